From an optimization exercise on the open Yosys and OpenROAD flow, aimed at small area; shortcuts taken in it are not production practice. At most, simulation tests tie the RTL to the original design; equivalence was not proved. The runs stand in the order in which they began. Some may have run side by side, so a run need not build on the results above it, and the first need not be the original design. Some runs may be left out. An edit can pass the tests and still lose a function that they never use. Function not checked in runs 4 and 5: the RTL went through the layout flow alone. Power and IR drop assume default switching activity.

===== flow/config.mk =====
export PLATFORM = sky130hd
export DESIGN_NAME = pipeline_cpu
export DESIGN_NICKNAME = pipeline_cpu
export VERILOG_FILES = /design/flow/design.v
export SDC_FILE = /design/flow/constraint.sdc
export NUM_CORES = 4
export LEC_CHECK = 0
export CAP_MARGIN = 20
export CORE_MARGIN = 2
export CORE_UTILIZATION = 40
export SLEW_MARGIN = 20

===== flow/constraint.sdc =====
create_clock -name core_clock -period 7.0 [get_ports {clk}]
set_input_delay 1.4000 -clock core_clock [delete_from_list [all_inputs] [get_ports {clk}]]
set_output_delay 1.4000 -clock core_clock [all_outputs]
set_load 0.01 [all_outputs]

===== flow/design.v =====
module pipeline_cpu(
	clk,
	rst_n,
	in_valid,
	instruction,
	dout,
	out_valid,
	ren,
	wen,
	addr,
	out_addr,
	din,
	out
);
input clk, rst_n, in_valid;
input [18:0] instruction;
input [15:0] dout;
output logic out_valid, ren, wen;
output logic [15:0] out, din;
output logic [3:0] out_addr, addr;
logic [18:0] in, in1, in2;
logic [15:0] out0, out1, out2, out3, out4, out5, out6, out7, out8, out9, out10, out11, out12, out13, out14, out15;
logic [19:0] rd, rs, rt, rl;
logic [19:0] rd1, rs1, rt1, rl1;
logic [19:0] rd2, rs2, rt2, rl2;
logic ok_in, ok_cal1, ok_cal2;
always @(posedge clk or negedge rst_n) begin
	if (!rst_n) begin
		rs <= 0;
		rt <= 0;
		ok_in <= 0;
		in <= 0;
	end else if (in_valid) begin
		ok_in <= 1;
		in <= instruction;
		case (instruction[15:12])
			4'd0: rs <= out0;
			4'd1: rs <= out1;
			4'd2: rs <= out2;
			4'd3: rs <= out3;
			4'd4: rs <= out4;
			4'd5: rs <= out5;
			4'd6: rs <= out6;
			4'd7: rs <= out7;
			4'd8: rs <= out8;
			4'd9: rs <= out9;
			4'd10: rs <= out10;
			4'd11: rs <= out11;
			4'd12: rs <= out12;
			4'd13: rs <= out13;
			4'd14: rs <= out14;
			4'd15: rs <= out15;		
		endcase
		case (instruction[11:8])
			4'd0: rt <= out0;
			4'd1: rt <= out1;
			4'd2: rt <= out2;
			4'd3: rt <= out3;
			4'd4: rt <= out4;
			4'd5: rt <= out5;
			4'd6: rt <= out6;
			4'd7: rt <= out7;
			4'd8: rt <= out8;
			4'd9: rt <= out9;
			4'd10: rt <= out10;
			4'd11: rt <= out11;
			4'd12: rt <= out12;
			4'd13: rt <= out13;
			4'd14: rt <= out14;
			4'd15: rt <= out15;
		endcase
	end else
		ok_in <= 0;
end
always @(posedge clk or negedge rst_n) begin
	if (!rst_n) begin
		rd1 <= 0;
		rs1 <= 0;
		rt1 <= 0;
		rl1 <= 0;
		ok_cal1 <= 0;
		din <= 0;
		ren <= 0;
		wen <= 0;
		in1 <= 0;
		addr <= 0;
		rd2 <= 0;
		rs2 <= 0;
		rt2 <= 0;
		rl2 <= 0;
		in2 <= 0;
		ok_cal2 <= 0;
	end else begin
		if (ok_in) begin
			in1 <= in;
			rd1 <= 0;
			rl1 <= 0;
			ok_cal1 <= 1;
			rs1 <= rs;
			rt1 <= rt;
			case (in[18:16])
				3'b000: begin
					case (in[3:0])
						4'b0000: rd1 <= rs & rt;
						4'b0001: rd1 <= rs | rt;
						4'b0010: rd1 <= rs + rt;
						4'b0011: begin
							if (rs>rt) rd1 <= rs-rt;
							else rd1 <= rt-rs;
						end
					endcase
				end
				3'b001: begin
					rd1 <= rs[15:0]*rt[15:12];
					rs1 <= rs[15:0]*rt[11:8];
					rt1 <= rs[15:0]*rt[7:4];
					rl1 <= rs[15:0]*rt[3:0];
				end
				3'b010: begin
					rt1 <= rs + in[7:0];
				end
				3'b011: begin
					if (rs>in[7:0])
						rt1 <= rs - in[7:0];
					else 
						rt1 <= in[7:0] - rs;
				end
				3'b100: begin
					wen <= 1;
					addr <= rs[3:0];
					din <= rt + in[7:0];
				end
				3'b101: begin
					ren <= 1;
					addr <= rs[3:0];
				end
			endcase
		end else begin
			ok_cal1 <= 0;
		end
		if (ok_cal1) begin
			ok_cal2 <= 1;
			in2 <= in1;
			rd2 <= rd1;
			rs2 <= rs1;
			rt2 <= rt1;
			rl2 <= rl1;
			case (in1[18:16])
				3'b001: begin
					{rd2[15:0],rl2[15:0]} <= (rd1<<12)+(rs1<<8)+(rt1<<4)+rl1;
				end
				3'b100: begin
					rl2 <= din;
					wen <= 0;
				end
				3'b101: begin
					ren <= 0;
					rt2 <= dout + in1[7:0];
				end
			endcase
		end else begin
			ok_cal2 <= 0;
		end
	end
end
always @(posedge clk or negedge rst_n) begin
	if (!rst_n) begin
		out <= 0;
		out_addr <= 0;
		out0 <= 0;
		out1 <= 0;
		out2 <= 0;
		out3 <= 0;
		out4 <= 0;
		out5 <= 0;
		out6 <= 0;
		out7 <= 0;
		out8 <= 0;
		out9 <= 0;
		out10 <= 0;
		out11 <= 0;
		out12 <= 0;
		out13 <= 0;
		out14 <= 0;
		out15 <= 0;
		out_valid <= 0;
	end else if (ok_cal2) begin
		out_valid <= 1;
		case (in2[18:16])
			3'b000: begin
				out <= rd2;
				out_addr <= in2[7:4];
				case (in2[7:4])
					4'd0: out0 <= rd2;
					4'd1: out1 <= rd2;
					4'd2: out2 <= rd2;
					4'd3: out3 <= rd2;
					4'd4: out4 <= rd2;
					4'd5: out5 <= rd2;
					4'd6: out6 <= rd2;
					4'd7: out7 <= rd2;
					4'd8: out8 <= rd2;
					4'd9: out9 <= rd2;
					4'd10: out10 <= rd2;
					4'd11: out11 <= rd2;
					4'd12: out12 <= rd2;
					4'd13: out13 <= rd2;
					4'd14: out14 <= rd2;
					4'd15: out15 <= rd2;
				endcase
			end
			3'b001: begin
				out <= rd2&rl2;
				out_addr <= in2[7:4]+in2[3:0];
				case (in2[7:4])
					4'd0: out0 <= rd2;
					4'd1: out1 <= rd2;
					4'd2: out2 <= rd2;
					4'd3: out3 <= rd2;
					4'd4: out4 <= rd2;
					4'd5: out5 <= rd2;
					4'd6: out6 <= rd2;
					4'd7: out7 <= rd2;
					4'd8: out8 <= rd2;
					4'd9: out9 <= rd2;
					4'd10: out10 <= rd2;
					4'd11: out11 <= rd2;
					4'd12: out12 <= rd2;
					4'd13: out13 <= rd2;
					4'd14: out14 <= rd2;
					4'd15: out15 <= rd2;
				endcase
				case (in2[3:0])
					4'd0: out0 <= rl2;
					4'd1: out1 <= rl2;
					4'd2: out2 <= rl2;
					4'd3: out3 <= rl2;
					4'd4: out4 <= rl2;
					4'd5: out5 <= rl2;
					4'd6: out6 <= rl2;
					4'd7: out7 <= rl2;
					4'd8: out8 <= rl2;
					4'd9: out9 <= rl2;
					4'd10: out10 <= rl2;
					4'd11: out11 <= rl2;
					4'd12: out12 <= rl2;
					4'd13: out13 <= rl2;
					4'd14: out14 <= rl2;
					4'd15: out15 <= rl2;
				endcase
			end
			3'b010: begin
				out_addr <= in2[11:8];
				out <= rt2;
				case (in2[11:8])
					4'd0: out0 <= rt2;
					4'd1: out1 <= rt2;
					4'd2: out2 <= rt2;
					4'd3: out3 <= rt2;
					4'd4: out4 <= rt2;
					4'd5: out5 <= rt2;
					4'd6: out6 <= rt2;
					4'd7: out7 <= rt2;
					4'd8: out8 <= rt2;
					4'd9: out9 <= rt2;
					4'd10: out10 <= rt2;
					4'd11: out11 <= rt2;
					4'd12: out12 <= rt2;
					4'd13: out13 <= rt2;
					4'd14: out14 <= rt2;
					4'd15: out15 <= rt2;
				endcase
			end
			3'b011: begin
				out_addr <= in2[11:8];
				out <= rt2;
				case (in2[11:8])
					4'd0: out0 <= rt2;
					4'd1: out1 <= rt2;
					4'd2: out2 <= rt2;
					4'd3: out3 <= rt2;
					4'd4: out4 <= rt2;
					4'd5: out5 <= rt2;
					4'd6: out6 <= rt2;
					4'd7: out7 <= rt2;
					4'd8: out8 <= rt2;
					4'd9: out9 <= rt2;
					4'd10: out10 <= rt2;
					4'd11: out11 <= rt2;
					4'd12: out12 <= rt2;
					4'd13: out13 <= rt2;
					4'd14: out14 <= rt2;
					4'd15: out15 <= rt2;
				endcase
			end
			3'b100: begin
				out <= rl2;
				case (in2[11:8])
					4'd0: out_addr <= out0[3:0];
					4'd1: out_addr <= out1[3:0];
					4'd2: out_addr <= out2[3:0];
					4'd3: out_addr <= out3[3:0];
					4'd4: out_addr <= out4[3:0];
					4'd5: out_addr <= out5[3:0];
					4'd6: out_addr <= out6[3:0];
					4'd7: out_addr <= out7[3:0];
					4'd8: out_addr <= out8[3:0];
					4'd9: out_addr <= out9[3:0];
					4'd10: out_addr <= out10[3:0];
					4'd11: out_addr <= out11[3:0];
					4'd12: out_addr <= out12[3:0];
					4'd13: out_addr <= out13[3:0];
					4'd14: out_addr <= out14[3:0];
					4'd15: out_addr <= out15[3:0];
				endcase
			end
			3'b101: begin
				out_addr <= in2[11:8];
				out <= rt2;
				case (in2[11:8])
					4'd0: out0 <= rt2;
					4'd1: out1 <= rt2;
					4'd2: out2 <= rt2;
					4'd3: out3 <= rt2;
					4'd4: out4 <= rt2;
					4'd5: out5 <= rt2;
					4'd6: out6 <= rt2;
					4'd7: out7 <= rt2;
					4'd8: out8 <= rt2;
					4'd9: out9 <= rt2;
					4'd10: out10 <= rt2;
					4'd11: out11 <= rt2;
					4'd12: out12 <= rt2;
					4'd13: out13 <= rt2;
					4'd14: out14 <= rt2;
					4'd15: out15 <= rt2;
				endcase
			end
		endcase
	end
end
endmodule

===== flow/run.sh =====
#!/bin/bash
# synth_recipe.tcl (not shown) runs the flow's synth.tcl, then flattens the netlist and writes it again
# the make line also repeats each setting of config.mk as NAME=value (left out here)
make -C /OpenROAD-flow-scripts/flow DESIGN_CONFIG=/design/flow/config.mk WORK_HOME=/design/flow/orfs CLKGATE_MAP_FILE= SYNTH_SCRIPT=/design/flow/synth_recipe.tcl finish

==> impl_metrics.tcl, run 1 <==
set metrics [dict create \
    leakage_nw 21.2 \
    postRouteAntennaNets 0 \
    syn_area_um2 44800 \
    cp-end-kind "flop" \
    std_cell_rows 122 \
    finalHoldViolCount 0 \
    synthTopCellsByArea "dfrtp_1, a21oi_1, nor2_1" \
    final_nets 5983 \
    drcViolationCount 0 \
    core_um2 111000 \
    synth_flop_cell "dfrtp_1" \
    path_class "flop to flop" \
    yosysSeqAreaShare 0.283 \
    yosys.area.top_type_share 0.283 \
    synth_edf_count 0 \
    drv_cap 0 \
    wl_per_cell_um 30.0 \
    p_clk_frac 0.171 \
    comb_power_share 0.537 \
    cts_max_level 3 \
    path_clk_slew_ns 0.07 \
    grt_overflow 0 \
    timing.fmax_ghz 0.191 \
    status "timing/DRC/antenna clean" \
    power-per-cell-area_nw_per_um2 425 \
    totalWireLength_mm 212 \
    clock_latency_ns 0.69 \
    post_cts_buffers 0 \
    netlist_instances 5696 \
    yosys_warnings 1 \
    peakVddDrop_mv 0.213 \
    io_pins 81 \
    hp-class "flop to flop" \
    cts_root_buffer "clkbuf_16" \
    vias 46100 \
    grt_max_degree 163 \
    min_period_over_period 0.747 \
    cts_resized 0 \
    numCtsBuffers 67 \
    tightest_slew_ns 1.29 \
    syn2layout_area_growth_pct 10.5 \
    startpoint_type "flop" \
    drtIter0Drc 6867 \
    required_ns 7.51 \
    min_delay_path_depth 1 \
    gp_congestion 1.03 \
    power_frac_seq 0.292 \
    intPower_mw 10.5 \
    portBuffers 80 \
    syn_area_per_cell_um2 7.86 \
    setup_violations 0 \
    grt_pass1_vias 42200 \
    dp_hpwl_mm 140 \
    async_flop_share 1.00 \
    drt_pass1_iterations 13 \
    avgViaCountPerCell 6.50 \
    ys_ff_latch 507 \
    post-synth-top-count-cell "a21oi_1" \
    synth.largest_area_cell "dfrtp_1" \
    synth_commonest_cells "a21oi_1, nor2_1, dfrtp_1" \
    ctsHoldBuffers 0 \
    rsz0062_at_grt "false" \
    setup_tns_ns 0 \
    die_h_um 339 \
    final_util 0.446 \
    swShare 0.503 \
    initial_utilization 0.404 \
    grt.total_usage 0.358 \
    grt_pass1_wl_mm 301 \
    fin_skew_ns 0.0570 \
    drive_gt1_frac 0.0722 \
    reg2regPathDepth 16 \
    cts_tree "done" \
    antenna_found_initial 13 \
    finalCriticalPeriod_ns 5.23 \
    power_mw 21.0 \
    ctsLongestPathBuffers 3 \
    ff2ff_setup_slack_ns 1.77 \
    cp.arrival_ns 5.74 \
    p_sw_mw 10.6 \
    fp.dieArea_um2 115000 \
    ys_types 86 \
    clock-sinks 507 \
    slew_headroom 0.138 \
    worstPathMaxFanout 16 \
    drv_slew 0 \
    die_width_um 339 \
]
## power groups by stage
| stage | Combinational, mW | Clock (mW) | Sequential, mW |
|---|---|---|---|
| finish | 11.3 | 3.60 | 6.13 |
| CTS | 11.0 | 3.61 | 6.00 |
| global route | 12.4 | 3.72 | 6.17 |
| global placement | 10.8 | 0 | 6.02 |
| detailed placement | 11.0 | 0 | 6.04 |
| floorplan | 8.14 | 0 | 4.95 |
## registers in the layout, indices dropped and copies added, names as in the netlist, 20 cells and up
| signal | count |
|---|---|
| rt1 | 20 |
| rl1 | 20 |
| rs1 | 20 |
| rd1 | 20 |
## metrics by stage
| stage | worst slack (ns) | hold WS, ns | instances | area, um2 |
|---|---|---|---|---|
| after floorplan | 2.71 | 0.352 | 5696 | 44800 |
| after global placement | 2.04 | 0.456 | 6960 | 47100 |
| after detailed placement | 2.00 | 0.457 | 6963 | 47200 |
| after CTS | 1.94 | 0.473 | 7082 | 49400 |
| after global routing | 1.63 | 0.489 | 7083 | 49500 |
| final | 1.77 | 0.469 | 7090 | 49500 |
## final timing paths
check,startpoint,end
max,rs[4],rl1[18]
min,out_valid,out_valid
max reg2reg,rs[4],rl1[18]
min reg2reg,out_valid,out_valid
max in group asynchronous,rst_n,rd1[12]
min in group asynchronous,rst_n,in1[11]
## cell families (layout without fill, tap and decap cells)
kind of cell	after synthesis	in the layout	share of synthesized area
xor gates and xnor gates	129	129	0.0252
and+or+nand+nor	1590	1590	0.152
muxes	334	334	0.0765
DFF	507	507	0.283
AOI/OAI and AO/OA	1927	1927	0.257
buffers and inverters	809	708	0.0699
adders and majority gates	400	400	0.136
other	0	7	0
## cell usage in the layout, fill, tap and decap left out, types with 43 or more instances in the layout
cell / Yosys / final
a21o_1: 47 / 46
a21oi_1: 957 / 949
a221oi_1: 45 / 45
a22o_1: 44 / 44
a22oi_1: 196 / 196
a31oi_1: 43 / 43
buf_4: 4 / 145
clkbuf_16: 0 / 67
clkdlybuf4s50_1: 0 / 78
dfrtp_1: 507 / 504
fa_1: 143 / 143
ha_1: 257 / 257
inv_1: 349 / 349
mux2_2: 54 / 54
mux2i_1: 278 / 278
nand2_1: 365 / 362
nand3_1: 79 / 79
nand4_1: 58 / 58
nor2_1: 860 / 846
nor3_1: 66 / 51
o21ai_0: 316 / 316
o221ai_1: 49 / 49
xnor2_1: 92 / 92
## critical path: stages, from the launching register on
cell	delay, ns
dfrtp_1	0.57
inv_1	0.68
nor2_1	0.15
fa_1	0.52
inv_1	0.06
fa_1	0.53
inv_1	0.04
ha_1	0.19
a21oi_1	0.21
o21ai_0	0.16
a2111oi_0	0.73
o311ai_0	0.38
a21oi_1	0.29
o21bai_1	0.09
a21oi_1	0.18
xor2_1	0.16
o22ai_1	0.09
## layer usage
layer  GRT usage  wire (um)  vias up
li1            -          -    19700
met1       0.449      79300    22200
met2       0.515      86100     3218
met3       0.117      27400      976
met4       0.255      19400       14
met5     0.00250        126        -
## cell type report
class	instances	area (um2)
multi-input combinational	4380	29300
fill	11200	61400
tap	1488	1860
inverter	357	1340
clock inverter	18	273
clock buffer	101	1960
antenna	7	17.5
sequential	507	12700
timing repair buffer	232	2040
==> run 2: changes to the inputs <==
==> flow/design.v (replaced) <==
module pipeline_cpu(
	clk,
	rst_n,
	in_valid,
	instruction,
	dout,
	out_valid,
	ren,
	wen,
	addr,
	out_addr,
	din,
	out
);
input clk, rst_n, in_valid;
input [18:0] instruction;
input [15:0] dout;
output logic out_valid, ren, wen;
output logic [15:0] out, din;
output logic [3:0] out_addr, addr;
localparam K_NOP = 3'd0, K_ONE = 3'd1, K_ABS = 3'd2, K_MUL = 3'd3, K_LD = 3'd4, K_ST = 3'd5;
localparam C_NOP = 2'd0, C_ONE = 2'd1, C_MUL = 2'd2, C_ST = 2'd3;
logic [255:0] rf;    
logic [15:0] rv;     
function automatic [15:0] rd_rf(input [3:0] a, input [255:0] f, input [15:0] v);
	rd_rf = 16'd0;
	for (int i = 0; i < 16; i++)
		rd_rf = rd_rf | (f[16*i +: 16] & {16{v[i] && a == i}});
endfunction
logic        a_v;
logic [14:0] a_ins;      
logic [15:0] a_s, a_t;
logic        b_v;
logic [2:0]  b_k;
logic [7:0]  b_d;
logic [31:0] b_w;
logic        c_v;
logic [1:0]  c_k;
logic [7:0]  c_d;
logic [31:0] c_w;
wire i_mem = instruction[18:17] == 2'b10;
wire [3:0] i_sa = i_mem ? instruction[11:8] : instruction[15:12];
wire [3:0] i_ta = i_mem ? instruction[15:12] : instruction[11:8];
always_ff @(posedge clk) begin
	a_ins <= {instruction[18:16], instruction[11:0]};
	a_s   <= rd_rf(i_sa, rf, rv);
	a_t   <= rd_rf(i_ta, rf, rv);
end
wire [2:0] a_op = a_ins[14:12];
wire [3:0] a_frt = a_ins[11:8];
wire [7:0] a_imm = a_ins[7:0];
wire [3:0] a_fn = a_ins[3:0];
wire a_rr  = a_op == 3'b000;
wire a_sub = (a_rr && a_fn == 4'd3) || a_op == 3'b011;
wire [15:0] a_y = a_rr ? a_t : {8'd0, a_imm};
wire [16:0] a_sum = {1'b0, a_s} + {1'b0, a_y ^ {16{a_sub}}};
logic [2:0]  a_k;
logic [7:0]  a_d;
logic [16:0] a_r;
always_comb begin
	a_k = K_NOP;
	a_d = {4'd0, a_frt};
	a_r = a_sum;
	case (a_op)
		3'b000: begin
			a_k = a_fn == 4'd3 ? K_ABS : K_ONE;
			a_d = {4'd0, a_imm[7:4]};
			case (a_fn)
				4'd0: a_r = {1'b0, a_s & a_t};
				4'd1: a_r = {1'b0, a_s | a_t};
				4'd2, 4'd3: a_r = a_sum;
				default: a_r = 17'd0;
			endcase
		end
		3'b001: begin a_k = K_MUL; a_d = a_imm; end
		3'b010: a_k = K_ONE;
		3'b011: a_k = K_ABS;
		3'b100: a_k = K_ST;
		3'b101: begin a_k = K_LD; a_r = {9'd0, a_imm}; end
		default: ;
	endcase
end
wire [31:0] prod;
mul16 u_mul (.a(a_s), .b(a_t), .p(prod));
always_ff @(posedge clk) begin
	b_k <= a_k;
	b_d <= a_d;
	b_w <= (a_op == 3'b001) ? prod : {15'd0, a_r};
end
wire a_st = a_v && a_op == 3'b100;
wire a_ld = a_v && a_op == 3'b101;
wire b_st = b_v && b_k == K_ST;
wire b_ld = b_v && b_k == K_LD;
always_ff @(posedge clk or negedge rst_n) begin
	if (!rst_n) begin
		a_v <= 1'b0;
		b_v <= 1'b0;
		c_v <= 1'b0;
		wen <= 1'b0;
		ren <= 1'b0;
		addr <= 4'd0;
		din <= 16'd0;
	end else begin
		a_v <= in_valid;
		b_v <= a_v;
		c_v <= b_v;
		wen <= a_st && !b_st;
		ren <= a_ld && !b_ld;
		if (a_st || a_ld) addr <= a_t[3:0];
		if (a_st) din <= a_sum[15:0];
	end
end
always_ff @(posedge clk) begin
	c_d <= b_d;
	case (b_k)
		K_ONE: c_k <= C_ONE;
		K_ABS: c_k <= C_ONE;
		K_LD:  c_k <= C_ONE;
		K_MUL: c_k <= C_MUL;
		K_ST:  c_k <= C_ST;
		default: c_k <= C_NOP;
	endcase
	case (b_k)
		K_LD:  c_w <= {16'd0, dout + {8'd0, b_w[7:0]}};
		K_ABS: c_w <= {16'd0, b_w[16] ? b_w[15:0] + 16'd1 : ~b_w[15:0]};
		K_ST:  c_w <= {16'd0, din};
		default: c_w <= b_w;
	endcase
end
wire c_one = c_v && c_k == C_ONE;
wire c_mul = c_v && c_k == C_MUL;
wire c_st  = c_v && c_k == C_ST;
wire [15:0] lo = c_w[15:0];
wire [15:0] hi = c_w[31:16];
wire [15:0] rd_o = rd_rf(c_d[3:0], rf, rv);
logic [15:0] wl, wh;
always_comb
	for (int i = 0; i < 16; i++) begin
		wl[i] = (c_one || c_mul) && c_d[3:0] == i;
		wh[i] = c_mul && c_d[7:4] == i && c_d[3:0] != i;
	end
always_ff @(posedge clk or negedge rst_n) begin
	if (!rst_n) begin
		out_valid <= 1'b0;
		out <= 16'd0;
		out_addr <= 4'd0;
		rv <= 16'd0;
	end else begin
		if (c_v) out_valid <= 1'b1;
		if (c_one) begin
			out <= lo;
			out_addr <= c_d[3:0];
		end
		if (c_mul) begin
			out <= hi & lo;
			out_addr <= c_d[7:4] + c_d[3:0];
		end
		if (c_st) begin
			out <= lo;
			out_addr <= rd_o[3:0];
		end
		rv <= rv | wl | wh;
	end
end
always_ff @(posedge clk)
	for (int i = 0; i < 16; i++)
		rf[16*i +: 16] <= ({16{wl[i]}} & lo) | ({16{wh[i]}} & hi) | ({16{!(wl[i] || wh[i])}} & rf[16*i +: 16]);
endmodule
module mul16(input [15:0] a, input [15:0] b, output [31:0] p);
wire [255:0] pp;
genvar gi, gj;
generate for (gi = 0; gi < 16; gi = gi + 1) begin : g_i for (gj = 0; gj < 16; gj = gj + 1) begin : g_j assign pp[gi*16+gj] = a[gi] & b[gj]; end end endgenerate
wire t1;
wire t2;
wire t3;
wire t4;
wire t5;
wire t6;
wire t7;
wire t8;
wire t9;
wire t10;
wire t11;
wire t12;
wire t13;
wire t14;
wire t15;
wire t16;
wire t17;
wire t18;
wire t19;
wire t20;
wire t21;
wire t22;
wire t23;
wire t24;
wire t25;
wire t26;
wire t27;
wire t28;
wire t29;
wire t30;
wire t31;
wire t32;
wire t33;
wire t34;
wire t35;
wire t36;
wire t37;
wire t38;
wire t39;
wire t40;
wire t41;
wire t42;
wire t43;
wire t44;
wire t45;
wire t46;
wire t47;
wire t48;
wire t49;
wire t50;
wire t51;
wire t52;
wire t53;
wire t54;
wire t55;
wire t56;
wire t57;
wire t58;
wire t59;
wire t60;
wire t61;
wire t62;
wire t63;
wire t64;
wire t65;
wire t66;
wire t67;
wire t68;
wire t69;
wire t70;
wire t71;
wire t72;
wire t73;
wire t74;
wire t75;
wire t76;
wire t77;
wire t78;
wire t79;
wire t80;
wire t81;
wire t82;
wire t83;
wire t84;
wire t85;
wire t86;
wire t87;
wire t88;
wire t89;
wire t90;
wire t91;
wire t92;
wire t93;
wire t94;
wire t95;
wire t96;
wire t97;
wire t98;
wire t99;
wire t100;
wire t101;
wire t102;
wire t103;
wire t104;
wire t105;
wire t106;
wire t107;
wire t108;
wire t109;
wire t110;
wire t111;
wire t112;
wire t113;
wire t114;
wire t115;
wire t116;
wire t117;
wire t118;
wire t119;
wire t120;
wire t121;
wire t122;
wire t123;
wire t124;
wire t125;
wire t126;
wire t127;
wire t128;
wire t129;
wire t130;
wire t131;
wire t132;
wire t133;
wire t134;
wire t135;
wire t136;
wire t137;
wire t138;
wire t139;
wire t140;
wire t141;
wire t142;
wire t143;
wire t144;
wire t145;
wire t146;
wire t147;
wire t148;
wire t149;
wire t150;
wire t151;
wire t152;
wire t153;
wire t154;
wire t155;
wire t156;
wire t157;
wire t158;
wire t159;
wire t160;
wire t161;
wire t162;
wire t163;
wire t164;
wire t165;
wire t166;
wire t167;
wire t168;
wire t169;
wire t170;
wire t171;
wire t172;
wire t173;
wire t174;
wire t175;
wire t176;
wire t177;
wire t178;
wire t179;
wire t180;
wire t181;
wire t182;
wire t183;
wire t184;
wire t185;
wire t186;
wire t187;
wire t188;
wire t189;
wire t190;
wire t191;
wire t192;
wire t193;
wire t194;
wire t195;
wire t196;
wire t197;
wire t198;
wire t199;
wire t200;
wire t201;
wire t202;
wire t203;
wire t204;
wire t205;
wire t206;
wire t207;
wire t208;
wire t209;
wire t210;
wire t211;
wire t212;
wire t213;
wire t214;
wire t215;
wire t216;
wire t217;
wire t218;
wire t219;
wire t220;
wire t221;
wire t222;
wire t223;
wire t224;
wire t225;
wire t226;
wire t227;
wire t228;
wire t229;
wire t230;
wire t231;
wire t232;
wire t233;
wire t234;
wire t235;
wire t236;
wire t237;
wire t238;
wire t239;
wire t240;
wire t241;
wire t242;
wire t243;
wire t244;
wire t245;
wire t246;
wire t247;
wire t248;
wire t249;
wire t250;
wire t251;
wire t252;
wire t253;
wire t254;
wire t255;
wire t256;
wire t257;
wire t258;
wire t259;
wire t260;
wire t261;
wire t262;
wire t263;
wire t264;
wire t265;
wire t266;
wire t267;
wire t268;
wire t269;
wire t270;
wire t271;
wire t272;
wire t273;
wire t274;
wire t275;
wire t276;
wire t277;
wire t278;
wire t279;
wire t280;
wire t281;
wire t282;
wire t283;
wire t284;
wire t285;
wire t286;
wire t287;
wire t288;
wire t289;
wire t290;
wire t291;
wire t292;
wire t293;
wire t294;
wire t295;
wire t296;
wire t297;
wire t298;
wire t299;
wire t300;
wire t301;
wire t302;
wire t303;
wire t304;
wire t305;
wire t306;
wire t307;
wire t308;
wire t309;
wire t310;
wire t311;
wire t312;
wire t313;
wire t314;
wire t315;
wire t316;
wire t317;
wire t318;
wire t319;
wire t320;
wire t321;
wire t322;
wire t323;
wire t324;
wire t325;
wire t326;
wire t327;
wire t328;
wire t329;
wire t330;
wire t331;
wire t332;
wire t333;
wire t334;
wire t335;
wire t336;
wire t337;
wire t338;
wire t339;
wire t340;
wire t341;
wire t342;
wire t343;
wire t344;
wire t345;
wire t346;
wire t347;
wire t348;
wire t349;
wire t350;
wire t351;
wire t352;
wire t353;
wire t354;
wire t355;
wire t356;
wire t357;
wire t358;
wire t359;
wire t360;
wire t361;
wire t362;
wire t363;
wire t364;
wire t365;
wire t366;
wire t367;
wire t368;
wire t369;
wire t370;
wire t371;
wire t372;
wire t373;
wire t374;
wire t375;
wire t376;
wire t377;
wire t378;
wire t379;
wire t380;
wire t381;
wire t382;
wire t383;
wire t384;
wire t385;
wire t386;
wire t387;
wire t388;
wire t389;
wire t390;
wire t391;
wire t392;
wire t393;
wire t394;
wire t395;
wire t396;
wire t397;
wire t398;
wire t399;
wire t400;
wire t401;
wire t402;
wire t403;
wire t404;
wire t405;
wire t406;
wire t407;
wire t408;
wire t409;
wire t410;
wire t411;
wire t412;
wire t413;
wire t414;
wire t415;
wire t416;
wire t417;
wire t418;
wire t419;
wire t420;
wire t421;
wire t422;
wire t423;
wire t424;
wire t425;
wire t426;
wire t427;
wire t428;
wire t429;
wire t430;
wire t431;
wire t432;
wire t433;
wire t434;
wire t435;
wire t436;
wire t437;
wire t438;
wire t439;
wire t440;
wire t441;
wire t442;
ha ut1 (.a(pp[13]), .b(pp[28]), .s(t1), .co(t2));
fa ut3 (.a(pp[14]), .b(pp[29]), .c(pp[44]), .s(t3), .co(t4));
ha ut5 (.a(pp[59]), .b(pp[74]), .s(t5), .co(t6));
fa ut7 (.a(pp[15]), .b(pp[30]), .c(pp[45]), .s(t7), .co(t8));
fa ut9 (.a(pp[60]), .b(pp[75]), .c(pp[90]), .s(t9), .co(t10));
ha ut11 (.a(pp[105]), .b(pp[120]), .s(t11), .co(t12));
fa ut13 (.a(pp[31]), .b(pp[46]), .c(pp[61]), .s(t13), .co(t14));
fa ut15 (.a(pp[76]), .b(pp[91]), .c(pp[106]), .s(t15), .co(t16));
ha ut17 (.a(pp[121]), .b(pp[136]), .s(t17), .co(t18));
fa ut19 (.a(pp[47]), .b(pp[62]), .c(pp[77]), .s(t19), .co(t20));
fa ut21 (.a(pp[92]), .b(pp[107]), .c(pp[122]), .s(t21), .co(t22));
fa ut23 (.a(pp[63]), .b(pp[78]), .c(pp[93]), .s(t23), .co(t24));
ha ut25 (.a(pp[9]), .b(pp[24]), .s(t25), .co(t26));
fa ut27 (.a(pp[10]), .b(pp[25]), .c(pp[40]), .s(t27), .co(t28));
ha ut29 (.a(pp[55]), .b(pp[70]), .s(t29), .co(t30));
fa ut31 (.a(pp[11]), .b(pp[26]), .c(pp[41]), .s(t31), .co(t32));
fa ut33 (.a(pp[56]), .b(pp[71]), .c(pp[86]), .s(t33), .co(t34));
ha ut35 (.a(pp[101]), .b(pp[116]), .s(t35), .co(t36));
fa ut37 (.a(pp[12]), .b(pp[27]), .c(pp[42]), .s(t37), .co(t38));
fa ut39 (.a(pp[57]), .b(pp[72]), .c(pp[87]), .s(t39), .co(t40));
fa ut41 (.a(pp[102]), .b(pp[117]), .c(pp[132]), .s(t41), .co(t42));
ha ut43 (.a(pp[147]), .b(pp[162]), .s(t43), .co(t44));
fa ut45 (.a(pp[43]), .b(pp[58]), .c(pp[73]), .s(t45), .co(t46));
fa ut47 (.a(pp[88]), .b(pp[103]), .c(pp[118]), .s(t47), .co(t48));
fa ut49 (.a(pp[133]), .b(pp[148]), .c(pp[163]), .s(t49), .co(t50));
fa ut51 (.a(pp[178]), .b(pp[193]), .c(pp[208]), .s(t51), .co(t52));
fa ut53 (.a(pp[89]), .b(pp[104]), .c(pp[119]), .s(t53), .co(t54));
fa ut55 (.a(pp[134]), .b(pp[149]), .c(pp[164]), .s(t55), .co(t56));
fa ut57 (.a(pp[179]), .b(pp[194]), .c(pp[209]), .s(t57), .co(t58));
fa ut59 (.a(pp[224]), .b(t3), .c(t5), .s(t59), .co(t60));
fa ut61 (.a(pp[135]), .b(pp[150]), .c(pp[165]), .s(t61), .co(t62));
fa ut63 (.a(pp[180]), .b(pp[195]), .c(pp[210]), .s(t63), .co(t64));
fa ut65 (.a(pp[225]), .b(pp[240]), .c(t7), .s(t65), .co(t66));
fa ut67 (.a(t9), .b(t11), .c(t4), .s(t67), .co(t68));
fa ut69 (.a(pp[151]), .b(pp[166]), .c(pp[181]), .s(t69), .co(t70));
fa ut71 (.a(pp[196]), .b(pp[211]), .c(pp[226]), .s(t71), .co(t72));
fa ut73 (.a(pp[241]), .b(t13), .c(t15), .s(t73), .co(t74));
fa ut75 (.a(t17), .b(t8), .c(t10), .s(t75), .co(t76));
fa ut77 (.a(pp[137]), .b(pp[152]), .c(pp[167]), .s(t77), .co(t78));
fa ut79 (.a(pp[182]), .b(pp[197]), .c(pp[212]), .s(t79), .co(t80));
fa ut81 (.a(pp[227]), .b(pp[242]), .c(t19), .s(t81), .co(t82));
fa ut83 (.a(t21), .b(t14), .c(t16), .s(t83), .co(t84));
fa ut85 (.a(pp[108]), .b(pp[123]), .c(pp[138]), .s(t85), .co(t86));
fa ut87 (.a(pp[153]), .b(pp[168]), .c(pp[183]), .s(t87), .co(t88));
fa ut89 (.a(pp[198]), .b(pp[213]), .c(pp[228]), .s(t89), .co(t90));
fa ut91 (.a(pp[243]), .b(t23), .c(t20), .s(t91), .co(t92));
fa ut93 (.a(pp[79]), .b(pp[94]), .c(pp[109]), .s(t93), .co(t94));
fa ut95 (.a(pp[124]), .b(pp[139]), .c(pp[154]), .s(t95), .co(t96));
fa ut97 (.a(pp[169]), .b(pp[184]), .c(pp[199]), .s(t97), .co(t98));
fa ut99 (.a(pp[214]), .b(pp[229]), .c(pp[244]), .s(t99), .co(t100));
fa ut101 (.a(pp[95]), .b(pp[110]), .c(pp[125]), .s(t101), .co(t102));
fa ut103 (.a(pp[140]), .b(pp[155]), .c(pp[170]), .s(t103), .co(t104));
fa ut105 (.a(pp[185]), .b(pp[200]), .c(pp[215]), .s(t105), .co(t106));
fa ut107 (.a(pp[111]), .b(pp[126]), .c(pp[141]), .s(t107), .co(t108));
fa ut109 (.a(pp[156]), .b(pp[171]), .c(pp[186]), .s(t109), .co(t110));
fa ut111 (.a(pp[127]), .b(pp[142]), .c(pp[157]), .s(t111), .co(t112));
ha ut113 (.a(pp[6]), .b(pp[21]), .s(t113), .co(t114));
fa ut115 (.a(pp[7]), .b(pp[22]), .c(pp[37]), .s(t115), .co(t116));
ha ut117 (.a(pp[52]), .b(pp[67]), .s(t117), .co(t118));
fa ut119 (.a(pp[8]), .b(pp[23]), .c(pp[38]), .s(t119), .co(t120));
fa ut121 (.a(pp[53]), .b(pp[68]), .c(pp[83]), .s(t121), .co(t122));
ha ut123 (.a(pp[98]), .b(pp[113]), .s(t123), .co(t124));
fa ut125 (.a(pp[39]), .b(pp[54]), .c(pp[69]), .s(t125), .co(t126));
fa ut127 (.a(pp[84]), .b(pp[99]), .c(pp[114]), .s(t127), .co(t128));
fa ut129 (.a(pp[129]), .b(pp[144]), .c(t25), .s(t129), .co(t130));
fa ut131 (.a(pp[85]), .b(pp[100]), .c(pp[115]), .s(t131), .co(t132));
fa ut133 (.a(pp[130]), .b(pp[145]), .c(pp[160]), .s(t133), .co(t134));
fa ut135 (.a(t27), .b(t29), .c(t26), .s(t135), .co(t136));
fa ut137 (.a(pp[131]), .b(pp[146]), .c(pp[161]), .s(t137), .co(t138));
fa ut139 (.a(pp[176]), .b(t31), .c(t33), .s(t139), .co(t140));
fa ut141 (.a(t35), .b(t28), .c(t30), .s(t141), .co(t142));
fa ut143 (.a(pp[177]), .b(pp[192]), .c(t37), .s(t143), .co(t144));
fa ut145 (.a(t39), .b(t41), .c(t43), .s(t145), .co(t146));
fa ut147 (.a(t32), .b(t34), .c(t36), .s(t147), .co(t148));
fa ut149 (.a(t1), .b(t45), .c(t47), .s(t149), .co(t150));
fa ut151 (.a(t49), .b(t51), .c(t38), .s(t151), .co(t152));
fa ut153 (.a(t40), .b(t42), .c(t44), .s(t153), .co(t154));
fa ut155 (.a(t2), .b(t53), .c(t55), .s(t155), .co(t156));
fa ut157 (.a(t57), .b(t59), .c(t46), .s(t157), .co(t158));
fa ut159 (.a(t48), .b(t50), .c(t52), .s(t159), .co(t160));
fa ut161 (.a(t6), .b(t61), .c(t63), .s(t161), .co(t162));
fa ut163 (.a(t65), .b(t67), .c(t54), .s(t163), .co(t164));
fa ut165 (.a(t56), .b(t58), .c(t60), .s(t165), .co(t166));
fa ut167 (.a(t12), .b(t69), .c(t71), .s(t167), .co(t168));
fa ut169 (.a(t73), .b(t75), .c(t62), .s(t169), .co(t170));
fa ut171 (.a(t64), .b(t66), .c(t68), .s(t171), .co(t172));
fa ut173 (.a(t18), .b(t77), .c(t79), .s(t173), .co(t174));
fa ut175 (.a(t81), .b(t83), .c(t70), .s(t175), .co(t176));
fa ut177 (.a(t72), .b(t74), .c(t76), .s(t177), .co(t178));
fa ut179 (.a(t22), .b(t85), .c(t87), .s(t179), .co(t180));
fa ut181 (.a(t89), .b(t91), .c(t78), .s(t181), .co(t182));
fa ut183 (.a(t80), .b(t82), .c(t84), .s(t183), .co(t184));
fa ut185 (.a(t24), .b(t93), .c(t95), .s(t185), .co(t186));
fa ut187 (.a(t97), .b(t99), .c(t86), .s(t187), .co(t188));
fa ut189 (.a(t88), .b(t90), .c(t92), .s(t189), .co(t190));
fa ut191 (.a(pp[230]), .b(pp[245]), .c(t101), .s(t191), .co(t192));
fa ut193 (.a(t103), .b(t105), .c(t94), .s(t193), .co(t194));
fa ut195 (.a(t96), .b(t98), .c(t100), .s(t195), .co(t196));
fa ut197 (.a(pp[201]), .b(pp[216]), .c(pp[231]), .s(t197), .co(t198));
fa ut199 (.a(pp[246]), .b(t107), .c(t109), .s(t199), .co(t200));
fa ut201 (.a(t102), .b(t104), .c(t106), .s(t201), .co(t202));
fa ut203 (.a(pp[172]), .b(pp[187]), .c(pp[202]), .s(t203), .co(t204));
fa ut205 (.a(pp[217]), .b(pp[232]), .c(pp[247]), .s(t205), .co(t206));
fa ut207 (.a(t111), .b(t108), .c(t110), .s(t207), .co(t208));
fa ut209 (.a(pp[143]), .b(pp[158]), .c(pp[173]), .s(t209), .co(t210));
fa ut211 (.a(pp[188]), .b(pp[203]), .c(pp[218]), .s(t211), .co(t212));
fa ut213 (.a(pp[233]), .b(pp[248]), .c(t112), .s(t213), .co(t214));
fa ut215 (.a(pp[159]), .b(pp[174]), .c(pp[189]), .s(t215), .co(t216));
fa ut217 (.a(pp[204]), .b(pp[219]), .c(pp[234]), .s(t217), .co(t218));
fa ut219 (.a(pp[175]), .b(pp[190]), .c(pp[205]), .s(t219), .co(t220));
ha ut221 (.a(pp[4]), .b(pp[19]), .s(t221), .co(t222));
fa ut223 (.a(pp[5]), .b(pp[20]), .c(pp[35]), .s(t223), .co(t224));
ha ut225 (.a(pp[50]), .b(pp[65]), .s(t225), .co(t226));
fa ut227 (.a(pp[36]), .b(pp[51]), .c(pp[66]), .s(t227), .co(t228));
fa ut229 (.a(pp[81]), .b(pp[96]), .c(t113), .s(t229), .co(t230));
fa ut231 (.a(pp[82]), .b(pp[97]), .c(pp[112]), .s(t231), .co(t232));
fa ut233 (.a(t115), .b(t117), .c(t114), .s(t233), .co(t234));
fa ut235 (.a(pp[128]), .b(t119), .c(t121), .s(t235), .co(t236));
fa ut237 (.a(t123), .b(t116), .c(t118), .s(t237), .co(t238));
fa ut239 (.a(t125), .b(t127), .c(t129), .s(t239), .co(t240));
fa ut241 (.a(t120), .b(t122), .c(t124), .s(t241), .co(t242));
fa ut243 (.a(t131), .b(t133), .c(t135), .s(t243), .co(t244));
fa ut245 (.a(t126), .b(t128), .c(t130), .s(t245), .co(t246));
fa ut247 (.a(t137), .b(t139), .c(t141), .s(t247), .co(t248));
fa ut249 (.a(t132), .b(t134), .c(t136), .s(t249), .co(t250));
fa ut251 (.a(t143), .b(t145), .c(t147), .s(t251), .co(t252));
fa ut253 (.a(t138), .b(t140), .c(t142), .s(t253), .co(t254));
fa ut255 (.a(t149), .b(t151), .c(t153), .s(t255), .co(t256));
fa ut257 (.a(t144), .b(t146), .c(t148), .s(t257), .co(t258));
fa ut259 (.a(t155), .b(t157), .c(t159), .s(t259), .co(t260));
fa ut261 (.a(t150), .b(t152), .c(t154), .s(t261), .co(t262));
fa ut263 (.a(t161), .b(t163), .c(t165), .s(t263), .co(t264));
fa ut265 (.a(t156), .b(t158), .c(t160), .s(t265), .co(t266));
fa ut267 (.a(t167), .b(t169), .c(t171), .s(t267), .co(t268));
fa ut269 (.a(t162), .b(t164), .c(t166), .s(t269), .co(t270));
fa ut271 (.a(t173), .b(t175), .c(t177), .s(t271), .co(t272));
fa ut273 (.a(t168), .b(t170), .c(t172), .s(t273), .co(t274));
fa ut275 (.a(t179), .b(t181), .c(t183), .s(t275), .co(t276));
fa ut277 (.a(t174), .b(t176), .c(t178), .s(t277), .co(t278));
fa ut279 (.a(t185), .b(t187), .c(t189), .s(t279), .co(t280));
fa ut281 (.a(t180), .b(t182), .c(t184), .s(t281), .co(t282));
fa ut283 (.a(t191), .b(t193), .c(t195), .s(t283), .co(t284));
fa ut285 (.a(t186), .b(t188), .c(t190), .s(t285), .co(t286));
fa ut287 (.a(t197), .b(t199), .c(t201), .s(t287), .co(t288));
fa ut289 (.a(t192), .b(t194), .c(t196), .s(t289), .co(t290));
fa ut291 (.a(t203), .b(t205), .c(t207), .s(t291), .co(t292));
fa ut293 (.a(t198), .b(t200), .c(t202), .s(t293), .co(t294));
fa ut295 (.a(t209), .b(t211), .c(t213), .s(t295), .co(t296));
fa ut297 (.a(t204), .b(t206), .c(t208), .s(t297), .co(t298));
fa ut299 (.a(pp[249]), .b(t215), .c(t217), .s(t299), .co(t300));
fa ut301 (.a(t210), .b(t212), .c(t214), .s(t301), .co(t302));
fa ut303 (.a(pp[220]), .b(pp[235]), .c(pp[250]), .s(t303), .co(t304));
fa ut305 (.a(t219), .b(t216), .c(t218), .s(t305), .co(t306));
fa ut307 (.a(pp[191]), .b(pp[206]), .c(pp[221]), .s(t307), .co(t308));
fa ut309 (.a(pp[236]), .b(pp[251]), .c(t220), .s(t309), .co(t310));
fa ut311 (.a(pp[207]), .b(pp[222]), .c(pp[237]), .s(t311), .co(t312));
ha ut313 (.a(pp[3]), .b(pp[18]), .s(t313), .co(t314));
fa ut315 (.a(pp[34]), .b(pp[49]), .c(pp[64]), .s(t315), .co(t316));
fa ut317 (.a(pp[80]), .b(t223), .c(t225), .s(t317), .co(t318));
fa ut319 (.a(t227), .b(t229), .c(t224), .s(t319), .co(t320));
fa ut321 (.a(t231), .b(t233), .c(t228), .s(t321), .co(t322));
fa ut323 (.a(t235), .b(t237), .c(t232), .s(t323), .co(t324));
fa ut325 (.a(t239), .b(t241), .c(t236), .s(t325), .co(t326));
fa ut327 (.a(t243), .b(t245), .c(t240), .s(t327), .co(t328));
fa ut329 (.a(t247), .b(t249), .c(t244), .s(t329), .co(t330));
fa ut331 (.a(t251), .b(t253), .c(t248), .s(t331), .co(t332));
fa ut333 (.a(t255), .b(t257), .c(t252), .s(t333), .co(t334));
fa ut335 (.a(t259), .b(t261), .c(t256), .s(t335), .co(t336));
fa ut337 (.a(t263), .b(t265), .c(t260), .s(t337), .co(t338));
fa ut339 (.a(t267), .b(t269), .c(t264), .s(t339), .co(t340));
fa ut341 (.a(t271), .b(t273), .c(t268), .s(t341), .co(t342));
fa ut343 (.a(t275), .b(t277), .c(t272), .s(t343), .co(t344));
fa ut345 (.a(t279), .b(t281), .c(t276), .s(t345), .co(t346));
fa ut347 (.a(t283), .b(t285), .c(t280), .s(t347), .co(t348));
fa ut349 (.a(t287), .b(t289), .c(t284), .s(t349), .co(t350));
fa ut351 (.a(t291), .b(t293), .c(t288), .s(t351), .co(t352));
fa ut353 (.a(t295), .b(t297), .c(t292), .s(t353), .co(t354));
fa ut355 (.a(t299), .b(t301), .c(t296), .s(t355), .co(t356));
fa ut357 (.a(t303), .b(t305), .c(t300), .s(t357), .co(t358));
fa ut359 (.a(t307), .b(t309), .c(t304), .s(t359), .co(t360));
fa ut361 (.a(pp[252]), .b(t311), .c(t308), .s(t361), .co(t362));
fa ut363 (.a(pp[223]), .b(pp[238]), .c(pp[253]), .s(t363), .co(t364));
ha ut365 (.a(pp[2]), .b(pp[17]), .s(t365), .co(t366));
fa ut367 (.a(pp[33]), .b(pp[48]), .c(t313), .s(t367), .co(t368));
fa ut369 (.a(t221), .b(t315), .c(t314), .s(t369), .co(t370));
fa ut371 (.a(t222), .b(t317), .c(t316), .s(t371), .co(t372));
fa ut373 (.a(t226), .b(t319), .c(t318), .s(t373), .co(t374));
fa ut375 (.a(t230), .b(t321), .c(t320), .s(t375), .co(t376));
fa ut377 (.a(t234), .b(t323), .c(t322), .s(t377), .co(t378));
fa ut379 (.a(t238), .b(t325), .c(t324), .s(t379), .co(t380));
fa ut381 (.a(t242), .b(t327), .c(t326), .s(t381), .co(t382));
fa ut383 (.a(t246), .b(t329), .c(t328), .s(t383), .co(t384));
fa ut385 (.a(t250), .b(t331), .c(t330), .s(t385), .co(t386));
fa ut387 (.a(t254), .b(t333), .c(t332), .s(t387), .co(t388));
fa ut389 (.a(t258), .b(t335), .c(t334), .s(t389), .co(t390));
fa ut391 (.a(t262), .b(t337), .c(t336), .s(t391), .co(t392));
fa ut393 (.a(t266), .b(t339), .c(t338), .s(t393), .co(t394));
fa ut395 (.a(t270), .b(t341), .c(t340), .s(t395), .co(t396));
fa ut397 (.a(t274), .b(t343), .c(t342), .s(t397), .co(t398));
fa ut399 (.a(t278), .b(t345), .c(t344), .s(t399), .co(t400));
fa ut401 (.a(t282), .b(t347), .c(t346), .s(t401), .co(t402));
fa ut403 (.a(t286), .b(t349), .c(t348), .s(t403), .co(t404));
fa ut405 (.a(t290), .b(t351), .c(t350), .s(t405), .co(t406));
fa ut407 (.a(t294), .b(t353), .c(t352), .s(t407), .co(t408));
fa ut409 (.a(t298), .b(t355), .c(t354), .s(t409), .co(t410));
fa ut411 (.a(t302), .b(t357), .c(t356), .s(t411), .co(t412));
fa ut413 (.a(t306), .b(t359), .c(t358), .s(t413), .co(t414));
fa ut415 (.a(t310), .b(t361), .c(t360), .s(t415), .co(t416));
fa ut417 (.a(t312), .b(t363), .c(t362), .s(t417), .co(t418));
fa ut419 (.a(pp[239]), .b(pp[254]), .c(t364), .s(t419), .co(t420));
fa ut421 (.a(pp[1]), .b(pp[16]), .c(1'b0), .s(t421), .co(t422));
fa ut423 (.a(pp[32]), .b(t365), .c(t422), .s(t423), .co(t424));
fa ut425 (.a(t367), .b(t366), .c(t424), .s(t425), .co(t426));
fa ut427 (.a(t369), .b(t368), .c(t426), .s(t427), .co(t428));
fa ut429 (.a(t371), .b(t370), .c(t428), .s(t429), .co(t430));
fa ut431 (.a(t373), .b(t372), .c(t430), .s(t431), .co(t432));
fa ut433 (.a(t375), .b(t374), .c(t432), .s(t433), .co(t434));
fa ut435 (.a(t377), .b(t376), .c(t434), .s(t435), .co(t436));
fa ut437 (.a(t379), .b(t378), .c(t436), .s(t437), .co(t438));
fa ut439 (.a(t381), .b(t380), .c(t438), .s(t439), .co(t440));
fa ut441 (.a(t383), .b(t382), .c(t440), .s(t441), .co(t442));
wire [19:0] rr;
assign rr = {1'b0, pp[255], t419, t417, t415, t413, t411, t409, t407, t405, t403, t401, t399, t397, t395, t393, t391, t389, t387, t385} + {1'b0, t420, t418, t416, t414, t412, t410, t408, t406, t404, t402, t400, t398, t396, t394, t392, t390, t388, t386, t384} + t442;
assign p = {rr[19], rr[18], rr[17], rr[16], rr[15], rr[14], rr[13], rr[12], rr[11], rr[10], rr[9], rr[8], rr[7], rr[6], rr[5], rr[4], rr[3], rr[2], rr[1], rr[0], t441, t439, t437, t435, t433, t431, t429, t427, t425, t423, t421, pp[0]};
endmodule
module fa(input a, b, c, output s, co);
assign s = a ^ b ^ c;
assign co = (a & b) | (a & c) | (b & c);
endmodule
module ha(input a, b, output s, co);
assign s = a ^ b;
assign co = a & b;
endmodule
module hai(input a, b, output s, co);
assign s = ~(a ^ b);
assign co = a | b;
endmodule
--- a/flow/config.mk
+++ b/flow/config.mk
@@ -9,3 +9,4 @@
 export CORE_MARGIN = 2
 export CORE_UTILIZATION = 40
 export SLEW_MARGIN = 20
+export SYNTH_HIERARCHICAL = 1
==> run 2 against run 1 <==
  * Clock power fell by 23%
  * First-iteration DRC count fell by 39%
  * Clock skew fell by 0.019 ns
  * Count of clock-buffer cells in the layout fell by 29
  * Global-route usage fell by 2.2 points
  * Flip-flop and latch count fell by 57
  * Fmax fell by 22%
  * Sequential power fell by 23%
  * Via count fell by 40%
  * Critical path depth rose by 5
  * Critical endpoint is now b_w[24]
  * Highest routed layer unchanged
==> impl_metrics.tcl, run 2 <==
set metrics [dict create \
    cts_tree "done" \
    startpoint_type "flop" \
    crit_buf_inv 1 \
    finalHoldViolCount 0 \
    setup_violations 0 \
    dp_hpwl_mm 86.3 \
    intPower_mw 6.25 \
    timing.fmax_ghz 0.149 \
    clock_latency_ns 0.62 \
    synthTopCellsByArea "dfxtp_1, fa_1, nand2_1" \
    required_ns 7.48 \
    io_pins 81 \
    drt_pass1_iterations 9 \
    path_clk_slew_ns 0.07 \
    slowest_stage "fa_1" \
    peakVddDrop_mv 0.223 \
    vias 27800 \
    drive_gt1_frac 0.0857 \
    synth.largest_area_cell "dfxtp_1" \
    async_flop_share 0.138 \
    top_register "rf" \
    netlist_instances 3305 \
    ys_ff_latch 450 \
    comb_power_share 0.293 \
    path_common_cell "fa_1" \
    wl_per_cell_um 30.2 \
    drv_slew 0 \
    tightest_slew_ns 1.21 \
    grt_pass1_wl_mm 187 \
    cp-end-kind "flop" \
    initial_utilization 0.404 \
    power_frac_seq 0.445 \
    drcViolationCount 0 \
    slew_headroom 0.192 \
    synth_flop_cell "dfxtp_1" \
    worstPathMaxFanout 6 \
    grt_overflow 0 \
    numCtsBuffers 49 \
    path_cells "and2_1 -> fa_1 -> fa_1 -> fa_1 -> fa_1 -> fa_1 -> fa_1 -> fa_1 -> fa_1 -> fa_1 -> fa_1 -> fa_1 -> fa_2 -> inv_1 -> fa_1 -> nand2b_4 -> a21oi_2 -> o2111ai_4 -> a31oi_1 -> xor2_1 -> and3_1" \
    finalCriticalPeriod_ns 6.71 \
    grt.total_usage 0.336 \
    setup_tns_ns 0 \
    final_util 0.451 \
    yosys_warnings 7 \
    power-per-cell-area_nw_per_um2 323 \
    postRouteAntennaNets 0 \
    clock-sinks 450 \
    gp_congestion 0.980 \
    antenna_found_initial 5 \
    hp-class "flop to flop" \
    synth_commonest_cells "nand2_1, dfxtp_1, a22oi_1" \
    p_sw_mw 4.38 \
    path_delay_family "adder cells" \
    drv_cap 0 \
    final_nets 3585 \
    totalWireLength_mm 129 \
    post-synth-top-count-cell "nand2_1" \
    finalNonFillerCells 4273 \
    path_class "flop to flop" \
    ctsLongestPathBuffers 3 \
    drtIter0Drc 4205 \
    avgViaCountPerCell 6.51 \
    cp.arrival_ns 7.19 \
    yosys.area.top_type_share 0.264 \
    max_stage_delay_ns 0.43 \
    syn_area_um2 29500 \
    core_um2 73000 \
    fp.dieArea_um2 75900 \
    status "timing/DRC/antenna clean" \
    p_clk_frac 0.263 \
    die_h_um 275 \
    swShare 0.412 \
    syn2layout_area_growth_pct 11.7 \
    cts_max_level 2 \
    leakage_nw 14.8 \
    rsz0062_at_grt "false" \
    syn_area_per_cell_um2 8.92 \
    std_cell_rows 99 \
    portBuffers 80 \
    final_cell_mix "nand2_1, dfxtp_1, a22oi_1, and2_1, fa_1" \
    yosysSeqAreaShare 0.316 \
    fin_skew_ns 0.0380 \
    cts_root_buffer "clkbuf_16" \
    die_width_um 275 \
    grt_max_degree 63 \
    fillCellCount 7157 \
    min_period_over_period 0.958 \
    layout_commonest_cell "nand2_1" \
    ys_types 80 \
    synth_edf_count 0 \
    largest_register_ffs 256 \
    grt_pass1_vias 26700 \
    placed_cells 4181 \
    top_regs "rf x256, b_w x32, c_w x32" \
]
==> run 2: path summary, 6_finish.rpt <==
check | from | end | slack (ns) | cells past startpoint
max | a_t[1] | b_w[24] | 0.29 | 21
min | b_d[3] | c_d[3] | 0.32 | 0
max reg2reg | a_t[1] | b_w[24] | 0.29 | 21
min reg2reg | b_d[3] | c_d[3] | 0.32 | 0
max in group asynchronous | rst_n | out[8] | 5.36 | 1
min in group asynchronous | rst_n | rv[5] | 0.90 | 1
==> run 2: per-stage QoR <==
| stage | power, mW | hold WS [ns] | cell area [um2] | setup WS, ns |
|---|---|---|---|---|
| floorplan | 6.11 | 0.310 | 29500 | 0.373 |
| global placement | 7.68 | 0.311 | 31200 | 0.173 |
| detailed placement | 7.70 | 0.312 | 31200 | 0.0512 |
| CTS | 10.5 | 0.326 | 32900 | 0.0378 |
| global route | 11.1 | 0.328 | 32900 | 0.0256 |
| finish | 10.6 | 0.325 | 32900 | 0.291 |
==> run 2: per-layer routing <==
metal  vias up  GRT usage  part of all wire
met1     13500      0.452              0.40
met4         4      0.162             0.057
met5         -          0           0.00020
li1      11700          -                 -
met3       500     0.0873              0.13
met2      2083      0.499              0.42
==> run 2: logic make-up after synthesis <==
kind of cell | share of synthesized area
other | 0.000127
AO/OA/AOI/OAI | 0.208
flip-flops | 0.316
XOR/XNOR | 0.0202
adder cells (fa/ha/maj) | 0.174
AND/OR/NAND/NOR | 0.218
multiplexers | 0.0193
buffers and inverters | 0.0435
==> run 2: power groups by stage <==
stage	combinational (mW)	clock, mW	sequential [mW]
2_1_floorplan	2.11	0	4.00
3_3_place_gp	2.99	0	4.69
3_5_place_dp	3.02	0	4.68
4_1_cts	3.04	2.79	4.64
5_1_grt	3.38	2.90	4.77
6_report	3.11	2.79	4.73
==> run 2: cell type report <==
class                           instances  area (um2)  area share
Multi-Input combinational cell       2559       18900       0.576
Clock inverter                         19         253     0.00768
Tap cell                              959        1200      0.0364
Timing Repair Buffer                  196        1670      0.0507
Inverter                               17        65.1     0.00198
Sequential cell                       450        9320       0.283
Clock buffer                           72        1460      0.0445
Antenna cell                            1        2.50   0.0000760
==> run 2: repair_timing <==
| item | CTS | global route |
|---|---|---|
| setup endpoints to repair | 0 | 6 |
| endpoints found under the hold margin | 0 | 0 |
| buffers inserted | 0 | 0 |
| resized for setup | 0 | 5 |
| hold buffers | 0 | 0 |
==> run 2: per-module statistics from Yosys (local to each module, per instance) <==
module        flops+latches  area, um2  cells inside
mul16                     0       2850           444
fa                        0       20.0             1
ha                        0       12.5             1
pipeline_cpu            450      22300          2640
==> run 3: changes to the inputs <==
--- a/flow/config.mk
+++ b/flow/config.mk
@@ -7,6 +7,8 @@
 export LEC_CHECK = 0
 export CAP_MARGIN = 20
 export CORE_MARGIN = 2
-export CORE_UTILIZATION = 40
+export CORE_UTILIZATION = 60
+export CTS_BUF_LIST = sky130_fd_sc_hd__clkbuf_4
+export CTS_CLUSTER_SIZE = 30
 export SLEW_MARGIN = 20
 export SYNTH_HIERARCHICAL = 1
==> run 3 against run 2 <==
  * Fmax down 1.6%
  * Hold slack worse by 0.0043 ns
  * Final area down 2.6%
  * Power down 5.3%
  * Count of clock-buffer cells in the layout up 96
  * Non-clock buffer count down 30
  * Core utilization up 21 points
  * Flip-flop and latch count unchanged
  * Final cell count down 5.0%
  * Wire length down 3.5%
  * Synthesized cell count unchanged
  * Sequential power down 1%
  * Critical endpoint unchanged
  * Largest power group unchanged
  * Highest routed layer unchanged
==> impl_metrics.tcl, run 3 <==
set metrics [dict create \
    post_cts_buffers 0 \
    die_h_um 226 \
    worstPathMaxFanout 8 \
    antenna_found_initial 19 \
    cts_tree "done" \
    swShare 0.430 \
    largest_register_ffs 256 \
    rsz0062_at_grt "false" \
    avgViaCountPerCell 7.16 \
    grt_pass1_vias 28400 \
    core_um2 48700 \
    yosysSeqAreaShare 0.316 \
    min_delay_path_depth 0 \
    top_regs "rf x256, b_w x32, c_w x32" \
    drcViolationCount 0 \
    r2r-end "b_w[24]" \
    fp.dieArea_um2 50900 \
    yosys_warnings 7 \
    portBuffers 80 \
    path_class "flop to flop" \
    totalWireLength_mm 125 \
    std_cell_rows 81 \
    ctsLongestPathBuffers 3 \
    p_clk_frac 0.225 \
    final_area_um2 32100 \
    required_ns 7.75 \
    syn2layout_area_growth_pct 8.76 \
    post-synth-top-count-cell "nand2_1" \
    setup_violations 0 \
    drt_pass1_iterations 13 \
    critPathLaunch "a_t[1]" \
    cts_max_level 3 \
    finalHoldViolCount 0 \
    p_sw_mw 4.33 \
    peakVddDrop_mv 0.229 \
    layout_commonest_cell "nand2_1" \
    postRouteAntennaNets 0 \
    setup_tns_ns 0 \
    die_width_um 226 \
    synthTopCellsByArea "dfxtp_1, fa_1, nand2_1" \
    synth.largest_area_cell "dfxtp_1" \
    timing.fmax_ghz 0.147 \
    io_pins 81 \
    drv_cap 0 \
    intPower_mw 5.74 \
    syn_area_um2 29500 \
    clock_latency_ns 0.98 \
    holdCritStartpoint "b_d[2]" \
    path_clk_slew_ns 0.07 \
    async_flop_share 0.138 \
    clock-sinks 450 \
    grt_max_degree 63 \
    top_register "rf" \
    synth_flop_cell "dfxtp_1" \
    cp-end-kind "flop" \
    initial_utilization 0.605 \
    r2r_start "a_t[1]" \
    drtIter0Drc 5115 \
    dp_hpwl_mm 81.7 \
    fin_skew_ns 0.148 \
    ys_types 80 \
    comb_power_share 0.311 \
    dpl_cell_area_um2 30600 \
    yosys.area.top_type_share 0.264 \
    power-per-cell-area_nw_per_um2 314 \
    power_frac_seq 0.464 \
    slew_headroom 0.0662 \
    grt_overflow 0 \
    cp.arrival_ns 7.57 \
    synth_edf_count 0 \
    wl_per_cell_um 30.7 \
    hp-class "flop to flop" \
    synth_commonest_cells "nand2_1, dfxtp_1, a22oi_1" \
    leakage_nw 14.6 \
    syn_area_per_cell_um2 8.92 \
    tightest_slew_ns 1.40 \
    cts_root_buffer "clkbuf_4" \
    reg2regPathDepth 21 \
    drv_slew 0 \
    grt_pass1_wl_mm 181 \
    startpoint_type "flop" \
    final_nets 3621 \
    ff2ff_setup_slack_ns 0.18 \
    drive_gt1_frac 0.104 \
    min_period_over_period 0.974 \
    finalCriticalPeriod_ns 6.82 \
    ys_ff_latch 450 \
    status "timing/DRC/antenna clean" \
    grt.total_usage 0.486 \
    vias 29100 \
    gp_congestion 1.06 \
    numCtsBuffers 115 \
    final_cell_mix "nand2_1, dfxtp_1, a22oi_1, and2_1, fa_1" \
    netlist_instances 3305 \
    endpoint "b_w[24]" \
]
run 3: kinds of logic after synthesis:
kind of cell	after synthesis	synth area share
xor gates and xnor gates	68	0.0202
AOI/OAI and AO/OA	827	0.208
and+or+nand+nor	1325	0.218
muxes	52	0.0193
DFF	450	0.316
adders and majority gates	286	0.174
other	1	0.000127
buffers and inverters	296	0.0435
run 3: worst min path at each step:
stage | end
after floorplan | c_d[0]
after global placement | c_d[0]
after detailed placement | c_d[7]
after CTS | c_d[1]
after global routing | c_d[1]
final | c_d[2]
run 3: routing by layer:
layer	up-vias	track usage	share of wire
li1	11800	-	-
met1	13800	0.589	0.35
met2	2627	0.719	0.42
met3	855	0.179	0.14
met4	20	0.336	0.085
met5	-	0.00782	0.0022
run 3: worst max-delay path, cell delays in order, from the launching register on:
cell and delay (ns):
dfxtp_2 0.36, and2_1 0.18, fa_1 0.44, fa_1 0.41
fa_1 0.40, fa_1 0.40, fa_1 0.41, fa_1 0.39
fa_1 0.41, fa_1 0.41, fa_2 0.36, fa_1 0.40
fa_1 0.42, fa_2 0.37, inv_1 0.08, fa_1 0.19
nand2b_2 0.18, a21oi_2 0.10, o2111ai_4 0.27, a31oi_1 0.15
xor2_1 0.17, and3_1 0.17
run 3: repair_timing:
item,in CTS,in global routing
endpoints found under the setup margin,2,7
endpoints found under the hold margin,0,0
hold buffers,0,0
pin swaps,0,1
gates resized for setup,1,5
run 3: layout make-up:
class	instances	area, um2
Inverter	17	65.1
Clock buffer	168	1260
Tap cell	664	831
Timing Repair Buffer	166	1450
Clock inverter	28	156
Antenna cell	7	17.5
Multi-Input combinational cell	2559	19000
Fill cell	4057	16700
Sequential cell	450	9320
run 3: per-stage QoR:
stage | power, mW | worst slack [ns] | cells | hold WS, ns | util
floorplan | 6.11 | 0.373 | 3305 | 0.310 | -
global placement | 7.50 | 0.136 | 3855 | 0.313 | 0.627
detailed placement | 7.60 | 0.0513 | 3855 | 0.316 | 0.627
CTS | 9.82 | 0.0172 | 4051 | 0.326 | 0.656
global route | 10.5 | 0.0485 | 4055 | 0.321 | 0.657
finish | 10.1 | 0.184 | 4059 | 0.320 | 0.658
run 3: modules after synthesis (local to each module, per instance):
module / cells inside / cell area (um2)
pipeline_cpu: 2640 / 22300
mul16: 444 / 2850
fa: 1 / 20.0
ha: 1 / 12.5
run 3: power by group through the flow:
stage	registers (mW)	clock network, mW	logic, mW
global route	4.71	2.39	3.36
finish	4.68	2.26	3.13
CTS	4.56	2.24	3.02
floorplan	4.00	0	2.11
detailed placement	4.60	0	2.99
global placement	4.57	0	2.92
==> run 4: changes to the inputs <==
--- a/flow/design.v
+++ b/flow/design.v
@@ -22,11 +22,6 @@
 localparam C_NOP = 2'd0, C_ONE = 2'd1, C_MUL = 2'd2, C_ST = 2'd3;
 logic [255:0] rf;    
 logic [15:0] rv;     
-function automatic [15:0] rd_rf(input [3:0] a, input [255:0] f, input [15:0] v);
-	rd_rf = 16'd0;
-	for (int i = 0; i < 16; i++)
-		rd_rf = rd_rf | (f[16*i +: 16] & {16{v[i] && a == i}});
-endfunction
 logic        a_v;
 logic [14:0] a_ins;      
 logic [15:0] a_s, a_t;
@@ -41,10 +36,13 @@
 wire i_mem = instruction[18:17] == 2'b10;
 wire [3:0] i_sa = i_mem ? instruction[11:8] : instruction[15:12];
 wire [3:0] i_ta = i_mem ? instruction[15:12] : instruction[11:8];
+wire [15:0] rd_s, rd_t;
+rf_rd u_rs (.a(i_sa), .v(rv), .f(rf), .y(rd_s));
+rf_rd u_rt (.a(i_ta), .v(rv), .f(rf), .y(rd_t));
 always_ff @(posedge clk) begin
 	a_ins <= {instruction[18:16], instruction[11:0]};
-	a_s   <= rd_rf(i_sa, rf, rv);
-	a_t   <= rd_rf(i_ta, rf, rv);
+	a_s   <= rd_s;
+	a_t   <= rd_t;
 end
 wire [2:0] a_op = a_ins[14:12];
 wire [3:0] a_frt = a_ins[11:8];
@@ -85,7 +83,8 @@
 always_ff @(posedge clk) begin
 	b_k <= a_k;
 	b_d <= a_d;
-	b_w <= (a_op == 3'b001) ? prod : {15'd0, a_r};
+	b_w[31:17] <= prod[31:17];    
+	b_w[16:0] <= (a_op == 3'b001) ? prod[16:0] : a_r;
 end
 wire a_st = a_v && a_op == 3'b100;
 wire a_ld = a_v && a_op == 3'b101;
@@ -110,6 +109,10 @@
 		if (a_st) din <= a_sum[15:0];
 	end
 end
+wire b_ldk = b_k == K_LD;
+wire [15:0] b_p = b_ldk ? dout : b_w[15:0] ^ {16{!b_w[16]}};
+wire [7:0]  b_q = b_w[7:0] & {8{b_ldk}};
+wire [15:0] b_sum = b_p + {8'd0, b_q} + {15'd0, !b_ldk && b_w[16]};
 always_ff @(posedge clk) begin
 	c_d <= b_d;
 	case (b_k)
@@ -120,11 +123,11 @@
 		K_ST:  c_k <= C_ST;
 		default: c_k <= C_NOP;
 	endcase
+	c_w[31:16] <= b_w[31:16];     
 	case (b_k)
-		K_LD:  c_w <= {16'd0, dout + {8'd0, b_w[7:0]}};
-		K_ABS: c_w <= {16'd0, b_w[16] ? b_w[15:0] + 16'd1 : ~b_w[15:0]};
-		K_ST:  c_w <= {16'd0, din};
-		default: c_w <= b_w;
+		K_LD, K_ABS: c_w[15:0] <= b_sum;
+		K_ST:  c_w[15:0] <= din;
+		default: c_w[15:0] <= b_w[15:0];
 	endcase
 end
 wire c_one = c_v && c_k == C_ONE;
@@ -132,7 +135,8 @@
 wire c_st  = c_v && c_k == C_ST;
 wire [15:0] lo = c_w[15:0];
 wire [15:0] hi = c_w[31:16];
-wire [15:0] rd_o = rd_rf(c_d[3:0], rf, rv);
+wire [3:0] rd_o;
+rf_rd4 u_ro (.a(c_d[3:0]), .v(rv), .f(rf), .y(rd_o));
 logic [15:0] wl, wh;
 always_comb
 	for (int i = 0; i < 16; i++) begin
@@ -162,14 +166,71 @@
 		rv <= rv | wl | wh;
 	end
 end
-always_ff @(posedge clk)
-	for (int i = 0; i < 16; i++)
-		rf[16*i +: 16] <= ({16{wl[i]}} & lo) | ({16{wh[i]}} & hi) | ({16{!(wl[i] || wh[i])}} & rf[16*i +: 16]);
+wire [255:0] rf_nx;
+genvar gi, gb;
+generate for (gi = 0; gi < 16; gi = gi + 1) begin : g_wr
+	wire hold = !(wl[gi] || wh[gi]);
+	for (gb = 0; gb < 16; gb = gb + 1) begin : g_b
+		rf_bit u_b (.wl(wl[gi]), .wh(wh[gi]), .hold(hold), .lo(lo[gb]), .hi(hi[gb]), .r(rf[16*gi+gb]), .d(rf_nx[16*gi+gb]));
+	end
+end endgenerate
+always_ff @(posedge clk) rf <= rf_nx;
+endmodule
+module rf_bit(input wl, wh, hold, lo, hi, r, output d);
+assign d = (wl & lo) | (wh & hi) | (hold & r);
+endmodule
+module rf_rd(input [3:0] a, input [15:0] v, input [255:0] f, output [15:0] y);
+wire [15:0] s;
+genvar i, b;
+generate for (i = 0; i < 16; i = i + 1) begin : g_s
+	assign s[i] = v[i] && a == i;
+end
+for (b = 0; b < 16; b = b + 1) begin : g_b
+	wire [5:0] n;
+	wire m0, m1;
+	for (i = 0; i < 5; i = i + 1) begin : g_d
+		aoi222 u_a (.a(s[3*i]), .b(f[16*(3*i)+b]), .c(s[3*i+1]), .d(f[16*(3*i+1)+b]), .e(s[3*i+2]), .f(f[16*(3*i+2)+b]), .y(n[i]));
+	end
+	nand2 u_l (.a(s[15]), .b(f[16*15+b]), .y(n[5]));
+	nand3 u_n0 (.a(n[0]), .b(n[1]), .c(n[2]), .y(m0));
+	nand3 u_n1 (.a(n[3]), .b(n[4]), .c(n[5]), .y(m1));
+	or2 u_o (.a(m0), .b(m1), .y(y[b]));
+end endgenerate
+endmodule
+module rf_rd4(input [3:0] a, input [15:0] v, input [255:0] f, output [3:0] y);
+wire [15:0] s;
+genvar i, b;
+generate for (i = 0; i < 16; i = i + 1) begin : g_s
+	assign s[i] = v[i] && a == i;
+end
+for (b = 0; b < 4; b = b + 1) begin : g_b
+	wire [5:0] n;
+	wire m0, m1;
+	for (i = 0; i < 5; i = i + 1) begin : g_d
+		aoi222 u_a (.a(s[3*i]), .b(f[16*(3*i)+b]), .c(s[3*i+1]), .d(f[16*(3*i+1)+b]), .e(s[3*i+2]), .f(f[16*(3*i+2)+b]), .y(n[i]));
+	end
+	nand2 u_l (.a(s[15]), .b(f[16*15+b]), .y(n[5]));
+	nand3 u_n0 (.a(n[0]), .b(n[1]), .c(n[2]), .y(m0));
+	nand3 u_n1 (.a(n[3]), .b(n[4]), .c(n[5]), .y(m1));
+	or2 u_o (.a(m0), .b(m1), .y(y[b]));
+end endgenerate
+endmodule
+module aoi222(input a, b, c, d, e, f, output y);
+assign y = ~((a & b) | (c & d) | (e & f));
+endmodule
+module nand3(input a, b, c, output y);
+assign y = ~(a & b & c);
+endmodule
+module nand2(input a, b, output y);
+assign y = ~(a & b);
+endmodule
+module or2(input a, b, output y);
+assign y = a | b;
 endmodule
 module mul16(input [15:0] a, input [15:0] b, output [31:0] p);
 wire [255:0] pp;
 genvar gi, gj;
-generate for (gi = 0; gi < 16; gi = gi + 1) begin : g_i for (gj = 0; gj < 16; gj = gj + 1) begin : g_j assign pp[gi*16+gj] = a[gi] & b[gj]; end end endgenerate
+generate for (gi = 0; gi < 16; gi = gi + 1) begin : g_i for (gj = 0; gj < 16; gj = gj + 1) begin : g_j assign pp[gi*16+gj] = ~(a[gi] & b[gj]); end end endgenerate
 wire t1;
 wire t2;
 wire t3;
@@ -606,34 +667,28 @@
 wire t434;
 wire t435;
 wire t436;
-wire t437;
-wire t438;
-wire t439;
-wire t440;
-wire t441;
-wire t442;
-ha ut1 (.a(pp[13]), .b(pp[28]), .s(t1), .co(t2));
+fa ut1 (.a(pp[13]), .b(pp[28]), .c(1'b1), .s(t1), .co(t2));
 fa ut3 (.a(pp[14]), .b(pp[29]), .c(pp[44]), .s(t3), .co(t4));
-ha ut5 (.a(pp[59]), .b(pp[74]), .s(t5), .co(t6));
+fa ut5 (.a(pp[59]), .b(pp[74]), .c(1'b1), .s(t5), .co(t6));
 fa ut7 (.a(pp[15]), .b(pp[30]), .c(pp[45]), .s(t7), .co(t8));
 fa ut9 (.a(pp[60]), .b(pp[75]), .c(pp[90]), .s(t9), .co(t10));
-ha ut11 (.a(pp[105]), .b(pp[120]), .s(t11), .co(t12));
+fa ut11 (.a(pp[105]), .b(pp[120]), .c(1'b1), .s(t11), .co(t12));
 fa ut13 (.a(pp[31]), .b(pp[46]), .c(pp[61]), .s(t13), .co(t14));
 fa ut15 (.a(pp[76]), .b(pp[91]), .c(pp[106]), .s(t15), .co(t16));
-ha ut17 (.a(pp[121]), .b(pp[136]), .s(t17), .co(t18));
+fa ut17 (.a(pp[121]), .b(pp[136]), .c(1'b1), .s(t17), .co(t18));
 fa ut19 (.a(pp[47]), .b(pp[62]), .c(pp[77]), .s(t19), .co(t20));
 fa ut21 (.a(pp[92]), .b(pp[107]), .c(pp[122]), .s(t21), .co(t22));
 fa ut23 (.a(pp[63]), .b(pp[78]), .c(pp[93]), .s(t23), .co(t24));
-ha ut25 (.a(pp[9]), .b(pp[24]), .s(t25), .co(t26));
+fa ut25 (.a(pp[9]), .b(pp[24]), .c(1'b1), .s(t25), .co(t26));
 fa ut27 (.a(pp[10]), .b(pp[25]), .c(pp[40]), .s(t27), .co(t28));
-ha ut29 (.a(pp[55]), .b(pp[70]), .s(t29), .co(t30));
+fa ut29 (.a(pp[55]), .b(pp[70]), .c(1'b1), .s(t29), .co(t30));
 fa ut31 (.a(pp[11]), .b(pp[26]), .c(pp[41]), .s(t31), .co(t32));
 fa ut33 (.a(pp[56]), .b(pp[71]), .c(pp[86]), .s(t33), .co(t34));
-ha ut35 (.a(pp[101]), .b(pp[116]), .s(t35), .co(t36));
+fa ut35 (.a(pp[101]), .b(pp[116]), .c(1'b1), .s(t35), .co(t36));
 fa ut37 (.a(pp[12]), .b(pp[27]), .c(pp[42]), .s(t37), .co(t38));
 fa ut39 (.a(pp[57]), .b(pp[72]), .c(pp[87]), .s(t39), .co(t40));
 fa ut41 (.a(pp[102]), .b(pp[117]), .c(pp[132]), .s(t41), .co(t42));
-ha ut43 (.a(pp[147]), .b(pp[162]), .s(t43), .co(t44));
+fa ut43 (.a(pp[147]), .b(pp[162]), .c(1'b1), .s(t43), .co(t44));
 fa ut45 (.a(pp[43]), .b(pp[58]), .c(pp[73]), .s(t45), .co(t46));
 fa ut47 (.a(pp[88]), .b(pp[103]), .c(pp[118]), .s(t47), .co(t48));
 fa ut49 (.a(pp[133]), .b(pp[148]), .c(pp[163]), .s(t49), .co(t50));
@@ -668,12 +723,12 @@
 fa ut107 (.a(pp[111]), .b(pp[126]), .c(pp[141]), .s(t107), .co(t108));
 fa ut109 (.a(pp[156]), .b(pp[171]), .c(pp[186]), .s(t109), .co(t110));
 fa ut111 (.a(pp[127]), .b(pp[142]), .c(pp[157]), .s(t111), .co(t112));
-ha ut113 (.a(pp[6]), .b(pp[21]), .s(t113), .co(t114));
+fa ut113 (.a(pp[6]), .b(pp[21]), .c(1'b1), .s(t113), .co(t114));
 fa ut115 (.a(pp[7]), .b(pp[22]), .c(pp[37]), .s(t115), .co(t116));
-ha ut117 (.a(pp[52]), .b(pp[67]), .s(t117), .co(t118));
+fa ut117 (.a(pp[52]), .b(pp[67]), .c(1'b1), .s(t117), .co(t118));
 fa ut119 (.a(pp[8]), .b(pp[23]), .c(pp[38]), .s(t119), .co(t120));
 fa ut121 (.a(pp[53]), .b(pp[68]), .c(pp[83]), .s(t121), .co(t122));
-ha ut123 (.a(pp[98]), .b(pp[113]), .s(t123), .co(t124));
+fa ut123 (.a(pp[98]), .b(pp[113]), .c(1'b1), .s(t123), .co(t124));
 fa ut125 (.a(pp[39]), .b(pp[54]), .c(pp[69]), .s(t125), .co(t126));
 fa ut127 (.a(pp[84]), .b(pp[99]), .c(pp[114]), .s(t127), .co(t128));
 fa ut129 (.a(pp[129]), .b(pp[144]), .c(t25), .s(t129), .co(t130));
@@ -722,9 +777,9 @@
 fa ut215 (.a(pp[159]), .b(pp[174]), .c(pp[189]), .s(t215), .co(t216));
 fa ut217 (.a(pp[204]), .b(pp[219]), .c(pp[234]), .s(t217), .co(t218));
 fa ut219 (.a(pp[175]), .b(pp[190]), .c(pp[205]), .s(t219), .co(t220));
-ha ut221 (.a(pp[4]), .b(pp[19]), .s(t221), .co(t222));
+fa ut221 (.a(pp[4]), .b(pp[19]), .c(1'b1), .s(t221), .co(t222));
 fa ut223 (.a(pp[5]), .b(pp[20]), .c(pp[35]), .s(t223), .co(t224));
-ha ut225 (.a(pp[50]), .b(pp[65]), .s(t225), .co(t226));
+fa ut225 (.a(pp[50]), .b(pp[65]), .c(1'b1), .s(t225), .co(t226));
 fa ut227 (.a(pp[36]), .b(pp[51]), .c(pp[66]), .s(t227), .co(t228));
 fa ut229 (.a(pp[81]), .b(pp[96]), .c(t113), .s(t229), .co(t230));
 fa ut231 (.a(pp[82]), .b(pp[97]), .c(pp[112]), .s(t231), .co(t232));
@@ -768,7 +823,7 @@
 fa ut307 (.a(pp[191]), .b(pp[206]), .c(pp[221]), .s(t307), .co(t308));
 fa ut309 (.a(pp[236]), .b(pp[251]), .c(t220), .s(t309), .co(t310));
 fa ut311 (.a(pp[207]), .b(pp[222]), .c(pp[237]), .s(t311), .co(t312));
-ha ut313 (.a(pp[3]), .b(pp[18]), .s(t313), .co(t314));
+fa ut313 (.a(pp[3]), .b(pp[18]), .c(1'b1), .s(t313), .co(t314));
 fa ut315 (.a(pp[34]), .b(pp[49]), .c(pp[64]), .s(t315), .co(t316));
 fa ut317 (.a(pp[80]), .b(t223), .c(t225), .s(t317), .co(t318));
 fa ut319 (.a(t227), .b(t229), .c(t224), .s(t319), .co(t320));
@@ -794,7 +849,7 @@
 fa ut359 (.a(t307), .b(t309), .c(t304), .s(t359), .co(t360));
 fa ut361 (.a(pp[252]), .b(t311), .c(t308), .s(t361), .co(t362));
 fa ut363 (.a(pp[223]), .b(pp[238]), .c(pp[253]), .s(t363), .co(t364));
-ha ut365 (.a(pp[2]), .b(pp[17]), .s(t365), .co(t366));
+fa ut365 (.a(pp[2]), .b(pp[17]), .c(1'b1), .s(t365), .co(t366));
 fa ut367 (.a(pp[33]), .b(pp[48]), .c(t313), .s(t367), .co(t368));
 fa ut369 (.a(t221), .b(t315), .c(t314), .s(t369), .co(t370));
 fa ut371 (.a(t222), .b(t317), .c(t316), .s(t371), .co(t372));
@@ -822,7 +877,7 @@
 fa ut415 (.a(t310), .b(t361), .c(t360), .s(t415), .co(t416));
 fa ut417 (.a(t312), .b(t363), .c(t362), .s(t417), .co(t418));
 fa ut419 (.a(pp[239]), .b(pp[254]), .c(t364), .s(t419), .co(t420));
-fa ut421 (.a(pp[1]), .b(pp[16]), .c(1'b0), .s(t421), .co(t422));
+fa ut421 (.a(pp[1]), .b(pp[16]), .c(1'b1), .s(t421), .co(t422));
 fa ut423 (.a(pp[32]), .b(t365), .c(t422), .s(t423), .co(t424));
 fa ut425 (.a(t367), .b(t366), .c(t424), .s(t425), .co(t426));
 fa ut427 (.a(t369), .b(t368), .c(t426), .s(t427), .co(t428));
@@ -830,12 +885,12 @@
 fa ut431 (.a(t373), .b(t372), .c(t430), .s(t431), .co(t432));
 fa ut433 (.a(t375), .b(t374), .c(t432), .s(t433), .co(t434));
 fa ut435 (.a(t377), .b(t376), .c(t434), .s(t435), .co(t436));
-fa ut437 (.a(t379), .b(t378), .c(t436), .s(t437), .co(t438));
-fa ut439 (.a(t381), .b(t380), .c(t438), .s(t439), .co(t440));
-fa ut441 (.a(t383), .b(t382), .c(t440), .s(t441), .co(t442));
-wire [19:0] rr;
-assign rr = {1'b0, pp[255], t419, t417, t415, t413, t411, t409, t407, t405, t403, t401, t399, t397, t395, t393, t391, t389, t387, t385} + {1'b0, t420, t418, t416, t414, t412, t410, t408, t406, t404, t402, t400, t398, t396, t394, t392, t390, t388, t386, t384} + t442;
-assign p = {rr[19], rr[18], rr[17], rr[16], rr[15], rr[14], rr[13], rr[12], rr[11], rr[10], rr[9], rr[8], rr[7], rr[6], rr[5], rr[4], rr[3], rr[2], rr[1], rr[0], t441, t439, t437, t435, t433, t431, t429, t427, t425, t423, t421, pp[0]};
+wire [22:0] rr;
+wire [22:0] rx = ~{1'b1, pp[255], t419, t417, t415, t413, t411, t409, t407, t405, t403, t401, t399, t397, t395, t393, t391, t389, t387, t385, t383, t381, t379};
+wire [22:0] ry = ~{1'b1, t420, t418, t416, t414, t412, t410, t408, t406, t404, t402, t400, t398, t396, t394, t392, t390, t388, t386, t384, t382, t380, t378};
+wire rc = ~t436;
+assign rr = ~(rx + ry + rc);
+assign p = ~{rr[22], rr[21], rr[20], rr[19], rr[18], rr[17], rr[16], rr[15], rr[14], rr[13], rr[12], rr[11], rr[10], rr[9], rr[8], rr[7], rr[6], rr[5], rr[4], rr[3], rr[2], rr[1], rr[0], t435, t433, t431, t429, t427, t425, t423, t421, pp[0]};
 endmodule
 module fa(input a, b, c, output s, co);
 assign s = a ^ b ^ c;
@@ -845,7 +900,3 @@
 assign s = a ^ b;
 assign co = a & b;
 endmodule
-module hai(input a, b, output s, co);
-assign s = ~(a ^ b);
-assign co = a | b;
-endmodule
==> flow/flow/run.sh (new file) <==
#!/bin/bash
# Own layout flow: the standard ORFS flow (standard.sh, with its standard synthesis),
# with these changes:
#  - ports buffered with buf_1 (the smallest buffer) instead of ORFS's default choice
#  - clock tree without dummy loads, from small clock buffers
#  - power recovery (downsizing gates off the critical paths) after global routing
# Each make step's full output is in orfs/logs/; make's own output is in standard.log here.
set -euo pipefail
bash standard.sh finish \
	"BUFFER_PORTS_ARGS=-buffer_cell sky130_fd_sc_hd__buf_1" \
	"CTS_ARGS=-sink_clustering_enable -repair_clock_nets -dont_use_dummy_load -buf_list {sky130_fd_sc_hd__clkbuf_4 sky130_fd_sc_hd__clkbuf_8}" \
	RECOVER_POWER=100 > standard.log 2>&1
==> flow/standard.sh (new file) <==
#!/bin/bash
# synth_recipe.tcl (not shown) runs the flow's synth.tcl, then flattens the netlist and writes it again
# the make line also repeats each setting of config.mk as NAME=value (left out here)
make -C /OpenROAD-flow-scripts/flow DESIGN_CONFIG=/design/flow/config.mk WORK_HOME=/design/flow/orfs CLKGATE_MAP_FILE= SYNTH_SCRIPT=/design/flow/synth_recipe.tcl "${@:-finish}"
--- a/flow/config.mk
+++ b/flow/config.mk
@@ -7,8 +7,6 @@
 export LEC_CHECK = 0
 export CAP_MARGIN = 20
 export CORE_MARGIN = 2
-export CORE_UTILIZATION = 60
-export CTS_BUF_LIST = sky130_fd_sc_hd__clkbuf_4
-export CTS_CLUSTER_SIZE = 30
+export CORE_UTILIZATION = 40
 export SLEW_MARGIN = 20
 export SYNTH_HIERARCHICAL = 1
removed: flow/run.sh
==> run 4 against run 3 <==
  * Now fails the layout checks on capacitance limit, slew limit
  * Power rose by 4.1%
  * First-iteration DRC count fell by 2.5%
  * Flip-flop and latch count is the same
  * Final cell count decreased by 6.1%
  * Global-route usage decreased by 21 points
  * Critical path type unchanged
  * Critical endpoint is now b_w[29]
==> impl_metrics.tcl, run 4 <==
set metrics [dict create \
    power_frac_seq 0.458 \
    timing.fmax_ghz 0.156 \
    final_nets 3250 \
    syn2layout_area_growth_pct 9.77 \
    power-per-cell-area_nw_per_um2 354 \
    post-synth-top-count-cell "a222oi_1" \
    grt_pass1_vias 24800 \
    tightest_slew_ns 4.08 \
    fp.dieArea_um2 69500 \
    drv_slew 63 \
    cp-end-kind "flop" \
    drv_cap 2 \
    grt.total_usage 0.278 \
    grt_overflow 0 \
    ctsLongestPathBuffers 3 \
    synthTopCellsByArea "dfxtp_1, fa_1, a222oi_1" \
    path_clk_slew_ns 0.06 \
    wl_per_cell_um 25.8 \
    top_register "rf" \
    synth_flop_cell "dfxtp_1" \
    avgViaCountPerCell 6.52 \
    path_cells "nand2_1 -> fa_1 -> fa_1 -> fa_1 -> fa_1 -> fa_1 -> fa_1 -> fa_1 -> fa_1 -> fa_1 -> inv_1 -> fa_1 -> a21o_1 -> a221o_1 -> a31oi_1 -> o41a_1 -> o21a_1 -> xnor2_1" \
    fin_skew_ns 0.0757 \
    comb_power_share 0.350 \
    totalWireLength_mm 98.5 \
    syn_area_per_cell_um2 9.70 \
    final_util 0.442 \
    dp_hpwl_mm 71.5 \
    intPower_mw 6.06 \
    grt_max_degree 63 \
    status "complete, but fails checks" \
    swShare 0.421 \
    rsz0062_at_grt "false" \
    ctsHoldBuffers 0 \
    p_clk_frac 0.192 \
    vias 24800 \
    drive_gt1_frac 0.0565 \
    largest_register_ffs 256 \
    min_period_over_period 0.913 \
    portBuffers 80 \
    finalHoldViolCount 0 \
    cts_max_level 3 \
    drtIter0Drc 4985 \
    die_width_um 264 \
    startpoint_type "flop" \
    synth.largest_area_cell "dfxtp_1" \
    async_flop_share 0.138 \
    yosys_warnings 7 \
    netlist_instances 2782 \
    required_ns 7.55 \
    clock-sinks 450 \
    cp.arrival_ns 6.94 \
    die_h_um 264 \
    drcViolationCount 0 \
    yosysSeqAreaShare 0.345 \
    finalCriticalPeriod_ns 6.39 \
    synth_commonest_cells "a222oi_1, nand2_1, dfxtp_1" \
    core_um2 66900 \
    worstPathMaxFanout 10 \
    slowest_stage "dfxtp_1" \
    max_stage_delay_ns 0.57 \
    final_cell_mix "a222oi_1, nand2_1, dfxtp_1, inv_1, fa_1" \
    grt_pass1_wl_mm 151 \
    cts_root_buffer "clkbuf_8" \
    antenna_found_initial 3 \
    std_cell_rows 95 \
    syn_area_um2 27000 \
    yosys.area.top_type_share 0.288 \
    ys_ff_latch 450 \
    path_class "flop to flop" \
    leakage_nw 11.9 \
    gp_congestion 0.957 \
    hp-class "flop to flop" \
    slew_headroom -1.72 \
    postRouteAntennaNets 0 \
    setup_violations 0 \
    violations "capacitance limit, slew limit" \
    numCtsBuffers 79 \
    synth_edf_count 0 \
    layout_commonest_cell "a222oi_1" \
    cts_resized 0 \
    io_pins 81 \
    cts_tree "done" \
    clock_latency_ns 0.70 \
    drt_pass1_iterations 15 \
    setup_tns_ns 0 \
    peakVddDrop_mv 0.176 \
    ys_types 64 \
    path_common_cell "fa_1" \
    top_regs "rf x256, b_w x32, c_w x32" \
    p_sw_mw 4.41 \
    post_cts_buffers 0 \
    initial_utilization 0.403 \
]
[run 4: cell families after synthesis]
family                     share of synthesized area
other                                       0.000139
and+or+nand+nor                                0.136
buffers and inverters                         0.0596
xor gates and xnor gates                      0.0270
DFF                                            0.345
muxes                                         0.0125
adders and majority gates                      0.193
AOI/OAI and AO/OA                              0.226
[run 4: final cells by class]
| type | instances | area [um2] |
|---|---|---|
| sequential | 450 | 9320 |
| multi-input combinational | 1922 | 16100 |
| timing repair buffer | 167 | 837 |
| clock buffer | 79 | 1090 |
| fill | 6579 | 37300 |
| tap | 873 | 1090 |
| inverter | 320 | 1200 |
| antenna | 1 | 2.50 |
[run 4: final timing paths]
kind,from,endpoint,slack [ns],cells past startpoint
worst max-delay path,a_s[1],b_w[29],0.61,18
worst min-delay path,b_d[4],c_d[4],0.30,0
worst max register to register,a_s[1],b_w[29],0.61,18
worst min register to register,b_d[4],c_d[4],0.30,0
max in group asynchronous,rst_n,din[13],2.45,1
min in group asynchronous,rst_n,out[3],2.11,1
[run 4: metal layers]
metal  wire length [um]  GRT usage
met1              38800      0.372
met2              44500      0.437
met3               9910     0.0442
met4               5260      0.143
met5                  0          0
[run 4: metrics by stage]
stage / power, mW / cell area (um2) / setup WS, ns / instances / hold WS [ns]
floorplan: 6.92 / 27000 / 0.869 / 2797 / 0.310
detailed placement: 8.41 / 28800 / 0.550 / 3732 / 0.313
CTS: 10.4 / 29900 / 0.551 / 3811 / 0.304
global placement: 8.28 / 28800 / 0.657 / 3732 / 0.313
finish: 10.5 / 29600 / 0.610 / 3812 / 0.304
global route: 11.1 / 29600 / 0.246 / 3812 / 0.310
[run 4: per-module statistics from Yosys (local to each module, per instance)]
| module | cell area, um2 | flops+latches | cells inside |
|---|---|---|---|
| nand3 | 5.00 | 0 | 1 |
| aoi222 | 10.0 | 0 | 1 |
| rf_bit | 13.8 | 0 | 2 |
| mul16 | 2390 | 0 | 505 |
| pipeline_cpu | 13700 | 450 | 1151 |
| nand2 | 3.75 | 0 | 1 |
| fa | 20.0 | 0 | 1 |
| or2 | 6.26 | 0 | 1 |
| rf_rd4 | 160 | 0 | 24 |
| rf_rd | 160 | 0 | 24 |
[run 4: critical path: cells and delay by family (launching register included)]
kind	cells	cell delay, ns
flops	1	0.57
compound gates	5	1.27
xor+xnor	1	0.13
fa+ha+maj	10	4.07
buf+inv	1	0.11
simple gates	1	0.15
[run 4: power by group through the flow]
stage | Sequential (mW) | Combinational [mW] | Clock, mW
4_1_cts | 4.74 | 3.65 | 2.05
5_1_grt | 4.91 | 4.06 | 2.15
3_3_place_gp | 4.73 | 3.55 | 0
2_1_floorplan | 4.29 | 2.64 | 0
3_5_place_dp | 4.78 | 3.63 | 0
6_report | 4.79 | 3.67 | 2.01
==> run 5: changes to the inputs <==
--- a/flow/design.v
+++ b/flow/design.v
@@ -36,11 +36,20 @@
 wire i_mem = instruction[18:17] == 2'b10;
 wire [3:0] i_sa = i_mem ? instruction[11:8] : instruction[15:12];
 wire [3:0] i_ta = i_mem ? instruction[15:12] : instruction[11:8];
+logic [15:0] s_s, s_t;
+always_comb
+	for (int i = 0; i < 16; i++) begin
+		s_s[i] = rv[i] && i_sa == i;
+		s_t[i] = rv[i] && i_ta == i;
+	end
 wire [15:0] rd_s, rd_t;
-rf_rd u_rs (.a(i_sa), .v(rv), .f(rf), .y(rd_s));
-rf_rd u_rt (.a(i_ta), .v(rv), .f(rf), .y(rd_t));
+rf_rd u_rs (.s(s_s), .f(rf), .y(rd_s));
+rf_rd u_rt (.s(s_t), .f(rf), .y(rd_t));
+logic a_rr, a_sub;
 always_ff @(posedge clk) begin
 	a_ins <= {instruction[18:16], instruction[11:0]};
+	a_rr  <= instruction[18:16] == 3'b000;
+	a_sub <= (instruction[18:16] == 3'b000 && instruction[3:0] == 4'd3) || instruction[18:16] == 3'b011;
 	a_s   <= rd_s;
 	a_t   <= rd_t;
 end
@@ -48,10 +57,16 @@
 wire [3:0] a_frt = a_ins[11:8];
 wire [7:0] a_imm = a_ins[7:0];
 wire [3:0] a_fn = a_ins[3:0];
-wire a_rr  = a_op == 3'b000;
-wire a_sub = (a_rr && a_fn == 4'd3) || a_op == 3'b011;
 wire [15:0] a_y = a_rr ? a_t : {8'd0, a_imm};
-wire [16:0] a_sum = {1'b0, a_s} + {1'b0, a_y ^ {16{a_sub}}};
+wire [15:0] a_yx = a_y ^ {16{a_sub}};
+wire [16:0] a_sum;
+wire [8:0] a_c;       
+assign a_c[0] = 1'b0;
+genvar ga;
+generate for (ga = 0; ga < 8; ga = ga + 1) begin : g_as
+	fa u_f (.a(a_s[ga]), .b(a_yx[ga]), .c(a_c[ga]), .s(a_sum[ga]), .co(a_c[ga+1]));
+end endgenerate
+assign a_sum[16:8] = {1'b0, a_s[15:8]} + {1'b0, a_yx[15:8]} + {8'd0, a_c[8]};
 logic [2:0]  a_k;
 logic [7:0]  a_d;
 logic [16:0] a_r;
@@ -112,7 +127,17 @@
 wire b_ldk = b_k == K_LD;
 wire [15:0] b_p = b_ldk ? dout : b_w[15:0] ^ {16{!b_w[16]}};
 wire [7:0]  b_q = b_w[7:0] & {8{b_ldk}};
-wire [15:0] b_sum = b_p + {8'd0, b_q} + {15'd0, !b_ldk && b_w[16]};
+wire [15:0] b_sum;
+wire [8:0]  b_c;       
+wire [8:0]  b_t;       
+assign b_c[0] = !b_ldk && b_w[16];
+assign b_t[0] = 1'b1;
+genvar gk;
+generate for (gk = 0; gk < 8; gk = gk + 1) begin : g_bs
+	fa u_f (.a(b_p[gk]), .b(b_q[gk]), .c(b_c[gk]), .s(b_sum[gk]), .co(b_c[gk+1]));
+	assign b_t[gk+1] = b_t[gk] && b_p[8+gk];
+	assign b_sum[8+gk] = b_p[8+gk] ^ (b_c[8] && b_t[gk]);
+end endgenerate
 always_ff @(posedge clk) begin
 	c_d <= b_d;
 	case (b_k)
@@ -126,8 +151,7 @@
 	c_w[31:16] <= b_w[31:16];     
 	case (b_k)
 		K_LD, K_ABS: c_w[15:0] <= b_sum;
-		K_ST:  c_w[15:0] <= din;
-		default: c_w[15:0] <= b_w[15:0];
+		default: c_w[15:0] <= b_w[15:0];    
 	endcase
 end
 wire c_one = c_v && c_k == C_ONE;
@@ -135,14 +159,16 @@
 wire c_st  = c_v && c_k == C_ST;
 wire [15:0] lo = c_w[15:0];
 wire [15:0] hi = c_w[31:16];
-wire [3:0] rd_o;
-rf_rd4 u_ro (.a(c_d[3:0]), .v(rv), .f(rf), .y(rd_o));
-logic [15:0] wl, wh;
+logic [15:0] dl, s_o, wl, wh;
 always_comb
 	for (int i = 0; i < 16; i++) begin
-		wl[i] = (c_one || c_mul) && c_d[3:0] == i;
-		wh[i] = c_mul && c_d[7:4] == i && c_d[3:0] != i;
+		dl[i] = c_d[3:0] == i;
+		s_o[i] = rv[i] && dl[i];
+		wl[i] = (c_one || c_mul) && dl[i];
+		wh[i] = c_mul && c_d[7:4] == i && !dl[i];
 	end
+wire [3:0] rd_o;
+rf_rd4 u_ro (.s(s_o), .f(rf), .y(rd_o));
 always_ff @(posedge clk or negedge rst_n) begin
 	if (!rst_n) begin
 		out_valid <= 1'b0;
@@ -179,13 +205,9 @@
 module rf_bit(input wl, wh, hold, lo, hi, r, output d);
 assign d = (wl & lo) | (wh & hi) | (hold & r);
 endmodule
-module rf_rd(input [3:0] a, input [15:0] v, input [255:0] f, output [15:0] y);
-wire [15:0] s;
+module rf_rd(input [15:0] s, input [255:0] f, output [15:0] y);
 genvar i, b;
-generate for (i = 0; i < 16; i = i + 1) begin : g_s
-	assign s[i] = v[i] && a == i;
-end
-for (b = 0; b < 16; b = b + 1) begin : g_b
+generate for (b = 0; b < 16; b = b + 1) begin : g_b
 	wire [5:0] n;
 	wire m0, m1;
 	for (i = 0; i < 5; i = i + 1) begin : g_d
@@ -197,13 +219,9 @@
 	or2 u_o (.a(m0), .b(m1), .y(y[b]));
 end endgenerate
 endmodule
-module rf_rd4(input [3:0] a, input [15:0] v, input [255:0] f, output [3:0] y);
-wire [15:0] s;
+module rf_rd4(input [15:0] s, input [255:0] f, output [3:0] y);
 genvar i, b;
-generate for (i = 0; i < 16; i = i + 1) begin : g_s
-	assign s[i] = v[i] && a == i;
-end
-for (b = 0; b < 4; b = b + 1) begin : g_b
+generate for (b = 0; b < 4; b = b + 1) begin : g_b
 	wire [5:0] n;
 	wire m0, m1;
 	for (i = 0; i < 5; i = i + 1) begin : g_d
==> flow/flow/run.sh (replaced) <==
#!/bin/bash
# Own layout flow: the standard ORFS flow (standard.sh, with its standard synthesis
# script synth_recipe.tcl), with these changes:
#  - ABC maps the logic with flow/abc.script, an area-oriented mapping script, in place of
#    ORFS's delay-oriented abc_speed.script. ORFS's scripts folder is copied to orfs_scripts/
#    and only that one file is replaced in the copy.
#  - ports buffered with buf_1 (the smallest buffer) instead of ORFS's default choice
#  - clock tree without dummy loads, from small clock buffers in clusters of up to 14 flip-flops
#  - before global routing, downsizing of gates off the critical paths (flow/pre_grt.tcl),
#    followed by the standard repairs
# Each make step's full output is in orfs/logs/; make's own output is in standard.log here.
set -euo pipefail
rm -rf orfs_scripts
cp -r "$FLOW_HOME/scripts" orfs_scripts
cp flow/abc.script orfs_scripts/abc_speed.script
bash standard.sh finish \
	"SCRIPTS_DIR=$PWD/orfs_scripts" \
	"BUFFER_PORTS_ARGS=-buffer_cell sky130_fd_sc_hd__buf_1" \
	"CTS_ARGS=-sink_clustering_enable -repair_clock_nets -dont_use_dummy_load -buf_list {sky130_fd_sc_hd__clkbuf_4 sky130_fd_sc_hd__clkbuf_8} -sink_clustering_buffer sky130_fd_sc_hd__clkbuf_8 -sink_clustering_size 14 -sink_clustering_max_diameter 70" \
	"PRE_GLOBAL_ROUTE_TCL=$PWD/flow/pre_grt.tcl" > standard.log 2>&1
==> flow/flow/abc.script (new file) <==
&get -n
&st
&dch
&nf
&st
&syn2
&dch
&nf
&put
==> flow/flow/pre_grt.tcl (new file) <==
# Before global routing: downsize gates off the critical paths (placement parasitics),
# then repair slew, capacitance and fanout again, since downsizing ignores them.
estimate_parasitics -placement
repair_timing -recover_power 100 -match_cell_footprint -verbose
repair_design -match_cell_footprint -cap_margin 20 -slew_margin 20 -verbose
detailed_placement
==> run 5 against run 4 <==
  * Now clean on timing, DRC and antenna
  * First-iteration DRC count is 8.0% lower
  * Clock power is about 30% lower
  * Power shrank 3.0%
  * Via count shrank 4.4%
  * Count of clock-buffer cells in the layout down 39
  * Synthesized cell count is 7.7% lower
  * Wire length decreased by 4.2%
==> impl_metrics.tcl, run 5 <==
set metrics [dict create \
    synth_edf_count 0 \
    clock-sinks 452 \
    rsz0062_at_grt "false" \
    synth_flop_cell "dfxtp_1" \
    worstPathMaxFanout 16 \
    drtIter0Drc 4588 \
    power-per-cell-area_nw_per_um2 356 \
    die_width_um 258 \
    tightest_slew_ns 1.17 \
    register_area_um2 9360 \
    initial_utilization 0.403 \
    multi_input_area_um2 15500 \
    drcViolationCount 0 \
    r2r_start "a_rr" \
    yosys_warnings 7 \
    top_regs "rf x256, b_w x32, c_w x32" \
    yosysSeqAreaShare 0.361 \
    path_clk_slew_ns 0.10 \
    synth_commonest_cells "a222oi_1, dfxtp_1, nand2_1" \
    path_cells "buf_1 -> mux2i_1 -> xnor2_1 -> fa_1 -> fa_1 -> fa_1 -> fa_1 -> fa_1 -> fa_1 -> fa_1 -> fa_1 -> clkinv_1 -> fa_1 -> clkinv_1 -> fa_1 -> a21o_1 -> a21oi_1 -> o21ai_0 -> a21o_1 -> nand2_1 -> o21ai_0 -> o22a_1" \
    portBuffers 80 \
    antenna_cells_inserted 0 \
    peakVddDrop_mv 0.197 \
    ctsLongestPathBuffers 3 \
    grt_pass1_vias 23500 \
    grt_pass1_wl_mm 145 \
    ctsHoldBuffers 0 \
    wl_per_cell_um 25.9 \
    slowest_stage "buf_1" \
    final_area_um2 28600 \
    p_clk_frac 0.138 \
    std_cell_rows 93 \
    cp.arrival_ns 7.15 \
    ys_ff_latch 452 \
    startpoint_type "flop" \
    grt_util_met1 0.372 \
    holdCritStartpoint "b_d[6]" \
    die_h_um 258 \
    fin_skew_ns 0.0728 \
    grt.total_usage 0.278 \
    required_ns 7.52 \
    antenna_found_initial 2 \
    post-synth-top-count-cell "a222oi_1" \
    path_class "flop to flop" \
    core_um2 64200 \
    setup_violations 0 \
    slew_headroom 0.219 \
    drv_slew 0 \
    clock_latency_ns 0.66 \
    use_met2 0.452 \
    netlist_instances 2568 \
    synthTopCellsByArea "dfxtp_1, fa_1, a222oi_1" \
    post_cts_buffers 0 \
    power_frac_seq 0.479 \
    cp-end-kind "flop" \
    io_pins 81 \
    hp-class "flop to flop" \
    postRouteAntennaNets 0 \
    vias 23700 \
    syn_area_per_cell_um2 10.1 \
    fillCellCount 6280 \
    fp.dieArea_um2 66800 \
    critPathLaunch "a_rr" \
    drv_cap 0 \
    grt_max_degree 46 \
    yosys.area.top_type_share 0.302 \
    syn_area_um2 25900 \
    p_sw_mw 4.47 \
    dpl_cell_area_um2 28100 \
    intPower_mw 5.69 \
    timing.fmax_ghz 0.151 \
    crit_buf_inv 3 \
    dp_hpwl_mm 69.9 \
    grt_overflow 0 \
    cts_tree "done" \
    max_stage_delay_ns 0.74 \
    finalCriticalPeriod_ns 6.63 \
    layout_commonest_cell "a222oi_1" \
    drt_pass1_iterations 15 \
    status "timing/DRC/antenna clean" \
    totalWireLength_mm 94.4 \
    path_delay_family "adder cells" \
    largest_register_ffs 256 \
    top_register "rf" \
    async_flop_share 0.137 \
    synth.largest_area_cell "dfxtp_1" \
    min_period_over_period 0.947 \
    finalHoldViolCount 0 \
    avgViaCountPerCell 6.51 \
    grt-busiest-layer "met2" \
    swShare 0.440 \
    leakage_nw 9.30 \
    ys_types 48 \
    use_met3 0.0417 \
    cts_max_level 2 \
    cts_root_buffer "clkbuf_8" \
    final_cell_mix "a222oi_1, dfxtp_1, nand2_1, clkinv_1, fa_1" \
    setup_tns_ns 0 \
    drive_gt1_frac 0.0455 \
    numCtsBuffers 40 \
    syn2layout_area_growth_pct 10.3 \
    gp_congestion 0.949 \
    final_nets 3102 \
    comb_power_share 0.383 \
    path_common_cell "fa_1" \
]
## run 5: kinds of logic (layout without fill, tap and decap cells)
family | Yosys count | after routing | share of synthesized area
and+or+nand+nor | 752 | 752 | 0.132
other | 2 | 17 | 0.000290
DFF | 452 | 452 | 0.361
buffers and inverters | 328 | 536 | 0.0476
muxes | 45 | 45 | 0.0187
xor gates and xnor gates | 64 | 64 | 0.0217
AOI/OAI and AO/OA | 652 | 652 | 0.218
adders and majority gates | 273 | 273 | 0.201
## run 5: power by group through the flow
stage,Combinational (mW),Clock (mW),Sequential (mW)
3_5_place_dp,3.85,0,4.85
3_3_place_gp,3.75,0,4.78
2_1_floorplan,2.49,0,4.53
6_report,3.89,1.40,4.87
4_1_cts,3.88,1.42,4.80
5_1_grt,4.29,1.52,4.98
## run 5: cell type report
type	count	area share
inverter	328	0.0431
timing repair buffer	168	0.0307
clock buffer	40	0.0193
multi-input combinational	1803	0.542
tap	855	0.0375
sequential	452	0.328
## run 5: worst paths after layout
check                      endpoint  slack [ns]  cells after the start
min in group asynchronous    out[9]        0.66                      1
hold reg to reg              c_d[6]        0.32                      0
hold / removal               c_d[6]        0.32                      0
setup / recovery            b_w[14]        0.37                     22
max in group asynchronous   din[14]        5.67                      2
setup reg to reg            b_w[14]        0.37                     22
## run 5: layer usage
layer | routed length [um] | up-vias
met3 | 8810 | 243
met5 | 13 | -
met4 | 3790 | 2
met2 | 43400 | 1478
met1 | 38400 | 11900
li1 | - | 10200
## run 5: modules after synthesis (local to each module, per instance), a selection
module | flops+latches | area (um2) | cells inside | times used
mul16 | 0 | 2100 | 437 | 1
nand2 | 0 | 3.75 | 1 | 36
rf_bit | 0 | 13.8 | 2 | 256
fa | 0 | 20.0 | 1 | 234
or2 | 0 | 6.26 | 1 | 36
nand3 | 0 | 5.00 | 1 | 72
pipeline_cpu | 452 | 13100 | 1061 | 1
aoi222 | 0 | 10.0 | 1 | 180
## run 5: through the flow
step	hold WS (ns)	setup WS, ns	instances	power (mW)	utilization
2_1_floorplan	0.310	0.119	2583	7.02	-
3_3_place_gp	0.312	0.533	3604	8.53	0.438
3_5_place_dp	0.312	0.406	3604	8.71	0.438
4_1_cts	0.315	0.347	3644	10.1	0.446
5_1_grt	0.326	0.0405	3646	10.8	0.445
6_report	0.317	0.368	3646	10.2	0.445
## run 5: timing repair
action	CTS	global route
endpoints found under the setup margin	0	1
gates resized for setup	0	1
endpoints found under the hold margin	0	0
==> run 6: changes to the inputs <==
--- a/flow/design.v
+++ b/flow/design.v
@@ -45,11 +45,8 @@
 wire [15:0] rd_s, rd_t;
 rf_rd u_rs (.s(s_s), .f(rf), .y(rd_s));
 rf_rd u_rt (.s(s_t), .f(rf), .y(rd_t));
-logic a_rr, a_sub;
 always_ff @(posedge clk) begin
 	a_ins <= {instruction[18:16], instruction[11:0]};
-	a_rr  <= instruction[18:16] == 3'b000;
-	a_sub <= (instruction[18:16] == 3'b000 && instruction[3:0] == 4'd3) || instruction[18:16] == 3'b011;
 	a_s   <= rd_s;
 	a_t   <= rd_t;
 end
@@ -57,6 +54,8 @@
 wire [3:0] a_frt = a_ins[11:8];
 wire [7:0] a_imm = a_ins[7:0];
 wire [3:0] a_fn = a_ins[3:0];
+wire a_rr  = a_op == 3'b000;
+wire a_sub = (a_rr && a_fn == 4'd3) || a_op == 3'b011;
 wire [15:0] a_y = a_rr ? a_t : {8'd0, a_imm};
 wire [15:0] a_yx = a_y ^ {16{a_sub}};
 wire [16:0] a_sum;
==> flow/flow/run.sh (replaced) <==
#!/bin/bash
# Own layout flow: the standard ORFS flow (standard.sh, with its standard synthesis),
# with these changes:
#  - ports buffered with buf_1 (the smallest buffer) instead of ORFS's default choice
#  - clock tree without dummy loads, from small clock buffers in clusters of up to 14 flip-flops
#  - before global routing, downsizing of gates off the critical paths (flow/pre_grt.tcl),
#    followed by the standard repairs
# Each make step's full output is in orfs/logs/; make's own output is in standard.log here.
set -euo pipefail
bash standard.sh finish \
	"BUFFER_PORTS_ARGS=-buffer_cell sky130_fd_sc_hd__buf_1" \
	"CTS_ARGS=-sink_clustering_enable -repair_clock_nets -dont_use_dummy_load -buf_list {sky130_fd_sc_hd__clkbuf_4 sky130_fd_sc_hd__clkbuf_8} -sink_clustering_buffer sky130_fd_sc_hd__clkbuf_8 -sink_clustering_size 14 -sink_clustering_max_diameter 70" \
	"PRE_GLOBAL_ROUTE_TCL=$PWD/flow/pre_grt.tcl" > standard.log 2>&1
removed: flow/flow/abc.script
==> run 6 against run 5 <==
  * Still clean
  * Sequential share of layout area down 0.45 points
  * Synthesized area up 2.7%
  * Clock power about the same
  * Count of clock-buffer cells in the layout up 3
  * Critical path type unchanged
==> impl_metrics.tcl, run 6 <==
set metrics [dict create \
    dpl_cell_area_um2 28400 \
    yosysSeqAreaShare 0.350 \
    cts_tree "done" \
    finalHoldViolCount 0 \
    startpoint_type "flop" \
    fillCellCount 6341 \
    worstPathMaxFanout 12 \
    yosys.area.top_type_share 0.292 \
    setup_violations 0 \
    drive_gt1_frac 0.0543 \
    avgViaCountPerCell 6.55 \
    syn_area_um2 26600 \
    synth_flop_cell "dfxtp_1" \
    async_flop_share 0.138 \
    io_pins 81 \
    ctsLongestPathBuffers 3 \
    yosys_warnings 7 \
    die_h_um 262 \
    post_cts_buffers 0 \
    ys_ff_latch 450 \
    synth_commonest_cells "a222oi_1, nand2_1, dfxtp_1" \
    final_cell_mix "a222oi_1, nand2_1, dfxtp_1, inv_1, fa_1" \
    dp_hpwl_mm 68.8 \
    core_um2 65700 \
    synth.largest_area_cell "dfxtp_1" \
    rsz0062_at_grt "false" \
    min_period_over_period 0.944 \
    path_class "flop to flop" \
    comb_power_share 0.353 \
    totalWireLength_mm 94.3 \
    tightest_slew_ns 1.14 \
    synth_edf_count 0 \
    timing.fmax_ghz 0.151 \
    postRouteAntennaNets 0 \
    grt_pass1_wl_mm 145 \
    syn_area_per_cell_um2 9.80 \
    top_regs "rf x256, b_w x32, c_w x32" \
    p_sw_mw 3.99 \
    path_delay_family "adder cells" \
    crit_buf_inv 2 \
    drt_pass1_iterations 13 \
    largest_register_ffs 256 \
    die_width_um 262 \
    initial_utilization 0.404 \
    top_register "rf" \
    portBuffers 80 \
    synthTopCellsByArea "dfxtp_1, fa_1, a222oi_1" \
    path_cells "buf_1 -> nand2_1 -> fa_1 -> fa_1 -> fa_1 -> fa_1 -> fa_1 -> fa_1 -> fa_1 -> fa_1 -> inv_1 -> fa_1 -> a21o_1 -> a221o_1 -> a31oi_1 -> o41a_1 -> o21a_1 -> xnor2_1" \
    slew_headroom 0.239 \
    leakage_nw 11.6 \
    slowest_stage "fa_1" \
    cts_max_level 2 \
    syn2layout_area_growth_pct 8.45 \
    gp_congestion 0.934 \
    final_area_um2 28800 \
    ys_types 75 \
    drtIter0Drc 4771 \
    cts_resized 0 \
    drcViolationCount 0 \
    final_nets 3149 \
    ctsHoldBuffers 0 \
    peakVddDrop_mv 0.151 \
    setup_tns_ns 0 \
    grt_max_degree 34 \
    netlist_instances 2712 \
    grt_overflow 0 \
    path_common_cell "fa_1" \
    fp.dieArea_um2 68500 \
    intPower_mw 5.41 \
    multi_input_area_um2 15700 \
    fin_skew_ns 0.0949 \
    numCtsBuffers 43 \
    power-per-cell-area_nw_per_um2 326 \
    swShare 0.424 \
    path_clk_slew_ns 0.09 \
    drv_cap 0 \
    max_stage_delay_ns 0.59 \
    post-synth-top-count-cell "a222oi_1" \
    vias 24200 \
    wl_per_cell_um 25.5 \
    finalCriticalPeriod_ns 6.61 \
    clock_latency_ns 0.67 \
    cp.arrival_ns 7.16 \
    grt.total_usage 0.272 \
    cp-end-kind "flop" \
    power_frac_seq 0.495 \
    clock-sinks 450 \
    hp-class "flop to flop" \
    layout_commonest_cell "a222oi_1" \
    register_area_um2 9320 \
    std_cell_rows 94 \
    cts_root_buffer "clkbuf_8" \
    grt_pass1_vias 24200 \
    p_clk_frac 0.153 \
    antenna_found_initial 1 \
    status "timing/DRC/antenna clean" \
    required_ns 7.55 \
    drv_slew 0 \
]
-- run 6: cells by family after synthesis --
group / Yosys count / synth area share
simple gates: 807 / 0.139
compound gates: 653 / 0.216
flops: 450 / 0.350
buf+inv: 423 / 0.0614
fa+ha+maj: 280 / 0.198
xor+xnor: 62 / 0.0204
mux: 35 / 0.0136
other cells: 2 / 0.000282
-- run 6: layer usage --
| layer | GRT usage | vias to the layer above | wire length (um) |
|---|---|---|---|
| met2 | 0.443 | 1552 | 43700 |
| met4 | 0.122 | 0 | 4500 |
| met5 | 0 | - | 0 |
| li1 | - | 10300 | - |
| met1 | 0.361 | 12100 | 37000 |
| met3 | 0.0383 | 263 | 9190 |
-- run 6: area by class of cell --
type	instances	area share
multi-input cells	1854	0.546
flip-flops and latches	450	0.323
inverters	323	0.0420
well taps	864	0.0375
repair buffers	168	0.0307
clock buffers	43	0.0205
diodes	1	0.0000868
-- run 6: worst reg2reg max path, stage by stage (launching register included) --
cell and delay [ns]:
dfxtp_1 0.49, buf_1 0.52, nand2_1 0.17, fa_1 0.59, fa_1 0.43, fa_1 0.54
fa_1 0.45, fa_1 0.44, fa_1 0.39, fa_1 0.40, fa_1 0.42, inv_1 0.09
fa_1 0.20, a21o_1 0.22, a221o_1 0.23, a31oi_1 0.20, o41a_1 0.41, o21a_1 0.22
xnor2_1 0.12
-- run 6: power by group through the flow --
stage	logic, mW	registers, mW	clock network [mW]
after floorplan	2.34	4.21	0
after global placement	3.20	4.59	0
after detailed placement	3.29	4.65	0
after CTS	3.30	4.60	1.47
after global routing	3.68	4.76	1.56
final	3.31	4.65	1.43
-- run 6: path summary, 6_finish.rpt --
kind | startpoint | endpoint | slack, ns | depth (start not counted)
max in group asynchronous | rst_n | din[15] | 5.49 | 4
worst max register to register | a_s[0] | b_w[29] | 0.39 | 18
worst min-delay path | b_w[26] | c_w[26] | 0.30 | 0
worst min register to register | b_w[26] | c_w[26] | 0.30 | 0
min in group asynchronous | rst_n | out[2] | 0.74 | 2
worst max-delay path | a_s[0] | b_w[29] | 0.39 | 18
-- run 6: per-module statistics from Yosys, one instance, submodules excluded, a selection --
| module | cells inside | flops+latches | times used |
|---|---|---|---|
| nand3 | 1 | 0 | 72 |
| or2 | 1 | 0 | 36 |
| pipeline_cpu | 1137 | 450 | 1 |
| fa | 1 | 0 | 234 |
| aoi222 | 1 | 0 | 180 |
| rf_bit | 2 | 0 | 256 |
| mul16 | 505 | 0 | 1 |
| nand2 | 1 | 0 | 36 |
-- run 6: metrics by stage --
stage / cells / hold slack [ns] / setup WS [ns] / total power, mW / utilization
floorplan: 2727 / 0.310 / 0.619 / 6.55 / -
global route: 3703 / 0.300 / 0.0811 / 9.99 / 0.439
detailed placement: 3656 / 0.313 / 0.495 / 7.94 / 0.432
CTS: 3699 / 0.298 / 0.459 / 9.38 / 0.441
finish: 3703 / 0.299 / 0.392 / 9.39 / 0.439
global placement: 3656 / 0.312 / 0.621 / 7.79 / 0.432
==> run 7: changes to the inputs <==
--- a/flow/design.v
+++ b/flow/design.v
@@ -45,8 +45,11 @@
 wire [15:0] rd_s, rd_t;
 rf_rd u_rs (.s(s_s), .f(rf), .y(rd_s));
 rf_rd u_rt (.s(s_t), .f(rf), .y(rd_t));
+logic a_rr, a_sub;
 always_ff @(posedge clk) begin
 	a_ins <= {instruction[18:16], instruction[11:0]};
+	a_rr  <= instruction[18:16] == 3'b000;
+	a_sub <= (instruction[18:16] == 3'b000 && instruction[3:0] == 4'd3) || instruction[18:16] == 3'b011;
 	a_s   <= rd_s;
 	a_t   <= rd_t;
 end
@@ -54,8 +57,6 @@
 wire [3:0] a_frt = a_ins[11:8];
 wire [7:0] a_imm = a_ins[7:0];
 wire [3:0] a_fn = a_ins[3:0];
-wire a_rr  = a_op == 3'b000;
-wire a_sub = (a_rr && a_fn == 4'd3) || a_op == 3'b011;
 wire [15:0] a_y = a_rr ? a_t : {8'd0, a_imm};
 wire [15:0] a_yx = a_y ^ {16{a_sub}};
 wire [16:0] a_sum;
@@ -684,28 +685,36 @@
 wire t434;
 wire t435;
 wire t436;
-fa ut1 (.a(pp[13]), .b(pp[28]), .c(1'b1), .s(t1), .co(t2));
+xnor2 ut1 (.a(pp[13]), .b(pp[28]), .y(t1));
+or2 ut2 (.a(pp[13]), .b(pp[28]), .y(t2));
 fa ut3 (.a(pp[14]), .b(pp[29]), .c(pp[44]), .s(t3), .co(t4));
-fa ut5 (.a(pp[59]), .b(pp[74]), .c(1'b1), .s(t5), .co(t6));
+xnor2 ut5 (.a(pp[59]), .b(pp[74]), .y(t5));
+or2 ut6 (.a(pp[59]), .b(pp[74]), .y(t6));
 fa ut7 (.a(pp[15]), .b(pp[30]), .c(pp[45]), .s(t7), .co(t8));
 fa ut9 (.a(pp[60]), .b(pp[75]), .c(pp[90]), .s(t9), .co(t10));
-fa ut11 (.a(pp[105]), .b(pp[120]), .c(1'b1), .s(t11), .co(t12));
+xnor2 ut11 (.a(pp[105]), .b(pp[120]), .y(t11));
+or2 ut12 (.a(pp[105]), .b(pp[120]), .y(t12));
 fa ut13 (.a(pp[31]), .b(pp[46]), .c(pp[61]), .s(t13), .co(t14));
 fa ut15 (.a(pp[76]), .b(pp[91]), .c(pp[106]), .s(t15), .co(t16));
-fa ut17 (.a(pp[121]), .b(pp[136]), .c(1'b1), .s(t17), .co(t18));
+xnor2 ut17 (.a(pp[121]), .b(pp[136]), .y(t17));
+or2 ut18 (.a(pp[121]), .b(pp[136]), .y(t18));
 fa ut19 (.a(pp[47]), .b(pp[62]), .c(pp[77]), .s(t19), .co(t20));
 fa ut21 (.a(pp[92]), .b(pp[107]), .c(pp[122]), .s(t21), .co(t22));
 fa ut23 (.a(pp[63]), .b(pp[78]), .c(pp[93]), .s(t23), .co(t24));
-fa ut25 (.a(pp[9]), .b(pp[24]), .c(1'b1), .s(t25), .co(t26));
+xnor2 ut25 (.a(pp[9]), .b(pp[24]), .y(t25));
+or2 ut26 (.a(pp[9]), .b(pp[24]), .y(t26));
 fa ut27 (.a(pp[10]), .b(pp[25]), .c(pp[40]), .s(t27), .co(t28));
-fa ut29 (.a(pp[55]), .b(pp[70]), .c(1'b1), .s(t29), .co(t30));
+xnor2 ut29 (.a(pp[55]), .b(pp[70]), .y(t29));
+or2 ut30 (.a(pp[55]), .b(pp[70]), .y(t30));
 fa ut31 (.a(pp[11]), .b(pp[26]), .c(pp[41]), .s(t31), .co(t32));
 fa ut33 (.a(pp[56]), .b(pp[71]), .c(pp[86]), .s(t33), .co(t34));
-fa ut35 (.a(pp[101]), .b(pp[116]), .c(1'b1), .s(t35), .co(t36));
+xnor2 ut35 (.a(pp[101]), .b(pp[116]), .y(t35));
+or2 ut36 (.a(pp[101]), .b(pp[116]), .y(t36));
 fa ut37 (.a(pp[12]), .b(pp[27]), .c(pp[42]), .s(t37), .co(t38));
 fa ut39 (.a(pp[57]), .b(pp[72]), .c(pp[87]), .s(t39), .co(t40));
 fa ut41 (.a(pp[102]), .b(pp[117]), .c(pp[132]), .s(t41), .co(t42));
-fa ut43 (.a(pp[147]), .b(pp[162]), .c(1'b1), .s(t43), .co(t44));
+xnor2 ut43 (.a(pp[147]), .b(pp[162]), .y(t43));
+or2 ut44 (.a(pp[147]), .b(pp[162]), .y(t44));
 fa ut45 (.a(pp[43]), .b(pp[58]), .c(pp[73]), .s(t45), .co(t46));
 fa ut47 (.a(pp[88]), .b(pp[103]), .c(pp[118]), .s(t47), .co(t48));
 fa ut49 (.a(pp[133]), .b(pp[148]), .c(pp[163]), .s(t49), .co(t50));
@@ -740,12 +749,15 @@
 fa ut107 (.a(pp[111]), .b(pp[126]), .c(pp[141]), .s(t107), .co(t108));
 fa ut109 (.a(pp[156]), .b(pp[171]), .c(pp[186]), .s(t109), .co(t110));
 fa ut111 (.a(pp[127]), .b(pp[142]), .c(pp[157]), .s(t111), .co(t112));
-fa ut113 (.a(pp[6]), .b(pp[21]), .c(1'b1), .s(t113), .co(t114));
+xnor2 ut113 (.a(pp[6]), .b(pp[21]), .y(t113));
+or2 ut114 (.a(pp[6]), .b(pp[21]), .y(t114));
 fa ut115 (.a(pp[7]), .b(pp[22]), .c(pp[37]), .s(t115), .co(t116));
-fa ut117 (.a(pp[52]), .b(pp[67]), .c(1'b1), .s(t117), .co(t118));
+xnor2 ut117 (.a(pp[52]), .b(pp[67]), .y(t117));
+or2 ut118 (.a(pp[52]), .b(pp[67]), .y(t118));
 fa ut119 (.a(pp[8]), .b(pp[23]), .c(pp[38]), .s(t119), .co(t120));
 fa ut121 (.a(pp[53]), .b(pp[68]), .c(pp[83]), .s(t121), .co(t122));
-fa ut123 (.a(pp[98]), .b(pp[113]), .c(1'b1), .s(t123), .co(t124));
+xnor2 ut123 (.a(pp[98]), .b(pp[113]), .y(t123));
+or2 ut124 (.a(pp[98]), .b(pp[113]), .y(t124));
 fa ut125 (.a(pp[39]), .b(pp[54]), .c(pp[69]), .s(t125), .co(t126));
 fa ut127 (.a(pp[84]), .b(pp[99]), .c(pp[114]), .s(t127), .co(t128));
 fa ut129 (.a(pp[129]), .b(pp[144]), .c(t25), .s(t129), .co(t130));
@@ -794,9 +806,11 @@
 fa ut215 (.a(pp[159]), .b(pp[174]), .c(pp[189]), .s(t215), .co(t216));
 fa ut217 (.a(pp[204]), .b(pp[219]), .c(pp[234]), .s(t217), .co(t218));
 fa ut219 (.a(pp[175]), .b(pp[190]), .c(pp[205]), .s(t219), .co(t220));
-fa ut221 (.a(pp[4]), .b(pp[19]), .c(1'b1), .s(t221), .co(t222));
+xnor2 ut221 (.a(pp[4]), .b(pp[19]), .y(t221));
+or2 ut222 (.a(pp[4]), .b(pp[19]), .y(t222));
 fa ut223 (.a(pp[5]), .b(pp[20]), .c(pp[35]), .s(t223), .co(t224));
-fa ut225 (.a(pp[50]), .b(pp[65]), .c(1'b1), .s(t225), .co(t226));
+xnor2 ut225 (.a(pp[50]), .b(pp[65]), .y(t225));
+or2 ut226 (.a(pp[50]), .b(pp[65]), .y(t226));
 fa ut227 (.a(pp[36]), .b(pp[51]), .c(pp[66]), .s(t227), .co(t228));
 fa ut229 (.a(pp[81]), .b(pp[96]), .c(t113), .s(t229), .co(t230));
 fa ut231 (.a(pp[82]), .b(pp[97]), .c(pp[112]), .s(t231), .co(t232));
@@ -840,7 +854,8 @@
 fa ut307 (.a(pp[191]), .b(pp[206]), .c(pp[221]), .s(t307), .co(t308));
 fa ut309 (.a(pp[236]), .b(pp[251]), .c(t220), .s(t309), .co(t310));
 fa ut311 (.a(pp[207]), .b(pp[222]), .c(pp[237]), .s(t311), .co(t312));
-fa ut313 (.a(pp[3]), .b(pp[18]), .c(1'b1), .s(t313), .co(t314));
+xnor2 ut313 (.a(pp[3]), .b(pp[18]), .y(t313));
+or2 ut314 (.a(pp[3]), .b(pp[18]), .y(t314));
 fa ut315 (.a(pp[34]), .b(pp[49]), .c(pp[64]), .s(t315), .co(t316));
 fa ut317 (.a(pp[80]), .b(t223), .c(t225), .s(t317), .co(t318));
 fa ut319 (.a(t227), .b(t229), .c(t224), .s(t319), .co(t320));
@@ -866,7 +881,8 @@
 fa ut359 (.a(t307), .b(t309), .c(t304), .s(t359), .co(t360));
 fa ut361 (.a(pp[252]), .b(t311), .c(t308), .s(t361), .co(t362));
 fa ut363 (.a(pp[223]), .b(pp[238]), .c(pp[253]), .s(t363), .co(t364));
-fa ut365 (.a(pp[2]), .b(pp[17]), .c(1'b1), .s(t365), .co(t366));
+xnor2 ut365 (.a(pp[2]), .b(pp[17]), .y(t365));
+or2 ut366 (.a(pp[2]), .b(pp[17]), .y(t366));
 fa ut367 (.a(pp[33]), .b(pp[48]), .c(t313), .s(t367), .co(t368));
 fa ut369 (.a(t221), .b(t315), .c(t314), .s(t369), .co(t370));
 fa ut371 (.a(t222), .b(t317), .c(t316), .s(t371), .co(t372));
@@ -913,6 +929,9 @@
 assign s = a ^ b ^ c;
 assign co = (a & b) | (a & c) | (b & c);
 endmodule
+module xnor2(input a, b, output y);
+assign y = ~(a ^ b);
+endmodule
 module ha(input a, b, output s, co);
 assign s = a ^ b;
 assign co = a & b;
==> flow/flow/run.sh (replaced) <==
#!/bin/bash
# Own layout flow: the standard ORFS flow (standard.sh, with its standard synthesis
# script synth_recipe.tcl), with these changes:
#  - ABC maps the logic with flow/abc.script, an area-oriented mapping script, in place of
#    ORFS's delay-oriented abc_speed.script. ORFS's scripts folder is copied to orfs_scripts/
#    and only that one file is replaced in the copy.
#  - ports buffered with buf_1 (the smallest buffer) instead of ORFS's default choice
#  - clock tree without dummy loads, from small clock buffers in clusters of up to 14 flip-flops
#  - before global routing, downsizing of gates off the critical paths (flow/pre_grt.tcl),
#    followed by the standard repairs
# Each make step's full output is in orfs/logs/; make's own output is in standard.log here.
set -euo pipefail
rm -rf orfs_scripts
cp -r "$FLOW_HOME/scripts" orfs_scripts
cp flow/abc.script orfs_scripts/abc_speed.script
bash standard.sh finish \
	"SCRIPTS_DIR=$PWD/orfs_scripts" \
	"BUFFER_PORTS_ARGS=-buffer_cell sky130_fd_sc_hd__buf_1" \
	"CTS_ARGS=-sink_clustering_enable -repair_clock_nets -dont_use_dummy_load -buf_list {sky130_fd_sc_hd__clkbuf_4 sky130_fd_sc_hd__clkbuf_8} -sink_clustering_buffer sky130_fd_sc_hd__clkbuf_8 -sink_clustering_size 14 -sink_clustering_max_diameter 70" \
	"PRE_GLOBAL_ROUTE_TCL=$PWD/flow/pre_grt.tcl" > standard.log 2>&1
==> flow/flow/abc.script (new file) <==
&get -n
&st
&dch
&nf
&st
&syn2
&dch
&nf
&put
--- a/flow/config.mk
+++ b/flow/config.mk
@@ -5,8 +5,8 @@
 export SDC_FILE = /design/flow/constraint.sdc
 export NUM_CORES = 4
 export LEC_CHECK = 0
-export CAP_MARGIN = 20
+export CAP_MARGIN = 10
 export CORE_MARGIN = 2
 export CORE_UTILIZATION = 40
-export SLEW_MARGIN = 20
+export SLEW_MARGIN = 10
 export SYNTH_HIERARCHICAL = 1
==> run 7 against run 6 <==
  * Setup slack gained 0.10 ns
  * Sequential share of layout area increased by 0.58 points
  * Final area down 1.3%
  * Count of clock-buffer cells in the layout shrank 3
  * Highest routed layer unchanged
==> impl_metrics.tcl, run 7 <==
set metrics [dict create \
    path_class "flop to flop" \
    wl_per_cell_um 25.3 \
    status "timing/DRC/antenna clean" \
    avgViaCountPerCell 6.45 \
    crit_buf_inv 2 \
    synth_flop_cell "dfxtp_1" \
    gp_congestion 0.957 \
    path_cells "mux2i_1 -> xnor2_1 -> fa_1 -> fa_1 -> fa_1 -> fa_1 -> fa_1 -> fa_1 -> fa_1 -> fa_1 -> clkinv_1 -> fa_1 -> clkinv_1 -> fa_1 -> a21o_1 -> a21oi_1 -> o21ai_0 -> a21o_1 -> nand2_1 -> o21ai_0 -> o22a_1" \
    post_cts_buffers 0 \
    largest_register_ffs 256 \
    cp.arrival_ns 7.01 \
    cts_resized 0 \
    synth_edf_count 0 \
    numCtsBuffers 40 \
    startpoint_type "flop" \
    antenna_found_initial 3 \
    required_ns 7.50 \
    ctsLongestPathBuffers 3 \
    path_clk_slew_ns 0.10 \
    yosys.area.top_type_share 0.302 \
    ff2ff_setup_slack_ns 0.50 \
    path_delay_family "adder cells" \
    final_cell_mix "a222oi_1, dfxtp_1, nand2_1, clkinv_1, fa_1" \
    drive_gt1_frac 0.0458 \
    setup_tns_ns 0 \
    worstPathMaxFanout 16 \
    finalCriticalPeriod_ns 6.50 \
    synth.largest_area_cell "dfxtp_1" \
    io_pins 81 \
    die_h_um 258 \
    synthTopCellsByArea "dfxtp_1, fa_1, a222oi_1" \
    die_width_um 258 \
    grt_overflow 0 \
    grt_pass1_vias 22900 \
    drt_pass1_iterations 14 \
    grt_pass1_wl_mm 141 \
    drcViolationCount 0 \
    final_nets 3091 \
    yosysSeqAreaShare 0.363 \
    reg2regPathDepth 21 \
    finalHoldViolCount 0 \
    drtIter0Drc 4218 \
    worst-path-stages 21 \
    r2r-end "b_w[14]" \
    initial_utilization 0.403 \
    syn_area_per_cell_um2 9.99 \
    dp_hpwl_mm 70.2 \
    peakVddDrop_mv 0.121 \
    fp.dieArea_um2 66600 \
    slowest_stage "dfxtp_1" \
    fin_skew_ns 0.0772 \
    power-per-cell-area_nw_per_um2 328 \
    top_register "rf" \
    std_cell_rows 93 \
    max_stage_delay_ns 0.87 \
    cts_root_buffer "clkbuf_8" \
    netlist_instances 2583 \
    fillCellCount 6205 \
    rsz0062_at_grt "false" \
    r2r_start "a_rr" \
    layout_commonest_cell "a222oi_1" \
    slew_headroom 0.200 \
    syn2layout_area_growth_pct 10.2 \
    postRouteAntennaNets 0 \
    grt.total_usage 0.270 \
    totalWireLength_mm 92.4 \
    syn_area_um2 25800 \
    cp-end-kind "flop" \
    timing.fmax_ghz 0.154 \
    cts_tree "done" \
    yosys_warnings 7 \
    drv_slew 0 \
    ys_types 48 \
    core_um2 64100 \
    antenna_cells_inserted 0 \
    cts_max_level 2 \
    ys_ff_latch 452 \
    vias 23500 \
    path_common_cell "fa_1" \
    setup_violations 0 \
    leakage_nw 9.15 \
    synth_commonest_cells "a222oi_1, dfxtp_1, nand2_1" \
    clock-sinks 452 \
    clock_latency_ns 0.66 \
    tightest_slew_ns 1.19 \
    post-synth-top-count-cell "a222oi_1" \
    grt_max_degree 36 \
    top_regs "rf x256, b_w x32, c_w x32" \
    hp-class "flop to flop" \
    final_util 0.444 \
    endpoint "b_w[14]" \
    critPathLaunch "a_rr" \
    ctsHoldBuffers 0 \
    async_flop_share 0.137 \
    drv_cap 0 \
    min_period_over_period 0.929 \
    portBuffers 80 \
]
run 7: kinds of logic (layout without fill, tap and decap cells):
family                     count (synthesis)  after routing  share of synthesized area
muxes                                     45             45                     0.0187
DFF                                      452            452                      0.363
buffers and inverters                    328            540                     0.0477
adders and majority gates                258            258                      0.190
and+or+nand+nor                          767            767                      0.136
other                                      2              2                   0.000291
AOI/OAI and AO/OA                        652            652                      0.218
xor gates and xnor gates                  79             79                     0.0268
run 7: Yosys stat by module, one instance, submodules excluded, excerpt:
module / area [um2] / times used / cells inside / flip-flops and latches
xnor2: 8.76 / 15 / 1 / 0
nand3: 5.00 / 72 / 1 / 0
or2: 6.26 / 51 / 1 / 0
nand2: 3.75 / 36 / 1 / 0
aoi222: 10.0 / 180 / 1 / 0
rf_bit: 13.8 / 256 / 2 / 0
fa: 20.0 / 219 / 1 / 0
mul16: 2100 / 1 / 437 / 0
pipeline_cpu: 13100 / 1 / 1061 / 452
run 7: how the worst min path moves through the flow:
stage / depth (start not counted) / end / startpoint / slack, ns
floorplan: 0 / c_d[0] / b_d[0] / 0.31
global placement: 0 / c_d[3] / b_d[3] / 0.31
detailed placement: 0 / c_w[28] / b_w[28] / 0.31
CTS: 0 / c_d[4] / b_d[4] / 0.32
global route: 0 / c_d[6] / b_d[6] / 0.33
finish: 0 / c_d[4] / b_d[4] / 0.32
run 7: cell type report:
cell class / instances / area, um2 / share of cell area
multi-input cells: 1803 / 15300 / 0.539
flip-flops and latches: 452 / 9360 / 0.329
well taps: 855 / 1070 / 0.0376
inverters: 328 / 1230 / 0.0433
clock buffers: 40 / 551 / 0.0194
repair buffers: 172 / 912 / 0.0321
run 7: power breakdown:
group          switching, mW  total (mW)  internal (mW)
combinational           1.85        3.20           1.35
clock                  0.872        1.38          0.512
sequential              1.25        4.75           3.49
total                   3.98        9.34           5.36
run 7: worst reg2reg max path, delay by kind of cell, from the launching register on:
family,cells,cell delay (ns)
adders and majority gates,10,3.80
AOI/OAI and AO/OA,6,1.01
DFF,1,0.87
muxes,1,0.30
buffers and inverters,2,0.18
xor gates and xnor gates,1,0.12
and+or+nand+nor,1,0.09
run 7: per-stage QoR:
step	cell area [um2]	instances	power, mW	setup slack (ns)	hold WS (ns)
final	28400	3650	9.34	0.495	0.321
after global routing	28400	3650	9.89	0.163	0.333
after CTS	28500	3647	9.29	0.572	0.320
after detailed placement	28000	3607	7.91	0.575	0.312
after global placement	28000	3607	7.75	0.715	0.311
after floorplan	25800	2583	6.44	0.119	0.310
run 7: layer usage:
| layer | global-route usage | wire length (um) | vias up |
|---|---|---|---|
| li1 | - | - | 10200 |
| met1 | 0.355 | 37400 | 11800 |
| met2 | 0.448 | 43200 | 1365 |
| met3 | 0.0456 | 8490 | 195 |
| met4 | 0.0984 | 3350 | 0 |
| met5 | 0 | 0 | - |
==> run 8: changes to the inputs <==
--- a/flow/design.v
+++ b/flow/design.v
@@ -919,10 +919,7 @@
 fa ut433 (.a(t375), .b(t374), .c(t432), .s(t433), .co(t434));
 fa ut435 (.a(t377), .b(t376), .c(t434), .s(t435), .co(t436));
 wire [22:0] rr;
-wire [22:0] rx = ~{1'b1, pp[255], t419, t417, t415, t413, t411, t409, t407, t405, t403, t401, t399, t397, t395, t393, t391, t389, t387, t385, t383, t381, t379};
-wire [22:0] ry = ~{1'b1, t420, t418, t416, t414, t412, t410, t408, t406, t404, t402, t400, t398, t396, t394, t392, t390, t388, t386, t384, t382, t380, t378};
-wire rc = ~t436;
-assign rr = ~(rx + ry + rc);
+assign rr = {1'b1, pp[255], t419, t417, t415, t413, t411, t409, t407, t405, t403, t401, t399, t397, t395, t393, t391, t389, t387, t385, t383, t381, t379} + {1'b1, t420, t418, t416, t414, t412, t410, t408, t406, t404, t402, t400, t398, t396, t394, t392, t390, t388, t386, t384, t382, t380, t378} + t436;
 assign p = ~{rr[22], rr[21], rr[20], rr[19], rr[18], rr[17], rr[16], rr[15], rr[14], rr[13], rr[12], rr[11], rr[10], rr[9], rr[8], rr[7], rr[6], rr[5], rr[4], rr[3], rr[2], rr[1], rr[0], t435, t433, t431, t429, t427, t425, t423, t421, pp[0]};
 endmodule
 module fa(input a, b, c, output s, co);
==> flow/flow/pre_grt.tcl (replaced) <==
# Before global routing: downsize gates off the critical paths (placement parasitics),
# then repair slew, capacitance and fanout again, since downsizing ignores them.
estimate_parasitics -placement
repair_timing -recover_power 100 -match_cell_footprint -verbose
repair_design -match_cell_footprint -cap_margin 10 -slew_margin 10 -verbose
detailed_placement
==> run 8 against run 7 <==
  * Final area is 0.62% lower
  * Power is 6.1% higher
  * Count of clock-buffer cells in the layout stayed put
  * Synthesized area is 0.60% lower
  * Die area is 0.59% lower
==> impl_metrics.tcl, run 8 <==
set metrics [dict create \
    status "timing/DRC/antenna clean" \
    comb_power_share 0.371 \
    cp-end-kind "flop" \
    cts_resized 0 \
    numCtsBuffers 40 \
    final_cell_mix "a222oi_1, dfxtp_1, nand2_1, clkinv_1, fa_1" \
    path_class "flop to flop" \
    ctsLongestPathBuffers 3 \
    syn_area_um2 25700 \
    intPower_mw 5.56 \
    top_regs "rf x256, b_w x32, c_w x32" \
    cts_max_level 2 \
    p_clk_frac 0.142 \
    totalWireLength_mm 95.5 \
    grt_overflow 0 \
    yosys.area.top_type_share 0.304 \
    cts_root_buffer "clkbuf_8" \
    die_h_um 257 \
    path_cells "nand2_1 -> fa_1 -> fa_1 -> fa_1 -> fa_1 -> fa_1 -> fa_1 -> fa_1 -> fa_1 -> fa_1 -> fa_1 -> a21o_1 -> a21oi_1 -> o21ai_0 -> a31oi_1 -> o31ai_1 -> nor2b_1 -> a31oi_1 -> xor2_1" \
    power-per-cell-area_nw_per_um2 351 \
    required_ns 7.53 \
    fin_skew_ns 0.122 \
    synthTopCellsByArea "dfxtp_1, fa_1, a222oi_1" \
    p_sw_mw 4.35 \
    postRouteAntennaNets 0 \
    vias 23700 \
    drive_gt1_frac 0.0453 \
    rsz0062_at_grt "false" \
    ctsHoldBuffers 0 \
    grt.total_usage 0.282 \
    finalHoldViolCount 0 \
    ys_types 48 \
    drv_cap 0 \
    slowest_stage "dfxtp_1" \
    antenna_found_initial 4 \
    swShare 0.439 \
    largest_register_ffs 256 \
    slew_headroom 0.0995 \
    post_cts_buffers 0 \
    holdCritStartpoint "b_w[30]" \
    dp_hpwl_mm 69.7 \
    top_register "rf" \
    r2r_start "a_s[0]" \
    core_um2 63200 \
    finalCriticalPeriod_ns 6.59 \
    grt_pass1_wl_mm 145 \
    synth_edf_count 0 \
    syn_area_per_cell_um2 10.1 \
    power_frac_seq 0.488 \
    die_width_um 257 \
    cp.arrival_ns 7.12 \
    timing.fmax_ghz 0.152 \
    cts_tree "done" \
    wl_per_cell_um 26.5 \
    setup_tns_ns 0 \
    ys_ff_latch 452 \
    peakVddDrop_mv 0.125 \
    yosys_warnings 7 \
    tightest_slew_ns 1.35 \
    gp_congestion 0.933 \
    netlist_instances 2543 \
    drcViolationCount 0 \
    synth_flop_cell "dfxtp_1" \
    startpoint_type "flop" \
    portBuffers 80 \
    antenna_cells_inserted 0 \
    path_clk_slew_ns 0.11 \
    power_mw 9.91 \
    leakage_nw 8.95 \
    clock_latency_ns 0.68 \
    register_area_um2 9360 \
    fp.dieArea_um2 66200 \
    yosysSeqAreaShare 0.365 \
    async_flop_share 0.137 \
    avgViaCountPerCell 6.58 \
    layout_commonest_cell "a222oi_1" \
    drtIter0Drc 4406 \
    clock-sinks 452 \
    hp-class "flop to flop" \
    min_period_over_period 0.942 \
    fillCellCount 6101 \
    synth_commonest_cells "a222oi_1, dfxtp_1, nand2_1" \
    final_nets 3054 \
    grt_max_degree 39 \
    synth.largest_area_cell "dfxtp_1" \
    initial_utilization 0.406 \
    std_cell_rows 92 \
    critPathLaunch "a_s[0]" \
    drv_slew 0 \
    io_pins 81 \
    setup_violations 0 \
    post-synth-top-count-cell "a222oi_1" \
    syn2layout_area_growth_pct 10.2 \
    grt_pass1_vias 23200 \
    multi_input_area_um2 15300 \
    max_stage_delay_ns 0.59 \
    worstPathMaxFanout 9 \
    path_common_cell "fa_1" \
    drt_pass1_iterations 14 \
]
## run 8: worst max-delay path, delay by kind of cell, from the launching register on
kind,cells,cell delay [ns]
adders and majority gates,10,4.05
DFF,1,0.59
and+or+nand+nor,2,0.31
xor gates and xnor gates,1,0.15
AOI/OAI and AO/OA,6,1.42
## run 8: final cells by class
cell class / count / share of cell area
inverter: 288 / 0.0382
tap: 846 / 0.0374
sequential: 452 / 0.331
timing repair buffer: 175 / 0.0323
multi-input combinational: 1803 / 0.542
clock buffer: 40 / 0.0195
## run 8: final timing paths
| check | to | cells after the start | slack [ns] |
|---|---|---|---|
| hold / removal | c_w[30] | 0 | 0.31 |
| hold reg to reg | c_w[30] | 0 | 0.31 |
| max in group asynchronous | din[4] | 3 | 4.96 |
| setup reg to reg | b_w[25] | 19 | 0.41 |
| setup / recovery | b_w[25] | 19 | 0.41 |
| min in group asynchronous | out[5] | 1 | 0.81 |
## run 8: logic make-up after synthesis
logic type	after synthesis	synth area share
compound gates	653	0.220
xor+xnor	79	0.0270
fa+ha+maj	258	0.191
buf+inv	288	0.0421
flops	452	0.365
mux	45	0.0188
other cells	2	0.000293
simple gates	766	0.136
## run 8: power groups by stage
stage                     logic [mW]  registers, mW  clock network [mW]
final                           3.67           4.83                1.40
after global routing            4.02           4.95                1.52
after CTS                       3.66           4.78                1.43
after detailed placement        3.63           4.83                   0
after global placement          3.55           4.76                   0
after floorplan                 2.28           4.50                   0
## run 8: per-layer routing
layer / part of all wire / wire length, um / GRT usage
met1: 0.40 / 38500 / 0.383
met2: 0.46 / 43700 / 0.446
met3: 0.10 / 9750 / 0.0514
met4: 0.037 / 3550 / 0.111
met5: 0.00028 / 27 / 0
## run 8: Yosys stat by module (local to each module, per instance), a selection
| module | area, um2 | times used |
|---|---|---|
| pipeline_cpu | 13100 | 1 |
| mul16 | 1940 | 1 |
| fa | 20.0 | 219 |
| rf_bit | 13.8 | 256 |
| aoi222 | 10.0 | 180 |
| xnor2 | 8.76 | 15 |
| or2 | 6.26 | 51 |
| nand3 | 5.00 | 72 |
| nand2 | 3.75 | 36 |
## run 8: metrics by stage
stage / area [um2] / std cells / util / setup slack [ns] / hold WS (ns)
2_1_floorplan: 25700 / 2543 / - / 0.119 / 0.310
3_3_place_gp: 27900 / 3562 / 0.441 / 0.519 / 0.311
3_5_place_dp: 27900 / 3562 / 0.441 / 0.464 / 0.312
4_1_cts: 28400 / 3602 / 0.450 / 0.414 / 0.312
5_1_grt: 28300 / 3604 / 0.447 / 0.0966 / 0.314
6_report: 28300 / 3604 / 0.447 / 0.408 / 0.308
==> run 9: changes to the inputs <==
==> flow/flow/run.sh (replaced) <==
#!/bin/bash
# Own layout flow: the standard ORFS flow (standard.sh, with its standard synthesis
# script synth_recipe.tcl), with these changes:
#  - ABC maps the logic with flow/abc.script, an area-oriented mapping script, in place of
#    ORFS's delay-oriented abc_speed.script. ORFS's scripts folder is copied to orfs_scripts/
#    and only that one file is replaced in the copy.
#  - ports buffered with buf_1 (the smallest buffer) instead of ORFS's default choice
#  - clock tree without dummy loads, from small clock buffers in clusters of up to 8 flip-flops
#  - before global routing, downsizing of gates off the critical paths (flow/pre_grt.tcl),
#    followed by the standard repairs
# Each make step's full output is in orfs/logs/; make's own output is in standard.log here.
set -euo pipefail
rm -rf orfs_scripts
cp -r "$FLOW_HOME/scripts" orfs_scripts
cp flow/abc.script orfs_scripts/abc_speed.script
bash standard.sh finish \
	"SCRIPTS_DIR=$PWD/orfs_scripts" \
	"BUFFER_PORTS_ARGS=-buffer_cell sky130_fd_sc_hd__buf_1" \
	"CTS_ARGS=-sink_clustering_enable -repair_clock_nets -dont_use_dummy_load -buf_list {sky130_fd_sc_hd__clkbuf_4 sky130_fd_sc_hd__clkbuf_8} -sink_clustering_buffer sky130_fd_sc_hd__clkbuf_4 -sink_clustering_size 8 -sink_clustering_max_diameter 50" \
	"PRE_GLOBAL_ROUTE_TCL=$PWD/flow/pre_grt.tcl" > standard.log 2>&1
==> run 9 against run 8 <==
  * Synthesized cell count unchanged
  * Flip-flop and latch count did not move
  * Sequential power is essentially flat
  * Critical path depth unchanged
  * Largest power group unchanged
  * Register-to-register slack better by 0.12 ns
  * Die area unchanged
  * Global-route usage up 0.17 points
  * Combinational power about the same
  * Largest cell class unchanged
  * Hold slack better by 0.022 ns
  * Non-clock buffer count stayed put
==> impl_metrics.tcl, run 9 <==
set metrics [dict create \
    status "timing/DRC/antenna clean" \
    syn_area_per_cell_um2 10.1 \
    ctsLongestPathBuffers 3 \
    synthTopCellsByArea "dfxtp_1, fa_1, a222oi_1" \
    yosys.area.top_type_share 0.304 \
    finalHoldViolCount 0 \
    ctsHoldBuffers 0 \
    clock-sinks 452 \
    core_um2 63200 \
    path_clk_slew_ns 0.10 \
    async_flop_share 0.137 \
    r2r-end "b_w[25]" \
    startpoint_type "flop" \
    layout_commonest_cell "a222oi_1" \
    synth_commonest_cells "a222oi_1, dfxtp_1, nand2_1" \
    required_ns 7.57 \
    ff2ff_setup_slack_ns 0.53 \
    grt_overflow 0 \
    portBuffers 80 \
    timing.fmax_ghz 0.155 \
    drv_cap 0 \
    leakage_nw 9.00 \
    top_register "rf" \
    cts_resized 0 \
    peakVddDrop_mv 0.156 \
    synth_flop_cell "dfxtp_1" \
    finalCriticalPeriod_ns 6.47 \
    clock_latency_ns 0.67 \
    grt_pass1_wl_mm 146 \
    cp.arrival_ns 7.04 \
    hold_end "c_d[4]" \
    ys_types 48 \
    dp_hpwl_mm 69.7 \
    die_width_um 257 \
    drv_slew 0 \
    syn2layout_area_growth_pct 10.3 \
    post_cts_buffers 0 \
    reg2regPathDepth 19 \
    die_h_um 257 \
    yosys_warnings 7 \
    drive_gt1_frac 0.0553 \
    totalWireLength_mm 95.7 \
    cts_root_buffer "clkbuf_8" \
    fp.dieArea_um2 66200 \
    antenna_found_initial 5 \
    min_delay_path_depth 0 \
    hold-worst-slack_ns 0.330 \
    min_period_over_period 0.924 \
    power-per-cell-area_nw_per_um2 351 \
    tightest_slew_ns 1.30 \
    setup_violations 0 \
    setup_tns_ns 0 \
    syn_area_um2 25700 \
    avgViaCountPerCell 6.56 \
    grt_pass1_vias 23400 \
    fin_skew_ns 0.117 \
    rsz0062_at_grt "false" \
    top_regs "rf x256, b_w x32, c_w x32" \
    antenna_cells_inserted 0 \
    holdCritStartpoint "b_d[4]" \
    drtIter0Drc 4276 \
    gp_congestion 0.933 \
    r2r_start "a_s[0]" \
    post-synth-top-count-cell "a222oi_1" \
    std_cell_rows 92 \
    yosysSeqAreaShare 0.365 \
    drcViolationCount 0 \
    postRouteAntennaNets 0 \
    synth_edf_count 0 \
    grt_max_degree 39 \
    hp-class "flop to flop" \
    largest_register_ffs 256 \
    drt_pass1_iterations 11 \
    slew_headroom 0.135 \
    initial_utilization 0.406 \
    vias 23800 \
    final_cell_mix "a222oi_1, dfxtp_1, nand2_1, clkinv_1, fa_1" \
    cp-end-kind "flop" \
    grt.total_usage 0.284 \
    netlist_instances 2543 \
    worstPathMaxFanout 9 \
    io_pins 81 \
    path_class "flop to flop" \
    cts_tree "done" \
    cts_max_level 3 \
    ys_ff_latch 452 \
    numCtsBuffers 69 \
    synth.largest_area_cell "dfxtp_1" \
    wl_per_cell_um 26.3 \
    final_nets 3083 \
]
==> run 9: final cells by class <==
cell class,instances,area (um2)
multi-input cells,1803,15300
flip-flops and latches,452,9360
fillers,6101,34900
clock buffers,69,574
well taps,846,1060
repair buffers,175,912
inverters,288,1080
==> run 9: stage by stage <==
stage	util	instance area (um2)	setup slack, ns	cells	power (mW)
floorplan	-	25700	0.119	2543	6.78
global route	0.448	28300	0.146	3633	10.6
detailed placement	0.441	27900	0.464	3562	8.46
finish	0.448	28300	0.531	3633	9.94
global placement	0.441	27900	0.519	3562	8.32
CTS	0.450	28400	0.479	3631	9.91
==> run 9: worst max-delay path: stages, from the launching register on <==
cell	delay, ns
dfxtp_1	0.58
nand2_1	0.15
fa_1	0.46
fa_1	0.39
fa_1	0.39
fa_1	0.38
fa_1	0.39
fa_1	0.39
fa_1	0.39
fa_1	0.39
fa_1	0.42
fa_1	0.43
a21o_1	0.20
a21oi_1	0.22
o21ai_0	0.29
a31oi_1	0.33
o31ai_1	0.15
nor2b_1	0.16
a31oi_1	0.19
xor2_1	0.15
==> run 9: power breakdown <==
part           switching [mW]  leakage, nW  total, mW  internal (mW)
sequential               1.31         3.97       4.83           3.52
clock                   0.924        0.341       1.44          0.514
combinational            2.15         4.69       3.67           1.52
==> run 9: kinds of logic (layout without fill, tap and decap cells) <==
| group | after synthesis | in the layout | synth area share |
|---|---|---|---|
| buffers and inverters | 288 | 532 | 0.0421 |
| DFF | 452 | 452 | 0.365 |
| AOI/OAI and AO/OA | 653 | 653 | 0.220 |
| xor gates and xnor gates | 79 | 79 | 0.0270 |
| and+or+nand+nor | 766 | 766 | 0.136 |
| other | 2 | 2 | 0.000293 |
| adders and majority gates | 258 | 258 | 0.191 |
| muxes | 45 | 45 | 0.0188 |
==> run 9: per-module statistics from Yosys (local to each module, per instance), a selection <==
module	area [um2]	copies in the design
aoi222	10.0	180
fa	20.0	219
mul16	1940	1
nand3	5.00	72
or2	6.26	51
pipeline_cpu	13100	1
==> run 9: how the worst max path moves through the flow <==
stage,from,to,slack (ns),cells past startpoint
5_1_grt,a_s[0],b_w[25],0.15,19
2_1_floorplan,b_k[2],c_w[15],0.12,16
3_3_place_gp,a_s[0],b_w[25],0.52,19
4_1_cts,a_s[0],b_w[25],0.48,19
3_5_place_dp,a_s[0],b_w[25],0.46,19
6_report,a_s[0],b_w[25],0.53,19
==> run 9: metal layers <==
layer | share of wire | GRT usage
met3 | 0.10 | 0.0571
met1 | 0.40 | 0.385
met5 | 0.00010 | 0
met2 | 0.45 | 0.446
met4 | 0.042 | 0.111
==> run 10: changes to the inputs <==
==> flow/flow/run.sh (replaced) <==
#!/bin/bash
# Own layout flow: the standard ORFS flow (standard.sh, with its standard synthesis
# script synth_recipe.tcl), with these changes:
#  - ABC maps the logic with flow/abc.script, an area-oriented mapping script, in place of
#    ORFS's delay-oriented abc_speed.script. ORFS's scripts folder is copied to orfs_scripts/
#    and only that one file is replaced in the copy.
#  - ports buffered with buf_1 (the smallest buffer) instead of ORFS's default choice
#  - clock tree without dummy loads, from small clock buffers in clusters of up to 14 flip-flops
#  - before global routing, downsizing of gates off the critical paths (flow/pre_grt.tcl),
#    followed by the standard repairs
# Each make step's full output is in orfs/logs/; make's own output is in standard.log here.
set -euo pipefail
rm -rf orfs_scripts
cp -r "$FLOW_HOME/scripts" orfs_scripts
cp flow/abc.script orfs_scripts/abc_speed.script
bash standard.sh finish \
	"SCRIPTS_DIR=$PWD/orfs_scripts" \
	"BUFFER_PORTS_ARGS=-buffer_cell sky130_fd_sc_hd__buf_1" \
	"CTS_ARGS=-sink_clustering_enable -repair_clock_nets -dont_use_dummy_load -buf_list {sky130_fd_sc_hd__clkbuf_4 sky130_fd_sc_hd__clkbuf_8} -sink_clustering_buffer sky130_fd_sc_hd__clkbuf_8 -sink_clustering_size 14 -sink_clustering_max_diameter 70" \
	"PRE_GLOBAL_ROUTE_TCL=$PWD/flow/pre_grt.tcl" > standard.log 2>&1
==> flow/flow/pre_grt.tcl (replaced) <==
# Before global routing: downsize gates off the critical paths (placement parasitics),
# then repair slew, capacitance and fanout again, since downsizing ignores them.
estimate_parasitics -placement
repair_timing -recover_power 100 -match_cell_footprint -verbose
repair_design -match_cell_footprint -cap_margin 0 -slew_margin 0 -verbose
detailed_placement
--- a/flow/config.mk
+++ b/flow/config.mk
@@ -5,8 +5,8 @@
 export SDC_FILE = /design/flow/constraint.sdc
 export NUM_CORES = 4
 export LEC_CHECK = 0
-export CAP_MARGIN = 10
+export CAP_MARGIN = 0
 export CORE_MARGIN = 2
 export CORE_UTILIZATION = 40
-export SLEW_MARGIN = 10
+export SLEW_MARGIN = 0
 export SYNTH_HIERARCHICAL = 1
==> run 10 against run 9 <==
  * Still clean
  * Sequential power barely moved
  * Global-route usage shrank 0.17 points
  * Wire length shrank 0.13%
  * Synthesized cell count did not move
  * Final area down 0.12%
  * Combinational power is essentially flat
  * Count of clock-buffer cells in the layout shrank 29
  * Via count decreased by 0.68%
  * Critical endpoint unchanged
==> impl_metrics.tcl, run 10 <==
set metrics [dict create \
    status "timing/DRC/antenna clean" \
    grt_pass1_wl_mm 145 \
    fin_skew_ns 0.120 \
    required_ns 7.53 \
    syn2layout_area_growth_pct 10.1 \
    drt_pass1_iterations 15 \
    grt.total_usage 0.282 \
    cp.arrival_ns 7.10 \
    fillCellCount 6102 \
    drtIter0Drc 4285 \
    wl_per_cell_um 26.5 \
    synthTopCellsByArea "dfxtp_1, fa_1, a222oi_1" \
    min_period_over_period 0.938 \
    initial_utilization 0.406 \
    die_h_um 257 \
    cts_tree "done" \
    yosys.area.top_type_share 0.304 \
    largest_register_ffs 256 \
    synth.largest_area_cell "dfxtp_1" \
    path_class "flop to flop" \
    portBuffers 80 \
    top_regs "rf x256, b_w x32, c_w x32" \
    clock_latency_ns 0.68 \
    worstPathMaxFanout 9 \
    ys_types 48 \
    numCtsBuffers 40 \
    yosys.area_share.simple 0.136 \
    clock-sinks 452 \
    setup_tns_ns 0 \
    muxShareOfSynthArea 0.0188 \
    finalHoldViolCount 0 \
    tightest_slew_ns 1.33 \
    synth_commonest_cells "a222oi_1, dfxtp_1, nand2_1" \
    yosys_warnings 7 \
    drv_cap 0 \
    synth_flop_cell "dfxtp_1" \
    cts_resized 0 \
    post-synth-top-count-cell "a222oi_1" \
    cp-end-kind "flop" \
    std_cell_rows 92 \
    synth-adder-area-share 0.191 \
    leakage_nw 8.94 \
    avgViaCountPerCell 6.57 \
    use_met2 0.446 \
    slowest_stage "dfxtp_1" \
    synth_edf_count 0 \
    yosysSeqAreaShare 0.365 \
    dp_hpwl_mm 69.7 \
    antenna_found_initial 4 \
    final_cell_mix "a222oi_1, dfxtp_1, nand2_1, clkinv_1, fa_1" \
    ctsLongestPathBuffers 3 \
    drv_slew 0 \
    path_delay_family "adder cells" \
    netlist_instances 2543 \
    antenna_cells_inserted 0 \
    io_pins 81 \
    drive_gt1_frac 0.0446 \
    hp-class "flop to flop" \
    placed_cells 3562 \
    finalCriticalPeriod_ns 6.57 \
    cts_root_buffer "clkbuf_8" \
    startpoint_type "flop" \
    use_met3 0.0514 \
    path_clk_slew_ns 0.10 \
    cts_max_level 2 \
    rsz0062_at_grt "false" \
    syn_area_per_cell_um2 10.1 \
    synth_top_family_by_area "compound AO/OA/AOI/OAI gates" \
    grt_util_met1 0.383 \
    synth_compound_area_frac 0.220 \
    ctsHoldBuffers 0 \
    grt_pass1_vias 23100 \
    post_cts_buffers 0 \
    top_register "rf" \
    async_flop_share 0.137 \
    core_um2 63200 \
    layout_commonest_cell "a222oi_1" \
    totalWireLength_mm 95.5 \
    ys_ff_latch 452 \
    finalNonFillerCells 3603 \
    peakVddDrop_mv 0.125 \
    grt-busiest-layer "met2" \
    syn_area_um2 25700 \
    grt_overflow 0 \
    postRouteAntennaNets 0 \
    path_cells "nand2_1 -> fa_1 -> fa_1 -> fa_1 -> fa_1 -> fa_1 -> fa_1 -> fa_1 -> fa_1 -> fa_1 -> fa_1 -> a21o_1 -> a21oi_1 -> o21ai_0 -> a31oi_1 -> o31ai_1 -> nor2b_1 -> a31oi_1 -> xor2_1" \
    final_nets 3053 \
    synth_xor_area_frac 0.0270 \
    die_width_um 257 \
    slew_headroom 0.111 \
    power-per-cell-area_nw_per_um2 351 \
    crit_buf_inv 0 \
    power_mw 9.91 \
    drcViolationCount 0 \
    gp_congestion 0.933 \
    setup_violations 0 \
    timing.fmax_ghz 0.152 \
    grt_max_degree 39 \
    max_stage_delay_ns 0.59 \
    vias 23700 \
    fp.dieArea_um2 66200 \
    path_common_cell "fa_1" \
]
## run 10: power by group
group	internal, mW	switching (mW)	total, mW
Sequential	3.52	1.32	4.84
Combinational	1.52	2.15	3.67
Clock	0.512	0.887	1.40
## run 10: cell type report
| type | instances | area [um2] | area share |
|---|---|---|---|
| sequential | 452 | 9360 | 0.331 |
| clock buffer | 40 | 551 | 0.0195 |
| tap | 846 | 1060 | 0.0375 |
| multi-input combinational | 1803 | 15300 | 0.542 |
| timing repair buffer | 174 | 905 | 0.0320 |
| inverter | 288 | 1080 | 0.0382 |
## run 10: routing by layer
metal  up-vias  wire length [um]
li1      10100                 -
met1     11900             38100
met2      1430             43800
met3       190             10000
met4         4              3590
met5         -                27
## run 10: final timing paths
check / from / slack [ns] / to / cells past startpoint
hold reg to reg: b_w[30] / 0.31 / c_w[30] / 0
setup / recovery: a_s[0] / 0.43 / b_w[25] / 19
setup reg to reg: a_s[0] / 0.43 / b_w[25] / 19
max in group asynchronous: rst_n / 4.97 / din[5] / 3
min in group asynchronous: rst_n / 0.81 / out[5] / 1
hold / removal: b_w[30] / 0.31 / c_w[30] / 0
## run 10: logic make-up (layout without fill, tap and decap cells)
kind of cell	count (synthesis)	in the layout
multiplexers	45	45
flip-flops	452	452
buffers and inverters	288	502
other	2	2
AND/OR/NAND/NOR	766	766
XOR/XNOR	79	79
AO/OA/AOI/OAI	653	653
adder cells (fa/ha/maj)	258	258
## run 10: per-stage QoR
stage / hold slack, ns / setup WS (ns) / instance area, um2 / utilization
global placement: 0.311 / 0.519 / 27900 / 0.441
CTS: 0.312 / 0.414 / 28400 / 0.450
global route: 0.314 / 0.0966 / 28300 / 0.447
finish: 0.308 / 0.435 / 28300 / 0.447
floorplan: 0.310 / 0.119 / 25700 / -
detailed placement: 0.312 / 0.464 / 27900 / 0.441
## run 10: modules after synthesis (local to each module, per instance), excerpt
module | copies in the design | cells | cell area [um2]
or2 | 51 | 1 | 6.26
fa | 219 | 1 | 20.0
nand2 | 36 | 1 | 3.75
pipeline_cpu | 1 | 1061 | 13100
nand3 | 72 | 1 | 5.00
xnor2 | 15 | 1 | 8.76
rf_bit | 256 | 2 | 13.8
mul16 | 1 | 397 | 1940
aoi222 | 180 | 1 | 10.0
==> run 11: changes to the inputs <==
==> flow/flow/pre_grt.tcl (replaced) <==
# Before global routing: downsize gates off the critical paths (placement parasitics),
# then repair slew, capacitance and fanout again, since downsizing ignores them.
estimate_parasitics -placement
repair_timing -recover_power 100 -match_cell_footprint -verbose
repair_design -match_cell_footprint -cap_margin 10 -slew_margin 10 -verbose
detailed_placement
--- a/flow/config.mk
+++ b/flow/config.mk
@@ -5,8 +5,8 @@
 export SDC_FILE = /design/flow/constraint.sdc
 export NUM_CORES = 4
 export LEC_CHECK = 0
-export CAP_MARGIN = 0
+export CAP_MARGIN = 10
 export CORE_MARGIN = 2
-export CORE_UTILIZATION = 40
-export SLEW_MARGIN = 0
+export CORE_UTILIZATION = 55
+export SLEW_MARGIN = 10
 export SYNTH_HIERARCHICAL = 1
==> run 11 against run 10 <==
  * Via count shrank 0.97%
  * Hold slack gained 0.025 ns
  * Die area shrank 27%
  * Still clean
  * Non-clock buffer count is 7 lower
  * Global-route usage is 8.6 points higher
  * Combinational power about the same
==> impl_metrics.tcl, run 11 <==
set metrics [dict create \
    status "timing/DRC/antenna clean" \
    fillCellCount 4066 \
    initial_utilization 0.555 \
    cp.arrival_ns 7.08 \
    wl_per_cell_um 26.6 \
    synth_edf_count 0 \
    timing.fmax_ghz 0.153 \
    register_area_um2 9360 \
    die_h_um 220 \
    syn_area_um2 25700 \
    syn_area_per_cell_um2 10.1 \
    cts_max_level 2 \
    grt_max_degree 40 \
    drt_pass1_iterations 15 \
    grt_pass1_wl_mm 136 \
    vias 23400 \
    netlist_instances 2543 \
    top_regs "rf x256, b_w x32, c_w x32" \
    drv_slew 0 \
    cts_tree "done" \
    swShare 0.433 \
    use_met2 0.612 \
    finalHoldViolCount 0 \
    path_class "flop to flop" \
    async_flop_share 0.137 \
    tightest_slew_ns 1.33 \
    ys_types 48 \
    startpoint_type "flop" \
    layout_commonest_cell "a222oi_1" \
    power-per-cell-area_nw_per_um2 351 \
    clock_latency_ns 0.67 \
    grt_overflow 0 \
    cp-end-kind "flop" \
    synth.largest_area_cell "dfxtp_1" \
    io_pins 81 \
    yosysSeqAreaShare 0.365 \
    fin_skew_ns 0.111 \
    drcViolationCount 0 \
    totalWireLength_mm 89.4 \
    largest_register_ffs 256 \
    hp-class "flop to flop" \
    numCtsBuffers 40 \
    gp_congestion 0.979 \
    peakVddDrop_mv 0.188 \
    min_period_over_period 0.933 \
    portBuffers 80 \
    intPower_mw 5.56 \
    antenna_found_initial 2 \
    setup_tns_ns 0 \
    leakage_nw 8.92 \
    syn2layout_area_growth_pct 8.89 \
    power_frac_seq 0.486 \
    post-synth-top-count-cell "a222oi_1" \
    grt-busiest-layer "met2" \
    final_nets 3046 \
    slew_headroom 0.108 \
    dp_hpwl_mm 66.2 \
    final_cell_mix "a222oi_1, dfxtp_1, nand2_1, clkinv_1, fa_1" \
    cts_root_buffer "clkbuf_8" \
    fp.dieArea_um2 48400 \
    p_clk_frac 0.142 \
    path_clk_slew_ns 0.09 \
    comb_power_share 0.372 \
    synth_commonest_cells "a222oi_1, dfxtp_1, nand2_1" \
    die_width_um 220 \
    multi_input_area_um2 15300 \
    final_util 0.604 \
    avgViaCountPerCell 6.98 \
    post_cts_buffers 0 \
    synthTopCellsByArea "dfxtp_1, fa_1, a222oi_1" \
    cts_resized 0 \
    ff2ff_setup_slack_ns 0.47 \
    synth_flop_cell "dfxtp_1" \
    ctsLongestPathBuffers 3 \
    setup_ws_ns 0.470 \
    clock-sinks 452 \
    rsz0062_at_grt "false" \
    postRouteAntennaNets 0 \
    p_sw_mw 4.24 \
    std_cell_rows 79 \
    dp_slack_ns 0.465 \
    grt_pass1_vias 22500 \
    top_register "rf" \
    finalCriticalPeriod_ns 6.53 \
    ys_ff_latch 452 \
    drtIter0Drc 4606 \
    use_met3 0.0580 \
    grt_util_met1 0.476 \
    yosys.area.top_type_share 0.304 \
    ctsHoldBuffers 0 \
    drive_gt1_frac 0.0429 \
    grt.total_usage 0.369 \
    drv_cap 0 \
    required_ns 7.55 \
    yosys_warnings 7 \
    worstPathMaxFanout 8 \
    core_um2 46300 \
    setup_violations 0 \
]
run 11: changes by cell type in the layout (fill, tap and decap cells not counted), sizes merged:
cell,before,now
diode,0,1
buf,174,166
clkbuf,40,41
run 11: layer usage:
layer / vias up / share of wire
li1: 10100 / -
met3: 267 / 0.090
met4: 2 / 0.046
met1: 11600 / 0.39
met2: 1415 / 0.48
met5: - / 0.00015
run 11: Yosys stat by module, one instance, submodules excluded, excerpt:
module        copies in the design  cell area (um2)  cells inside  flip-flops and latches
pipeline_cpu                     1            13100          1061                     452
mul16                            1             1940           397                       0
fa                             219             20.0             1                       0
rf_bit                         256             13.8             2                       0
aoi222                         180             10.0             1                       0
xnor2                           15             8.76             1                       0
or2                             51             6.26             1                       0
nand3                           72             5.00             1                       0
nand2                           36             3.75             1                       0
run 11: final cells by class:
class / instances / area share
multi-input cells: 1803 / 0.548
well taps: 607 / 0.0272
inverters: 288 / 0.0387
clock buffers: 40 / 0.0197
repair buffers: 167 / 0.0316
flip-flops and latches: 452 / 0.335
diodes: 1 / 0.0000896
run 11: path summary, 6_finish.rpt:
check / startpoint / to / cells past startpoint
setup / recovery: a_s[0] / b_w[25] / 19
hold / removal: b_d[3] / c_d[3] / 0
setup reg to reg: a_s[0] / b_w[25] / 19
hold reg to reg: b_d[3] / c_d[3] / 0
max in group asynchronous: rst_n / din[11] / 2
min in group asynchronous: rst_n / out[11] / 1
run 11: power groups by stage:
| stage | Sequential (mW) | Combinational, mW | Clock (mW) |
|---|---|---|---|
| 2_1_floorplan | 4.50 | 2.28 | 0 |
| 3_3_place_gp | 4.68 | 3.50 | 0 |
| 3_5_place_dp | 4.74 | 3.61 | 0 |
| 4_1_cts | 4.69 | 3.62 | 1.41 |
| 5_1_grt | 4.86 | 4.01 | 1.50 |
| 6_report | 4.76 | 3.65 | 1.39 |
run 11: cell families after synthesis:
family / count (synthesis) / share of synthesized area
flops: 452 / 0.365
fa+ha+maj: 258 / 0.191
simple gates: 766 / 0.136
buf+inv: 288 / 0.0421
mux: 45 / 0.0188
other cells: 2 / 0.000293
xor+xnor: 79 / 0.0270
compound gates: 653 / 0.220
run 11: per-stage QoR:
stage / area (um2) / power (mW) / hold WS, ns / std cells
4_1_cts: 28000 / 9.72 / 0.333 / 3355
3_5_place_dp: 27500 / 8.35 / 0.313 / 3315
2_1_floorplan: 25700 / 6.78 / 0.310 / 2543
5_1_grt: 27900 / 10.4 / 0.338 / 3357
6_report: 27900 / 9.80 / 0.333 / 3358
3_3_place_gp: 27500 / 8.18 / 0.312 / 3315
run 11: critical path, cell delays in order, from the launching register on:
cell     delay (ns)
dfxtp_1        0.55
nand2_1        0.15
fa_1           0.47
fa_1           0.41
fa_1           0.39
fa_1           0.39
fa_1           0.39
fa_1           0.40
fa_1           0.39
fa_1           0.39
fa_1           0.42
fa_1           0.42
a21o_1         0.20
a21oi_1        0.22
o21ai_0        0.33
a31oi_1        0.34
o31ai_1        0.15
nor2b_1        0.17
a31oi_1        0.19
xor2_1         0.16

-- port drivers added, routing unchanged --
No port has a modelled driver above. Below, the same layouts with a new extraction and two added sets of constraints.
Step 1 (the two cells are an assumption about what drives the block):
set clk [get_ports {clk}]
set_driving_cell -lib_cell sky130_fd_sc_hd__clkbuf_16 $clk
set_driving_cell -lib_cell sky130_fd_sc_hd__buf_2 [delete_from_list [all_inputs] $clk]
Step 2 adds t to the input delays and takes it off the output delays; t is the mean of the earliest and latest rising clock arrival at the registers after step 1. Input paths then give back, and output paths get back, about the clock's delay inside the block.
Three values: ideal ports, drivers, drivers and shift; two values: the first two.
run	shift t [ns]	setup WS [ns]	worst setup path after step 2	worst slew at a driven data input, ns
run 1	0.738	1.770 / 1.770 / 1.770	register to register	0.06
run 2	0.660	0.291 / 0.291 / 0.291	register to register	0.06
run 3	0.964	0.184 / 0.184 / 0.184	register to register	0.04
run 4	0.710	0.610 / 0.610 / 0.610	register to register	0.05
run 5	0.677	0.368 / 0.368 / 0.368	register to register	0.04
run 6	0.676	0.392 / 0.392 / 0.392	register to register	0.04
run 7	0.677	0.495 / 0.495 / 0.495	register to register	0.04
run 8	0.683	0.408 / 0.408 / 0.408	register to register	0.04
run 9	0.670	0.531 / 0.531 / 0.531	register to register	0.04
run 10	0.680	0.435 / 0.435 / 0.435	register to register	0.04
run 11	0.682	0.470 / 0.470 / 0.470	register to register	0.04
